Background: an optimization exercise with open tools, aiming at small area. Do not read the settings as production practice.
RTL that was checked went through simulation tests only; none was proved equivalent to the original.
The runs stand in the order in which they began. Some may have run side by side, so a run need not build on the results above it, and the first need not be the original design.
Some runs may be left out. An edit can pass the tests and still lose a function that they never use.
Only the layout flow was run in run 1; the RTL was not checked for function there.
Power figures rest on the tool's default switching activity, not on a simulated workload.

==> flow/design.v <==
module myrrBcd7sdDecoder(Input, Output);
  input  [3:0]Input;
  output [6:0]Output;
  reg    [6:0]Output;
  always @ (Input)
  begin
    case (Input)
      4'b0000 : Output = 7'b1000000;  
      4'b0001 : Output = 7'b1111001;  
      4'b0010 : Output = 7'b0100100;  
      4'b0011 : Output = 7'b0110000;  
      4'b0100 : Output = 7'b0011001;  
      4'b0101 : Output = 7'b0010010;  
      4'b0110 : Output = 7'b0000010;  
      4'b0111 : Output = 7'b1111000;  
      4'b1000 : Output = 7'b0000000;  
      4'b1001 : Output = 7'b0010000;  
      4'b1010 : Output = 7'b0001000;  
      4'b1011 : Output = 7'b0000011;  
      4'b1100 : Output = 7'b1000110;  
      4'b1101 : Output = 7'b0100001;  
      4'b1110 : Output = 7'b0000110;  
      4'b1111 : Output = 7'b0001110;  
    endcase
  end
endmodule
module myrr50M10H(Clock, Reset, Control);
  input  Clock;
  input  Reset;
  output Control;
  reg    Control;
  reg    [31:0]Q;
  always @ (posedge Clock)
   begin
    if (Reset)
     begin
      Q <= 32'd0;
      Control <= 1'b0;
     end
    else if (Q == 32'd9)
     begin
      Q <= 32'd0;
      Control <= 1'b1;
     end
    else
     begin
      Q <= Q + 1;
      Control <= 1'b0;
     end
   end
endmodule
module LightShow(
 Clock,
 Reset,
 Disp3,
 Disp2,
 Disp1,
 Disp0,
 LedRed,
 LedGrn
 );
  input       Clock;
  input       Reset;
  output [6:0]Disp3;
  output [6:0]Disp2;
  output [6:0]Disp1;
  output [6:0]Disp0;
  output [9:0]LedRed;
  output [7:0]LedGrn;
  wire        Pulse;
  reg   [15:0]Stopwatch;
  reg    [9:0]StateLedRed;
  reg    [3:0]SlideLedRed;
  reg    [7:0]StateLedGrn;
  reg    [3:0]SlideLedGrn;
  reg   [17:0]StateLedAll;
  reg    [4:0]SlideLedAll;
  reg   [27:0]StateDisplay;
  reg    [7:0]SnakeDisplay;
  reg    [3:0]StateHex;
  wire   [6:0]DispHex;
  reg    [7:0]TextPacer;
  reg   [15:0]RTN0START;
  reg   [15:0]RTN1START;
  reg   [15:0]RTN2START;
  reg   [15:0]RTN3START;
  reg   [15:0]RTN4START;
  reg   [15:0]RTN5START;
  reg   [15:0]RTN0CYCLE;
  myrrBcd7sdDecoder HexDisplay(StateHex, DispHex);
  myrr50M10H MasterClock(Clock, Reset, Pulse);
  always @ (posedge Clock)
   if (Reset)
    begin
     Stopwatch    = 16'd0;
     StateLedRed  = 10'd0;
     SlideLedRed  = 4'd0;
     StateLedGrn  = 8'd0;
     SlideLedGrn  = 4'd0;
     StateLedAll  = 18'd0;
     SlideLedAll  = 5'd0;
     StateDisplay = 28'd0;
     SnakeDisplay = 8'd0;
     StateHex     = 4'd0;
     TextPacer    = 8'd0;
    end
   else if (Pulse)
   begin
    RTN0START = 16'b0000_0000__0000_0000;
    RTN1START = 16'b0000_0000__0001_1100;
    RTN2START = 16'b0000_0000__0100_1100;
    RTN3START = 16'b0000_0000__0111_0111;
    RTN4START = 16'b0000_0000__1011_0111;
    RTN5START = 16'b0000_0000__1111_0001;
    RTN0CYCLE = 16'b0000_0001__1110_0011;
    if (Stopwatch == RTN0START)
     begin
      StateDisplay = 28'b1000000_0000000__0000000_0000000;
      StateLedAll  = 18'b10001_00100__1000_0000;
      StateLedRed  = 10'b00000_00001;
      StateLedGrn  =               8'b0000_0000;
     end
    if (Stopwatch < RTN1START)
     begin
      StateDisplay = (StateDisplay >> 1) + (1 << 27);
      if (Stopwatch < 16'b0000_0000__0000_1010)
       begin
        StateLedAll = StateLedAll << 1;
       end
      else
       begin
        StateLedAll = (StateLedAll >> 1) + (1 << 17);
       end
      StateLedRed = StateLedAll[17:8];
      StateLedGrn = StateLedAll[7:0];
     end
    else if (Stopwatch < RTN2START)
     begin
      if (Stopwatch == RTN1START)
       begin
        StateLedRed = 10'b11110_00000;
        SlideLedRed = 4'b0000;
        StateLedGrn =   8'b0000_1111;
        SlideLedGrn = 3'b000;
        StateHex    = 4'b0000;
       end
      else
       begin
        if (SlideLedGrn < 4'b0101)
         begin
          StateLedGrn = StateLedGrn << 1;
         end
        else if (SlideLedGrn < 4'b1001)
         begin
          StateLedGrn = StateLedGrn >> 1;
         end
        else if (SlideLedGrn == 4'b1001)
         begin
          StateLedGrn = StateLedGrn << 1;
          SlideLedGrn = 4'b0001;
         end
        if (SlideLedRed < 4'b0111)
         begin
          StateLedRed = StateLedRed >> 1;
         end
        else if (SlideLedRed < 4'b1101)
         begin
          StateLedRed = StateLedRed << 1;
         end
        else if (SlideLedRed == 4'b1101)
         begin
          StateLedRed = StateLedRed >> 1;
          SlideLedRed = 4'b0001;
         end
       end
      StateDisplay[27:21] = ~DispHex;
      StateDisplay[20:14] = ~DispHex;
      StateDisplay[13:7]  = ~DispHex;
      StateDisplay[6:0]   = ~DispHex;
      SlideLedRed = SlideLedRed + 1;
      SlideLedGrn = SlideLedGrn + 1;
      StateHex    = StateHex    + 1;
     end
    else if (Stopwatch < RTN3START)
     begin
      if (Stopwatch == RTN2START)
       begin
        StateLedAll = 18'b11110_00000__0000_0000;
        SlideLedAll = 5'b0_0000;
       end
      else if (SlideLedAll < 5'b0_1111)
       begin
        StateLedAll = StateLedAll >> 1;
       end
      else if (SlideLedAll < 5'b1_1101)
       begin
        StateLedAll = StateLedAll << 1;
       end
      else if (SlideLedAll == 5'b1_1101)
       begin
        StateLedAll = StateLedAll >> 1;
        SlideLedAll = 5'b0_0001;
       end
      StateDisplay[27:21] = ~DispHex;
      StateDisplay[20:14] = ~DispHex;
      StateDisplay[13:7]  = ~DispHex;
      StateDisplay[6:0]   = ~DispHex;
      StateHex = StateHex + 1;
      StateLedRed = StateLedAll[17:8];
      StateLedGrn = StateLedAll[7:0];
      SlideLedAll = SlideLedAll + 1;
     end
    else if (Stopwatch < RTN4START)
     begin
      if (Stopwatch == RTN3START)
       begin
        StateDisplay = 28'b0000000_0000000__0000000_0000000;
        SnakeDisplay = 8'b0000_0000;
        StateLedAll  = 18'b00000_00000__0000_0011;
       end
      case (SnakeDisplay)
        8'b0000_0000 : StateDisplay = StateDisplay + (1 << 3)  - (StateDisplay[14] ? (1 << 14) : 0);
        8'b0000_0001 : StateDisplay = StateDisplay + (1 << 10) - (StateDisplay[21] ? (1 << 21) : 0);
        8'b0000_0010 : StateDisplay = StateDisplay + (1 << 17);
        8'b0000_0011 : StateDisplay = StateDisplay + (1 << 24);
        8'b0000_0100 : StateDisplay = StateDisplay + (1 << 25) - (1 << 3);
        8'b0000_0101 : StateDisplay = StateDisplay + (1 << 27) - (1 << 10);
        8'b0000_0110 : StateDisplay = StateDisplay + (1 << 20) - (1 << 17);
        8'b0000_0111 : StateDisplay = StateDisplay + (1 << 13) - (1 << 24);
        8'b0000_1000 : StateDisplay = StateDisplay + (1 << 6)  - (1 << 25);
        8'b0000_1001 : StateDisplay = StateDisplay + (1 << 1)  - (1 << 27);
        8'b0000_1010 : StateDisplay = StateDisplay + (1 << 0)  - (1 << 20);
        8'b0000_1011 : StateDisplay = StateDisplay + (1 << 7)  - (1 << 13);
        8'b0000_1100 : StateDisplay = StateDisplay + (1 << 14) - (1 << 6);
        8'b0000_1101 : StateDisplay = StateDisplay + (1 << 21) - (1 << 1);
        8'b0000_1110 : StateDisplay = StateDisplay             - (1 << 0);
        8'b0000_1111 : StateDisplay = StateDisplay             - (1 << 7);
        8'b0001_0000 : SnakeDisplay = 8'b1111_1111;
      endcase
      StateLedAll = (StateLedAll << 1) + (StateLedAll[3] ? 0 : 1);
      StateLedRed = StateLedAll[17:8];
      StateLedGrn = StateLedAll[7:0];
      SnakeDisplay = SnakeDisplay + 1;
     end
    else if (Stopwatch < RTN5START)
     begin
      if (Stopwatch == RTN4START)
       begin
        StateDisplay = 28'b0000000_0000000__0000000_0000000;
        SnakeDisplay = 8'b0000_0000;
        StateLedAll  = 18'b11000_00000__0000_0000;
       end
      case (SnakeDisplay)
        8'b00000 : StateDisplay = StateDisplay + (1 << 1);
        8'b00001 : StateDisplay = StateDisplay + (1 << 2);
        8'b00010 : StateDisplay = StateDisplay + (1 << 3);
        8'b00011 : StateDisplay = StateDisplay + (1 << 4);
        8'b00100 : StateDisplay = StateDisplay + (1 << 5)  - (1 << 1);
        8'b00101 : StateDisplay = StateDisplay + (1 << 7)  - (1 << 2);
        8'b00110 : StateDisplay = StateDisplay + (1 << 12) - (1 << 3);
        8'b00111 : StateDisplay = StateDisplay + (1 << 11) - (1 << 4);
        8'b01000 : StateDisplay = StateDisplay + (1 << 17) - (1 << 5);
        8'b01001 : StateDisplay = StateDisplay + (1 << 18) - (1 << 7);
        8'b01010 : StateDisplay = StateDisplay + (1 << 19) - (1 << 12);
        8'b01011 : StateDisplay = StateDisplay + (1 << 21) - (1 << 11);
        8'b01100 : StateDisplay = StateDisplay + (1 << 26) - (1 << 17);
        8'b01101 : StateDisplay = StateDisplay + (1 << 25) - (1 << 18);
        8'b01110 : StateDisplay = StateDisplay + (1 << 24) - (1 << 19);
        8'b01111 : StateDisplay = StateDisplay + (1 << 23) - (1 << 21);
        8'b10000 : StateDisplay = StateDisplay + (1 << 22) - (1 << 26);
        8'b10001 : StateDisplay = StateDisplay + (1 << 14) - (1 << 25);
        8'b10010 : StateDisplay = StateDisplay + (1 << 15) - (1 << 24);
        8'b10011 : StateDisplay = StateDisplay + (1 << 16) - (1 << 23);
        8'b10100 : StateDisplay = StateDisplay + (1 << 10) - (1 << 22);
        8'b10101 : StateDisplay = StateDisplay + (1 << 9)  - (1 << 14);
        8'b10110 : StateDisplay = StateDisplay + (1 << 8)  - (1 << 15);
        8'b10111 : StateDisplay = StateDisplay + (1 << 0)  - (1 << 16);
        8'b11000 : StateDisplay = StateDisplay + (1 << 1)  - (1 << 10);
        8'b11001 : StateDisplay = StateDisplay + (1 << 2)  - (1 << 9);
        8'b11010 : StateDisplay = StateDisplay             - (1 << 8);
        8'b11011 : StateDisplay = StateDisplay             - (1 << 0);
        8'b11100 : StateDisplay = StateDisplay             - (1 << 1);
        8'b11101 : StateDisplay = StateDisplay             - (1 << 2);
        8'b11110 : SnakeDisplay = 8'b1111_1111;
      endcase
      StateLedAll = (StateLedAll >> 1) + (StateLedAll[15] ? 0 : (1 << 17));
      StateLedRed = StateLedAll[17:8];
      StateLedGrn = StateLedAll[7:0];
      SnakeDisplay = SnakeDisplay + 1;
     end
    else if (Stopwatch < RTN0CYCLE)
     begin
      if (Stopwatch == RTN5START)
       begin
        StateDisplay = 28'b0000000_0000000_0000000_0000000;  
        StateLedAll = 18'b11111_11111__0000_0000;
        TextPacer = 8'b0000_0000;
       end
      if (TextPacer[2:0] == 3'b000)
       begin
        StateDisplay = StateDisplay << 7;
        case (TextPacer)
         8'b0000_1000 : StateDisplay = StateDisplay + 7'b1110110;  
         8'b0001_0000 : StateDisplay = StateDisplay + 7'b1111001;  
         8'b0001_1000 : StateDisplay = StateDisplay + 7'b0111000;  
         8'b0010_0000 : StateDisplay = StateDisplay + 7'b0111000;  
         8'b0010_1000 : StateDisplay = StateDisplay + 7'b1011100;  
         8'b0011_0000 : StateDisplay = StateDisplay + 7'b0000000;  
         8'b0011_1000 : StateDisplay = StateDisplay + 7'b1110110;  
         8'b0100_0000 : StateDisplay = StateDisplay + 7'b1110111;  
         8'b0100_1000 : StateDisplay = StateDisplay + 7'b0111110;  
         8'b0101_0000 : StateDisplay = StateDisplay + 7'b1111001;  
         8'b0101_1000 : StateDisplay = StateDisplay + 7'b0000000;  
         8'b0110_0000 : StateDisplay = StateDisplay + 7'b1110111;  
         8'b0110_1000 : StateDisplay = StateDisplay + 7'b0000000;  
         8'b0111_0000 : StateDisplay = StateDisplay + 7'b1010100;  
         8'b0111_1000 : StateDisplay = StateDisplay + 7'b0110000;  
         8'b1000_0000 : StateDisplay = StateDisplay + 7'b0111001;  
         8'b1000_1000 : StateDisplay = StateDisplay + 7'b1111001;  
         8'b1001_0000 : StateDisplay = StateDisplay + 7'b0000000;  
         8'b1001_1000 : StateDisplay = StateDisplay + 7'b1011110;  
         8'b1010_0000 : StateDisplay = StateDisplay + 7'b1110111;  
         8'b1010_1000 : StateDisplay = StateDisplay + 7'b1101110;  
        endcase
       end
      SnakeDisplay = SnakeDisplay + 1;
      StateLedAll = ~StateLedAll;
      TextPacer = TextPacer + 1;
      StateLedRed = StateLedAll[17:8];
      StateLedGrn = StateLedAll[7:0];
     end
    else
     begin
      Stopwatch = ~(16'b0000_0000__0000_0000);
     end
    Stopwatch = Stopwatch + 1;
   end
  assign Disp3 = ~StateDisplay[27:21];
  assign Disp2 = ~StateDisplay[20:14];
  assign Disp1 = ~StateDisplay[13:7];
  assign Disp0 = ~StateDisplay[6:0];
  assign LedRed = StateLedRed;
  assign LedGrn = StateLedGrn;
endmodule
==> flow/run.sh <==
#!/bin/bash
# synth_recipe.tcl (not shown) runs the flow's synth.tcl, then flattens the netlist and writes it again
# the make line also repeats each setting of config.mk as NAME=value (left out here)
make -C /OpenROAD-flow-scripts/flow DESIGN_CONFIG=/design/flow/config.mk WORK_HOME=/design/flow/orfs CLKGATE_MAP_FILE= SYNTH_SCRIPT=/design/flow/synth_recipe.tcl finish
==> flow/config.mk <==
export PLATFORM = sky130hd
export DESIGN_NAME = LightShow
export DESIGN_NICKNAME = LightShow
export VERILOG_FILES = /design/flow/design.v
export SDC_FILE = /design/flow/constraint.sdc
export NUM_CORES = 4
export LEC_CHECK = 0
export CAP_MARGIN = 20
export CORE_MARGIN = 2
export CORE_UTILIZATION = 25
export CTS_CLUSTER_DIAMETER = 20
export CTS_CLUSTER_SIZE = 5
export PLACE_DENSITY = 0.5
export SLEW_MARGIN = 20
==> flow/constraint.sdc <==
create_clock -name core_clock -period 10.0 [get_ports {Clock}]
set_input_delay 2.0000 -clock core_clock [delete_from_list [all_inputs] [get_ports {Clock}]]
set_output_delay 2.0000 -clock core_clock [all_outputs]
set_load 0.01 [all_outputs]
==> results of run 1 <==
[state kept, by name (all words and copies together), names as in the netlist, 7 cells and up]
| name | cells |
|---|---|
| StateLedRed | 10 |
| Stopwatch | 16 |
| DispHex | 7 |
| TextPacer | 8 |
| MasterClock.Q | 32 |
| StateLedGrn | 8 |
| SnakeDisplay | 8 |
| StateLedAll | 18 |
| StateDisplay | 28 |
[cell type report]
cell class / count / share of cell area, %
Antenna cell: 24 / 0.162
Clock buffer: 17 / 1.15
Clock inverter: 15 / 0.405
Inverter: 133 / 1.35
Multi-Input combinational cell: 4596 / 75.5
Sequential cell: 153 / 8.26
Tap cell: 1755 / 5.92
Timing Repair Buffer: 340 / 7.26
[routing by layer]
layer	vias up	part of all wire [%]
met4	48	10
met2	5321	37
li1	20200	-
met3	1683	15
met1	25000	37
met5	-	0.15
[cell usage in the layout (no fill, tap or decap), drive strengths merged, types with 60 or more instances in the layout]
| master | count |
|---|---|
| a211oi | 83 |
| a21oi | 522 |
| a221oi | 60 |
| a22oi | 68 |
| a31oi | 143 |
| buf | 293 |
| dfxtp | 153 |
| ha | 146 |
| inv | 127 |
| nand2 | 599 |
| nand3 | 234 |
| nand4 | 100 |
| nor2 | 582 |
| nor3 | 189 |
| nor4 | 95 |
| o211ai | 86 |
| o21ai | 509 |
| o22ai | 115 |
| xnor2 | 131 |
[worst max-delay path: cells and delay by family, from the launching register on]
kind / cells / cell delay (ns)
AO/OA/AOI/OAI: 9 / 3.51
adder cells (fa/ha/maj): 1 / 0.65
AND/OR/NAND/NOR: 6 / 2.49
flip-flops: 1 / 0.43
buffers and inverters: 2 / 0.85
[through the flow]
step	hold WS, ns	std cells
2_1_floorplan	0.441	5336
3_3_place_gp	0.457	6973
3_5_place_dp	0.470	6974
4_1_cts	0.491	7006
5_1_grt	0.514	7011
6_report	0.492	7033
[logic make-up after synthesis]
group / Yosys count / synth area share, %
flops: 153 / 9.25
simple gates: 2120 / 30.5
mux: 50 / 1.57
xor+xnor: 182 / 4.81
fa+ha+maj: 146 / 5.51
buf+inv: 587 / 7.22
compound gates: 2098 / 41.1
[cells in the mapped netlist (all sizes together), types with 115 or more instances]
| master | n | area, um2 |
|---|---|---|
| ha | 146 | 1830 |
| inv | 116 | 435 |
| clkbuf | 334 | 1250 |
| buf | 120 | 638 |
| o22ai | 115 | 719 |
| nand3 | 234 | 1170 |
| a31oi | 143 | 895 |
| nand2 | 599 | 2250 |
| nor2 | 582 | 2190 |
| dfxtp | 153 | 3060 |
| a21oi | 522 | 2630 |
| xnor2 | 131 | 1150 |
| o21ai | 509 | 2590 |
| nor3 | 189 | 956 |
[how the worst min path moves through the flow]
stage | from | end | slack [ns] | depth (start not counted)
after CTS | MasterClock.Q[0] | MasterClock.Q[0] | 0.49 | 1
after detailed placement | MasterClock.Q[0] | MasterClock.Q[0] | 0.47 | 1
after global placement | MasterClock.Q[0] | MasterClock.Q[0] | 0.46 | 1
final | MasterClock.Q[0] | MasterClock.Q[0] | 0.49 | 1
after global routing | MasterClock.Q[0] | MasterClock.Q[0] | 0.51 | 1
after floorplan | MasterClock.Q[0] | MasterClock.Q[0] | 0.44 | 1
==> results_dict.tcl, run 1 <==
set metrics [dict create \
    synth_cell_types 107 \
    io_buffers 47 \
    vias 52200 \
    die_h_um 368 \
    ff2ff_setup_slack_ns 1.89 \
    vias_per_cell 7.43 \
    regArea_um2 3060 \
    dp_slack_ns 2.46 \
    ys_seq_elements 153 \
    tns_ns 0 \
    r2r_start "Stopwatch[4]" \
    max_freq_mhz 123 \
    timing.rr.end "StateDisplay[23]" \
    cts_hold_buf 0 \
    grt_max_degree 98 \
    r2r_cells 18 \
    yosysWarnings 3 \
    antenna_found_initial 56 \
    use_met3_pct 21.5 \
    avgSynthCellArea_um2 6.21 \
    final_layout_size_suffix_gt1_share_pct 9.25 \
    grt_pass1_vias 47100 \
    fin_nets 5389 \
    use_met2_pct 59.4 \
    hold_viol_final 0 \
    layout_min_cycle_time_ns 8.11 \
    clkSlewWorstSetupHoldPaths_ns 0.12 \
    dpl.hpwl_um 231000 \
    grtUsageTotal_pct 44.5 \
    die_w_um 368 \
    die-area_um2 135000 \
    worstSetupEndpointType "flip-flop" \
    initial_core_util_pct 25.2 \
    detail_route.wl_per_cell_um 45.1 \
    multiInputGateArea_um2 28000 \
    hold_class "flip-flop to flip-flop" \
    ys.flop_type "dfxtp_1" \
    status "no timing/DRC/antenna violations" \
    netlist_area_um2 33100 \
    ant_nets 0 \
    placed_cell_area_um2 36400 \
    finalSetupViolCount 0 \
    num_rows 133 \
    crit_start "Stopwatch[4]" \
    rsz0062_at_grt "no" \
    cp_max_fo 97 \
    cts_resized 0 \
    fillers 15000 \
    io_pins 48 \
    arrival_ns 8.50 \
    crit_path_frequent_cell "o21ai_0" \
    cap_viol_max_count 0 \
    use_met1_pct 53.3 \
    final_area_um2 37100 \
    finalWorstSetupSlack_ns 1.89 \
    cts_tree "built" \
    synth_async_sr_flop_share_pct 0 \
    core_um2 131000 \
    cts-root-buf "clkbuf_16" \
    finClkSkew_ns 0.0479 \
    drtPass1Iterations 14 \
    crit_chain "nor4_1 -> nand2_1 -> a21oi_4 -> buf_12 -> nor2_1 -> clkinv_1 -> ha_1 -> and2_1 -> nand3_1 -> o21ai_0 -> nor3_1 -> a21oi_1 -> o41a_1 -> a21oi_1 -> o21ai_0 -> o2111ai_1 -> o31ai_1 -> o21ai_0" \
    crit_slowest_cell "o31ai_1" \
    clock_tree.buffer_depth 2 \
    drt_iter0_markers 10400 \
    critPathRequiredTime_ns 10.39 \
    top_usage_layer "met2" \
    worst_slew_pin_slew_ns 1.35 \
    grt_overflow 0 \
    routabilityCongestion 1.12 \
    wl_um 317000 \
    syn_nets 5484 \
    slowest_delay_ns 0.89 \
    utilization_pct 28.2 \
    synth_edf_count 0 \
    ys_seq_area_share_pct 9.25 \
    grt_pass1_wl_um 421000 \
    relSlewSlack_pct 9.03 \
    cts_sinks 153 \
    post_cts_buffers 0 \
    drc 0 \
    critPathLaunchType "flip-flop" \
    syn2layout_area_growth_pct 12.0 \
    syn_inst 5336 \
    clock_latency_ns 0.54 \
    maxSlewViolCount 0 \
    cts_buffers 17 \
    htree_levels 4 \
    crit_type "flip-flop to flip-flop" \
    worstSetupEndpoint "StateDisplay[23]" \
    fin_crit_sh_pct 81.1 \
]
Power of run 1 is not shown: the default activity estimate is doubtful for this run.
==> run 2: changes to the inputs <==
==> flow/design.v (replaced) <==
module LightShow(Clock, Reset, Disp3, Disp2, Disp1, Disp0, LedRed, LedGrn);
  input Clock;
  wire Clock;
  input Reset;
  wire Reset;
  output [6:0] Disp3;
  wire [6:0] Disp3;
  output [6:0] Disp2;
  wire [6:0] Disp2;
  output [6:0] Disp1;
  wire [6:0] Disp1;
  output [6:0] Disp0;
  wire [6:0] Disp0;
  output [9:0] LedRed;
  wire [9:0] LedRed;
  output [7:0] LedGrn;
  wire [7:0] LedGrn;
  wire _0000_;
  wire _0001_;
  wire _0002_;
  wire _0003_;
  wire _0004_;
  wire _0005_;
  wire _0006_;
  wire _0007_;
  wire _0008_;
  wire _0009_;
  wire _0010_;
  wire _0011_;
  wire _0012_;
  wire _0013_;
  wire _0014_;
  wire _0015_;
  wire _0016_;
  wire _0017_;
  wire _0018_;
  wire _0019_;
  wire _0020_;
  wire _0021_;
  wire _0022_;
  wire _0023_;
  wire _0024_;
  wire _0025_;
  wire _0026_;
  wire _0027_;
  wire _0028_;
  wire _0029_;
  wire _0030_;
  wire _0031_;
  wire _0032_;
  wire _0033_;
  wire _0034_;
  wire _0035_;
  wire _0036_;
  wire _0037_;
  wire _0038_;
  wire _0039_;
  wire _0040_;
  wire _0041_;
  wire _0042_;
  wire _0043_;
  wire _0044_;
  wire _0045_;
  wire _0046_;
  wire _0047_;
  wire _0048_;
  wire _0049_;
  wire _0050_;
  wire _0051_;
  wire _0052_;
  wire _0053_;
  wire _0054_;
  wire _0055_;
  wire _0056_;
  wire _0057_;
  wire _0058_;
  wire _0059_;
  wire _0060_;
  wire _0061_;
  wire _0062_;
  wire _0063_;
  wire _0064_;
  wire _0065_;
  wire _0066_;
  wire _0067_;
  wire _0068_;
  wire _0069_;
  wire _0070_;
  wire _0071_;
  wire _0072_;
  wire _0073_;
  wire _0074_;
  wire _0075_;
  wire _0076_;
  wire _0077_;
  wire _0078_;
  wire _0079_;
  wire _0080_;
  wire _0081_;
  wire _0082_;
  wire _0083_;
  wire _0084_;
  wire _0085_;
  wire _0086_;
  wire _0087_;
  wire _0088_;
  wire _0089_;
  wire _0090_;
  wire _0091_;
  wire _0092_;
  wire _0093_;
  wire _0094_;
  wire _0095_;
  wire _0096_;
  wire _0097_;
  wire _0098_;
  wire _0099_;
  wire _0100_;
  wire _0101_;
  wire _0102_;
  wire _0103_;
  wire _0104_;
  wire _0105_;
  wire _0106_;
  wire _0107_;
  wire _0108_;
  wire _0109_;
  wire _0110_;
  wire _0111_;
  wire _0112_;
  wire _0113_;
  wire _0114_;
  wire _0115_;
  wire _0116_;
  wire _0117_;
  wire _0118_;
  wire _0119_;
  wire _0120_;
  wire _0121_;
  wire _0122_;
  wire _0123_;
  wire _0124_;
  wire _0125_;
  wire _0126_;
  wire _0127_;
  wire _0128_;
  wire _0129_;
  wire _0130_;
  wire _0131_;
  wire _0132_;
  wire _0133_;
  wire _0134_;
  wire _0135_;
  wire _0136_;
  wire _0137_;
  wire _0138_;
  wire _0139_;
  wire _0140_;
  wire _0141_;
  wire _0142_;
  wire _0143_;
  wire _0144_;
  wire _0145_;
  wire _0146_;
  wire _0147_;
  wire _0148_;
  wire _0149_;
  wire _0150_;
  wire _0151_;
  wire _0152_;
  wire _0153_;
  wire _0154_;
  wire _0155_;
  wire _0156_;
  wire _0157_;
  wire _0158_;
  wire _0159_;
  wire _0160_;
  wire _0161_;
  wire _0162_;
  wire _0163_;
  wire _0164_;
  wire _0165_;
  wire _0166_;
  wire _0167_;
  wire _0168_;
  wire _0169_;
  wire _0170_;
  wire _0171_;
  wire _0172_;
  wire _0173_;
  wire _0174_;
  wire _0175_;
  wire _0176_;
  wire _0177_;
  wire _0178_;
  wire _0179_;
  wire _0180_;
  wire _0181_;
  wire _0182_;
  wire _0183_;
  wire _0184_;
  wire _0185_;
  wire _0186_;
  wire _0187_;
  wire _0188_;
  wire _0189_;
  wire _0190_;
  wire _0191_;
  wire _0192_;
  wire _0193_;
  wire _0194_;
  wire _0195_;
  wire _0196_;
  wire _0197_;
  wire _0198_;
  wire _0199_;
  wire _0200_;
  wire _0201_;
  wire _0202_;
  wire _0203_;
  wire _0204_;
  wire _0205_;
  wire _0206_;
  wire _0207_;
  wire _0208_;
  wire _0209_;
  wire _0210_;
  wire _0211_;
  wire _0212_;
  wire _0213_;
  wire _0214_;
  wire _0215_;
  wire _0216_;
  wire _0217_;
  wire _0218_;
  wire _0219_;
  wire _0220_;
  wire _0221_;
  wire _0222_;
  wire _0223_;
  wire _0224_;
  wire _0225_;
  wire _0226_;
  wire _0227_;
  wire _0228_;
  wire _0229_;
  wire _0230_;
  wire _0231_;
  wire _0232_;
  wire _0233_;
  wire _0234_;
  wire _0235_;
  wire _0236_;
  wire _0237_;
  wire _0238_;
  wire _0239_;
  wire _0240_;
  wire _0241_;
  wire _0242_;
  wire _0243_;
  wire _0244_;
  wire _0245_;
  wire _0246_;
  wire _0247_;
  wire _0248_;
  wire _0249_;
  wire _0250_;
  wire _0251_;
  wire _0252_;
  wire _0253_;
  wire _0254_;
  wire _0255_;
  wire _0256_;
  wire _0257_;
  wire _0258_;
  wire _0259_;
  wire _0260_;
  wire _0261_;
  wire _0262_;
  wire _0263_;
  wire _0264_;
  wire _0265_;
  wire _0266_;
  wire _0267_;
  wire _0268_;
  wire _0269_;
  wire _0270_;
  wire _0271_;
  wire _0272_;
  wire _0273_;
  wire _0274_;
  wire _0275_;
  wire _0276_;
  wire _0277_;
  wire _0278_;
  wire _0279_;
  wire _0280_;
  wire _0281_;
  wire _0282_;
  wire _0283_;
  wire _0284_;
  wire _0285_;
  wire _0286_;
  wire _0287_;
  wire _0288_;
  wire _0289_;
  wire _0290_;
  wire _0291_;
  wire _0292_;
  wire _0293_;
  wire _0294_;
  wire _0295_;
  wire _0296_;
  wire _0297_;
  wire _0298_;
  wire _0299_;
  wire _0300_;
  wire _0301_;
  wire _0302_;
  wire _0303_;
  wire _0304_;
  wire _0305_;
  wire _0306_;
  wire _0307_;
  wire _0308_;
  wire _0309_;
  wire _0310_;
  wire _0311_;
  wire _0312_;
  wire _0313_;
  wire _0314_;
  wire _0315_;
  wire _0316_;
  wire _0317_;
  wire _0318_;
  wire _0319_;
  wire _0320_;
  wire _0321_;
  wire _0322_;
  wire _0323_;
  wire _0324_;
  wire _0325_;
  wire _0326_;
  wire _0327_;
  wire _0328_;
  wire _0329_;
  wire _0330_;
  wire _0331_;
  wire _0332_;
  wire _0333_;
  wire _0334_;
  wire _0335_;
  wire _0336_;
  wire _0337_;
  wire _0338_;
  wire _0339_;
  wire _0340_;
  wire _0341_;
  wire _0342_;
  wire _0343_;
  wire _0344_;
  wire _0345_;
  wire _0346_;
  wire _0347_;
  wire _0348_;
  wire _0349_;
  wire _0350_;
  wire _0351_;
  wire _0352_;
  wire _0353_;
  wire _0354_;
  wire _0355_;
  wire _0356_;
  wire _0357_;
  wire _0358_;
  wire _0359_;
  wire _0360_;
  wire _0361_;
  wire _0362_;
  wire _0363_;
  wire _0364_;
  wire _0365_;
  wire _0366_;
  wire _0367_;
  wire _0368_;
  wire _0369_;
  wire _0370_;
  wire _0371_;
  wire _0372_;
  wire _0373_;
  wire _0374_;
  wire _0375_;
  wire _0376_;
  wire _0377_;
  wire _0378_;
  wire _0379_;
  wire _0380_;
  wire _0381_;
  wire _0382_;
  wire _0383_;
  wire _0384_;
  wire _0385_;
  wire _0386_;
  wire _0387_;
  wire _0388_;
  wire _0389_;
  wire _0390_;
  wire _0391_;
  wire _0392_;
  wire _0393_;
  wire _0394_;
  wire _0395_;
  wire _0396_;
  wire _0397_;
  wire _0398_;
  wire _0399_;
  wire _0400_;
  wire _0401_;
  wire _0402_;
  wire _0403_;
  wire _0404_;
  wire _0405_;
  wire _0406_;
  wire _0407_;
  wire _0408_;
  wire _0409_;
  wire _0410_;
  wire _0411_;
  wire _0412_;
  wire _0413_;
  wire _0414_;
  wire _0415_;
  wire _0416_;
  wire _0417_;
  wire _0418_;
  wire _0419_;
  wire _0420_;
  wire _0421_;
  wire _0422_;
  wire _0423_;
  wire _0424_;
  wire _0425_;
  wire _0426_;
  wire _0427_;
  wire _0428_;
  wire _0429_;
  wire _0430_;
  wire _0431_;
  wire _0432_;
  wire _0433_;
  wire _0434_;
  wire _0435_;
  wire _0436_;
  wire _0437_;
  wire _0438_;
  wire _0439_;
  wire _0440_;
  wire _0441_;
  wire _0442_;
  wire _0443_;
  wire _0444_;
  wire _0445_;
  wire _0446_;
  wire _0447_;
  wire _0448_;
  wire _0449_;
  wire _0450_;
  wire _0451_;
  wire _0452_;
  wire _0453_;
  wire _0454_;
  wire _0455_;
  wire _0456_;
  wire _0457_;
  wire _0458_;
  wire _0459_;
  wire _0460_;
  wire _0461_;
  wire _0462_;
  wire _0463_;
  wire _0464_;
  wire _0465_;
  wire _0466_;
  wire _0467_;
  wire _0468_;
  wire _0469_;
  wire _0470_;
  wire _0471_;
  wire _0472_;
  wire _0473_;
  wire _0474_;
  wire _0475_;
  wire _0476_;
  wire _0477_;
  wire _0478_;
  wire _0479_;
  wire _0480_;
  wire _0481_;
  wire _0482_;
  wire _0483_;
  wire _0484_;
  wire _0485_;
  wire _0486_;
  wire _0487_;
  wire _0488_;
  wire _0489_;
  wire _0490_;
  wire _0491_;
  wire _0492_;
  wire _0493_;
  wire _0494_;
  wire _0495_;
  wire _0496_;
  wire _0497_;
  wire _0498_;
  wire _0499_;
  wire _0500_;
  wire _0501_;
  wire _0502_;
  wire _0503_;
  wire _0504_;
  wire _0505_;
  wire _0506_;
  wire _0507_;
  wire _0508_;
  wire _0509_;
  wire _0510_;
  wire _0511_;
  wire _0512_;
  wire _0513_;
  wire _0514_;
  wire _0515_;
  wire _0516_;
  wire _0517_;
  wire _0518_;
  wire _0519_;
  wire _0520_;
  wire _0521_;
  wire _0522_;
  wire _0523_;
  wire _0524_;
  wire _0525_;
  wire _0526_;
  wire _0527_;
  wire _0528_;
  wire _0529_;
  wire _0530_;
  wire _0531_;
  wire _0532_;
  wire _0533_;
  wire _0534_;
  wire _0535_;
  wire _0536_;
  wire _0537_;
  wire _0538_;
  wire _0539_;
  wire _0540_;
  wire _0541_;
  wire _0542_;
  wire _0543_;
  wire _0544_;
  wire _0545_;
  wire _0546_;
  wire _0547_;
  wire _0548_;
  wire _0549_;
  wire _0550_;
  wire _0551_;
  wire _0552_;
  wire _0553_;
  wire _0554_;
  wire _0555_;
  wire _0556_;
  wire _0557_;
  wire _0558_;
  wire _0559_;
  wire _0560_;
  wire _0561_;
  wire _0562_;
  wire _0563_;
  wire _0564_;
  wire _0565_;
  wire _0566_;
  wire _0567_;
  wire _0568_;
  wire _0569_;
  wire _0570_;
  wire _0571_;
  wire _0572_;
  wire _0573_;
  wire _0574_;
  wire _0575_;
  wire _0576_;
  wire _0577_;
  wire _0578_;
  wire _0579_;
  wire _0580_;
  wire _0581_;
  wire _0582_;
  wire _0583_;
  wire _0584_;
  wire _0585_;
  wire _0586_;
  wire _0587_;
  wire _0588_;
  wire _0589_;
  wire _0590_;
  wire _0591_;
  wire _0592_;
  wire _0593_;
  wire _0594_;
  wire _0595_;
  wire _0596_;
  wire _0597_;
  wire _0598_;
  wire _0599_;
  wire _0600_;
  wire _0601_;
  wire _0602_;
  wire _0603_;
  wire _0604_;
  wire _0605_;
  wire _0606_;
  wire _0607_;
  wire _0608_;
  wire _0609_;
  wire _0610_;
  wire _0611_;
  wire _0612_;
  wire _0613_;
  wire _0614_;
  wire _0615_;
  wire _0616_;
  wire _0617_;
  wire _0618_;
  wire _0619_;
  wire _0620_;
  wire _0621_;
  wire _0622_;
  wire _0623_;
  wire _0624_;
  wire _0625_;
  wire _0626_;
  wire _0627_;
  wire _0628_;
  wire _0629_;
  wire _0630_;
  wire _0631_;
  wire _0632_;
  wire _0633_;
  wire _0634_;
  wire _0635_;
  wire _0636_;
  wire _0637_;
  wire _0638_;
  wire _0639_;
  wire _0640_;
  wire _0641_;
  wire _0642_;
  wire _0643_;
  wire _0644_;
  wire _0645_;
  wire _0646_;
  wire _0647_;
  wire _0648_;
  wire _0649_;
  wire _0650_;
  wire _0651_;
  wire _0652_;
  wire _0653_;
  wire _0654_;
  wire _0655_;
  wire _0656_;
  wire _0657_;
  wire _0658_;
  wire _0659_;
  wire _0660_;
  wire _0661_;
  wire _0662_;
  wire _0663_;
  wire _0664_;
  wire _0665_;
  wire _0666_;
  wire _0667_;
  wire _0668_;
  wire _0669_;
  wire _0670_;
  wire _0671_;
  wire _0672_;
  wire _0673_;
  wire _0674_;
  wire _0675_;
  wire _0676_;
  wire _0677_;
  wire _0678_;
  wire _0679_;
  wire _0680_;
  wire _0681_;
  wire _0682_;
  wire _0683_;
  wire _0684_;
  wire _0685_;
  wire _0686_;
  wire _0687_;
  wire _0688_;
  wire _0689_;
  wire _0690_;
  wire _0691_;
  wire _0692_;
  wire _0693_;
  wire _0694_;
  wire _0695_;
  wire _0696_;
  wire _0697_;
  wire _0698_;
  wire _0699_;
  wire _0700_;
  wire _0701_;
  wire _0702_;
  wire _0703_;
  wire _0704_;
  wire _0705_;
  wire _0706_;
  wire _0707_;
  wire _0708_;
  wire _0709_;
  wire _0710_;
  wire _0711_;
  wire _0712_;
  wire _0713_;
  wire _0714_;
  wire _0715_;
  wire _0716_;
  wire _0717_;
  wire _0718_;
  wire _0719_;
  wire _0720_;
  wire _0721_;
  wire _0722_;
  wire _0723_;
  wire _0724_;
  wire _0725_;
  wire _0726_;
  wire _0727_;
  wire _0728_;
  wire _0729_;
  wire _0730_;
  wire _0731_;
  wire _0732_;
  wire _0733_;
  wire _0734_;
  wire _0735_;
  wire _0736_;
  wire _0737_;
  wire _0738_;
  wire [3:0] _0739_;
  wire [3:0] _0740_;
  reg [4:0] A;
  wire A0;
  reg [4:0] B;
  wire [2:0] B2;
  wire [3:0] B3;
  wire [29:0] T;
  wire c;
  reg [3:0] div;
  reg first;
  wire [45:0] lit;
  reg [2:0] part;
  wire [1:0] r;
  wire [27:0] sd;
  assign _0729_ = ~part[0];
  assign _0730_ = part[1] & part[2];
  assign _0731_ = ~(_0730_ & _0729_);
  assign _0732_ = _0731_ | B[3];
  assign _0733_ = B[4] & ~(_0732_);
  assign _0734_ = ~B[1];
  assign _0735_ = B[0] & B[2];
  assign _0736_ = _0735_ & ~(_0734_);
  assign _0737_ = B[4] & B[3];
  assign _0738_ = _0737_ | _0731_;
  assign _0022_ = B[1] | ~(B[2]);
  assign _0023_ = _0022_ | B[0];
  assign _0024_ = _0733_ & ~(_0023_);
  assign _0025_ = _0024_ | _0738_;
  assign _0026_ = ~(B[4] | B[3]);
  assign _0027_ = _0735_ & ~(_0026_);
  assign _0028_ = ~B[3];
  assign _0029_ = ~B[0];
  assign _0030_ = _0022_ | _0029_;
  assign _0031_ = _0028_ & ~(_0030_);
  assign _0032_ = _0027_ & ~(_0031_);
  assign _0033_ = ~B[2];
  assign _0034_ = B[1] & B[0];
  assign _0035_ = _0033_ & ~(_0034_);
  assign _0036_ = ~(B[1] | B[0]);
  assign _0037_ = B[3] & ~(_0036_);
  assign _0038_ = _0037_ | B[4];
  assign _0039_ = _0035_ & ~(_0038_);
  assign _0040_ = _0039_ | _0032_;
  assign _0041_ = _0040_ | _0025_;
  assign _0042_ = _0041_ | _0736_;
  assign _0043_ = B[2] & ~(_0034_);
  assign _0044_ = _0043_ | B[3];
  assign _0045_ = _0044_ | _0036_;
  assign _0046_ = B[3] & ~(_0030_);
  assign _0047_ = part[2] | ~(part[1]);
  assign _0048_ = _0047_ | _0046_;
  assign _0049_ = _0045_ & ~(_0048_);
  assign _0050_ = _0042_ & ~(_0049_);
  assign _0051_ = _0050_ | _0733_;
  assign _0052_ = _0036_ | ~(_0022_);
  assign _0053_ = _0052_ | ~(_0733_);
  assign _0054_ = ~A[3];
  assign _0055_ = ~part[2];
  assign _0056_ = part[1] | ~(part[0]);
  assign _0057_ = _0056_ | _0055_;
  assign _0058_ = _0057_ | A[4];
  assign _0059_ = _0058_ | _0054_;
  assign _0060_ = A[2] & A[1];
  assign _0061_ = A[2] | A[1];
  assign _0062_ = _0061_ & ~(_0060_);
  assign _0063_ = _0062_ & ~(_0059_);
  assign _0064_ = _0055_ & ~(_0056_);
  assign _0065_ = ~(A[3] | A[4]);
  assign _0066_ = _0064_ & ~(_0065_);
  assign _0067_ = ~(A[1] & A[0]);
  assign _0068_ = ~(A[3] | A[2]);
  assign _0069_ = _0068_ | _0067_;
  assign _0070_ = _0064_ & ~(_0069_);
  assign _0071_ = _0070_ | _0066_;
  assign _0072_ = ~(_0071_ | _0063_);
  assign _0073_ = ~(_0072_ & _0053_);
  assign Disp2[5] = _0051_ & ~(_0073_);
  assign _0739_[0] = ~div[0];
  assign _0074_ = ~(div[1] | div[0]);
  assign _0075_ = div[3] | ~(div[2]);
  assign _0006_ = _0074_ & ~(_0075_);
  assign _0076_ = A[1] | A[0];
  assign _0077_ = _0076_ | A[2];
  assign _0078_ = ~(_0076_ & A[2]);
  assign _0079_ = ~(_0078_ & _0077_);
  assign _0080_ = ~_0079_;
  assign _0081_ = _0080_ & ~(_0059_);
  assign _0082_ = ~_0047_;
  assign _0083_ = ~(B[1] | B[2]);
  assign _0084_ = _0083_ | _0028_;
  assign _0085_ = _0022_ & ~(B[0]);
  assign _0086_ = _0084_ & ~(_0085_);
  assign _0087_ = _0082_ & ~(_0086_);
  assign _0088_ = _0087_ | _0066_;
  assign _0089_ = _0088_ | _0081_;
  assign Disp2[4] = _0041_ & ~(_0089_);
  assign _0090_ = ~A[4];
  assign _0091_ = _0056_ | _0090_;
  assign _0092_ = ~_0091_;
  assign _0093_ = _0061_ & ~(_0054_);
  assign _0094_ = _0054_ & ~(_0060_);
  assign _0095_ = ~(_0094_ | _0093_);
  assign _0096_ = ~(_0095_ & _0092_);
  assign _0097_ = _0047_ | part[0];
  assign _0098_ = B[2] | ~(B[1]);
  assign _0099_ = ~(_0098_ & _0022_);
  assign _0100_ = B[0] | ~(B[2]);
  assign _0101_ = ~_0100_;
  assign _0102_ = _0101_ | _0099_;
  assign _0103_ = ~(_0102_ | _0097_);
  assign _0104_ = _0065_ & ~(_0047_);
  assign _0105_ = _0104_ & ~(_0077_);
  assign _0106_ = B[0] | B[3];
  assign _0107_ = ~(_0106_ | first);
  assign _0108_ = ~(_0107_ & _0105_);
  assign _0109_ = _0103_ & ~(_0108_);
  assign _0110_ = _0043_ & _0733_;
  assign _0111_ = B[1] & ~(B[0]);
  assign _0112_ = _0731_ | B[4];
  assign _0113_ = _0112_ | B[2];
  assign _0114_ = _0111_ & ~(_0113_);
  assign _0115_ = ~(_0114_ | _0110_);
  assign _0116_ = B[3] & ~(_0100_);
  assign _0117_ = ~(_0116_ | _0047_);
  assign _0118_ = _0100_ | _0734_;
  assign _0119_ = ~(B[0] & B[3]);
  assign _0120_ = _0119_ | _0734_;
  assign _0121_ = ~(_0120_ & _0118_);
  assign _0122_ = _0121_ | _0031_;
  assign _0123_ = _0117_ & ~(_0122_);
  assign _0124_ = _0100_ & ~(B[1]);
  assign _0125_ = _0112_ | _0028_;
  assign _0126_ = _0124_ & ~(_0125_);
  assign _0127_ = _0064_ & ~(_0090_);
  assign _0128_ = _0127_ & _0061_;
  assign _0129_ = _0128_ | _0126_;
  assign _0130_ = _0129_ | _0123_;
  assign _0131_ = _0115_ & ~(_0130_);
  assign _0132_ = ~(_0131_ | _0109_);
  assign Disp1[1] = _0096_ & ~(_0132_);
  assign _0133_ = _0735_ | ~(_0733_);
  assign _0134_ = _0029_ & ~(_0125_);
  assign _0135_ = _0133_ & ~(_0134_);
  assign _0136_ = _0732_ | _0033_;
  assign _0137_ = ~_0098_;
  assign _0138_ = _0137_ & ~(_0125_);
  assign _0139_ = _0138_ | ~(_0136_);
  assign _0140_ = ~(_0139_ & _0135_);
  assign _0141_ = B[0] & ~(B[1]);
  assign _0142_ = _0141_ & ~(B[2]);
  assign _0143_ = _0023_ & ~(_0142_);
  assign _0144_ = _0028_ & ~(_0143_);
  assign _0145_ = ~(_0144_ | _0047_);
  assign _0146_ = _0098_ | B[0];
  assign _0147_ = B[3] & ~(_0146_);
  assign _0148_ = _0147_ | _0736_;
  assign _0149_ = _0145_ & ~(_0148_);
  assign _0150_ = part[1] | ~(part[2]);
  assign _0151_ = _0150_ | part[0];
  assign _0152_ = _0151_ | A[4];
  assign _0153_ = ~(_0062_ & _0054_);
  assign _0154_ = ~(_0153_ | _0152_);
  assign _0155_ = _0090_ & ~(_0077_);
  assign _0156_ = _0066_ & ~(_0155_);
  assign _0157_ = ~(_0112_ | _0023_);
  assign _0158_ = _0157_ | _0156_;
  assign _0159_ = _0158_ | _0154_;
  assign _0160_ = ~A[2];
  assign _0161_ = _0160_ & ~(_0059_);
  assign _0162_ = _0733_ & ~(_0098_);
  assign _0163_ = _0162_ | _0161_;
  assign _0164_ = _0163_ | _0159_;
  assign _0165_ = _0164_ | _0149_;
  assign Disp2[3] = _0140_ & ~(_0165_);
  assign _0166_ = _0064_ | ~(_0151_);
  assign _0167_ = ~(_0095_ & _0090_);
  assign _0168_ = _0166_ & ~(_0167_);
  assign _0169_ = _0034_ & ~(_0732_);
  assign _0170_ = ~(_0169_ | _0066_);
  assign _0171_ = _0170_ | _0733_;
  assign _0172_ = _0171_ | _0168_;
  assign _0173_ = ~(_0142_ | _0111_);
  assign _0174_ = _0173_ | _0125_;
  assign _0175_ = B[0] & ~(B[2]);
  assign _0176_ = B[1] & B[2];
  assign _0177_ = ~(_0176_ | _0124_);
  assign _0178_ = _0177_ | _0175_;
  assign _0179_ = _0733_ & ~(_0178_);
  assign _0180_ = _0174_ & ~(_0179_);
  assign _0181_ = _0028_ & ~(_0146_);
  assign _0182_ = B[2] & ~(_0120_);
  assign _0183_ = _0117_ & ~(_0182_);
  assign _0184_ = _0183_ & ~(_0181_);
  assign _0185_ = _0034_ & ~(_0113_);
  assign _0186_ = A[2] & ~(_0067_);
  assign _0187_ = A[1] & A[0];
  assign _0188_ = _0160_ & ~(_0187_);
  assign _0189_ = ~(_0188_ | _0186_);
  assign _0190_ = ~(_0189_ & _0054_);
  assign _0191_ = _0092_ & ~(_0190_);
  assign _0192_ = _0191_ | _0185_;
  assign _0193_ = ~(_0192_ | _0184_);
  assign _0194_ = ~(_0193_ & _0180_);
  assign Disp2[2] = _0172_ & ~(_0194_);
  assign _0195_ = _0153_ | _0091_;
  assign _0196_ = _0180_ | _0036_;
  assign _0197_ = _0185_ | _0127_;
  assign _0198_ = ~(A[2] | A[0]);
  assign _0199_ = _0198_ | _0054_;
  assign _0200_ = _0199_ | ~(_0061_);
  assign _0201_ = _0064_ & ~(_0200_);
  assign _0202_ = _0201_ | _0123_;
  assign _0203_ = _0202_ | _0197_;
  assign _0204_ = _0196_ & ~(_0203_);
  assign _0205_ = ~(_0204_ | _0109_);
  assign Disp2[1] = _0195_ & ~(_0205_);
  assign _0206_ = _0135_ | _0734_;
  assign _0207_ = _0099_ & ~(_0119_);
  assign _0208_ = _0207_ | _0109_;
  assign _0209_ = _0145_ & ~(_0208_);
  assign _0210_ = _0079_ | A[3];
  assign _0211_ = _0092_ & ~(_0210_);
  assign _0212_ = ~(A[3] & A[2]);
  assign _0213_ = _0212_ & ~(A[4]);
  assign _0214_ = _0166_ & ~(_0213_);
  assign _0215_ = _0214_ | _0157_;
  assign _0216_ = _0215_ | _0211_;
  assign _0217_ = _0216_ | _0209_;
  assign Disp2[0] = _0206_ & ~(_0217_);
  assign _0020_ = part[0] ^ part[1];
  assign _0218_ = ~_0026_;
  assign _0219_ = _0218_ & ~(_0118_);
  assign _0220_ = _0219_ | _0738_;
  assign _0221_ = ~B[4];
  assign _0222_ = _0034_ & ~(_0221_);
  assign _0223_ = ~(_0222_ | _0116_);
  assign _0224_ = ~_0175_;
  assign _0225_ = _0036_ | _0221_;
  assign _0226_ = _0224_ & ~(_0225_);
  assign _0227_ = _0028_ & ~(_0118_);
  assign _0228_ = _0227_ | _0207_;
  assign _0229_ = _0228_ | _0226_;
  assign _0230_ = _0223_ & ~(_0229_);
  assign _0231_ = _0230_ | _0734_;
  assign _0232_ = _0221_ & ~(_0030_);
  assign _0233_ = _0232_ | ~(_0231_);
  assign _0234_ = ~(_0148_ | _0101_);
  assign _0235_ = _0234_ & ~(_0233_);
  assign _0236_ = _0235_ | _0220_;
  assign _0237_ = A[2] & ~(_0059_);
  assign _0238_ = ~(_0237_ | _0064_);
  assign _0239_ = _0083_ & ~(B[0]);
  assign _0240_ = _0731_ | _0028_;
  assign _0241_ = _0239_ & ~(_0240_);
  assign _0242_ = _0241_ & ~(_0221_);
  assign _0243_ = _0242_ | _0049_;
  assign _0244_ = _0243_ | ~(_0238_);
  assign Disp3[5] = _0236_ & ~(_0244_);
  assign _0245_ = _0134_ & ~(B[1]);
  assign _0246_ = ~A[0];
  assign _0247_ = part[2] & ~(_0068_);
  assign _0248_ = _0068_ & ~(A[4]);
  assign _0249_ = _0248_ | _0056_;
  assign _0250_ = _0249_ | _0247_;
  assign _0251_ = _0250_ | A[1];
  assign _0252_ = _0246_ & ~(_0251_);
  assign _0253_ = A[3] | ~(A[2]);
  assign _0254_ = ~(_0253_ | _0152_);
  assign _0255_ = _0254_ | _0087_;
  assign _0256_ = _0255_ | _0252_;
  assign _0257_ = _0256_ | _0245_;
  assign _0258_ = _0076_ & ~(_0238_);
  assign _0259_ = ~(_0136_ | _0027_);
  assign _0260_ = _0053_ & ~(_0259_);
  assign _0261_ = ~(_0260_ | _0034_);
  assign _0262_ = _0261_ | _0258_;
  assign _0263_ = _0262_ | _0257_;
  assign Disp3[4] = _0236_ & ~(_0263_);
  assign _0264_ = ~(_0100_ & _0098_);
  assign _0265_ = ~(_0264_ | _0125_);
  assign _0266_ = _0111_ & ~(_0732_);
  assign _0267_ = ~_0064_;
  assign _0268_ = A[3] & ~(_0078_);
  assign _0269_ = _0268_ & ~(_0267_);
  assign _0270_ = _0269_ | _0266_;
  assign _0271_ = ~(_0270_ | _0265_);
  assign _0272_ = _0271_ | _0112_;
  assign _0273_ = ~(_0077_ & _0055_);
  assign _0274_ = _0068_ | ~(_0212_);
  assign _0275_ = _0079_ & ~(_0274_);
  assign _0276_ = _0273_ & ~(_0275_);
  assign _0277_ = _0092_ & ~(_0276_);
  assign _0278_ = _0184_ | ~(_0115_);
  assign _0279_ = _0278_ | _0277_;
  assign Disp1[2] = _0272_ & ~(_0279_);
  assign _0280_ = _0133_ | _0035_;
  assign _0281_ = _0241_ | _0157_;
  assign _0282_ = _0281_ & ~(_0028_);
  assign _0283_ = _0282_ | _0149_;
  assign _0284_ = _0280_ & ~(_0283_);
  assign _0285_ = A[1] & ~(_0238_);
  assign _0286_ = ~(_0112_ | _0030_);
  assign _0287_ = _0286_ | ~(_0251_);
  assign _0288_ = ~_0152_;
  assign _0289_ = _0288_ & ~(_0190_);
  assign _0290_ = _0732_ | B[4];
  assign _0291_ = _0176_ & ~(_0290_);
  assign _0292_ = _0291_ | _0289_;
  assign _0293_ = _0292_ | _0287_;
  assign _0294_ = _0293_ | _0285_;
  assign Disp3[3] = _0284_ & ~(_0294_);
  assign _0295_ = _0288_ & ~(_0210_);
  assign _0296_ = ~(_0253_ | _0091_);
  assign _0297_ = _0296_ | _0138_;
  assign _0298_ = _0297_ | _0295_;
  assign _0299_ = _0197_ | _0149_;
  assign _0300_ = ~(_0299_ | _0298_);
  assign Disp1[3] = _0300_ & ~(_0261_);
  assign _0301_ = _0137_ | _0053_;
  assign _0302_ = ~(_0100_ & B[1]);
  assign _0303_ = ~(_0302_ | _0125_);
  assign _0304_ = _0303_ | _0281_;
  assign _0305_ = _0301_ & ~(_0304_);
  assign _0306_ = _0187_ & ~(_0238_);
  assign _0307_ = ~(_0250_ | _0187_);
  assign _0308_ = _0307_ | _0184_;
  assign _0309_ = _0308_ | _0306_;
  assign Disp3[2] = _0305_ & ~(_0309_);
  assign _0310_ = _0127_ & ~(_0067_);
  assign _0311_ = _0127_ & ~(_0068_);
  assign _0312_ = _0311_ | _0310_;
  assign _0313_ = _0312_ | _0185_;
  assign _0314_ = _0152_ | _0054_;
  assign _0315_ = _0189_ & ~(_0314_);
  assign _0316_ = _0275_ & ~(_0058_);
  assign _0317_ = _0181_ | _0141_;
  assign _0318_ = _0026_ | _0737_;
  assign _0319_ = _0318_ | _0731_;
  assign _0320_ = _0317_ & ~(_0319_);
  assign _0321_ = _0320_ | _0316_;
  assign _0322_ = _0321_ | _0315_;
  assign _0323_ = _0322_ | _0313_;
  assign Disp1[0] = ~(_0323_ | _0209_);
  assign _0324_ = div[1] & div[0];
  assign _0740_[2] = _0324_ ^ div[2];
  assign _0325_ = ~(div[3] & div[0]);
  assign _0326_ = _0325_ | _0740_[2];
  assign _0327_ = ~(_0326_ | div[1]);
  assign _0328_ = ~(_0324_ | _0074_);
  assign _0017_ = _0328_ & ~(_0327_);
  assign _0329_ = _0305_ | _0083_;
  assign _0330_ = _0123_ | ~(_0250_);
  assign _0331_ = _0330_ | _0242_;
  assign _0332_ = _0329_ & ~(_0331_);
  assign Disp3[1] = _0332_ | _0109_;
  assign _0333_ = _0239_ & ~(_0218_);
  assign _0334_ = _0333_ | _0738_;
  assign _0335_ = _0334_ | _0233_;
  assign _0336_ = _0311_ & _0210_;
  assign _0337_ = ~(_0253_ | _0058_);
  assign _0338_ = _0337_ | _0049_;
  assign _0339_ = _0338_ | _0336_;
  assign Disp0[5] = _0335_ & ~(_0339_);
  assign _0340_ = ~(_0314_ | _0737_);
  assign _0341_ = _0267_ & ~(_0340_);
  assign _0342_ = _0341_ | _0078_;
  assign _0343_ = _0286_ | _0066_;
  assign _0344_ = _0076_ | ~(_0068_);
  assign _0345_ = ~(_0344_ | _0151_);
  assign _0346_ = A[4] ? _0737_ : _0026_;
  assign _0347_ = _0345_ & ~(_0346_);
  assign _0348_ = _0034_ & ~(_0319_);
  assign _0349_ = _0348_ | _0347_;
  assign _0350_ = _0349_ | _0343_;
  assign _0351_ = _0189_ & ~(_0059_);
  assign _0352_ = _0351_ | _0024_;
  assign _0353_ = _0352_ | _0350_;
  assign _0354_ = _0353_ | _0209_;
  assign Disp3[0] = _0342_ & ~(_0354_);
  assign _0019_ = _0730_ | _0729_;
  assign _0355_ = _0334_ | _0229_;
  assign _0356_ = ~(_0190_ | _0058_);
  assign _0357_ = _0127_ & ~(_0094_);
  assign _0358_ = _0357_ | _0087_;
  assign _0359_ = _0358_ | _0356_;
  assign Disp0[4] = _0355_ & ~(_0359_);
  assign _0360_ = _0047_ | _0729_;
  assign _0361_ = ~(_0150_ & _0731_);
  assign _0021_ = _0361_ | ~(_0360_);
  assign _0362_ = _0021_ | _0020_;
  assign _0363_ = _0097_ | A[4];
  assign _0364_ = _0182_ & ~(_0363_);
  assign _0365_ = _0364_ | _0127_;
  assign _0366_ = A[2] & ~(_0730_);
  assign _0367_ = _0366_ | _0069_;
  assign _0368_ = part[2] & ~(_0091_);
  assign _0369_ = A[0] | ~(A[1]);
  assign _0370_ = _0369_ | _0054_;
  assign _0371_ = _0368_ & ~(_0370_);
  assign _0372_ = _0367_ & ~(_0371_);
  assign _0373_ = _0365_ & ~(_0372_);
  assign _0374_ = _0360_ | A[4];
  assign _0375_ = _0374_ | _0212_;
  assign _0376_ = _0375_ | _0146_;
  assign _0377_ = _0187_ & ~(_0212_);
  assign _0378_ = _0377_ | _0068_;
  assign _0379_ = _0378_ | _0189_;
  assign _0380_ = _0368_ & ~(_0379_);
  assign _0381_ = _0376_ & ~(_0380_);
  assign _0382_ = _0381_ | _0369_;
  assign _0383_ = _0314_ | _0079_;
  assign _0384_ = _0383_ | _0160_;
  assign _0385_ = _0061_ | _0246_;
  assign _0386_ = _0730_ & ~(_0385_);
  assign _0387_ = _0386_ & ~(_0118_);
  assign _0388_ = _0384_ & ~(_0387_);
  assign _0389_ = B[4] & ~(_0388_);
  assign _0390_ = _0382_ & ~(_0389_);
  assign _0391_ = B[3] & ~(_0390_);
  assign _0392_ = _0391_ | _0373_;
  assign _0393_ = _0362_ & ~(_0392_);
  assign _0394_ = _0360_ | _0090_;
  assign _0395_ = ~(_0394_ & _0363_);
  assign _0396_ = _0160_ & ~(_0395_);
  assign _0397_ = ~(_0396_ | _0372_);
  assign _0398_ = _0345_ & ~(_0090_);
  assign _0399_ = _0398_ | _0397_;
  assign _0400_ = _0393_ & ~(_0399_);
  assign _0401_ = _0378_ | ~(_0190_);
  assign _0015_ = _0400_ & ~(_0401_);
  assign _0014_ = _0400_ & _0189_;
  assign _0402_ = ~(_0076_ & _0067_);
  assign _0013_ = _0400_ & ~(_0402_);
  assign _0403_ = _0180_ | B[1];
  assign _0404_ = _0099_ & ~(_0290_);
  assign _0405_ = _0357_ & _0190_;
  assign _0406_ = _0068_ & ~(_0152_);
  assign _0407_ = ~(_0153_ | _0058_);
  assign _0408_ = _0407_ | _0406_;
  assign _0409_ = _0408_ | _0405_;
  assign _0410_ = _0409_ | _0404_;
  assign _0411_ = _0733_ & ~(_0224_);
  assign _0412_ = _0411_ | _0114_;
  assign _0413_ = _0412_ | _0149_;
  assign _0414_ = _0413_ | _0410_;
  assign Disp0[3] = _0403_ & ~(_0414_);
  assign _0415_ = _0176_ | _0035_;
  assign _0416_ = _0733_ & ~(_0415_);
  assign _0417_ = _0736_ & ~(_0290_);
  assign _0418_ = _0142_ & ~(_0112_);
  assign _0419_ = _0418_ | _0417_;
  assign _0420_ = ~(_0419_ | _0416_);
  assign _0421_ = _0420_ & ~(_0245_);
  assign _0422_ = A[3] & A[4];
  assign _0423_ = ~(_0422_ | _0065_);
  assign _0424_ = _0423_ | _0057_;
  assign _0425_ = ~(_0424_ | _0079_);
  assign _0426_ = _0127_ & ~(_0054_);
  assign _0427_ = _0426_ | _0425_;
  assign _0428_ = _0427_ | _0184_;
  assign _0429_ = _0101_ & ~(_0125_);
  assign _0430_ = _0735_ & ~(_0290_);
  assign _0431_ = _0430_ | _0429_;
  assign _0432_ = _0431_ | _0428_;
  assign Disp0[2] = _0421_ & ~(_0432_);
  assign _0012_ = _0400_ & ~(A[0]);
  assign _0433_ = ~(_0186_ | _0731_);
  assign _0434_ = _0433_ | _0029_;
  assign _0435_ = _0052_ & ~(_0057_);
  assign _0436_ = _0435_ | B[1];
  assign _0437_ = _0434_ ? _0734_ : _0436_;
  assign _0010_ = _0393_ & ~(_0437_);
  assign _0438_ = _0433_ ^ B[0];
  assign _0009_ = _0393_ & ~(_0438_);
  assign _0439_ = _0160_ & ~(_0424_);
  assign _0440_ = _0439_ | _0123_;
  assign _0441_ = ~_0077_;
  assign _0442_ = _0426_ & ~(_0441_);
  assign _0443_ = _0442_ | ~(_0383_);
  assign _0444_ = _0443_ | _0440_;
  assign _0445_ = _0421_ & ~(_0444_);
  assign Disp0[1] = _0445_ | _0109_;
  assign _0446_ = _0135_ | B[1];
  assign _0447_ = ~_0093_;
  assign _0448_ = _0127_ & ~(_0447_);
  assign _0449_ = _0448_ | _0114_;
  assign _0450_ = _0062_ & ~(_0314_);
  assign _0451_ = _0450_ | _0380_;
  assign _0452_ = _0451_ | _0449_;
  assign _0453_ = _0452_ | _0209_;
  assign Disp0[0] = _0446_ & ~(_0453_);
  assign _0454_ = _0176_ & ~(B[4]);
  assign _0455_ = ~(_0083_ & _0026_);
  assign _0456_ = ~(_0455_ & _0223_);
  assign _0457_ = _0456_ | _0454_;
  assign _0458_ = _0457_ | _0025_;
  assign _0459_ = A[1] & ~(_0212_);
  assign _0460_ = _0090_ & ~(_0459_);
  assign _0461_ = _0064_ & ~(_0460_);
  assign _0462_ = ~(_0167_ | _0057_);
  assign _0463_ = _0462_ | _0461_;
  assign _0464_ = _0463_ | _0049_;
  assign Disp1[5] = _0458_ & ~(_0464_);
  assign _0465_ = _0022_ | ~(_0733_);
  assign _0466_ = _0735_ | _0734_;
  assign _0467_ = _0082_ & ~(_0466_);
  assign _0468_ = _0117_ & _0044_;
  assign _0469_ = _0468_ | _0467_;
  assign _0470_ = _0469_ | _0109_;
  assign _0471_ = _0465_ & ~(_0470_);
  assign _0472_ = _0141_ & ~(_0732_);
  assign _0473_ = _0472_ | _0311_;
  assign _0474_ = _0473_ | _0134_;
  assign _0475_ = _0160_ & ~(_0314_);
  assign _0476_ = _0475_ | _0430_;
  assign _0477_ = _0476_ | _0474_;
  assign _0478_ = _0477_ | _0412_;
  assign Disp0[6] = _0471_ & ~(_0478_);
  assign _0479_ = _0288_ & ~(_0379_);
  assign _0480_ = ~(_0479_ | _0197_);
  assign _0481_ = ~(_0480_ & _0271_);
  assign Disp1[6] = _0471_ & ~(_0481_);
  assign _0482_ = _0170_ & ~(_0157_);
  assign _0483_ = _0482_ & ~(_0168_);
  assign _0484_ = _0470_ | ~(_0180_);
  assign Disp2[6] = _0483_ & ~(_0484_);
  assign _0485_ = _0033_ & ~(_0106_);
  assign _0486_ = B[4] & ~(_0119_);
  assign _0487_ = _0026_ & ~(_0734_);
  assign _0488_ = _0487_ | _0486_;
  assign _0489_ = _0488_ | _0485_;
  assign _0490_ = _0099_ & ~(_0225_);
  assign _0491_ = _0116_ | _0731_;
  assign _0492_ = _0491_ | _0490_;
  assign _0493_ = _0492_ | _0489_;
  assign _0494_ = _0493_ | _0418_;
  assign _0495_ = _0275_ & ~(_0152_);
  assign _0496_ = _0495_ | _0064_;
  assign _0497_ = _0496_ | _0470_;
  assign Disp3[6] = _0494_ & ~(_0497_);
  assign _0498_ = _0393_ & ~(part[2]);
  assign _0002_ = _0006_ & ~(_0498_);
  assign _0499_ = ~_0151_;
  assign _0500_ = ~(_0035_ | _0736_);
  assign _0501_ = _0499_ & ~(_0500_);
  assign _0502_ = ~(_0026_ & _0090_);
  assign _0503_ = ~(_0377_ | _0502_);
  assign _0504_ = _0501_ & ~(_0503_);
  assign _0505_ = _0435_ | _0105_;
  assign _0506_ = _0505_ | _0156_;
  assign _0507_ = _0246_ & ~(_0731_);
  assign _0508_ = _0730_ & ~(_0507_);
  assign _0509_ = ~(_0064_ & A[1]);
  assign _0510_ = _0189_ & ~(_0509_);
  assign _0511_ = _0510_ | _0508_;
  assign _0512_ = _0511_ | _0506_;
  assign LedRed[9] = _0512_ | _0504_;
  assign _0000_ = _0006_ & ~(_0393_);
  assign _0005_ = _0327_ | Reset;
  assign _0513_ = ~(_0104_ & A[1]);
  assign _0514_ = _0104_ & ~(A[2]);
  assign _0515_ = _0213_ | part[2];
  assign _0516_ = _0020_ & ~(_0515_);
  assign _0517_ = _0516_ | _0514_;
  assign _0518_ = ~(_0151_ | _0099_);
  assign _0519_ = ~(_0459_ | _0502_);
  assign _0520_ = _0518_ & ~(_0519_);
  assign _0521_ = _0124_ & ~(_0057_);
  assign _0522_ = _0521_ | _0520_;
  assign _0523_ = ~(_0522_ | _0517_);
  assign _0524_ = _0513_ & ~(_0523_);
  assign _0525_ = A[1] | ~(_0064_);
  assign _0526_ = ~(_0525_ | _0078_);
  assign _0527_ = ~(_0068_ & _0064_);
  assign _0528_ = ~(_0527_ | _0369_);
  assign _0529_ = _0508_ | _0127_;
  assign _0530_ = _0529_ | _0528_;
  assign _0531_ = _0530_ | _0526_;
  assign _0532_ = _0395_ & ~(_0199_);
  assign _0533_ = _0532_ | _0066_;
  assign _0534_ = A[0] & ~(_0093_);
  assign _0535_ = _0533_ & ~(_0534_);
  assign _0536_ = _0535_ | _0531_;
  assign LedRed[8] = _0536_ | _0524_;
  assign _0537_ = _0186_ ? _0423_ : A[4];
  assign _0016_ = _0537_ & _0400_;
  assign _0538_ = ~(_0525_ | _0210_);
  assign _0539_ = _0538_ | _0508_;
  assign _0540_ = _0395_ & ~(_0447_);
  assign _0541_ = _0035_ & ~(_0057_);
  assign _0542_ = _0541_ | _0070_;
  assign _0543_ = _0542_ | _0540_;
  assign _0544_ = _0543_ | _0539_;
  assign _0545_ = _0502_ | _0268_;
  assign _0546_ = _0499_ & ~(_0178_);
  assign _0547_ = _0546_ & _0545_;
  assign _0548_ = ~_0104_;
  assign _0549_ = _0189_ & ~(_0548_);
  assign _0550_ = _0517_ & ~(_0549_);
  assign _0551_ = _0550_ | _0547_;
  assign LedRed[7] = _0551_ | _0544_;
  assign _0552_ = part[0] & ~(_0422_);
  assign _0553_ = _0065_ | _0047_;
  assign _0554_ = ~(_0553_ | _0552_);
  assign _0555_ = _0554_ & ~(_0441_);
  assign _0556_ = B[2] & ~(_0151_);
  assign _0557_ = _0213_ & ~(_0218_);
  assign _0558_ = _0556_ & ~(_0557_);
  assign _0559_ = _0558_ | _0555_;
  assign _0560_ = _0559_ | _0517_;
  assign _0561_ = _0402_ & ~(_0527_);
  assign _0562_ = _0561_ | _0508_;
  assign _0563_ = A[2] & ~(_0369_);
  assign _0564_ = _0563_ & _0064_;
  assign _0565_ = _0036_ | B[2];
  assign _0566_ = ~(_0565_ | _0057_);
  assign _0567_ = _0566_ | _0564_;
  assign _0568_ = _0502_ | A[3];
  assign _0569_ = _0441_ & ~(_0568_);
  assign _0570_ = _0567_ & ~(_0569_);
  assign _0571_ = _0570_ | _0562_;
  assign LedRed[6] = _0571_ | _0560_;
  assign _0572_ = _0568_ | _0061_;
  assign _0573_ = _0057_ | ~(_0177_);
  assign _0574_ = _0200_ & ~(_0502_);
  assign _0575_ = ~(_0500_ & _0499_);
  assign _0576_ = ~(_0575_ | _0574_);
  assign _0577_ = _0573_ & ~(_0576_);
  assign _0578_ = _0572_ & ~(_0577_);
  assign _0579_ = _0104_ & ~(_0079_);
  assign _0580_ = _0554_ | _0269_;
  assign _0581_ = _0580_ | _0579_;
  assign _0582_ = _0581_ | _0531_;
  assign LedRed[5] = _0582_ | _0578_;
  assign _0583_ = _0099_ & ~(_0151_);
  assign _0584_ = ~(_0502_ | _0093_);
  assign _0585_ = _0583_ & ~(_0584_);
  assign _0586_ = _0104_ & _0062_;
  assign _0587_ = _0586_ | _0461_;
  assign _0588_ = _0587_ | _0585_;
  assign _0589_ = _0395_ & ~(_0379_);
  assign _0590_ = ~(_0415_ | _0057_);
  assign _0591_ = _0188_ & ~(_0568_);
  assign _0592_ = _0590_ & ~(_0591_);
  assign _0593_ = _0592_ | _0589_;
  assign _0594_ = _0593_ | _0588_;
  assign LedRed[4] = _0594_ | _0539_;
  assign _0595_ = _0584_ & _0199_;
  assign _0596_ = _0178_ & ~(_0151_);
  assign _0597_ = _0596_ & ~(_0595_);
  assign _0598_ = _0090_ & ~(_0186_);
  assign _0599_ = _0066_ & ~(_0598_);
  assign _0600_ = _0068_ & ~(_0502_);
  assign _0601_ = _0435_ & ~(_0600_);
  assign _0602_ = _0601_ | _0549_;
  assign _0603_ = _0602_ | _0599_;
  assign _0604_ = _0395_ & _0095_;
  assign _0605_ = _0604_ | _0562_;
  assign _0606_ = _0605_ | _0603_;
  assign LedRed[3] = _0606_ | _0597_;
  assign _0607_ = _0395_ & _0275_;
  assign _0608_ = _0078_ & ~(_0568_);
  assign _0609_ = _0521_ & ~(_0608_);
  assign _0610_ = _0104_ & ~(_0160_);
  assign _0611_ = _0033_ & ~(_0151_);
  assign _0612_ = _0611_ & _0568_;
  assign _0613_ = _0612_ | _0610_;
  assign _0614_ = _0613_ | _0609_;
  assign _0615_ = _0614_ | _0607_;
  assign LedRed[2] = _0615_ | _0530_;
  assign _0616_ = _0399_ | _0055_;
  assign _0617_ = _0150_ & ~(_0736_);
  assign _0618_ = _0616_ & ~(_0617_);
  assign _0619_ = _0618_ ^ _0028_;
  assign _0008_ = _0393_ & ~(_0619_);
  assign _0620_ = _0394_ | A[3];
  assign _0621_ = A[2] & ~(_0620_);
  assign _0622_ = ~(_0568_ | _0060_);
  assign _0623_ = _0541_ & ~(_0622_);
  assign _0624_ = _0623_ | _0621_;
  assign _0625_ = ~(_0568_ | _0186_);
  assign _0626_ = _0501_ & ~(_0625_);
  assign _0627_ = _0374_ & _0548_;
  assign _0628_ = _0275_ & ~(_0627_);
  assign _0629_ = _0628_ | _0626_;
  assign _0630_ = _0629_ | _0624_;
  assign _0631_ = _0538_ & ~(_0246_);
  assign _0632_ = _0426_ | _0128_;
  assign _0633_ = _0632_ | _0508_;
  assign _0634_ = _0633_ | _0631_;
  assign LedRed[1] = _0634_ | _0630_;
  assign _0635_ = ~(_0324_ & div[2]);
  assign _0636_ = _0635_ & ~(div[3]);
  assign _0018_ = _0326_ & ~(_0636_);
  assign _0637_ = _0189_ & ~(_0620_);
  assign _0638_ = _0518_ & ~(_0622_);
  assign _0639_ = _0638_ | _0637_;
  assign _0640_ = _0566_ & ~(_0625_);
  assign _0641_ = _0090_ & ~(_0187_);
  assign _0642_ = _0641_ & _0561_;
  assign _0643_ = _0642_ | _0640_;
  assign _0644_ = _0643_ | _0639_;
  assign _0645_ = _0374_ & ~(_0549_);
  assign _0646_ = _0095_ & ~(_0645_);
  assign _0647_ = _0646_ | _0633_;
  assign LedRed[0] = _0647_ | _0644_;
  assign _0648_ = _0546_ & ~(_0608_);
  assign _0649_ = _0507_ | _0311_;
  assign _0650_ = _0649_ | _0310_;
  assign _0651_ = _0650_ | _0648_;
  assign _0652_ = _0568_ & ~(_0573_);
  assign _0653_ = ~(_0379_ | _0374_);
  assign _0654_ = _0653_ | _0652_;
  assign _0655_ = ~(_0097_ | _0023_);
  assign _0656_ = _0062_ & ~(_0620_);
  assign _0657_ = ~(_0656_ | _0655_);
  assign _0658_ = _0654_ | ~(_0657_);
  assign LedGrn[7] = _0658_ | _0651_;
  assign _0659_ = _0415_ & ~(_0097_);
  assign _0660_ = _0375_ & ~(_0659_);
  assign _0661_ = A[3] & ~(_0374_);
  assign _0662_ = _0097_ & ~(_0661_);
  assign _0663_ = _0660_ & ~(_0662_);
  assign _0664_ = _0556_ & ~(_0600_);
  assign _0665_ = _0664_ | _0649_;
  assign _0666_ = _0080_ & ~(_0620_);
  assign _0667_ = _0590_ & ~(_0595_);
  assign _0668_ = _0667_ | _0666_;
  assign _0669_ = _0668_ | _0665_;
  assign LedGrn[6] = _0669_ | _0663_;
  assign _0670_ = _0661_ & ~(_0079_);
  assign _0671_ = _0670_ | ~(_0575_);
  assign _0672_ = _0671_ & ~(_0591_);
  assign _0673_ = _0160_ & ~(_0620_);
  assign _0674_ = _0097_ ? _0673_ : _0102_;
  assign _0675_ = _0435_ & ~(_0584_);
  assign _0676_ = _0675_ | _0507_;
  assign _0677_ = _0676_ | _0336_;
  assign _0678_ = _0677_ | _0674_;
  assign LedGrn[5] = _0678_ | _0672_;
  assign _0001_ = _0006_ & ~(_0097_);
  assign _0679_ = _0574_ | ~(_0521_);
  assign _0680_ = _0583_ | _0357_;
  assign _0681_ = _0679_ & ~(_0680_);
  assign _0682_ = _0572_ & ~(_0681_);
  assign _0683_ = ~(_0673_ | _0507_);
  assign _0684_ = _0683_ | _0187_;
  assign _0685_ = ~(_0239_ | _0097_);
  assign _0686_ = _0563_ | ~(_0093_);
  assign _0687_ = ~(_0686_ | _0374_);
  assign _0688_ = ~(_0687_ | _0685_);
  assign _0689_ = ~(_0688_ & _0684_);
  assign LedGrn[4] = _0689_ | _0682_;
  assign _0690_ = _0064_ & ~(_0392_);
  assign _0004_ = _0006_ & ~(_0690_);
  assign _0691_ = ~(_0736_ | _0731_);
  assign _0692_ = _0691_ | ~(_0399_);
  assign _0693_ = _0692_ ? _0221_ : _0318_;
  assign _0007_ = _0393_ & ~(_0693_);
  assign _0694_ = _0661_ | _0596_;
  assign _0695_ = _0654_ | _0569_;
  assign _0696_ = _0694_ & ~(_0695_);
  assign _0697_ = _0097_ & ~(_0673_);
  assign _0698_ = _0657_ & ~(_0697_);
  assign _0699_ = _0541_ & ~(_0557_);
  assign _0700_ = _0699_ | _0507_;
  assign _0701_ = _0700_ | _0405_;
  assign _0702_ = _0701_ | _0698_;
  assign LedGrn[3] = _0702_ | _0696_;
  assign _0703_ = ~(_0683_ | _0666_);
  assign _0704_ = _0566_ & _0545_;
  assign _0705_ = ~(_0611_ | _0426_);
  assign _0706_ = ~(_0705_ & _0660_);
  assign _0707_ = _0706_ | _0704_;
  assign LedGrn[2] = _0707_ | _0703_;
  assign _0708_ = _0268_ & ~(_0374_);
  assign _0709_ = _0507_ | _0103_;
  assign _0710_ = ~(_0709_ | _0708_);
  assign _0711_ = ~(_0573_ | _0519_);
  assign _0712_ = _0501_ | _0442_;
  assign _0713_ = ~(_0712_ | _0711_);
  assign LedGrn[1] = ~(_0713_ & _0710_);
  assign _0714_ = _0434_ | _0098_;
  assign _0715_ = _0436_ & ~(_0434_);
  assign _0716_ = B[2] & ~(_0715_);
  assign _0717_ = _0714_ & ~(_0716_);
  assign _0011_ = _0393_ & ~(_0717_);
  assign _0718_ = _0688_ & ~(_0710_);
  assign _0719_ = _0590_ & ~(_0503_);
  assign _0720_ = _0518_ | _0448_;
  assign _0721_ = _0720_ | _0719_;
  assign LedGrn[0] = _0721_ | _0718_;
  assign _0722_ = ~(_0220_ | _0736_);
  assign _0723_ = _0125_ & ~(_0722_);
  assign _0724_ = _0723_ | _0456_;
  assign _0725_ = _0463_ & ~(_0641_);
  assign _0726_ = _0161_ & ~(_0187_);
  assign _0727_ = _0726_ | _0087_;
  assign _0728_ = _0727_ | _0725_;
  assign Disp1[4] = _0724_ & ~(_0728_);
  assign _0003_ = _0006_ & ~(_0690_);
  always @(posedge Clock)
    if (Reset) A[0] <= 1'h0;
    else if (_0006_) A[0] <= _0012_;
  always @(posedge Clock)
    if (Reset) A[1] <= 1'h0;
    else if (_0006_) A[1] <= _0013_;
  always @(posedge Clock)
    if (Reset) A[2] <= 1'h0;
    else if (_0006_) A[2] <= _0014_;
  always @(posedge Clock)
    if (Reset) A[3] <= 1'h0;
    else if (_0006_) A[3] <= _0015_;
  always @(posedge Clock)
    if (Reset) A[4] <= 1'h0;
    else if (_0006_) A[4] <= _0016_;
  always @(posedge Clock)
    if (Reset) B[0] <= 1'h0;
    else if (_0004_) B[0] <= _0009_;
  always @(posedge Clock)
    if (Reset) B[1] <= 1'h0;
    else if (_0004_) B[1] <= _0010_;
  always @(posedge Clock)
    if (Reset) B[2] <= 1'h0;
    else if (_0004_) B[2] <= _0011_;
  always @(posedge Clock)
    if (Reset) B[3] <= 1'h0;
    else if (_0003_) B[3] <= _0008_;
  always @(posedge Clock)
    if (Reset) B[4] <= 1'h0;
    else if (_0002_) B[4] <= _0007_;
  always @(posedge Clock)
    if (Reset) first <= 1'h1;
    else if (_0001_) first <= 1'h0;
  always @(posedge Clock)
    if (Reset) part[0] <= 1'h0;
    else if (_0000_) part[0] <= _0019_;
  always @(posedge Clock)
    if (Reset) part[1] <= 1'h0;
    else if (_0000_) part[1] <= _0020_;
  always @(posedge Clock)
    if (Reset) part[2] <= 1'h0;
    else if (_0000_) part[2] <= _0021_;
  always @(posedge Clock)
    if (_0005_) div[0] <= 1'h0;
    else div[0] <= _0739_[0];
  always @(posedge Clock)
    if (_0005_) div[2] <= 1'h0;
    else div[2] <= _0740_[2];
  always @(posedge Clock)
    if (Reset) div[1] <= 1'h1;
    else div[1] <= _0017_;
  always @(posedge Clock)
    if (Reset) div[3] <= 1'h1;
    else div[3] <= _0018_;
  assign _0739_[3:1] = div[3:1];
  assign T[0] = 1'hx;
  assign _0740_[0] = _0739_[0];
  assign { sd[26:23], sd[19:16], sd[12:9], sd[5:2] } = { lit[44:41], lit[37:34], lit[30:27], lit[23:20] };
  assign lit[17:0] = { LedRed, LedGrn };
  assign c = 1'h0;
  assign A0 = A[0];
  assign r = B[4:3];
  assign B3 = B[3:0];
  assign B2 = B[2:0];
endmodule
--- a/flow/config.mk
+++ b/flow/config.mk
@@ -9,6 +9,6 @@
 export CORE_MARGIN = 2
-export CORE_UTILIZATION = 25
+export CORE_UTILIZATION = 50
 export CTS_CLUSTER_DIAMETER = 20
 export CTS_CLUSTER_SIZE = 5
-export PLACE_DENSITY = 0.5
+export PLACE_DENSITY = 0.6
 export SLEW_MARGIN = 20
==> results_dict.tcl, run 2 <==
set metrics [dict create \
    io_pins 48 \
    final_common_cell "nand2_1" \
    avgSynthCellArea_um2 6.19 \
    hold_start "div[0]" \
    vias_per_cell 7.72 \
    crit_start "B[2]" \
    ant_nets 0 \
    grtUsageTotal_pct 43.3 \
    critPathLaunchType "flip-flop" \
    cts_tree "built" \
    worstSetupEndpointType "output port" \
    hold_class "flip-flop to flip-flop" \
    routabilityCongestion 1.10 \
    drc 0 \
    worstHoldEndpoint "div[0]" \
    io_buffers 47 \
    layout_common_cells "88 x nand2_1, 68 x nor2_1, 48 x o21ai_0, 47 x clkdlybuf4s50_1, 44 x a21oi_1" \
    cts_sinks 18 \
    final_area_um2 4450 \
    synth_async_sr_flop_share_pct 0 \
    r2r_start "A[2]" \
    clock_tree.buffer_depth 2 \
    finalSetupViolCount 0 \
    die-area_um2 8580 \
    syn2layout_area_growth_pct 13.3 \
    fin_crit_sh_pct 60.7 \
    crit_slowest_cell "clkdlybuf4s50_1" \
    cp_max_fo 29 \
    initial_core_util_pct 51.1 \
    clkSlewWorstSetupHoldPaths_ns 0.06 \
    status "no timing/DRC/antenna violations" \
    syn_nets 660 \
    drtPass1Iterations 9 \
    timing.rr.end "A[3]" \
    ff2ff_setup_slack_ns 6.34 \
    arrival_ns 4.07 \
    fillers 763 \
    crit_type "flip-flop to output port" \
    utilization_pct 57.9 \
    r2r_cells 7 \
    synth_top_area_share_pct 9.17 \
    ys_seq_elements 18 \
    detail_route.wl_per_cell_um 25.9 \
    crit_chain "buf_4 -> inv_1 -> ha_1 -> nor3_1 -> nand4b_1 -> and3b_1 -> a211oi_1 -> clkdlybuf4s50_1" \
    dpl.hpwl_um 14000 \
    cts_buffers 3 \
    cts_resized 0 \
    yosysWarnings 1 \
    drt_iter0_markers 1306 \
    antenna_found_initial 0 \
    finalWorstSetupSlack_ns 3.93 \
    synth_cell_types 70 \
    clock_latency_ns 0.25 \
    die_w_um 92.6 \
    worst_slew_pin_slew_ns 1.31 \
    ys_seq_area_share_pct 9.17 \
    cts_hold_buf 0 \
    cts-root-buf "clkbuf_8" \
    slowest_delay_ns 0.63 \
    relSlewSlack_pct 12.2 \
    maxSlewViolCount 0 \
    ys.flop_type "dfxtp_1" \
    syn_inst 635 \
    fin_nets 668 \
    synth_edf_count 0 \
    vias 5741 \
    holdPathStages 1 \
    grt_pass1_wl_um 29200 \
    max_freq_mhz 165 \
    layout_min_cycle_time_ns 6.07 \
    die_h_um 92.6 \
    grt_overflow 0 \
    synth_top_area_cell "dfxtp_1" \
    critPathRequiredTime_ns 8.00 \
    synth_most_common_cell "nand2_1" \
    synth_area_leaders "dfxtp_1 9.2%, nand2_1 8.4%, ha_1 7.3%" \
    diodes 0 \
    rsz0062_at_grt "no" \
    cap_viol_max_count 0 \
    htree_levels 1 \
    placed_cell_area_um2 4400 \
    final_layout_size_suffix_gt1_share_pct 4.36 \
    grt_pass1_vias 5296 \
    core_um2 7690 \
    post_cts_buffers 0 \
    grt_max_degree 36 \
    netlist_area_um2 3930 \
    num_rows 32 \
    dp_slack_ns 4.46 \
    wl_um 19200 \
    finClkSkew_ns 0.00316 \
    hold_viol_final 0 \
    ys_top_cells_by_count "88 x nand2_1, 68 x nor2_1, 48 x o21ai_0" \
    tns_ns 0 \
]
## run 2: worst max-delay path by stage
stage	end	slack, ns	cells past startpoint
3_5_place_dp	Disp3[0]	4.46	8
2_1_floorplan	Disp1[0]	5.46	8
6_report	Disp3[0]	3.93	8
3_3_place_gp	Disp3[0]	4.23	8
4_1_cts	Disp3[0]	4.16	8
5_1_grt	LedRed[5]	3.96	8
## run 2: per-stage QoR
| step | instances | hold slack, ns |
|---|---|---|
| after floorplan | 635 | 0.417 |
| after global placement | 740 | 0.433 |
| after detailed placement | 740 | 0.438 |
| after CTS | 744 | 0.449 |
| after global routing | 744 | 0.483 |
| final | 744 | 0.447 |
## run 2: cell families after synthesis
family / Yosys count / synth area share [%]
AO/OA/AOI/OAI: 211 / 35.7
XOR/XNOR: 2 / 0.446
adder cells (fa/ha/maj): 23 / 7.32
buffers and inverters: 73 / 7.39
flip-flops: 18 / 9.17
multiplexers: 4 / 1.08
AND/OR/NAND/NOR: 304 / 38.9
## run 2: critical path: cells and delay by family (launching register included)
kind / cells / cell delay, ns
simple gates: 3 / 1.44
buf+inv: 3 / 1.21
fa+ha+maj: 1 / 0.48
compound gates: 1 / 0.36
flops: 1 / 0.31
## run 2: area by class of cell
class                   count  area [um2]  share of cell area [%]
repair buffers             57         546                    12.3
flip-flops and latches     18         360                    8.10
well taps                 102         128                    2.87
inverters                  19        71.3                    1.60
clock buffers               4        55.1                    1.24
multi-input cells         544        3290                    73.9
## run 2: routing by layer
layer / global-route usage, % / up-vias / part of all wire [%] / routed length (um)
met3: 14.0 / 173 / 16 / 3130
met1: 55.8 / 2562 / 36 / 6910
met5: 0 / - / 0 / 0
met4: 24.6 / 0 / 7.9 / 1510
met2: 63.1 / 624 / 40 / 7680
li1: - / 2382 / - / -
Power of run 2 is not shown: the default activity estimate is doubtful for this run.
==> run 3: changes to the inputs <==
==> flow/flow/run.sh (new file) <==
#!/bin/bash
# Own layout flow: the standard flow (standard.sh) with two changes.
#  1. After the standard synthesis, its combinational logic is re-mapped for area by Yosys/ABC
#     (resynth.tcl with abc_area.script). The flip-flops keep their instances, names and cell types.
#  2. Ports are buffered with sky130_fd_sc_hd__buf_1 (BUFFER_PORTS_ARGS) instead of the default
#     buffer; every input and output port still gets its buffer.
# Each tool's output goes to a log file in the work folder.
set -euo pipefail
W=$(pwd)
F=$W/flow
R=$W/orfs/results/$FLOW_PLATFORM/LightShow/base
YOSYS=$FLOW_HOME/../tools/install/yosys/bin/yosys
[ -x "$YOSYS" ] || YOSYS=$(command -v yosys)
LIB=$FLOW_HOME/platforms/$FLOW_PLATFORM/lib/sky130_fd_sc_hd__tt_025C_1v80.lib
export BUFFER_PORTS_ARGS="-buffer_cell sky130_fd_sc_hd__buf_1"

bash standard.sh synth > $W/std_synth.log 2>&1
cp $R/1_2_yosys.v $W/std_1_2_yosys.v

# sequential cells of the standard netlist stay as they are
KEEP=$(grep -oE '^\s*sky130_fd_sc_hd__[a-z0-9_]+' $W/std_1_2_yosys.v | tr -d ' ' | sort -u \
       | grep -E '__(df|edf|sdf|dl|sdl)' | tr '\n' ' ' || true)
DONT_USE="sky130_fd_sc_hd__probe_p_8 sky130_fd_sc_hd__probec_p_8 sky130_fd_sc_hd__lpflow_*"
RS_LIB=$LIB RS_KEEP="$KEEP" RS_DONT_USE="$DONT_USE" RS_IN=$W/std_1_2_yosys.v RS_TOP=$FLOW_TOP \
  RS_ABC=$F/abc_area.script RS_STAT=$W/resynth_stat.txt RS_OUT=$W/resynth.v \
  $YOSYS -c $F/resynth.tcl > $W/resynth.log 2>&1
if ! grep -q "Chip area" $W/resynth_stat.txt; then echo "resynthesis failed" >&2; exit 1; fi
cp $W/resynth.v $R/1_2_yosys.v
rm -f $R/1_synth.odb

bash standard.sh finish > $W/std_finish.log 2>&1
==> flow/flow/abc_area.script (new file) <==
strash
&get -n
&deepsyn -T 60
&put
dch -f
map -a
topo
==> flow/flow/resynth.tcl (new file) <==
# Yosys script (run by run.sh): re-maps the combinational logic of the standard synthesis's
# netlist for area with ABC (abc_area.script). The flip-flop instances keep their names and
# cell types: their cells are black boxes here, so ABC never sees them.
yosys -import
set lib $::env(RS_LIB)
read_liberty -overwrite -setattr liberty_cell -lib $lib
read_liberty -overwrite -ignore_miss_func $lib
foreach ff [split $::env(RS_KEEP) " "] { if {$ff ne ""} { blackbox $ff } }
read_verilog $::env(RS_IN)
hierarchy -top $::env(RS_TOP)
flatten
opt_clean -purge
set dua {}
foreach c [split $::env(RS_DONT_USE) " "] { if {$c ne ""} { lappend dua -dont_use $c } }
abc -liberty $lib {*}$dua -script $::env(RS_ABC)
opt_clean -purge
hilomap -singleton -hicell sky130_fd_sc_hd__conb_1 HI -locell sky130_fd_sc_hd__conb_1 LO
splitnets
opt_clean -purge
tee -o $::env(RS_STAT) stat -liberty $lib
write_verilog -noattr -nohex -nodec $::env(RS_OUT)
==> flow/standard.sh (new file) <==
#!/bin/bash
# synth_recipe.tcl (not shown) runs the flow's synth.tcl, then flattens the netlist and writes it again
# the make line also repeats each setting of config.mk as NAME=value (left out here)
make -C /OpenROAD-flow-scripts/flow DESIGN_CONFIG=/design/flow/config.mk WORK_HOME=/design/flow/orfs CLKGATE_MAP_FILE= SYNTH_SCRIPT=/design/flow/synth_recipe.tcl "${@:-finish}"
removed: flow/run.sh
==> results_dict.tcl, run 3 <==
set metrics [dict create \
    vias_per_cell 7.34 \
    avgSynthCellArea_um2 5.21 \
    grt_pass1_vias 4617 \
    initial_core_util_pct 51.4 \
    worstSetupEndpointType "output port" \
    cts_resized 0 \
    hold_viol_final 0 \
    hold_class "flip-flop to flip-flop" \
    netlist_area_um2 3020 \
    crit_start "part[1]" \
    detail_route.wl_per_cell_um 23.3 \
    drt_iter0_markers 1558 \
    drc 0 \
    dpl.hpwl_um 12900 \
    num_rows 28 \
    cp_max_fo 14 \
    vias 5180 \
    multiInputGateArea_um2 2280 \
    timing.rr.end "B[2]" \
    final_area_um2 3350 \
    fillers 625 \
    syn_inst 580 \
    arrival_ns 4.47 \
    htree_levels 1 \
    io_pins 48 \
    final_common_cell "nor2_1" \
    clock_tree.buffer_depth 2 \
    syn_nets 582 \
    drtPass1Iterations 34 \
    hold_start "div[0]" \
    crit_type "flip-flop to output port" \
    layout_common_cells "160 x nor2_1, 102 x clkinv_1, 61 x nand2_1, 49 x o21ai_0, 47 x buf_1" \
    routabilityCongestion 1.22 \
    cts_buffers 3 \
    die_w_um 81.8 \
    dp_cells 702 \
    finClkSkew_ns 0.00180 \
    grt_pass1_wl_um 24700 \
    core_um2 5890 \
    clkSlewWorstSetupHoldPaths_ns 0.06 \
    status "no timing/DRC/antenna violations" \
    cap_viol_max_count 0 \
    holdPathStages 1 \
    wl_um 16400 \
    cts_tree "built" \
    tns_ns 0 \
    worstSetupEndpoint "Disp1[4]" \
    clock_latency_ns 0.26 \
    yosysWarnings 1 \
    critPathLaunchType "flip-flop" \
    maxSlewViolCount 0 \
    ff2ff_setup_slack_ns 5.51 \
    cts-root-buf "clkbuf_8" \
    syn2layout_area_growth_pct 10.8 \
    rsz0062_at_grt "no" \
    cts_hold_buf 0 \
    r2r_start "A[1]" \
    diodes 0 \
    final_layout_size_suffix_gt1_share_pct 0.792 \
    grtUsageTotal_pct 49.9 \
    worst_slew_pin_slew_ns 1.20 \
    critPathRequiredTime_ns 8.00 \
    grt_max_degree 15 \
    fin_nets 634 \
    die_h_um 81.8 \
    post_cts_buffers 0 \
    fin_crit_sh_pct 64.7 \
    regArea_um2 360 \
    r2r_cells 14 \
    placed_cell_area_um2 3290 \
    ant_nets 0 \
    die-area_um2 6690 \
    fin_cells 706 \
    antenna_found_initial 0 \
    max_freq_mhz 154 \
    layout_min_cycle_time_ns 6.47 \
    finalSetupViolCount 0 \
    grt_overflow 0 \
    cts_sinks 18 \
    io_buffers 47 \
    relSlewSlack_pct 19.2 \
]
[run 3: metrics by stage]
step           hold slack (ns)  setup slack, ns  util [%]
2_1_floorplan            0.410             5.04         -
3_3_place_gp             0.427             4.11      56.0
3_5_place_dp             0.432             4.09      56.0
4_1_cts                  0.448             3.81      56.9
5_1_grt                  0.468             3.27      56.9
6_report                 0.444             3.53      56.9
[run 3: critical path: stages (launching register included)]
cell	delay, ns
dfxtp_1	0.49
clkinv_1	0.20
nor2_1	0.25
clkinv_1	0.18
nor2_1	0.12
clkinv_1	0.20
nor2_1	0.31
clkinv_1	0.23
nor2_1	0.86
nor2_1	0.33
o21ai_0	0.17
clkinv_1	0.12
a211oi_1	0.22
clkinv_1	0.14
nor2_1	0.12
a2111oi_0	0.06
buf_1	0.20
[run 3: metal layers]
layer | wire length, um | GRT usage [%] | part of all wire [%] | vias to the layer above
met2 | 5960 | 68.9 | 36 | 637
met5 | 0 | 0 | 0 | -
met1 | 5580 | 62.8 | 34 | 2153
li1 | - | - | - | 2152
met4 | 1830 | 32.5 | 11 | 0
met3 | 3090 | 21.0 | 19 | 238
[run 3: layout make-up]
type,instances,share of cell area (%)
clock buffers,4,1.64
well taps,75,2.80
flip-flops and latches,18,10.8
repair buffers,47,5.27
multi-input cells,460,68.1
inverters,102,11.4
[run 3: worst min-delay path by stage]
stage | to
after detailed placement | div[0]
after global placement | div[0]
final | div[0]
after CTS | div[0]
after global routing | div[0]
after floorplan | div[0]
Power of run 3 is not shown: the default activity estimate is doubtful for this run.
==> run 4: changes to the inputs <==
==> flow/flow/abc_area.script (replaced) <==
strash
&get -n
&deepsyn -T 60
&put
dch -f
amap
topo
--- a/flow/config.mk
+++ b/flow/config.mk
@@ -9,6 +9,7 @@
 export CORE_MARGIN = 2
-export CORE_UTILIZATION = 50
-export CTS_CLUSTER_DIAMETER = 20
-export CTS_CLUSTER_SIZE = 5
-export PLACE_DENSITY = 0.6
+export CORE_UTILIZATION = 35
+export CTS_BUF_LIST = sky130_fd_sc_hd__clkbuf_4 sky130_fd_sc_hd__clkbuf_8
+export CTS_CLUSTER_DIAMETER = 40
+export CTS_CLUSTER_SIZE = 10
+export PLACE_DENSITY = 0.5
 export SLEW_MARGIN = 20
==> results_dict.tcl, run 4 <==
set metrics [dict create \
    cap_viol_max_count 0 \
    netlist_area_um2 3020 \
    hold_class "flip-flop to flip-flop" \
    finalSetupViolCount 0 \
    antenna_found_initial 0 \
    critPathRequiredTime_ns 8.00 \
    detail_route.wl_per_cell_um 23.9 \
    cts_resized 0 \
    status "no timing/DRC/antenna violations" \
    vias_per_cell 6.98 \
    initial_core_util_pct 36.3 \
    diodes 0 \
    die_h_um 96.8 \
    cts_buffers 3 \
    finClkSkew_ns 0.00428 \
    maxSlewViolCount 0 \
    final_common_cell "nor2_1" \
    die-area_um2 9380 \
    rsz0062_at_grt "no" \
    grt_pass1_vias 4589 \
    cts_hold_buf 0 \
    post_cts_buffers 0 \
    grt_max_degree 20 \
    syn2layout_area_growth_pct 12.3 \
    critPathLaunchType "flip-flop" \
    cts_sinks 18 \
    syn_nets 566 \
    final_layout_size_suffix_gt1_share_pct 0.812 \
    vias 5029 \
    drtPass1Iterations 16 \
    grtUsageTotal_pct 34.3 \
    io_buffers 47 \
    fin_nets 619 \
    grt_pass1_wl_um 25400 \
    clkSlewWorstSetupHoldPaths_ns 0.07 \
    io_pins 48 \
    ff2ff_setup_slack_ns 5.38 \
    layout_min_cycle_time_ns 6.86 \
    max_freq_mhz 146 \
    cts_tree "built" \
    clock_latency_ns 0.25 \
    drt_iter0_markers 1319 \
    syn_inst 564 \
    clock_tree.buffer_depth 2 \
    cp_max_fo 12 \
    grt_overflow 0 \
    relSlewSlack_pct 18.1 \
    worst_slew_pin_slew_ns 1.22 \
    hold_viol_final 0 \
    htree_levels 1 \
    avgSynthCellArea_um2 5.35 \
    crit_type "flip-flop to output port" \
    layout_common_cells "183 x nor2_1, 80 x clkinv_1, 48 x nand2_1, 47 x o21ai_0, 47 x buf_1" \
    fin_crit_sh_pct 68.6 \
    cts-root-buf "clkbuf_8" \
    drc 0 \
    dpl.hpwl_um 13400 \
    core_um2 8300 \
    ant_nets 0 \
    arrival_ns 4.86 \
    worstSetupEndpointType "output port" \
    num_rows 33 \
    routabilityCongestion 1.20 \
    die_w_um 96.8 \
    tns_ns 0 \
    yosysWarnings 1 \
    wl_um 17200 \
]
## run 4: cell types whose count changed in the layout (fill, tap and decap cells not counted), sizes merged, moves of 7 or more
cell	delta
nand2	-13
a21oi	-13
nor2	+23
clkinv	-22
a22oi	-7
nand3	-11
## run 4: final timing paths
check                                end  cells past startpoint   start
worst min register to register    div[0]                      1  div[0]
worst min-delay path              div[0]                      1  div[0]
worst max-delay path            Disp1[2]                     13    A[4]
worst max register to register   part[2]                     17    A[1]
## run 4: metrics by stage
step                      hold WS, ns  setup WS (ns)  cell area (um2)  util [%]  cells
after floorplan                 0.389           5.05             3020         -    564
after global placement          0.401           3.67             3330      40.1    717
after detailed placement        0.406           3.80             3330      40.1    717
after CTS                       0.418           3.52             3390      40.8    721
after global routing            0.446           3.11             3390      40.8    721
final                           0.412           3.14             3390      40.8    721
## run 4: worst max-delay path: stages (launching register included)
cell and delay [ns]:
dfxtp_1 0.61, clkinv_1 0.45, nor3_1 0.80, clkinv_1 0.45
nor2_1 0.42, clkinv_1 0.36, nor2_1 0.42, nor2_1 0.10
o21ai_0 0.15, a21oi_1 0.06, o21ai_0 0.14, o21ai_0 0.23
nor4bb_1 0.25, buf_1 0.16
## run 4: cell type report
class                   instances  area, um2
clock buffers                   4       55.1
well taps                     105        131
flip-flops and latches         18        360
fillers                       937       4910
multi-input cells             466       2360
inverters                      80        300
repair buffers                 48        184
## run 4: per-layer routing
layer,vias up,GRT usage (%),part of all wire [%]
li1,2122,-,-
met1,2143,43.6,34
met2,571,48.6,39
met3,193,11.1,17
met4,0,23.5,9.4
met5,-,0,0
Power of run 4 is not shown: the default activity estimate is doubtful for this run.
==> run 5: changes to the inputs <==
--- a/flow/flow/run.sh
+++ b/flow/flow/run.sh
@@ -3,3 +3,4 @@
 #  1. After the standard synthesis, its combinational logic is re-mapped for area by Yosys/ABC
-#     (resynth.tcl with abc_area.script). The flip-flops keep their instances, names and cell types.
+#     (resynth.tcl with abc_area.script), with a few random seeds of ABC's deepsyn run side by side;
+#     the smallest result is kept. The flip-flops keep their instances, names and cell types.
 #  2. Ports are buffered with sky130_fd_sc_hd__buf_1 (BUFFER_PORTS_ARGS) instead of the default
@@ -23,7 +24,20 @@
 DONT_USE="sky130_fd_sc_hd__probe_p_8 sky130_fd_sc_hd__probec_p_8 sky130_fd_sc_hd__lpflow_*"
-RS_LIB=$LIB RS_KEEP="$KEEP" RS_DONT_USE="$DONT_USE" RS_IN=$W/std_1_2_yosys.v RS_TOP=$FLOW_TOP \
-  RS_ABC=$F/abc_area.script RS_STAT=$W/resynth_stat.txt RS_OUT=$W/resynth.v \
-  $YOSYS -c $F/resynth.tcl > $W/resynth.log 2>&1
-if ! grep -q "Chip area" $W/resynth_stat.txt; then echo "resynthesis failed" >&2; exit 1; fi
-cp $W/resynth.v $R/1_2_yosys.v
+for s in 1 2 3 4; do
+  sed "s/@SEED@/$s/" $F/abc_area.script > $W/abc_area_$s.script
+  RS_LIB=$LIB RS_KEEP="$KEEP" RS_DONT_USE="$DONT_USE" RS_IN=$W/std_1_2_yosys.v RS_TOP=$FLOW_TOP \
+    RS_ABC=$W/abc_area_$s.script RS_STAT=$W/resynth_stat_$s.txt RS_OUT=$W/resynth_$s.v \
+    $YOSYS -c $F/resynth.tcl > $W/resynth_$s.log 2>&1 &
+done
+wait
+best=""; besta=""
+for s in 1 2 3 4; do
+  a=$(grep "Chip area" $W/resynth_stat_$s.txt 2>/dev/null | awk '{print $NF}' || true)
+  echo "seed $s: ${a:-failed}" >> $W/resynth_choice.log
+  if [ -n "$a" ] && { [ -z "$besta" ] || awk -v a="$a" -v b="$besta" 'BEGIN{exit !(a<b)}'; }; then
+    best=$s; besta=$a
+  fi
+done
+if [ -z "$best" ]; then echo "resynthesis failed" >&2; exit 1; fi
+echo "kept seed $best ($besta)" >> $W/resynth_choice.log
+cp $W/resynth_$best.v $R/1_2_yosys.v
 rm -f $R/1_synth.odb
==> flow/flow/abc_area.script (replaced) <==
strash
&get -n
&deepsyn -T 90 -S @SEED@
&put
dch -f
amap
topo
--- a/flow/config.mk
+++ b/flow/config.mk
@@ -10,5 +10,5 @@
 export CORE_UTILIZATION = 35
-export CTS_BUF_LIST = sky130_fd_sc_hd__clkbuf_4 sky130_fd_sc_hd__clkbuf_8
-export CTS_CLUSTER_DIAMETER = 40
-export CTS_CLUSTER_SIZE = 10
+export CTS_BUF_LIST = sky130_fd_sc_hd__clkbuf_4
+export CTS_CLUSTER_DIAMETER = 100
+export CTS_CLUSTER_SIZE = 20
 export PLACE_DENSITY = 0.5
==> results_dict.tcl, run 5 <==
set metrics [dict create \
    fin_nets 613 \
    initial_core_util_pct 36.1 \
    layout_common_cells "175 x nor2_1, 83 x clkinv_1, 47 x buf_1, 44 x o21ai_0" \
    syn_nets 557 \
    worstSetupEndpointType "output port" \
    crit_type "flip-flop to output port" \
    detail_route.wl_per_cell_um 25.1 \
    clkSlewWorstSetupHoldPaths_ns 0.11 \
    cap_viol_max_count 0 \
    finalWorstSetupSlack_ns 2.96 \
    arrival_ns 5.04 \
    final_area_um2 3350 \
    drtPass1Iterations 7 \
    hold_viol_final 0 \
    maxSlewViolCount 0 \
    fin_crit_sh_pct 70.4 \
    cts-root-buf "clkbuf_4" \
    cts_resized 0 \
    critPathRequiredTime_ns 8.00 \
    regArea_um2 360 \
    drt_iter0_markers 1059 \
    antenna_found_initial 0 \
    cts_buffers 3 \
    die-area_um2 9280 \
    crit_chain "clkinv_1 -> nor2_1 -> clkinv_1 -> nor2_1 -> clkinv_1 -> nor2_1 -> clkinv_1 -> nand3_1 -> clkinv_1 -> a2111oi_0 -> o21ai_0 -> nor3_1 -> buf_1" \
    critPathLaunchType "flip-flop" \
    htree_levels 1 \
    status "no timing/DRC/antenna violations" \
    grt_pass1_wl_um 27000 \
    relSlewSlack_pct 38.2 \
    final_common_cell "nor2_1" \
    core_um2 8260 \
    worst_slew_pin_slew_ns 0.920 \
    grt_overflow 0 \
    netlist_area_um2 2980 \
    yosysWarnings 1 \
    routabilityCongestion 1.26 \
    vias_per_cell 7.03 \
    cts_tree "built" \
    placed_cell_area_um2 3320 \
    grt_pass1_vias 4751 \
    io_pins 48 \
    post_cts_buffers 0 \
    tns_ns 0 \
    finalSetupViolCount 0 \
    die_h_um 96.3 \
    vias 5026 \
    crit_slowest_cell "dfxtp_1" \
    dpl.hpwl_um 14100 \
    clock_tree.buffer_depth 2 \
    ant_nets 0 \
    drc 0 \
    hold_class "flip-flop to flip-flop" \
    clock_latency_ns 0.29 \
    wl_um 17900 \
    cts_hold_buf 0 \
    avgSynthCellArea_um2 5.37 \
    grtUsageTotal_pct 38.9 \
    crit_path_frequent_cell "clkinv_1" \
    slowest_delay_ns 0.80 \
    max_freq_mhz 142 \
    grt_max_degree 19 \
    dp_slack_ns 3.72 \
    cp_max_fo 18 \
    diodes 0 \
    layout_min_cycle_time_ns 7.04 \
    num_rows 33 \
    syn_inst 555 \
    multiInputGateArea_um2 2310 \
    io_buffers 47 \
    final_layout_size_suffix_gt1_share_pct 1.15 \
    cts_sinks 18 \
    syn2layout_area_growth_pct 12.2 \
    finClkSkew_ns 0.00192 \
    rsz0062_at_grt "no" \
    hold_ws_ns 0.443 \
    fillers 966 \
    die_w_um 96.3 \
]
run 5: layout make-up:
class,instances,area share [%]
clock buffer,3,0.673
clock inverter,1,0.112
inverter,82,9.20
multi-input combinational,455,69.2
sequential,18,10.8
tap,105,3.93
timing repair buffer,51,6.17
run 5: layer usage:
layer	vias to the layer above	track usage, %	wire length, um
li1	2121	-	-
met1	2190	49.2	6260
met2	562	58.7	7230
met3	153	10.1	2840
met4	0	23.7	1580
met5	-	0	0
run 5: worst max-delay path: cells and delay by family (launching register included):
family,cells,cell delay [ns]
simple gates,5,1.70
buf+inv,6,1.67
flops,1,0.80
compound gates,2,0.58
run 5: final timing paths:
check / startpoint / end / slack, ns / depth (start not counted)
worst max-delay path: B[2] / Disp3[4] / 2.96 / 13
worst min-delay path: div[0] / div[0] / 0.44 / 1
worst max register to register: A[1] / A[4] / 5.39 / 16
worst min register to register: div[0] / div[0] / 0.44 / 1
run 5: stage by stage:
step | utilization [%] | std cells
2_1_floorplan | - | 555
3_3_place_gp | 40.2 | 711
3_5_place_dp | 40.2 | 711
4_1_cts | 40.5 | 715
5_1_grt | 40.5 | 715
6_report | 40.5 | 715
Power of run 5 is not shown: the default activity estimate is doubtful for this run.
==> run 6: changes to the inputs <==
==> flow/design.v (replaced) <==
module LightShow(Clock, Reset, Disp3, Disp2, Disp1, Disp0, LedRed, LedGrn);
  input Clock;
  input Reset;
  output [6:0] Disp3;
  output [6:0] Disp2;
  output [6:0] Disp1;
  output [6:0] Disp0;
  output [9:0] LedRed;
  output [7:0] LedGrn;
  reg [3:0] div;
  wire tick = (div == 4'd4);
  always @(posedge Clock)
    if (Reset) div <= 4'd10;
    else if (div == 4'd9) div <= 4'd0;
    else div <= div + 4'd1;
  reg [2:0] part;
  reg [4:0] A;
  reg [4:0] B;
  reg first;
  reg last, awrap;
  always @* begin
    last = 1'b0; awrap = 1'b0;
    case (part)
      3'd1: last = (A == 5'd27);
      3'd2: begin last = (A == 5'd11) && (B[3:0] == 4'd15); awrap = (A == 5'd11); end
      3'd3: begin last = (A == 5'd14) && (B[3:0] == 4'd10); awrap = (A == 5'd27); end
      3'd4: begin awrap = (A == 5'd16); last = (A == 5'd12) && (B[4:3] == 2'd3); end
      3'd5: begin awrap = (A == 5'd30); last = (A == 5'd26) && B[3]; end
      3'd6: begin awrap = (A[2:0] == 3'd7); last = (A[2:0] == 3'd1) && (B == 5'd30); end
      default: last = 1'b1;
    endcase
  end
  always @(posedge Clock)
    if (Reset) begin
      part <= 3'd0; A <= 5'd0; B <= 5'd0; first <= 1'b1;
    end else if (tick) begin
      if (part == 3'd2) first <= 1'b0;
      if (last) begin
        part <= (part == 3'd7) ? 3'd1 : part + 3'd1;
        A <= 5'd0; B <= 5'd0;
      end else begin
        A <= awrap ? 5'd0 : A + 5'd1;
        case (part)
          3'd2, 3'd3: B[3:0] <= B[3:0] + 4'd1;
          3'd4: begin B[2:0] <= B[2:0] + 3'd1; B[4:3] <= B[4:3] + awrap; end
          3'd5: begin B[2:0] <= (B[2:0] == 3'd5) ? 3'd0 : B[2:0] + 3'd1; B[4:3] <= B[4:3] + awrap; end
          3'd6: B <= B + awrap;
          default: ;
        endcase
      end
    end
  wire [2:0] B2 = B[2:0];
  wire [3:0] B3 = B[3:0];
  wire [1:0] r = B[4:3];
  wire A0 = A[0];
  wire c = 1'b0;
  wire [7:0] P = 8'd1 << part;
  wire [31:0] T;
  genvar gi;
  generate for (gi = 0; gi < 32; gi = gi + 1) begin : th
    assign T[gi] = (A >= gi);
  end endgenerate
  wire [45:0] lit;
  reg [6:0] H;    
  always @* case (B3)
    4'd0: H = 7'h3f;
    4'd1: H = 7'h06;
    4'd2: H = 7'h5b;
    4'd3: H = 7'h4f;
    4'd4: H = 7'h66;
    4'd5: H = 7'h6d;
    4'd6: H = 7'h7d;
    4'd7: H = 7'h07;
    4'd8: H = 7'h7f;
    4'd9: H = 7'h6f;
    4'd10: H = 7'h77;
    4'd11: H = 7'h7c;
    4'd12: H = 7'h39;
    4'd13: H = 7'h5e;
    4'd14: H = 7'h79;
    4'd15: H = 7'h71;
  endcase
  wire P23 = P[2] | P[3];
  wire r0 = (r == 2'd0);
  assign lit[0] = (P[1] & ((T[26]))) | (P[2] & ((B2 == 3'd0))) | (P[3] & ((T[14] & !T[15]))) | (P[4] & ((B2 == 3'd0) | (B2 == 3'd1) | (B2 == 3'd6) | (B2 == 3'd7)) & 1'b1) | (P[5] & ((B2 == 3'd3) | (B2 == 3'd4) | (B2 == 3'd5)) & (!r0 | T[15])) | (P[6] & ((A0 == 1'd0)));
  assign lit[1] = (P[1] & ((T[25]))) | (P[2] & ((B2 == 3'd0) | (B2 == 3'd1) | (B2 == 3'd7))) | (P[3] & ((T[13] & !T[16]))) | (P[4] & ((B2 == 3'd0) | (B2 == 3'd1) | (B2 == 3'd2) | (B2 == 3'd7)) & 1'b1) | (P[5] & ((B2 == 3'd2) | (B2 == 3'd3) | (B2 == 3'd4)) & (!r0 | T[14])) | (P[6] & ((A0 == 1'd0)));
  assign lit[2] = (P[1] & ((T[24]))) | (P[2] & ((B2 == 3'd0) | (B2 == 3'd1) | (B2 == 3'd2) | (B2 == 3'd6) | (B2 == 3'd7))) | (P[3] & ((T[12] & !T[17]))) | (P[4] & ((B2 == 3'd0) | (B2 == 3'd1) | (B2 == 3'd2) | (B2 == 3'd3)) & 1'b1) | (P[5] & ((B2 == 3'd1) | (B2 == 3'd2) | (B2 == 3'd3)) & (!r0 | T[13])) | (P[6] & ((A0 == 1'd0)));
  assign lit[3] = (P[1] & ((T[23]))) | (P[2] & ((B2 == 3'd0) | (B2 == 3'd1) | (B2 == 3'd2) | (B2 == 3'd3) | (B2 == 3'd5) | (B2 == 3'd6) | (B2 == 3'd7))) | (P[3] & ((T[11] & !T[18]))) | (P[4] & ((B2 == 3'd1) | (B2 == 3'd2) | (B2 == 3'd3) | (B2 == 3'd4)) & (!r0 | T[1])) | (P[5] & ((B2 == 3'd0) | (B2 == 3'd1) | (B2 == 3'd2)) & (!r0 | T[12])) | (P[6] & ((A0 == 1'd0)));
  assign lit[4] = (P[1] & ((T[22]))) | (P[2] & ((B2 == 3'd1) | (B2 == 3'd2) | (B2 == 3'd3) | (B2 == 3'd4) | (B2 == 3'd5) | (B2 == 3'd6) | (B2 == 3'd7))) | (P[3] & ((T[10] & !T[14]) | (T[15] & !T[19]))) | (P[4] & ((B2 == 3'd2) | (B2 == 3'd3) | (B2 == 3'd4) | (B2 == 3'd5)) & (!r0 | T[2])) | (P[5] & ((B2 == 3'd0) | (B2 == 3'd1) | (B2 == 3'd5)) & (!r0 | T[11])) | (P[6] & ((A0 == 1'd0)));
  assign lit[5] = (P[1] & ((T[21]))) | (P[2] & ((B2 == 3'd2) | (B2 == 3'd3) | (B2 == 3'd4) | (B2 == 3'd5) | (B2 == 3'd6))) | (P[3] & ((T[9] & !T[13]) | (T[16] & !T[20]))) | (P[4] & ((B2 == 3'd3) | (B2 == 3'd4) | (B2 == 3'd5) | (B2 == 3'd6)) & (!r0 | T[3])) | (P[5] & ((B2 == 3'd0) | (B2 == 3'd4) | (B2 == 3'd5)) & (!r0 | T[10])) | (P[6] & ((A0 == 1'd0)));
  assign lit[6] = (P[1] & ((T[20]))) | (P[2] & ((B2 == 3'd3) | (B2 == 3'd4) | (B2 == 3'd5))) | (P[3] & ((T[8] & !T[12]) | (T[17] & !T[21]))) | (P[4] & ((B2 == 3'd4) | (B2 == 3'd5) | (B2 == 3'd6) | (B2 == 3'd7)) & (!r0 | T[4])) | (P[5] & ((B2 == 3'd3) | (B2 == 3'd4) | (B2 == 3'd5)) & (!r0 | T[9])) | (P[6] & ((A0 == 1'd0)));
  assign lit[7] = (P[1] & ((T[19]))) | (P[2] & ((B2 == 3'd4))) | (P[3] & ((T[7] & !T[11]) | (T[18] & !T[22]))) | (P[4] & ((B2 == 3'd0) | (B2 == 3'd5) | (B2 == 3'd6) | (B2 == 3'd7)) & (!r0 | T[5])) | (P[5] & ((B2 == 3'd2) | (B2 == 3'd3) | (B2 == 3'd4)) & (!r0 | T[8])) | (P[6] & ((A0 == 1'd0)));
  assign lit[8] = (P[1] & ((!T[1]) | (T[18]))) | (P[2] & ((T[6] & !T[7]))) | (P[3] & ((T[6] & !T[10]) | (T[19] & !T[23]))) | (P[4] & ((B2 == 3'd0) | (B2 == 3'd1) | (B2 == 3'd6) | (B2 == 3'd7)) & (!r0 | T[6])) | (P[5] & ((B2 == 3'd1) | (B2 == 3'd2) | (B2 == 3'd3)) & (!r0 | T[7])) | (P[6] & ((A0 == 1'd1))) | (P[7] & 1'b1);
  assign lit[9] = (P[1] & ((T[1] & !T[2]) | (T[17]))) | (P[2] & ((T[5] & !T[8]))) | (P[3] & ((T[5] & !T[9]) | (T[20] & !T[24]))) | (P[4] & ((B2 == 3'd0) | (B2 == 3'd1) | (B2 == 3'd2) | (B2 == 3'd7)) & (!r0 | T[7])) | (P[5] & ((B2 == 3'd0) | (B2 == 3'd1) | (B2 == 3'd2)) & (!r0 | T[6])) | (P[6] & ((A0 == 1'd1))) | (P[7] & 1'b1);
  assign lit[10] = (P[1] & ((T[2] & !T[3]) | (T[16]))) | (P[2] & ((T[4] & !T[9]))) | (P[3] & ((T[4] & !T[8]) | (T[21] & !T[25]))) | (P[4] & ((B2 == 3'd0) | (B2 == 3'd1) | (B2 == 3'd2) | (B2 == 3'd3)) & (!r0 | T[8])) | (P[5] & ((B2 == 3'd0) | (B2 == 3'd1) | (B2 == 3'd5)) & (!r0 | T[5])) | (P[6] & ((A0 == 1'd1))) | (P[7] & 1'b1);
  assign lit[11] = (P[1] & ((!T[1]) | (T[3] & !T[4]) | (T[15]))) | (P[2] & ((T[3] & !T[10]))) | (P[3] & ((T[3] & !T[7]) | (T[22] & !T[26]))) | (P[4] & ((B2 == 3'd1) | (B2 == 3'd2) | (B2 == 3'd3) | (B2 == 3'd4)) & (!r0 | T[9])) | (P[5] & ((B2 == 3'd0) | (B2 == 3'd4) | (B2 == 3'd5)) & (!r0 | T[4])) | (P[6] & ((A0 == 1'd1))) | (P[7] & 1'b1);
  assign lit[12] = (P[1] & ((T[1] & !T[2]) | (T[4] & !T[5]) | (T[14]))) | (P[2] & ((T[2] & !T[6]) | (T[7] & !T[11]))) | (P[3] & ((T[2] & !T[6]) | (T[23] & !T[27]))) | (P[4] & ((B2 == 3'd2) | (B2 == 3'd3) | (B2 == 3'd4) | (B2 == 3'd5)) & (!r0 | T[10])) | (P[5] & ((B2 == 3'd3) | (B2 == 3'd4) | (B2 == 3'd5)) & (!r0 | T[3])) | (P[6] & ((A0 == 1'd1))) | (P[7] & 1'b1);
  assign lit[13] = (P[1] & ((T[2] & !T[3]) | (T[5] & !T[6]) | (T[13]))) | (P[2] & ((T[1] & !T[5]) | (T[8]))) | (P[3] & ((T[1] & !T[5]) | (T[24]))) | (P[4] & ((B2 == 3'd3) | (B2 == 3'd4) | (B2 == 3'd5) | (B2 == 3'd6)) & (!r0 | T[11])) | (P[5] & ((B2 == 3'd2) | (B2 == 3'd3) | (B2 == 3'd4)) & (!r0 | T[2])) | (P[6] & ((A0 == 1'd1))) | (P[7] & 1'b1);
  assign lit[14] = (P[1] & ((!T[1]) | (T[3] & !T[4]) | (T[6] & !T[7]) | (T[12]))) | (P[2] & ((!T[4]) | (T[9]))) | (P[3] & ((!T[4]) | (T[25]))) | (P[4] & ((B2 == 3'd4) | (B2 == 3'd5) | (B2 == 3'd6) | (B2 == 3'd7)) & (!r0 | T[12])) | (P[5] & ((B2 == 3'd1) | (B2 == 3'd2) | (B2 == 3'd3)) & (!r0 | T[1])) | (P[6] & ((A0 == 1'd1))) | (P[7] & 1'b1);
  assign lit[15] = (P[1] & ((T[1] & !T[2]) | (T[4] & !T[5]) | (T[7] & !T[8]) | (T[11]))) | (P[2] & ((!T[3]) | (T[10]))) | (P[3] & ((!T[3]) | (T[26]))) | (P[4] & ((B2 == 3'd0) | (B2 == 3'd5) | (B2 == 3'd6) | (B2 == 3'd7)) & (!r0 | T[13])) | (P[5] & ((B2 == 3'd0) | (B2 == 3'd1) | (B2 == 3'd2)) & 1'b1) | (P[6] & ((A0 == 1'd1))) | (P[7] & 1'b1);
  assign lit[16] = (P[1] & ((T[2] & !T[3]) | (T[5] & !T[6]) | (T[8] & !T[9]) | (T[10]))) | (P[2] & ((!T[2]) | (T[11]))) | (P[3] & ((!T[2]) | (T[27]))) | (P[4] & ((B2 == 3'd0) | (B2 == 3'd1) | (B2 == 3'd6) | (B2 == 3'd7)) & (!r0 | T[14])) | (P[5] & ((B2 == 3'd0) | (B2 == 3'd1) | (B2 == 3'd5)) & 1'b1) | (P[6] & ((A0 == 1'd1))) | (P[7] & 1'b1);
  assign lit[17] = (P[1] & ((T[3] & !T[4]) | (T[6] & !T[7]) | (T[9]))) | (P[2] & ((!T[1]))) | (P[3] & ((!T[1]))) | (P[4] & ((B2 == 3'd0) | (B2 == 3'd1) | (B2 == 3'd2) | (B2 == 3'd7)) & (!r0 | T[15])) | (P[5] & ((B2 == 3'd0) | (B2 == 3'd4) | (B2 == 3'd5)) & 1'b1) | (P[6] & ((A0 == 1'd1))) | (P[7] & 1'b1);
  assign lit[18] = (P[1] & ((T[26]))) | (P23 & H[0]) | (P[4] & ((T[10] & !T[14]))) | (P[5] & ((T[23] & !T[27]))) | (P[6] & ((B == 5'd2) | (B == 5'd8) | (B == 5'd10) | (B == 5'd12) | (B == 5'd16) | (B == 5'd17) | (B == 5'd20)));
  assign lit[19] = (P[1] & ((T[25]))) | (P23 & H[1]) | (P[4] & ((T[9] & !T[13]))) | (P[5] & ((!T[4]) | (T[24] & !T[28]))) | (P[6] & ((B == 5'd1) | (B == 5'd7) | (B == 5'd8) | (B == 5'd9) | (B == 5'd12) | (B == 5'd19) | (B == 5'd20) | (B == 5'd21)));
  assign lit[20] = (P[1] & ((T[24]))) | (P23 & H[2]) | (P[5] & ((T[1] & !T[5]) | (T[25] & !T[29]))) | (P[6] & ((B == 5'd1) | (B == 5'd5) | (B == 5'd7) | (B == 5'd8) | (B == 5'd9) | (B == 5'd12) | (B == 5'd14) | (B == 5'd19) | (B == 5'd20) | (B == 5'd21)));
  assign lit[21] = (P[1] & ((T[23]))) | (P23 & H[3]) | (P[4] & ((!T[4]))) | (P[5] & ((T[2] & !T[6]))) | (P[6] & ((B == 5'd2) | (B == 5'd3) | (B == 5'd4) | (B == 5'd5) | (B == 5'd9) | (B == 5'd10) | (B == 5'd16) | (B == 5'd17) | (B == 5'd19) | (B == 5'd21)));
  assign lit[22] = (P[1] & ((T[22]))) | (P23 & H[4]) | (P[5] & ((T[3] & !T[7]))) | (P[6] & ((B == 5'd1) | (B == 5'd2) | (B == 5'd3) | (B == 5'd4) | (B == 5'd5) | (B == 5'd7) | (B == 5'd8) | (B == 5'd9) | (B == 5'd10) | (B == 5'd12) | (B == 5'd14) | (B == 5'd15) | (B == 5'd16) | (B == 5'd17) | (B == 5'd19) | (B == 5'd20)));
  assign lit[23] = (P[1] & ((T[21]))) | (P23 & H[5]) | (P[5] & ((T[4] & !T[8]))) | (P[6] & ((B == 5'd1) | (B == 5'd2) | (B == 5'd3) | (B == 5'd4) | (B == 5'd7) | (B == 5'd8) | (B == 5'd9) | (B == 5'd10) | (B == 5'd12) | (B == 5'd15) | (B == 5'd16) | (B == 5'd17) | (B == 5'd20) | (B == 5'd21)));
  assign lit[24] = (P[1] & ((T[20]))) | (P23 & H[6]) | (P[4] & ((T[8] & !T[12]))) | (P[6] & ((B == 5'd1) | (B == 5'd2) | (B == 5'd5) | (B == 5'd7) | (B == 5'd8) | (B == 5'd10) | (B == 5'd12) | (B == 5'd14) | (B == 5'd17) | (B == 5'd19) | (B == 5'd20) | (B == 5'd21)));
  assign lit[25] = (P[1] & ((T[19]))) | (P23 & H[0]) | (P[4] & ((T[11] & !T[15]))) | (P[5] & ((T[5] & !T[9]))) | (P[6] & ((B == 5'd3) | (B == 5'd9) | (B == 5'd11) | (B == 5'd13) | (B == 5'd17) | (B == 5'd18) | (B == 5'd21)));
  assign lit[26] = (P[1] & ((T[18]))) | (P23 & H[1]) | (P[5] & ((T[22] & !T[26]))) | (P[6] & ((B == 5'd2) | (B == 5'd8) | (B == 5'd9) | (B == 5'd10) | (B == 5'd13) | (B == 5'd20) | (B == 5'd21) | (B == 5'd22)));
  assign lit[27] = (P[1] & ((T[17]))) | (P23 & H[2]) | (P[5] & ((T[21] & !T[25]))) | (P[6] & ((B == 5'd2) | (B == 5'd6) | (B == 5'd8) | (B == 5'd9) | (B == 5'd10) | (B == 5'd13) | (B == 5'd15) | (B == 5'd20) | (B == 5'd21) | (B == 5'd22)));
  assign lit[28] = (P[1] & ((T[16]))) | (P23 & H[3]) | (P[4] & ((T[1] & !T[5]))) | (P[5] & ((T[20] & !T[24]))) | (P[6] & ((B == 5'd3) | (B == 5'd4) | (B == 5'd5) | (B == 5'd6) | (B == 5'd10) | (B == 5'd11) | (B == 5'd17) | (B == 5'd18) | (B == 5'd20) | (B == 5'd22)));
  assign lit[29] = (P[1] & ((T[15]))) | (P23 & H[4]) | (P[5] & ((T[7] & !T[11]))) | (P[6] & ((B == 5'd2) | (B == 5'd3) | (B == 5'd4) | (B == 5'd5) | (B == 5'd6) | (B == 5'd8) | (B == 5'd9) | (B == 5'd10) | (B == 5'd11) | (B == 5'd13) | (B == 5'd15) | (B == 5'd16) | (B == 5'd17) | (B == 5'd18) | (B == 5'd20) | (B == 5'd21)));
  assign lit[30] = (P[1] & ((T[14]))) | (P23 & H[5]) | (P[5] & ((T[6] & !T[10]))) | (P[6] & ((B == 5'd2) | (B == 5'd3) | (B == 5'd4) | (B == 5'd5) | (B == 5'd8) | (B == 5'd9) | (B == 5'd10) | (B == 5'd11) | (B == 5'd13) | (B == 5'd16) | (B == 5'd17) | (B == 5'd18) | (B == 5'd21) | (B == 5'd22)));
  assign lit[31] = (P[1] & ((T[13]))) | (P23 & H[6]) | (P[4] & ((T[7] & !T[11]))) | (P[6] & ((B == 5'd2) | (B == 5'd3) | (B == 5'd6) | (B == 5'd8) | (B == 5'd9) | (B == 5'd11) | (B == 5'd13) | (B == 5'd15) | (B == 5'd18) | (B == 5'd20) | (B == 5'd21) | (B == 5'd22)));
  assign lit[32] = (P[1] & ((T[12]))) | (P23 & H[0]) | (P[4] & ((T[12]))) | (P[5] & ((T[17] & !T[21]))) | (P[6] & ((B == 5'd4) | (B == 5'd10) | (B == 5'd12) | (B == 5'd14) | (B == 5'd18) | (B == 5'd19) | (B == 5'd22)));
  assign lit[33] = (P[1] & ((T[11]))) | (P23 & H[1]) | (P[5] & ((T[18] & !T[22]))) | (P[6] & ((B == 5'd3) | (B == 5'd9) | (B == 5'd10) | (B == 5'd11) | (B == 5'd14) | (B == 5'd21) | (B == 5'd22) | (B == 5'd23)));
  assign lit[34] = (P[1] & ((T[10]))) | (P23 & H[2]) | (P[5] & ((T[19] & !T[23]))) | (P[6] & ((B == 5'd3) | (B == 5'd7) | (B == 5'd9) | (B == 5'd10) | (B == 5'd11) | (B == 5'd14) | (B == 5'd16) | (B == 5'd21) | (B == 5'd22) | (B == 5'd23)));
  assign lit[35] = (P[1] & ((T[9]))) | (P23 & H[3]) | (P[4] & ((T[2] & !T[6]))) | (P[5] & ((T[8] & !T[12]))) | (P[6] & ((B == 5'd4) | (B == 5'd5) | (B == 5'd6) | (B == 5'd7) | (B == 5'd11) | (B == 5'd12) | (B == 5'd18) | (B == 5'd19) | (B == 5'd21) | (B == 5'd23)));
  assign lit[36] = (P[1] & ((T[8]))) | (P23 & H[4]) | (P[5] & ((T[9] & !T[13]))) | (P[6] & ((B == 5'd3) | (B == 5'd4) | (B == 5'd5) | (B == 5'd6) | (B == 5'd7) | (B == 5'd9) | (B == 5'd10) | (B == 5'd11) | (B == 5'd12) | (B == 5'd14) | (B == 5'd16) | (B == 5'd17) | (B == 5'd18) | (B == 5'd19) | (B == 5'd21) | (B == 5'd22)));
  assign lit[37] = (P[1] & ((T[7]))) | (P23 & H[5]) | (P[5] & ((T[10] & !T[14]))) | (P[6] & ((B == 5'd3) | (B == 5'd4) | (B == 5'd5) | (B == 5'd6) | (B == 5'd9) | (B == 5'd10) | (B == 5'd11) | (B == 5'd12) | (B == 5'd14) | (B == 5'd17) | (B == 5'd18) | (B == 5'd19) | (B == 5'd22) | (B == 5'd23)));
  assign lit[38] = (P[1] & ((T[6]))) | (P23 & H[6]) | (P[4] & ((T[6] & !T[10]))) | (P[6] & ((B == 5'd3) | (B == 5'd4) | (B == 5'd7) | (B == 5'd9) | (B == 5'd10) | (B == 5'd12) | (B == 5'd14) | (B == 5'd16) | (B == 5'd19) | (B == 5'd21) | (B == 5'd22) | (B == 5'd23)));
  assign lit[39] = (P[1] & ((T[5]))) | (P23 & H[0]) | (P[4] & (({A,r} == 7'd1) | ({A,r} == 7'd2) | ({A,r} == 7'd3) | ({A,r} == 7'd52) | ({A,r} == 7'd53) | ({A,r} == 7'd54) | ({A,r} == 7'd56) | ({A,r} == 7'd57) | ({A,r} == 7'd58) | ({A,r} == 7'd60) | ({A,r} == 7'd61) | ({A,r} == 7'd62) | ({A,r} == 7'd64) | ({A,r} == 7'd65) | ({A,r} == 7'd66))) | (P[5] & ((T[11] & !T[15]))) | (P[6] & ((B == 5'd5) | (B == 5'd11) | (B == 5'd13) | (B == 5'd15) | (B == 5'd19) | (B == 5'd20) | (B == 5'd23)));
  assign lit[40] = (P[1] & ((T[4]))) | (P23 & H[1]) | (P[5] & ((T[16] & !T[20]))) | (P[6] & ((B == 5'd4) | (B == 5'd10) | (B == 5'd11) | (B == 5'd12) | (B == 5'd15) | (B == 5'd22) | (B == 5'd23) | (B == 5'd24)));
  assign lit[41] = (P[1] & ((T[3]))) | (P23 & H[2]) | (P[5] & ((T[15] & !T[19]))) | (P[6] & ((B == 5'd4) | (B == 5'd8) | (B == 5'd10) | (B == 5'd11) | (B == 5'd12) | (B == 5'd15) | (B == 5'd17) | (B == 5'd22) | (B == 5'd23) | (B == 5'd24)));
  assign lit[42] = (P[1] & ((T[2]))) | (P23 & H[3]) | (P[4] & ((T[3] & !T[7]))) | (P[5] & ((T[14] & !T[18]))) | (P[6] & ((B == 5'd5) | (B == 5'd6) | (B == 5'd7) | (B == 5'd8) | (B == 5'd12) | (B == 5'd13) | (B == 5'd19) | (B == 5'd20) | (B == 5'd22) | (B == 5'd24)));
  assign lit[43] = (P[1] & ((T[1]))) | (P23 & H[4]) | (P[4] & ((T[4] & !T[8]))) | (P[5] & ((T[13] & !T[17]))) | (P[6] & ((B == 5'd4) | (B == 5'd5) | (B == 5'd6) | (B == 5'd7) | (B == 5'd8) | (B == 5'd10) | (B == 5'd11) | (B == 5'd12) | (B == 5'd13) | (B == 5'd15) | (B == 5'd17) | (B == 5'd18) | (B == 5'd19) | (B == 5'd20) | (B == 5'd22) | (B == 5'd23)));
  assign lit[44] = (P[1] & 1'b1) | (P23 & H[5]) | (P[5] & ((T[12] & !T[16]))) | (P[6] & ((B == 5'd4) | (B == 5'd5) | (B == 5'd6) | (B == 5'd7) | (B == 5'd10) | (B == 5'd11) | (B == 5'd12) | (B == 5'd13) | (B == 5'd15) | (B == 5'd18) | (B == 5'd19) | (B == 5'd20) | (B == 5'd23) | (B == 5'd24)));
  assign lit[45] = (P[1] & 1'b1) | (P23 & H[6]) | (P[4] & ((T[5] & !T[9]))) | (P[6] & ((B == 5'd4) | (B == 5'd5) | (B == 5'd8) | (B == 5'd10) | (B == 5'd11) | (B == 5'd13) | (B == 5'd15) | (B == 5'd17) | (B == 5'd20) | (B == 5'd22) | (B == 5'd23) | (B == 5'd24)));
  wire fix = !first & P[2] & (B[3:0] == 4'd0) & (A == 5'd0);
  wire [27:0] sd = lit[45:18] ^ ({28{fix}} & {4{7'h3f ^ 7'h7c}});
  assign Disp3 = ~sd[27:21];
  assign Disp2 = ~sd[20:14];
  assign Disp1 = ~sd[13:7];
  assign Disp0 = ~sd[6:0];
  assign LedRed = lit[17:8];
  assign LedGrn = lit[7:0];
endmodule
==> results_dict.tcl, run 6 <==
set metrics [dict create \
    crit_path_frequent_cell "nor2_1" \
    maxSlewViolCount 0 \
    io_buffers 47 \
    cts-root-buf "clkbuf_4" \
    cts_buffers 3 \
    clock_tree.buffer_depth 2 \
    cap_viol_max_count 0 \
    crit_cells 11 \
    fin_crit_sh_pct 69.7 \
    syn_inst 547 \
    avgSynthCellArea_um2 5.42 \
    cp_max_fo 14 \
    finalWorstSetupSlack_ns 3.03 \
    worst_slew_pin_slew_ns 1.15 \
    hold_class "flip-flop to flip-flop" \
    fin_nets 603 \
    drc 0 \
    final_common_cell "nor2_1" \
    arrival_ns 4.97 \
    path_buf_inv 3 \
    crit_chain "clkinv_1 -> nor2_1 -> clkinv_1 -> nor2_1 -> nor3_1 -> o31ai_1 -> nor2_1 -> a2111oi_0 -> nand2_1 -> nand2_1 -> buf_1" \
    relSlewSlack_pct 22.9 \
    drtPass1Iterations 12 \
    tns_ns 0 \
    yosysWarnings 1 \
    critical_path.top_delay_family "simple AND/OR/NAND/NOR gates" \
    layout_common_cells "161 x nor2_1, 75 x clkinv_1, 48 x nand2_1, 48 x o21ai_0, 47 x buf_1" \
    hold_viol_final 0 \
    worstSetupEndpointType "output port" \
    initial_core_util_pct 36.1 \
    wl_um 17000 \
    dp_slack_ns 3.84 \
    critPathRequiredTime_ns 8.00 \
    die_h_um 96.0 \
    dpl.hpwl_um 13100 \
    finClkSkew_ns 0.0108 \
    status "no timing/DRC/antenna violations" \
    r2r_start "part[2]" \
    cts_tree "built" \
    htree_levels 1 \
    detail_route.wl_per_cell_um 24.1 \
    cts_sinks 18 \
    vias_per_cell 7.19 \
    ant_nets 0 \
    antenna_found_initial 0 \
    grtUsageTotal_pct 36.6 \
    dp_cells 701 \
    slowest_delay_ns 0.76 \
    crit_start "B[2]" \
    drt_iter0_markers 1147 \
    rsz0062_at_grt "no" \
    grt_overflow 0 \
    r2r_cells 15 \
    crit_type "flip-flop to output port" \
    die-area_um2 9220 \
    core_um2 8220 \
    syn2layout_area_growth_pct 11.8 \
    diodes 0 \
    die_w_um 96.0 \
    max_freq_mhz 144 \
    finalSetupViolCount 0 \
    cts_resized 0 \
    num_rows 33 \
    critPathLaunchType "flip-flop" \
    hold_start "div[0]" \
    io_pins 48 \
    clkSlewWorstSetupHoldPaths_ns 0.10 \
    crit_slowest_cell "dfxtp_1" \
    cts_hold_buf 0 \
    final_layout_size_suffix_gt1_share_pct 0.833 \
    routabilityCongestion 1.16 \
    grt_pass1_wl_um 25600 \
    netlist_area_um2 2960 \
    fin_cells 705 \
    clock_latency_ns 0.30 \
    layout_min_cycle_time_ns 6.97 \
    holdPathStages 1 \
    grt_max_degree 19 \
    syn_nets 549 \
    post_cts_buffers 0 \
    vias 5071 \
    grt_pass1_vias 4712 \
]
## run 6: cell types whose count changed in the layout (fill, tap and decap cells not counted), sizes merged, moves of 6 or more
cell    change
nand4       +6
nor4        -6
clkinv      -8
nand2      +15
a21oi      -12
nor2       -14
## run 6: metal layers
layer  routed length, um  GRT usage [%]  up-vias  part of all wire, %
li1                    -              -     2092                    -
met1                5840           45.9     2199                   34
met2                6630           51.8      570                   39
met3                2800           12.0      210                   16
met4                1750           26.4        0                   10
met5                   0              0        -                    0
## run 6: worst paths after layout
check	endpoint	slack, ns
worst max register to register	A[4]	5.77
worst max-delay path	Disp0[0]	3.03
worst min-delay path	div[0]	0.45
worst min register to register	div[0]	0.45
## run 6: metrics by stage
stage / hold slack, ns / util, % / instance area [um2]
6_report: 0.452 / 40.3 / 3310
5_1_grt: 0.477 / 40.3 / 3310
3_3_place_gp: 0.418 / 40.0 / 3290
2_1_floorplan: 0.402 / - / 2960
4_1_cts: 0.457 / 40.3 / 3310
3_5_place_dp: 0.431 / 40.0 / 3290
## run 6: final cells by class
class | instances | area, um2
fill | 917 | 4900
multi-input combinational | 455 | 2330
sequential | 18 | 360
inverter | 74 | 278
timing repair buffer | 49 | 191
tap | 105 | 131
clock buffer | 3 | 22.5
clock inverter | 1 | 3.75
## run 6: worst reg2reg max path: cells and delay by family (launching register included)
kind	cells	cell delay (ns)
buffers and inverters	4	1.18
and+or+nand+nor	9	2.21
AOI/OAI and AO/OA	2	0.16
DFF	1	0.57
Power of run 6 is not shown: the default activity estimate is doubtful for this run.
==> run 7: changes to the inputs <==
--- a/flow/design.v
+++ b/flow/design.v
@@ -18,3 +18,2 @@
   reg [4:0] B;
-  reg first;
   reg last, awrap;
@@ -34,8 +33,8 @@
     if (Reset) begin
-      part <= 3'd0; A <= 5'd0; B <= 5'd0; first <= 1'b1;
+      part <= 3'd0; A <= 5'd0; B <= 5'd0;
     end else if (tick) begin
-      if (part == 3'd2) first <= 1'b0;
       if (last) begin
         part <= (part == 3'd7) ? 3'd1 : part + 3'd1;
-        A <= 5'd0; B <= 5'd0;
+        A <= 5'd0;
+        B <= (part == 3'd7) ? 5'd1 : (part == 3'd1) ? {B[0], 4'd0} : 5'd0;
       end else begin
@@ -130,3 +129,3 @@
   assign lit[45] = (P[1] & 1'b1) | (P23 & H[6]) | (P[4] & ((T[5] & !T[9]))) | (P[6] & ((B == 5'd4) | (B == 5'd5) | (B == 5'd8) | (B == 5'd10) | (B == 5'd11) | (B == 5'd13) | (B == 5'd15) | (B == 5'd17) | (B == 5'd20) | (B == 5'd22) | (B == 5'd23) | (B == 5'd24)));
-  wire fix = !first & P[2] & (B[3:0] == 4'd0) & (A == 5'd0);
+  wire fix = P[2] & B[4] & (B[3:0] == 4'd0) & (A == 5'd0);
   wire [27:0] sd = lit[45:18] ^ ({28{fix}} & {4{7'h3f ^ 7'h7c}});
--- a/flow/flow/run.sh
+++ b/flow/flow/run.sh
@@ -3,3 +3,3 @@
 #  1. After the standard synthesis, its combinational logic is re-mapped for area by Yosys/ABC
-#     (resynth.tcl with abc_area.script), with a few random seeds of ABC's deepsyn run side by side;
+#     (resynth.tcl with abc_area.script), with eight random seeds of ABC's deepsyn (run four at a time);
 #     the smallest result is kept. The flip-flops keep their instances, names and cell types.
@@ -24,3 +24,6 @@
 DONT_USE="sky130_fd_sc_hd__probe_p_8 sky130_fd_sc_hd__probec_p_8 sky130_fd_sc_hd__lpflow_*"
-for s in 1 2 3 4; do
+SEEDS="1 2 3 4 5 6 7 8"
+PAR=${NUM_CORES:-4}
+n=0
+for s in $SEEDS; do
   sed "s/@SEED@/$s/" $F/abc_area.script > $W/abc_area_$s.script
@@ -29,2 +32,3 @@
     $YOSYS -c $F/resynth.tcl > $W/resynth_$s.log 2>&1 &
+  n=$((n+1)); if [ $((n % PAR)) -eq 0 ]; then wait; fi
 done
@@ -32,3 +36,3 @@
 best=""; besta=""
-for s in 1 2 3 4; do
+for s in $SEEDS; do
   a=$(grep "Chip area" $W/resynth_stat_$s.txt 2>/dev/null | awk '{print $NF}' || true)
==> results_dict.tcl, run 7 <==
set metrics [dict create \
    avgSynthCellArea_um2 5.42 \
    r2r_start "A[1]" \
    initial_core_util_pct 36.1 \
    cap_viol_max_count 0 \
    grtUsageTotal_pct 38.7 \
    num_rows 33 \
    fin_crit_sh_pct 74.4 \
    netlist_area_um2 2970 \
    die_w_um 96.0 \
    arrival_ns 5.44 \
    layout_common_cells "156 x nor2_1, 71 x clkinv_1, 55 x nand2_1, 47 x o21ai_0, 47 x buf_1" \
    detail_route.wl_per_cell_um 25.3 \
    htree_levels 1 \
    cts_resized 0 \
    post_cts_buffers 0 \
    worstSetupEndpoint "LedGrn[2]" \
    cts_sinks 17 \
    crit_type "flip-flop to output port" \
    finalSetupViolCount 0 \
    dp_slack_ns 3.36 \
    relSlewSlack_pct 35.8 \
    grt_overflow 0 \
    routabilityCongestion 1.16 \
    worst_slew_pin_slew_ns 0.953 \
    syn2layout_area_growth_pct 12.1 \
    clock_latency_ns 0.30 \
    clkSlewWorstSetupHoldPaths_ns 0.10 \
    cts_hold_buf 0 \
    maxSlewViolCount 0 \
    drt_iter0_markers 1132 \
    grt_pass1_vias 4722 \
    rsz0062_at_grt "no" \
    status "no timing/DRC/antenna violations" \
    timing.rr.end "B[4]" \
    io_buffers 47 \
    worstSetupEndpointType "output port" \
    wl_um 17900 \
    critPathLaunchType "flip-flop" \
    tns_ns 0 \
    yosysWarnings 1 \
    syn_nets 549 \
    antenna_found_initial 0 \
    drc 0 \
    r2r_cells 15 \
    diodes 0 \
    grt_pass1_wl_um 26600 \
    cts_tree "built" \
    final_common_cell "nor2_1" \
    finalWorstSetupSlack_ns 2.56 \
    max_freq_mhz 134 \
    fin_nets 604 \
    ant_nets 0 \
    clock_tree.buffer_depth 2 \
    vias 5122 \
    hold_class "flip-flop to flip-flop" \
    cts-root-buf "clkbuf_4" \
    die_h_um 96.0 \
    layout_min_cycle_time_ns 7.44 \
    cp_max_fo 10 \
    crit_start "part[0]" \
    dpl.hpwl_um 13800 \
    cts_buffers 3 \
    core_um2 8220 \
    drtPass1Iterations 12 \
    critPathRequiredTime_ns 8.00 \
    ff2ff_setup_slack_ns 5.21 \
    syn_inst 547 \
    hold_viol_final 0 \
    io_pins 48 \
    grt_max_degree 18 \
    vias_per_cell 7.25 \
    finClkSkew_ns 0.00677 \
    die-area_um2 9220 \
    final_layout_size_suffix_gt1_share_pct 1.16 \
]
==> run 7: final cells by class <==
cell class                      count  area (um2)
Multi-Input combinational cell    459        2360
Clock buffer                        3        22.5
Inverter                           71         267
Clock inverter                      1        5.00
Sequential cell                    17         340
Timing Repair Buffer               50         199
Fill cell                         946        4890
Tap cell                          105         131
==> run 7: worst min path at each step <==
stage	start	endpoint	cells after the start
finish	div[0]	div[0]	1
global route	div[0]	div[0]	1
CTS	div[0]	div[0]	1
detailed placement	div[0]	div[0]	1
global placement	div[0]	div[0]	1
floorplan	div[0]	div[0]	1
==> run 7: stage by stage <==
step | std cells | utilization [%] | hold WS, ns | instance area (um2)
final | 706 | 40.5 | 0.444 | 3320
after global routing | 706 | 40.5 | 0.472 | 3320
after CTS | 706 | 40.5 | 0.457 | 3320
after detailed placement | 702 | 40.1 | 0.433 | 3300
after global placement | 702 | 40.1 | 0.413 | 3300
after floorplan | 547 | - | 0.397 | 2970
==> run 7: metal layers <==
metal	GRT usage, %	up-vias	part of all wire, %
li1	-	2109	-
met1	47.6	2216	35
met2	55.0	581	38
met3	15.3	216	17
met4	25.8	0	9.6
met5	0	-	0
==> run 7: worst max-delay path: stages (launching register included) <==
cell and delay [ns]:
dfxtp_1 0.53, clkinv_1 0.33, nor2_1 0.23, clkinv_1 0.16, nor2_1 0.75, clkinv_1 0.61, nor2_1 0.78, clkinv_1 0.43
nor2_1 0.27, clkinv_1 0.16, nand2_1 0.12, nor4_1 0.08, a2111oi_0 0.37, o21ai_0 0.15, buf_1 0.16
Power of run 7 is not shown: the default activity estimate is doubtful for this run.
==> run 8: changes to the inputs <==
--- a/flow/design.v
+++ b/flow/design.v
@@ -18,2 +18,3 @@
   reg [4:0] B;
+  reg first;
   reg last, awrap;
@@ -33,8 +34,8 @@
     if (Reset) begin
-      part <= 3'd0; A <= 5'd0; B <= 5'd0;
+      part <= 3'd0; A <= 5'd0; B <= 5'd0; first <= 1'b1;
     end else if (tick) begin
+      if (part == 3'd2) first <= 1'b0;
       if (last) begin
         part <= (part == 3'd7) ? 3'd1 : part + 3'd1;
-        A <= 5'd0;
-        B <= (part == 3'd7) ? 5'd1 : (part == 3'd1) ? {B[0], 4'd0} : 5'd0;
+        A <= 5'd0; B <= 5'd0;
       end else begin
@@ -129,3 +130,3 @@
   assign lit[45] = (P[1] & 1'b1) | (P23 & H[6]) | (P[4] & ((T[5] & !T[9]))) | (P[6] & ((B == 5'd4) | (B == 5'd5) | (B == 5'd8) | (B == 5'd10) | (B == 5'd11) | (B == 5'd13) | (B == 5'd15) | (B == 5'd17) | (B == 5'd20) | (B == 5'd22) | (B == 5'd23) | (B == 5'd24)));
-  wire fix = P[2] & B[4] & (B[3:0] == 4'd0) & (A == 5'd0);
+  wire fix = !first & P[2] & (B[3:0] == 4'd0) & (A == 5'd0);
   wire [27:0] sd = lit[45:18] ^ ({28{fix}} & {4{7'h3f ^ 7'h7c}});
--- a/flow/flow/run.sh
+++ b/flow/flow/run.sh
@@ -3,3 +3,3 @@
 #  1. After the standard synthesis, its combinational logic is re-mapped for area by Yosys/ABC
-#     (resynth.tcl with abc_area.script), with eight random seeds of ABC's deepsyn (run four at a time);
+#     (resynth.tcl with abc_area.script), with a portfolio of runs (ABC deepsyn seeds, start-up passes and mappers, four at a time);
 #     the smallest result is kept. The flip-flops keep their instances, names and cell types.
@@ -24,10 +24,24 @@
 DONT_USE="sky130_fd_sc_hd__probe_p_8 sky130_fd_sc_hd__probec_p_8 sky130_fd_sc_hd__lpflow_*"
-SEEDS="1 2 3 4 5 6 7 8"
+# portfolio: deepsyn seed x start-up pass x mapper; each run is an equivalent netlist of the same
+# combinational logic, and the smallest one is kept
+RUNS=""
+for s in 1 2 3 4; do
+  for v in p d r; do RUNS="$RUNS $v$s"; done
+  RUNS="$RUNS m$s"
+done
 PAR=${NUM_CORES:-4}
 n=0
-for s in $SEEDS; do
-  sed "s/@SEED@/$s/" $F/abc_area.script > $W/abc_area_$s.script
+for run in $RUNS; do
+  v=${run:0:1}; s=${run:1}
+  case $v in
+    p|m) pre="" ;;
+    d) pre="dch -f; strash" ;;
+    r) pre="balance; rewrite; refactor; balance; rewrite -z; balance; refactor -z; rewrite -z; balance" ;;
+  esac
+  if [ $v = m ]; then map="map -a"; else map="amap"; fi
+  sed -e "s/@SEED@/$s/" -e "s/@PRE@/$pre/" -e "s/@MAP@/$map/" $F/abc_area.script | tr ';' '\n' \
+    | sed 's/^ *//' > $W/abc_area_$run.script
   RS_LIB=$LIB RS_KEEP="$KEEP" RS_DONT_USE="$DONT_USE" RS_IN=$W/std_1_2_yosys.v RS_TOP=$FLOW_TOP \
-    RS_ABC=$W/abc_area_$s.script RS_STAT=$W/resynth_stat_$s.txt RS_OUT=$W/resynth_$s.v \
-    $YOSYS -c $F/resynth.tcl > $W/resynth_$s.log 2>&1 &
+    RS_ABC=$W/abc_area_$run.script RS_STAT=$W/resynth_stat_$run.txt RS_OUT=$W/resynth_$run.v \
+    $YOSYS -c $F/resynth.tcl > $W/resynth_$run.log 2>&1 &
   n=$((n+1)); if [ $((n % PAR)) -eq 0 ]; then wait; fi
@@ -36,7 +50,7 @@
 best=""; besta=""
-for s in $SEEDS; do
-  a=$(grep "Chip area" $W/resynth_stat_$s.txt 2>/dev/null | awk '{print $NF}' || true)
-  echo "seed $s: ${a:-failed}" >> $W/resynth_choice.log
+for run in $RUNS; do
+  a=$(grep "Chip area" $W/resynth_stat_$run.txt 2>/dev/null | awk '{print $NF}' || true)
+  echo "run $run: ${a:-failed}" >> $W/resynth_choice.log
   if [ -n "$a" ] && { [ -z "$besta" ] || awk -v a="$a" -v b="$besta" 'BEGIN{exit !(a<b)}'; }; then
-    best=$s; besta=$a
+    best=$run; besta=$a
   fi
==> flow/flow/abc_area.script (replaced) <==
strash
@PRE@
&get -n
&deepsyn -T 90 -S @SEED@
&put
dch -f
@MAP@
topo
==> results_dict.tcl, run 8 <==
set metrics [dict create \
    status "no timing/DRC/antenna violations" \
    finClkSkew_ns 0.00760 \
    grtUsageTotal_pct 36.6 \
    initial_core_util_pct 36.2 \
    worstSetupEndpointType "output port" \
    die_h_um 96.1 \
    hold_class "flip-flop to flip-flop" \
    io_pins 48 \
    grt_pass1_vias 4707 \
    cts_resized 0 \
    cp_max_fo 17 \
    cts_tree "built" \
    syn_inst 552 \
    max_freq_mhz 141 \
    critPathRequiredTime_ns 8.00 \
    syn_nets 554 \
    arrival_ns 5.09 \
    netlist_area_um2 2970 \
    dp_slack_ns 3.77 \
    io_buffers 47 \
    grt_overflow 0 \
    dpl.hpwl_um 13100 \
    cts_buffers 3 \
    wl_met2_um 6760 \
    die-area_um2 9240 \
    cap_viol_max_count 0 \
    post_cts_buffers 0 \
    antenna_found_initial 0 \
    wl_met1_um 5600 \
    drtPass1Iterations 20 \
    clock_tree.buffer_depth 2 \
    critPathLaunchType "flip-flop" \
    avgSynthCellArea_um2 5.38 \
    relSlewSlack_pct 38.6 \
    yosysWarnings 1 \
    cts-root-buf "clkbuf_4" \
    htree_levels 1 \
    layout_common_cells "165 x nor2_1, 81 x clkinv_1, 60 x o21ai_0, 54 x nand2_1, 47 x buf_1" \
    finalWorstSetupSlack_ns 2.91 \
    ff2ff_setup_slack_ns 5.24 \
    grt_max_degree 18 \
    topRoutingLayerUsed "met4" \
    layout_min_cycle_time_ns 7.09 \
    worst_slew_pin_slew_ns 0.918 \
    finalSetupViolCount 0 \
    clkSlewWorstSetupHoldPaths_ns 0.11 \
    cts_hold_buf 0 \
    grt_pass1_wl_um 25500 \
    vias_per_cell 7.15 \
    clock_latency_ns 0.30 \
    route.met3.wl_um 2970 \
    rsz0062_at_grt "no" \
    syn2layout_area_growth_pct 12.0 \
    ant_nets 0 \
    detail_route.wl_per_cell_um 24.0 \
    hold_viol_final 0 \
    die_w_um 96.1 \
    num_rows 33 \
    final_common_cell "nor2_1" \
    fin_nets 609 \
    cts_sinks 18 \
    fin_crit_sh_pct 70.9 \
    crit_type "flip-flop to output port" \
    tns_ns 0 \
    core_um2 8220 \
    drt_iter0_markers 1524 \
    routabilityCongestion 1.23 \
    diodes 0 \
    final_layout_size_suffix_gt1_share_pct 0.990 \
    vias 5082 \
    maxSlewViolCount 0 \
    wl_um 17000 \
    drc 0 \
]
## run 8: final timing paths
path,start,end,cells after the start
setup / recovery,B[2],Disp3[3],11
hold / removal,div[0],div[0],1
setup reg to reg,B[1],A[2],14
hold reg to reg,div[0],div[0],1
## run 8: layout make-up
class / instances / area [um2]
inverter: 80 / 300
fill: 919 / 4890
timing repair buffer: 50 / 199
clock inverter: 1 / 3.75
multi-input combinational: 454 / 2310
clock buffer: 3 / 22.5
tap: 105 / 131
sequential: 18 / 360
## run 8: per-layer routing
| layer | vias to the layer above | GRT usage (%) |
|---|---|---|
| met5 | - | 0 |
| met4 | 0 | 22.4 |
| met3 | 224 | 17.0 |
| met2 | 587 | 53.7 |
| met1 | 2167 | 43.1 |
| li1 | 2104 | - |
## run 8: critical path, stage by stage, from the launching register on
cell and delay (ns):
dfxtp_1 0.84, clkinv_1 0.71, nor2_1 0.41, clkinv_1 0.27, nor2_1 0.76, o21ai_0 0.28
nand2_1 0.19, nor2_1 0.07, o21ai_0 0.19, nand2_1 0.12, a2111oi_0 0.73, buf_1 0.21
## run 8: per-stage QoR
step	utilization, %	instance area [um2]	hold WS (ns)	cells
6_report	40.5	3330	0.420	711
3_5_place_dp	40.2	3300	0.404	707
3_3_place_gp	40.2	3300	0.400	707
5_1_grt	40.5	3330	0.457	711
2_1_floorplan	-	2970	0.389	552
4_1_cts	40.5	3330	0.421	711
Power of run 8 is not shown: the default activity estimate is doubtful for this run.
==> run 9: changes to the inputs <==
--- a/flow/design.v
+++ b/flow/design.v
@@ -25,3 +25,3 @@
       3'd2: begin last = (A == 5'd11) && (B[3:0] == 4'd15); awrap = (A == 5'd11); end
-      3'd3: begin last = (A == 5'd14) && (B[3:0] == 4'd10); awrap = (A == 5'd27); end
+      3'd3: begin last = (A == 5'd14) && (B[3:0] == 4'd10); awrap = 1'b0; end
       3'd4: begin awrap = (A == 5'd16); last = (A == 5'd12) && (B[4:3] == 2'd3); end
@@ -41,5 +41,9 @@
       end else begin
-        A <= awrap ? 5'd0 : A + 5'd1;
+        A <= awrap ? 5'd0 : (part == 3'd3 && B[4]) ? A - 5'd1 : A + 5'd1;
         case (part)
-          3'd2, 3'd3: B[3:0] <= B[3:0] + 4'd1;
+          3'd2: B[3:0] <= B[3:0] + 4'd1;
+          3'd3: begin
+            B[3:0] <= B[3:0] + 4'd1;
+            B[4] <= B[4] ? (A != 5'd1) : (A == 5'd13);
+          end
           3'd4: begin B[2:0] <= B[2:0] + 3'd1; B[4:3] <= B[4:3] + awrap; end
@@ -84,19 +88,19 @@
   wire r0 = (r == 2'd0);
-  assign lit[0] = (P[1] & ((T[26]))) | (P[2] & ((B2 == 3'd0))) | (P[3] & ((T[14] & !T[15]))) | (P[4] & ((B2 == 3'd0) | (B2 == 3'd1) | (B2 == 3'd6) | (B2 == 3'd7)) & 1'b1) | (P[5] & ((B2 == 3'd3) | (B2 == 3'd4) | (B2 == 3'd5)) & (!r0 | T[15])) | (P[6] & ((A0 == 1'd0)));
-  assign lit[1] = (P[1] & ((T[25]))) | (P[2] & ((B2 == 3'd0) | (B2 == 3'd1) | (B2 == 3'd7))) | (P[3] & ((T[13] & !T[16]))) | (P[4] & ((B2 == 3'd0) | (B2 == 3'd1) | (B2 == 3'd2) | (B2 == 3'd7)) & 1'b1) | (P[5] & ((B2 == 3'd2) | (B2 == 3'd3) | (B2 == 3'd4)) & (!r0 | T[14])) | (P[6] & ((A0 == 1'd0)));
-  assign lit[2] = (P[1] & ((T[24]))) | (P[2] & ((B2 == 3'd0) | (B2 == 3'd1) | (B2 == 3'd2) | (B2 == 3'd6) | (B2 == 3'd7))) | (P[3] & ((T[12] & !T[17]))) | (P[4] & ((B2 == 3'd0) | (B2 == 3'd1) | (B2 == 3'd2) | (B2 == 3'd3)) & 1'b1) | (P[5] & ((B2 == 3'd1) | (B2 == 3'd2) | (B2 == 3'd3)) & (!r0 | T[13])) | (P[6] & ((A0 == 1'd0)));
-  assign lit[3] = (P[1] & ((T[23]))) | (P[2] & ((B2 == 3'd0) | (B2 == 3'd1) | (B2 == 3'd2) | (B2 == 3'd3) | (B2 == 3'd5) | (B2 == 3'd6) | (B2 == 3'd7))) | (P[3] & ((T[11] & !T[18]))) | (P[4] & ((B2 == 3'd1) | (B2 == 3'd2) | (B2 == 3'd3) | (B2 == 3'd4)) & (!r0 | T[1])) | (P[5] & ((B2 == 3'd0) | (B2 == 3'd1) | (B2 == 3'd2)) & (!r0 | T[12])) | (P[6] & ((A0 == 1'd0)));
-  assign lit[4] = (P[1] & ((T[22]))) | (P[2] & ((B2 == 3'd1) | (B2 == 3'd2) | (B2 == 3'd3) | (B2 == 3'd4) | (B2 == 3'd5) | (B2 == 3'd6) | (B2 == 3'd7))) | (P[3] & ((T[10] & !T[14]) | (T[15] & !T[19]))) | (P[4] & ((B2 == 3'd2) | (B2 == 3'd3) | (B2 == 3'd4) | (B2 == 3'd5)) & (!r0 | T[2])) | (P[5] & ((B2 == 3'd0) | (B2 == 3'd1) | (B2 == 3'd5)) & (!r0 | T[11])) | (P[6] & ((A0 == 1'd0)));
-  assign lit[5] = (P[1] & ((T[21]))) | (P[2] & ((B2 == 3'd2) | (B2 == 3'd3) | (B2 == 3'd4) | (B2 == 3'd5) | (B2 == 3'd6))) | (P[3] & ((T[9] & !T[13]) | (T[16] & !T[20]))) | (P[4] & ((B2 == 3'd3) | (B2 == 3'd4) | (B2 == 3'd5) | (B2 == 3'd6)) & (!r0 | T[3])) | (P[5] & ((B2 == 3'd0) | (B2 == 3'd4) | (B2 == 3'd5)) & (!r0 | T[10])) | (P[6] & ((A0 == 1'd0)));
-  assign lit[6] = (P[1] & ((T[20]))) | (P[2] & ((B2 == 3'd3) | (B2 == 3'd4) | (B2 == 3'd5))) | (P[3] & ((T[8] & !T[12]) | (T[17] & !T[21]))) | (P[4] & ((B2 == 3'd4) | (B2 == 3'd5) | (B2 == 3'd6) | (B2 == 3'd7)) & (!r0 | T[4])) | (P[5] & ((B2 == 3'd3) | (B2 == 3'd4) | (B2 == 3'd5)) & (!r0 | T[9])) | (P[6] & ((A0 == 1'd0)));
-  assign lit[7] = (P[1] & ((T[19]))) | (P[2] & ((B2 == 3'd4))) | (P[3] & ((T[7] & !T[11]) | (T[18] & !T[22]))) | (P[4] & ((B2 == 3'd0) | (B2 == 3'd5) | (B2 == 3'd6) | (B2 == 3'd7)) & (!r0 | T[5])) | (P[5] & ((B2 == 3'd2) | (B2 == 3'd3) | (B2 == 3'd4)) & (!r0 | T[8])) | (P[6] & ((A0 == 1'd0)));
-  assign lit[8] = (P[1] & ((!T[1]) | (T[18]))) | (P[2] & ((T[6] & !T[7]))) | (P[3] & ((T[6] & !T[10]) | (T[19] & !T[23]))) | (P[4] & ((B2 == 3'd0) | (B2 == 3'd1) | (B2 == 3'd6) | (B2 == 3'd7)) & (!r0 | T[6])) | (P[5] & ((B2 == 3'd1) | (B2 == 3'd2) | (B2 == 3'd3)) & (!r0 | T[7])) | (P[6] & ((A0 == 1'd1))) | (P[7] & 1'b1);
-  assign lit[9] = (P[1] & ((T[1] & !T[2]) | (T[17]))) | (P[2] & ((T[5] & !T[8]))) | (P[3] & ((T[5] & !T[9]) | (T[20] & !T[24]))) | (P[4] & ((B2 == 3'd0) | (B2 == 3'd1) | (B2 == 3'd2) | (B2 == 3'd7)) & (!r0 | T[7])) | (P[5] & ((B2 == 3'd0) | (B2 == 3'd1) | (B2 == 3'd2)) & (!r0 | T[6])) | (P[6] & ((A0 == 1'd1))) | (P[7] & 1'b1);
-  assign lit[10] = (P[1] & ((T[2] & !T[3]) | (T[16]))) | (P[2] & ((T[4] & !T[9]))) | (P[3] & ((T[4] & !T[8]) | (T[21] & !T[25]))) | (P[4] & ((B2 == 3'd0) | (B2 == 3'd1) | (B2 == 3'd2) | (B2 == 3'd3)) & (!r0 | T[8])) | (P[5] & ((B2 == 3'd0) | (B2 == 3'd1) | (B2 == 3'd5)) & (!r0 | T[5])) | (P[6] & ((A0 == 1'd1))) | (P[7] & 1'b1);
-  assign lit[11] = (P[1] & ((!T[1]) | (T[3] & !T[4]) | (T[15]))) | (P[2] & ((T[3] & !T[10]))) | (P[3] & ((T[3] & !T[7]) | (T[22] & !T[26]))) | (P[4] & ((B2 == 3'd1) | (B2 == 3'd2) | (B2 == 3'd3) | (B2 == 3'd4)) & (!r0 | T[9])) | (P[5] & ((B2 == 3'd0) | (B2 == 3'd4) | (B2 == 3'd5)) & (!r0 | T[4])) | (P[6] & ((A0 == 1'd1))) | (P[7] & 1'b1);
-  assign lit[12] = (P[1] & ((T[1] & !T[2]) | (T[4] & !T[5]) | (T[14]))) | (P[2] & ((T[2] & !T[6]) | (T[7] & !T[11]))) | (P[3] & ((T[2] & !T[6]) | (T[23] & !T[27]))) | (P[4] & ((B2 == 3'd2) | (B2 == 3'd3) | (B2 == 3'd4) | (B2 == 3'd5)) & (!r0 | T[10])) | (P[5] & ((B2 == 3'd3) | (B2 == 3'd4) | (B2 == 3'd5)) & (!r0 | T[3])) | (P[6] & ((A0 == 1'd1))) | (P[7] & 1'b1);
-  assign lit[13] = (P[1] & ((T[2] & !T[3]) | (T[5] & !T[6]) | (T[13]))) | (P[2] & ((T[1] & !T[5]) | (T[8]))) | (P[3] & ((T[1] & !T[5]) | (T[24]))) | (P[4] & ((B2 == 3'd3) | (B2 == 3'd4) | (B2 == 3'd5) | (B2 == 3'd6)) & (!r0 | T[11])) | (P[5] & ((B2 == 3'd2) | (B2 == 3'd3) | (B2 == 3'd4)) & (!r0 | T[2])) | (P[6] & ((A0 == 1'd1))) | (P[7] & 1'b1);
-  assign lit[14] = (P[1] & ((!T[1]) | (T[3] & !T[4]) | (T[6] & !T[7]) | (T[12]))) | (P[2] & ((!T[4]) | (T[9]))) | (P[3] & ((!T[4]) | (T[25]))) | (P[4] & ((B2 == 3'd4) | (B2 == 3'd5) | (B2 == 3'd6) | (B2 == 3'd7)) & (!r0 | T[12])) | (P[5] & ((B2 == 3'd1) | (B2 == 3'd2) | (B2 == 3'd3)) & (!r0 | T[1])) | (P[6] & ((A0 == 1'd1))) | (P[7] & 1'b1);
-  assign lit[15] = (P[1] & ((T[1] & !T[2]) | (T[4] & !T[5]) | (T[7] & !T[8]) | (T[11]))) | (P[2] & ((!T[3]) | (T[10]))) | (P[3] & ((!T[3]) | (T[26]))) | (P[4] & ((B2 == 3'd0) | (B2 == 3'd5) | (B2 == 3'd6) | (B2 == 3'd7)) & (!r0 | T[13])) | (P[5] & ((B2 == 3'd0) | (B2 == 3'd1) | (B2 == 3'd2)) & 1'b1) | (P[6] & ((A0 == 1'd1))) | (P[7] & 1'b1);
-  assign lit[16] = (P[1] & ((T[2] & !T[3]) | (T[5] & !T[6]) | (T[8] & !T[9]) | (T[10]))) | (P[2] & ((!T[2]) | (T[11]))) | (P[3] & ((!T[2]) | (T[27]))) | (P[4] & ((B2 == 3'd0) | (B2 == 3'd1) | (B2 == 3'd6) | (B2 == 3'd7)) & (!r0 | T[14])) | (P[5] & ((B2 == 3'd0) | (B2 == 3'd1) | (B2 == 3'd5)) & 1'b1) | (P[6] & ((A0 == 1'd1))) | (P[7] & 1'b1);
+  assign lit[0] = (P[1] & ((T[26]))) | (P[2] & ((B2 == 3'd0))) | (P[3] & ((T[14]))) | (P[4] & ((B2 == 3'd0) | (B2 == 3'd1) | (B2 == 3'd6) | (B2 == 3'd7)) & 1'b1) | (P[5] & ((B2 == 3'd3) | (B2 == 3'd4) | (B2 == 3'd5)) & (!r0 | T[15])) | (P[6] & ((A0 == 1'd0)));
+  assign lit[1] = (P[1] & ((T[25]))) | (P[2] & ((B2 == 3'd0) | (B2 == 3'd1) | (B2 == 3'd7))) | (P[3] & ((T[13]))) | (P[4] & ((B2 == 3'd0) | (B2 == 3'd1) | (B2 == 3'd2) | (B2 == 3'd7)) & 1'b1) | (P[5] & ((B2 == 3'd2) | (B2 == 3'd3) | (B2 == 3'd4)) & (!r0 | T[14])) | (P[6] & ((A0 == 1'd0)));
+  assign lit[2] = (P[1] & ((T[24]))) | (P[2] & ((B2 == 3'd0) | (B2 == 3'd1) | (B2 == 3'd2) | (B2 == 3'd6) | (B2 == 3'd7))) | (P[3] & ((T[12]))) | (P[4] & ((B2 == 3'd0) | (B2 == 3'd1) | (B2 == 3'd2) | (B2 == 3'd3)) & 1'b1) | (P[5] & ((B2 == 3'd1) | (B2 == 3'd2) | (B2 == 3'd3)) & (!r0 | T[13])) | (P[6] & ((A0 == 1'd0)));
+  assign lit[3] = (P[1] & ((T[23]))) | (P[2] & ((B2 == 3'd0) | (B2 == 3'd1) | (B2 == 3'd2) | (B2 == 3'd3) | (B2 == 3'd5) | (B2 == 3'd6) | (B2 == 3'd7))) | (P[3] & ((T[11]))) | (P[4] & ((B2 == 3'd1) | (B2 == 3'd2) | (B2 == 3'd3) | (B2 == 3'd4)) & (!r0 | T[1])) | (P[5] & ((B2 == 3'd0) | (B2 == 3'd1) | (B2 == 3'd2)) & (!r0 | T[12])) | (P[6] & ((A0 == 1'd0)));
+  assign lit[4] = (P[1] & ((T[22]))) | (P[2] & ((B2 == 3'd1) | (B2 == 3'd2) | (B2 == 3'd3) | (B2 == 3'd4) | (B2 == 3'd5) | (B2 == 3'd6) | (B2 == 3'd7))) | (P[3] & ((T[10] & !T[14]))) | (P[4] & ((B2 == 3'd2) | (B2 == 3'd3) | (B2 == 3'd4) | (B2 == 3'd5)) & (!r0 | T[2])) | (P[5] & ((B2 == 3'd0) | (B2 == 3'd1) | (B2 == 3'd5)) & (!r0 | T[11])) | (P[6] & ((A0 == 1'd0)));
+  assign lit[5] = (P[1] & ((T[21]))) | (P[2] & ((B2 == 3'd2) | (B2 == 3'd3) | (B2 == 3'd4) | (B2 == 3'd5) | (B2 == 3'd6))) | (P[3] & ((T[9] & !T[13]))) | (P[4] & ((B2 == 3'd3) | (B2 == 3'd4) | (B2 == 3'd5) | (B2 == 3'd6)) & (!r0 | T[3])) | (P[5] & ((B2 == 3'd0) | (B2 == 3'd4) | (B2 == 3'd5)) & (!r0 | T[10])) | (P[6] & ((A0 == 1'd0)));
+  assign lit[6] = (P[1] & ((T[20]))) | (P[2] & ((B2 == 3'd3) | (B2 == 3'd4) | (B2 == 3'd5))) | (P[3] & ((T[8] & !T[12]))) | (P[4] & ((B2 == 3'd4) | (B2 == 3'd5) | (B2 == 3'd6) | (B2 == 3'd7)) & (!r0 | T[4])) | (P[5] & ((B2 == 3'd3) | (B2 == 3'd4) | (B2 == 3'd5)) & (!r0 | T[9])) | (P[6] & ((A0 == 1'd0)));
+  assign lit[7] = (P[1] & ((T[19]))) | (P[2] & ((B2 == 3'd4))) | (P[3] & ((T[7] & !T[11]))) | (P[4] & ((B2 == 3'd0) | (B2 == 3'd5) | (B2 == 3'd6) | (B2 == 3'd7)) & (!r0 | T[5])) | (P[5] & ((B2 == 3'd2) | (B2 == 3'd3) | (B2 == 3'd4)) & (!r0 | T[8])) | (P[6] & ((A0 == 1'd0)));
+  assign lit[8] = (P[1] & ((!T[1]) | (T[18]))) | (P[2] & ((T[6] & !T[7]))) | (P[3] & ((T[6] & !T[10]))) | (P[4] & ((B2 == 3'd0) | (B2 == 3'd1) | (B2 == 3'd6) | (B2 == 3'd7)) & (!r0 | T[6])) | (P[5] & ((B2 == 3'd1) | (B2 == 3'd2) | (B2 == 3'd3)) & (!r0 | T[7])) | (P[6] & ((A0 == 1'd1))) | (P[7] & 1'b1);
+  assign lit[9] = (P[1] & ((T[1] & !T[2]) | (T[17]))) | (P[2] & ((T[5] & !T[8]))) | (P[3] & ((T[5] & !T[9]))) | (P[4] & ((B2 == 3'd0) | (B2 == 3'd1) | (B2 == 3'd2) | (B2 == 3'd7)) & (!r0 | T[7])) | (P[5] & ((B2 == 3'd0) | (B2 == 3'd1) | (B2 == 3'd2)) & (!r0 | T[6])) | (P[6] & ((A0 == 1'd1))) | (P[7] & 1'b1);
+  assign lit[10] = (P[1] & ((T[2] & !T[3]) | (T[16]))) | (P[2] & ((T[4] & !T[9]))) | (P[3] & ((T[4] & !T[8]))) | (P[4] & ((B2 == 3'd0) | (B2 == 3'd1) | (B2 == 3'd2) | (B2 == 3'd3)) & (!r0 | T[8])) | (P[5] & ((B2 == 3'd0) | (B2 == 3'd1) | (B2 == 3'd5)) & (!r0 | T[5])) | (P[6] & ((A0 == 1'd1))) | (P[7] & 1'b1);
+  assign lit[11] = (P[1] & ((!T[1]) | (T[3] & !T[4]) | (T[15]))) | (P[2] & ((T[3] & !T[10]))) | (P[3] & ((T[3] & !T[7]))) | (P[4] & ((B2 == 3'd1) | (B2 == 3'd2) | (B2 == 3'd3) | (B2 == 3'd4)) & (!r0 | T[9])) | (P[5] & ((B2 == 3'd0) | (B2 == 3'd4) | (B2 == 3'd5)) & (!r0 | T[4])) | (P[6] & ((A0 == 1'd1))) | (P[7] & 1'b1);
+  assign lit[12] = (P[1] & ((T[1] & !T[2]) | (T[4] & !T[5]) | (T[14]))) | (P[2] & ((T[2] & !T[6]) | (T[7] & !T[11]))) | (P[3] & ((T[2] & !T[6]))) | (P[4] & ((B2 == 3'd2) | (B2 == 3'd3) | (B2 == 3'd4) | (B2 == 3'd5)) & (!r0 | T[10])) | (P[5] & ((B2 == 3'd3) | (B2 == 3'd4) | (B2 == 3'd5)) & (!r0 | T[3])) | (P[6] & ((A0 == 1'd1))) | (P[7] & 1'b1);
+  assign lit[13] = (P[1] & ((T[2] & !T[3]) | (T[5] & !T[6]) | (T[13]))) | (P[2] & ((T[1] & !T[5]) | (T[8]))) | (P[3] & ((T[1] & !T[5]))) | (P[4] & ((B2 == 3'd3) | (B2 == 3'd4) | (B2 == 3'd5) | (B2 == 3'd6)) & (!r0 | T[11])) | (P[5] & ((B2 == 3'd2) | (B2 == 3'd3) | (B2 == 3'd4)) & (!r0 | T[2])) | (P[6] & ((A0 == 1'd1))) | (P[7] & 1'b1);
+  assign lit[14] = (P[1] & ((!T[1]) | (T[3] & !T[4]) | (T[6] & !T[7]) | (T[12]))) | (P[2] & ((!T[4]) | (T[9]))) | (P[3] & ((!T[4]))) | (P[4] & ((B2 == 3'd4) | (B2 == 3'd5) | (B2 == 3'd6) | (B2 == 3'd7)) & (!r0 | T[12])) | (P[5] & ((B2 == 3'd1) | (B2 == 3'd2) | (B2 == 3'd3)) & (!r0 | T[1])) | (P[6] & ((A0 == 1'd1))) | (P[7] & 1'b1);
+  assign lit[15] = (P[1] & ((T[1] & !T[2]) | (T[4] & !T[5]) | (T[7] & !T[8]) | (T[11]))) | (P[2] & ((!T[3]) | (T[10]))) | (P[3] & ((!T[3]))) | (P[4] & ((B2 == 3'd0) | (B2 == 3'd5) | (B2 == 3'd6) | (B2 == 3'd7)) & (!r0 | T[13])) | (P[5] & ((B2 == 3'd0) | (B2 == 3'd1) | (B2 == 3'd2)) & 1'b1) | (P[6] & ((A0 == 1'd1))) | (P[7] & 1'b1);
+  assign lit[16] = (P[1] & ((T[2] & !T[3]) | (T[5] & !T[6]) | (T[8] & !T[9]) | (T[10]))) | (P[2] & ((!T[2]) | (T[11]))) | (P[3] & ((!T[2]))) | (P[4] & ((B2 == 3'd0) | (B2 == 3'd1) | (B2 == 3'd6) | (B2 == 3'd7)) & (!r0 | T[14])) | (P[5] & ((B2 == 3'd0) | (B2 == 3'd1) | (B2 == 3'd5)) & 1'b1) | (P[6] & ((A0 == 1'd1))) | (P[7] & 1'b1);
   assign lit[17] = (P[1] & ((T[3] & !T[4]) | (T[6] & !T[7]) | (T[9]))) | (P[2] & ((!T[1]))) | (P[3] & ((!T[1]))) | (P[4] & ((B2 == 3'd0) | (B2 == 3'd1) | (B2 == 3'd2) | (B2 == 3'd7)) & (!r0 | T[15])) | (P[5] & ((B2 == 3'd0) | (B2 == 3'd4) | (B2 == 3'd5)) & 1'b1) | (P[6] & ((A0 == 1'd1))) | (P[7] & 1'b1);
==> results_dict.tcl, run 9 <==
set metrics [dict create \
    grt_pass1_wl_um 25500 \
    layout_min_cycle_time_ns 7.50 \
    routabilityCongestion 1.24 \
    critPathLaunchType "flip-flop" \
    syn_nets 543 \
    cts_sinks 18 \
    cts_hold_buf 0 \
    relSlewSlack_pct 37.1 \
    finalSetupViolCount 0 \
    drc 0 \
    syn2layout_area_growth_pct 12.7 \
    ant_nets 0 \
    crit_type "flip-flop to output port" \
    cap_viol_max_count 0 \
    tns_ns 0 \
    placed_cell_area_um2 3280 \
    drtPass1Iterations 20 \
    die_w_um 95.6 \
    fin_nets 600 \
    worst_slew_pin_slew_ns 0.920 \
    netlist_area_um2 2940 \
    final_area_um2 3310 \
    maxSlewViolCount 0 \
    clock_latency_ns 0.29 \
    grt_max_degree 20 \
    cp_max_fo 15 \
    core_um2 8180 \
    hold_class "flip-flop to flip-flop" \
    die_h_um 95.6 \
    status "no timing/DRC/antenna violations" \
    vias_per_cell 7.15 \
    grtUsageTotal_pct 37.3 \
    clock_tree.buffer_depth 2 \
    fillers 937 \
    syn_inst 541 \
    grt_overflow 0 \
    vias 5017 \
    num_rows 33 \
    grt_pass1_vias 4587 \
    worstSetupEndpointType "output port" \
    layout_common_cells "175 x nor2_1, 73 x clkinv_1, 47 x buf_1, 44 x o21ai_0, 41 x nor3_1" \
    io_pins 48 \
    htree_levels 1 \
    avgSynthCellArea_um2 5.43 \
    cts_buffers 3 \
    detail_route.wl_per_cell_um 24.7 \
    max_freq_mhz 133 \
    final_common_cell "nor2_1" \
    finClkSkew_ns 0.00710 \
    wl_um 17300 \
    initial_core_util_pct 35.9 \
    fin_crit_sh_pct 75.0 \
    yosysWarnings 1 \
    post_cts_buffers 0 \
    arrival_ns 5.50 \
    critPathRequiredTime_ns 8.00 \
    final_layout_size_suffix_gt1_share_pct 1.34 \
    cts_resized 0 \
    clkSlewWorstSetupHoldPaths_ns 0.10 \
    drt_iter0_markers 1161 \
    diodes 0 \
    cts-root-buf "clkbuf_4" \
    cts_tree "built" \
    die-area_um2 9140 \
    hold_ws_ns 0.444 \
    rsz0062_at_grt "no" \
    io_buffers 47 \
    dpl.hpwl_um 13400 \
    hold_viol_final 0 \
    utilization_pct 40.5 \
    antenna_found_initial 0 \
]
==> run 9: metrics by stage <==
step           worst slack, ns  instances
2_1_floorplan             5.13        541
3_3_place_gp              2.95        698
3_5_place_dp              3.25        698
4_1_cts                   2.90        702
5_1_grt                   2.43        702
6_report                  2.50        702
==> run 9: metal layers <==
layer / up-vias / track usage (%) / wire [um]
li1: 2087 / - / -
met1: 2199 / 47.4 / 5990
met2: 560 / 53.3 / 6650
met3: 171 / 13.4 / 3090
met4: 0 / 22.5 / 1610
met5: - / 0 / 0
==> run 9: cell type report <==
class	instances	area, um2	area share, %
clock buffer	3	22.5	0.681
clock inverter	1	3.75	0.113
inverter	72	270	8.17
multi-input combinational	451	2310	69.7
sequential	18	360	10.9
tap	105	131	3.97
timing repair buffer	52	214	6.47
==> run 9: path summary, 6_finish.rpt <==
| kind | to | cells after the start | from | slack, ns |
|---|---|---|---|---|
| setup / recovery | Disp0[3] | 12 | B[2] | 2.50 |
| hold / removal | div[0] | 1 | div[0] | 0.44 |
| setup reg to reg | A[2] | 16 | A[1] | 4.93 |
| hold reg to reg | div[0] | 1 | div[0] | 0.44 |
==> run 9: critical path, cell delays in order (launching register included) <==
cell      delay [ns]
dfxtp_1         0.80
clkinv_1        0.76
nor2_1          0.50
clkinv_1        0.36
nor2_1          0.63
clkinv_1        0.23
o21ai_0         0.39
nor2_1          0.18
o21ai_0         0.35
o221ai_1        0.27
o21a_1          0.28
nor4_1          0.27
buf_1           0.20
Power of run 9 is not shown: the default activity estimate is doubtful for this run.
==> run 10: changes to the inputs <==
--- a/flow/flow/run.sh
+++ b/flow/flow/run.sh
@@ -26,7 +26,3 @@
 # combinational logic, and the smallest one is kept
-RUNS=""
-for s in 1 2 3 4; do
-  for v in p d r; do RUNS="$RUNS $v$s"; done
-  RUNS="$RUNS m$s"
-done
+RUNS="p1 p2 p3 p4 p5 p6 p7 p8 d1 d2 d3 d4 r1 r2 r3 r4"
 PAR=${NUM_CORES:-4}
--- a/flow/config.mk
+++ b/flow/config.mk
@@ -13,2 +13,3 @@
 export CTS_CLUSTER_SIZE = 20
+export GPL_TIMING_DRIVEN = 0
 export PLACE_DENSITY = 0.5
==> results_dict.tcl, run 10 <==
set metrics [dict create \
    grt_max_degree 20 \
    vias 4914 \
    crit_type "flip-flop to output port" \
    syn_nets 543 \
    worstHoldEndpoint "div[0]" \
    holdPathStages 1 \
    die_h_um 95.6 \
    status "no timing/DRC/antenna violations" \
    rsz0062_at_grt "no" \
    maxSlewViolCount 0 \
    grt_overflow 0 \
    routabilityCongestion 1.09 \
    grtUsageTotal_pct 36.2 \
    tns_ns 0 \
    die_w_um 95.6 \
    critPathLaunchType "flip-flop" \
    drt_iter0_markers 1064 \
    worstSetupEndpointType "output port" \
    cts_hold_buf 0 \
    grt_pass1_wl_um 24900 \
    cts_buffers 3 \
    cts_sinks 18 \
    hold_viol_final 0 \
    arrival_ns 5.47 \
    grt_pass1_vias 4404 \
    diodes 0 \
    syn_inst 541 \
    cap_viol_max_count 0 \
    cp_max_fo 15 \
    final_common_cell "nor2_1" \
    core_um2 8180 \
    layout_common_cells "175 x nor2_1, 73 x clkinv_1, 47 x buf_1, 43 x o21ai_0, 41 x nor3_1" \
    final_area_um2 3270 \
    placed_cell_area_um2 3240 \
    detail_route.wl_per_cell_um 23.8 \
    yosysWarnings 1 \
    fin_crit_sh_pct 74.7 \
    finalSetupViolCount 0 \
    io_pins 48 \
    hold_start "div[0]" \
    r2r_start "A[1]" \
    drtPass1Iterations 7 \
    dp_slack_ns 3.35 \
    syn2layout_area_growth_pct 11.4 \
    critPathRequiredTime_ns 8.00 \
    initial_core_util_pct 35.9 \
    cts_tree "built" \
    dpl.hpwl_um 13000 \
    netlist_area_um2 2940 \
    io_buffers 47 \
    antenna_found_initial 0 \
    hold_ws_ns 0.454 \
    fillers 974 \
    clkSlewWorstSetupHoldPaths_ns 0.10 \
    ff2ff_setup_slack_ns 4.66 \
    final_layout_size_suffix_gt1_share_pct 0.507 \
    clock_latency_ns 0.29 \
    hold_class "flip-flop to flip-flop" \
    cts-root-buf "clkbuf_4" \
    fin_nets 595 \
    die-area_um2 9140 \
    cts_resized 0 \
    r2r_cells 15 \
    drc 0 \
    htree_levels 1 \
    max_freq_mhz 134 \
    avgSynthCellArea_um2 5.43 \
    wl_um 16600 \
    finalWorstSetupSlack_ns 2.53 \
    layout_min_cycle_time_ns 7.47 \
    ant_nets 0 \
    post_cts_buffers 0 \
    worst_slew_pin_slew_ns 1.09 \
    relSlewSlack_pct 26.8 \
    vias_per_cell 7.05 \
    timing.rr.end "A[2]" \
    clock_tree.buffer_depth 2 \
    num_rows 33 \
    finClkSkew_ns 0.00703 \
]
## run 10: per-stage QoR
step,cells,utilization [%]
3_3_place_gp,693,39.7
2_1_floorplan,541,-
3_5_place_dp,693,39.7
6_report,697,40.0
5_1_grt,697,40.0
4_1_cts,697,40.0
## run 10: per-layer routing
metal / GRT usage, % / wire [um]
met3: 10.4 / 2580
met2: 52.4 / 6600
met4: 21.2 / 1440
met1: 47.2 / 5990
met5: 0 / 0
## run 10: worst max path at each step
stage,from,endpoint,slack (ns),cells past startpoint
2_1_floorplan,B[2],Disp2[5],5.13,13
3_3_place_gp,B[2],Disp0[3],3.07,12
3_5_place_dp,B[2],Disp0[3],3.35,12
4_1_cts,B[2],Disp0[3],3.02,12
5_1_grt,B[2],Disp0[0],2.48,12
6_report,B[2],Disp0[3],2.53,12
## run 10: area by class of cell
class	count	area, um2	area share (%)
flip-flops and latches	18	360	11.0
multi-input cells	451	2310	70.5
clock buffers	3	22.5	0.689
well taps	105	131	4.02
clock inverters	1	3.75	0.115
repair buffers	47	176	5.39
inverters	72	270	8.26
## run 10: critical path: stages, from the launching register on
cell,delay [ns]
dfxtp_1,0.81
clkinv_1,0.76
nor2_1,0.50
clkinv_1,0.36
nor2_1,0.47
clkinv_1,0.20
o21ai_0,0.32
nor2_1,0.18
o21ai_0,0.47
o221ai_1,0.34
o21a_1,0.27
nor4_1,0.29
buf_1,0.19
Power of run 10 is not shown: the default activity estimate is doubtful for this run.
==> run 11: changes to the inputs <==
--- a/flow/design.v
+++ b/flow/design.v
@@ -18,3 +18,2 @@
   reg [4:0] B;
-  reg first;
   reg last, awrap;
@@ -34,8 +33,8 @@
     if (Reset) begin
-      part <= 3'd0; A <= 5'd0; B <= 5'd0; first <= 1'b1;
+      part <= 3'd0; A <= 5'd0; B <= 5'd0;
     end else if (tick) begin
-      if (part == 3'd2) first <= 1'b0;
       if (last) begin
         part <= (part == 3'd7) ? 3'd1 : part + 3'd1;
-        A <= 5'd0; B <= 5'd0;
+        A <= 5'd0;
+        B <= (part == 3'd7) ? 5'd1 : (part == 3'd1) ? {B[0], 4'd0} : 5'd0;
       end else begin
@@ -134,3 +133,3 @@
   assign lit[45] = (P[1] & 1'b1) | (P23 & H[6]) | (P[4] & ((T[5] & !T[9]))) | (P[6] & ((B == 5'd4) | (B == 5'd5) | (B == 5'd8) | (B == 5'd10) | (B == 5'd11) | (B == 5'd13) | (B == 5'd15) | (B == 5'd17) | (B == 5'd20) | (B == 5'd22) | (B == 5'd23) | (B == 5'd24)));
-  wire fix = !first & P[2] & (B[3:0] == 4'd0) & (A == 5'd0);
+  wire fix = P[2] & B[4] & (B[3:0] == 4'd0) & (A == 5'd0);
   wire [27:0] sd = lit[45:18] ^ ({28{fix}} & {4{7'h3f ^ 7'h7c}});
==> results_dict.tcl, run 11 <==
set metrics [dict create \
    arrival_ns 4.58 \
    clock_tree.buffer_depth 2 \
    vias 4977 \
    grt_overflow 0 \
    ant_nets 0 \
    cts_buffers 3 \
    io_pins 48 \
    rsz0062_at_grt "no" \
    yosysWarnings 1 \
    r2r_start "part[0]" \
    dpl.hpwl_um 13900 \
    placed_cell_area_um2 3270 \
    clock_latency_ns 0.30 \
    fin_crit_sh_pct 65.8 \
    drc 0 \
    hold_viol_final 0 \
    cts_hold_buf 0 \
    use_met3_pct 11.0 \
    diodes 0 \
    crit_chain "clkinv_1 -> nor2_1 -> clkinv_1 -> nor2_1 -> clkinv_1 -> nor2_1 -> nor3_1 -> nand2_1 -> o21ai_0 -> a2111oi_0 -> buf_1" \
    slowest_delay_ns 0.64 \
    cp_max_fo 12 \
    cap_viol_max_count 0 \
    timing.rr.end "A[4]" \
    worstSetupEndpoint "Disp0[0]" \
    r2r_cells 16 \
    io_buffers 47 \
    syn2layout_area_growth_pct 11.4 \
    cts_tree "built" \
    wl_um 17600 \
    core_um2 8220 \
    crit_type "flip-flop to output port" \
    final_common_cell "nor2_1" \
    syn_inst 554 \
    initial_core_util_pct 36.0 \
    post_cts_buffers 0 \
    grt_pass1_wl_um 26300 \
    tns_ns 0 \
    drt_iter0_markers 958 \
    layout_common_cells "177 x nor2_1, 76 x clkinv_1, 47 x buf_1, 41 x o21ai_0, 41 x nand2_1" \
    die_h_um 96.0 \
    htree_levels 1 \
    cts-root-buf "clkbuf_4" \
    cts_resized 0 \
    top_usage_layer "met2" \
    antenna_found_initial 0 \
    maxSlewViolCount 0 \
    critPathRequiredTime_ns 8.00 \
    clkSlewWorstSetupHoldPaths_ns 0.10 \
    drtPass1Iterations 7 \
    grt_pass1_vias 4544 \
    syn_nets 556 \
    worst_slew_pin_slew_ns 1.04 \
    avgSynthCellArea_um2 5.34 \
    crit_slowest_cell "dfxtp_1" \
    final_layout_size_suffix_gt1_share_pct 0.661 \
    relSlewSlack_pct 29.9 \
    die_w_um 96.0 \
    peakVddDrop_v 0.0000783 \
    netlist_area_um2 2960 \
    detail_route.wl_per_cell_um 24.8 \
    status "no timing/DRC/antenna violations" \
    grt_max_degree 18 \
    num_rows 33 \
    finClkSkew_ns 0.0125 \
    final_area_um2 3300 \
    layout_min_cycle_time_ns 6.58 \
    die-area_um2 9210 \
    max_freq_mhz 152 \
    vias_per_cell 7.01 \
    leakage_uw 0.000982 \
    grtUsageTotal_pct 38.5 \
    fin_nets 608 \
    cts_sinks 17 \
    ff2ff_setup_slack_ns 5.09 \
    routabilityCongestion 1.12 \
    hold_class "flip-flop to flip-flop" \
    use_met1_pct 48.7 \
    finalSetupViolCount 0 \
    power_density_nw_per_um2 45.1 \
    use_met2_pct 56.1 \
    worstSetupEndpointType "output port" \
    critPathLaunchType "flip-flop" \
    crit_start "B[1]" \
]
[run 11: cell count changes in the layout (fill, tap and decap cells not counted), sizes merged, moves of 5 or more]
cell / before / now
a2111oi: 3 / 9
a221oi: 9 / 3
or3: 3 / 10
nand2: 36 / 41
o211ai: 12 / 3
o22ai: 7 / 15
[run 11: metal layers]
metal	routed length, um	up-vias
met2	6990	527
li1	-	2115
met4	1560	0
met1	6310	2186
met5	0	-
met3	2730	149
[run 11: layout make-up]
type	instances	area (um2)
tap	105	131
fill	948	4920
inverter	76	285
clock inverter	1	7.51
multi-input combinational	461	2330
sequential	17	340
timing repair buffer	47	176
clock buffer	3	22.5
[run 11: worst max-delay path, delay by kind of cell, from the launching register on]
kind | cells | cell delay [ns]
flip-flops | 1 | 0.64
buffers and inverters | 4 | 1.33
AO/OA/AOI/OAI | 2 | 0.76
AND/OR/NAND/NOR | 5 | 1.54
[run 11: how the worst min path moves through the flow]
stage | slack, ns | depth (start not counted) | end | from
6_report | 0.46 | 1 | div[0] | div[0]
5_1_grt | 0.52 | 1 | div[0] | div[0]
4_1_cts | 0.47 | 1 | div[0] | div[0]
3_5_place_dp | 0.44 | 1 | div[0] | div[0]
3_3_place_gp | 0.43 | 1 | div[0] | div[0]
2_1_floorplan | 0.42 | 1 | div[0] | div[0]
[run 11: per-stage QoR]
stage          total power (uW)  setup WS [ns]  hold WS (ns)  utilization (%)  instances
3_5_place_dp                110           4.05         0.443             39.8        706
3_3_place_gp                111           3.86         0.435             39.8        706
4_1_cts                     148           3.68         0.469             40.1        710
6_report                    149           3.42         0.463             40.1        710
2_1_floorplan              96.4           5.42         0.418                -        554
5_1_grt                     157           3.24         0.516             40.1        710
[run 11: power breakdown]
group / total (uW) / switching (uW) / internal (uW)
combinational: 34.4 / 27.8 / 6.60
sequential: 77.0 / 6.46 / 70.5
clock: 37.5 / 22.2 / 15.3
total: 149 / 56.4 / 92.4
==> run 12: changes to the inputs <==
--- a/flow/design.v
+++ b/flow/design.v
@@ -18,2 +18,3 @@
   reg [4:0] B;
+  reg first;
   reg last, awrap;
@@ -27,3 +28,3 @@
       3'd5: begin awrap = (A == 5'd30); last = (A == 5'd26) && B[3]; end
-      3'd6: begin awrap = (A[2:0] == 3'd7); last = (A[2:0] == 3'd1) && (B == 5'd30); end
+      3'd6: begin awrap = (A[2:0] == 3'd7); last = (A == 5'd9) && (B == 5'd30); end
       default: last = 1'b1;
@@ -33,10 +34,10 @@
     if (Reset) begin
-      part <= 3'd0; A <= 5'd0; B <= 5'd0;
+      part <= 3'd0; A <= 5'd0; B <= 5'd0; first <= 1'b1;
     end else if (tick) begin
+      if (part == 3'd2) first <= 1'b0;
       if (last) begin
-        part <= (part == 3'd7) ? 3'd1 : part + 3'd1;
-        A <= 5'd0;
-        B <= (part == 3'd7) ? 5'd1 : (part == 3'd1) ? {B[0], 4'd0} : 5'd0;
+        part <= (part == 3'd6) ? 3'd1 : part + 3'd1;
+        A <= 5'd0; B <= 5'd0;
       end else begin
-        A <= awrap ? 5'd0 : (part == 3'd3 && B[4]) ? A - 5'd1 : A + 5'd1;
+        A <= awrap ? 5'd0 : (part == 3'd3 && B[4]) ? A - 5'd1 : (part == 3'd6 && B == 5'd30 && A == 5'd1) ? 5'd9 : A + 5'd1;
         case (part)
@@ -87,20 +88,20 @@
   wire r0 = (r == 2'd0);
-  assign lit[0] = (P[1] & ((T[26]))) | (P[2] & ((B2 == 3'd0))) | (P[3] & ((T[14]))) | (P[4] & ((B2 == 3'd0) | (B2 == 3'd1) | (B2 == 3'd6) | (B2 == 3'd7)) & 1'b1) | (P[5] & ((B2 == 3'd3) | (B2 == 3'd4) | (B2 == 3'd5)) & (!r0 | T[15])) | (P[6] & ((A0 == 1'd0)));
-  assign lit[1] = (P[1] & ((T[25]))) | (P[2] & ((B2 == 3'd0) | (B2 == 3'd1) | (B2 == 3'd7))) | (P[3] & ((T[13]))) | (P[4] & ((B2 == 3'd0) | (B2 == 3'd1) | (B2 == 3'd2) | (B2 == 3'd7)) & 1'b1) | (P[5] & ((B2 == 3'd2) | (B2 == 3'd3) | (B2 == 3'd4)) & (!r0 | T[14])) | (P[6] & ((A0 == 1'd0)));
-  assign lit[2] = (P[1] & ((T[24]))) | (P[2] & ((B2 == 3'd0) | (B2 == 3'd1) | (B2 == 3'd2) | (B2 == 3'd6) | (B2 == 3'd7))) | (P[3] & ((T[12]))) | (P[4] & ((B2 == 3'd0) | (B2 == 3'd1) | (B2 == 3'd2) | (B2 == 3'd3)) & 1'b1) | (P[5] & ((B2 == 3'd1) | (B2 == 3'd2) | (B2 == 3'd3)) & (!r0 | T[13])) | (P[6] & ((A0 == 1'd0)));
-  assign lit[3] = (P[1] & ((T[23]))) | (P[2] & ((B2 == 3'd0) | (B2 == 3'd1) | (B2 == 3'd2) | (B2 == 3'd3) | (B2 == 3'd5) | (B2 == 3'd6) | (B2 == 3'd7))) | (P[3] & ((T[11]))) | (P[4] & ((B2 == 3'd1) | (B2 == 3'd2) | (B2 == 3'd3) | (B2 == 3'd4)) & (!r0 | T[1])) | (P[5] & ((B2 == 3'd0) | (B2 == 3'd1) | (B2 == 3'd2)) & (!r0 | T[12])) | (P[6] & ((A0 == 1'd0)));
-  assign lit[4] = (P[1] & ((T[22]))) | (P[2] & ((B2 == 3'd1) | (B2 == 3'd2) | (B2 == 3'd3) | (B2 == 3'd4) | (B2 == 3'd5) | (B2 == 3'd6) | (B2 == 3'd7))) | (P[3] & ((T[10] & !T[14]))) | (P[4] & ((B2 == 3'd2) | (B2 == 3'd3) | (B2 == 3'd4) | (B2 == 3'd5)) & (!r0 | T[2])) | (P[5] & ((B2 == 3'd0) | (B2 == 3'd1) | (B2 == 3'd5)) & (!r0 | T[11])) | (P[6] & ((A0 == 1'd0)));
-  assign lit[5] = (P[1] & ((T[21]))) | (P[2] & ((B2 == 3'd2) | (B2 == 3'd3) | (B2 == 3'd4) | (B2 == 3'd5) | (B2 == 3'd6))) | (P[3] & ((T[9] & !T[13]))) | (P[4] & ((B2 == 3'd3) | (B2 == 3'd4) | (B2 == 3'd5) | (B2 == 3'd6)) & (!r0 | T[3])) | (P[5] & ((B2 == 3'd0) | (B2 == 3'd4) | (B2 == 3'd5)) & (!r0 | T[10])) | (P[6] & ((A0 == 1'd0)));
-  assign lit[6] = (P[1] & ((T[20]))) | (P[2] & ((B2 == 3'd3) | (B2 == 3'd4) | (B2 == 3'd5))) | (P[3] & ((T[8] & !T[12]))) | (P[4] & ((B2 == 3'd4) | (B2 == 3'd5) | (B2 == 3'd6) | (B2 == 3'd7)) & (!r0 | T[4])) | (P[5] & ((B2 == 3'd3) | (B2 == 3'd4) | (B2 == 3'd5)) & (!r0 | T[9])) | (P[6] & ((A0 == 1'd0)));
-  assign lit[7] = (P[1] & ((T[19]))) | (P[2] & ((B2 == 3'd4))) | (P[3] & ((T[7] & !T[11]))) | (P[4] & ((B2 == 3'd0) | (B2 == 3'd5) | (B2 == 3'd6) | (B2 == 3'd7)) & (!r0 | T[5])) | (P[5] & ((B2 == 3'd2) | (B2 == 3'd3) | (B2 == 3'd4)) & (!r0 | T[8])) | (P[6] & ((A0 == 1'd0)));
-  assign lit[8] = (P[1] & ((!T[1]) | (T[18]))) | (P[2] & ((T[6] & !T[7]))) | (P[3] & ((T[6] & !T[10]))) | (P[4] & ((B2 == 3'd0) | (B2 == 3'd1) | (B2 == 3'd6) | (B2 == 3'd7)) & (!r0 | T[6])) | (P[5] & ((B2 == 3'd1) | (B2 == 3'd2) | (B2 == 3'd3)) & (!r0 | T[7])) | (P[6] & ((A0 == 1'd1))) | (P[7] & 1'b1);
-  assign lit[9] = (P[1] & ((T[1] & !T[2]) | (T[17]))) | (P[2] & ((T[5] & !T[8]))) | (P[3] & ((T[5] & !T[9]))) | (P[4] & ((B2 == 3'd0) | (B2 == 3'd1) | (B2 == 3'd2) | (B2 == 3'd7)) & (!r0 | T[7])) | (P[5] & ((B2 == 3'd0) | (B2 == 3'd1) | (B2 == 3'd2)) & (!r0 | T[6])) | (P[6] & ((A0 == 1'd1))) | (P[7] & 1'b1);
-  assign lit[10] = (P[1] & ((T[2] & !T[3]) | (T[16]))) | (P[2] & ((T[4] & !T[9]))) | (P[3] & ((T[4] & !T[8]))) | (P[4] & ((B2 == 3'd0) | (B2 == 3'd1) | (B2 == 3'd2) | (B2 == 3'd3)) & (!r0 | T[8])) | (P[5] & ((B2 == 3'd0) | (B2 == 3'd1) | (B2 == 3'd5)) & (!r0 | T[5])) | (P[6] & ((A0 == 1'd1))) | (P[7] & 1'b1);
-  assign lit[11] = (P[1] & ((!T[1]) | (T[3] & !T[4]) | (T[15]))) | (P[2] & ((T[3] & !T[10]))) | (P[3] & ((T[3] & !T[7]))) | (P[4] & ((B2 == 3'd1) | (B2 == 3'd2) | (B2 == 3'd3) | (B2 == 3'd4)) & (!r0 | T[9])) | (P[5] & ((B2 == 3'd0) | (B2 == 3'd4) | (B2 == 3'd5)) & (!r0 | T[4])) | (P[6] & ((A0 == 1'd1))) | (P[7] & 1'b1);
-  assign lit[12] = (P[1] & ((T[1] & !T[2]) | (T[4] & !T[5]) | (T[14]))) | (P[2] & ((T[2] & !T[6]) | (T[7] & !T[11]))) | (P[3] & ((T[2] & !T[6]))) | (P[4] & ((B2 == 3'd2) | (B2 == 3'd3) | (B2 == 3'd4) | (B2 == 3'd5)) & (!r0 | T[10])) | (P[5] & ((B2 == 3'd3) | (B2 == 3'd4) | (B2 == 3'd5)) & (!r0 | T[3])) | (P[6] & ((A0 == 1'd1))) | (P[7] & 1'b1);
-  assign lit[13] = (P[1] & ((T[2] & !T[3]) | (T[5] & !T[6]) | (T[13]))) | (P[2] & ((T[1] & !T[5]) | (T[8]))) | (P[3] & ((T[1] & !T[5]))) | (P[4] & ((B2 == 3'd3) | (B2 == 3'd4) | (B2 == 3'd5) | (B2 == 3'd6)) & (!r0 | T[11])) | (P[5] & ((B2 == 3'd2) | (B2 == 3'd3) | (B2 == 3'd4)) & (!r0 | T[2])) | (P[6] & ((A0 == 1'd1))) | (P[7] & 1'b1);
-  assign lit[14] = (P[1] & ((!T[1]) | (T[3] & !T[4]) | (T[6] & !T[7]) | (T[12]))) | (P[2] & ((!T[4]) | (T[9]))) | (P[3] & ((!T[4]))) | (P[4] & ((B2 == 3'd4) | (B2 == 3'd5) | (B2 == 3'd6) | (B2 == 3'd7)) & (!r0 | T[12])) | (P[5] & ((B2 == 3'd1) | (B2 == 3'd2) | (B2 == 3'd3)) & (!r0 | T[1])) | (P[6] & ((A0 == 1'd1))) | (P[7] & 1'b1);
-  assign lit[15] = (P[1] & ((T[1] & !T[2]) | (T[4] & !T[5]) | (T[7] & !T[8]) | (T[11]))) | (P[2] & ((!T[3]) | (T[10]))) | (P[3] & ((!T[3]))) | (P[4] & ((B2 == 3'd0) | (B2 == 3'd5) | (B2 == 3'd6) | (B2 == 3'd7)) & (!r0 | T[13])) | (P[5] & ((B2 == 3'd0) | (B2 == 3'd1) | (B2 == 3'd2)) & 1'b1) | (P[6] & ((A0 == 1'd1))) | (P[7] & 1'b1);
-  assign lit[16] = (P[1] & ((T[2] & !T[3]) | (T[5] & !T[6]) | (T[8] & !T[9]) | (T[10]))) | (P[2] & ((!T[2]) | (T[11]))) | (P[3] & ((!T[2]))) | (P[4] & ((B2 == 3'd0) | (B2 == 3'd1) | (B2 == 3'd6) | (B2 == 3'd7)) & (!r0 | T[14])) | (P[5] & ((B2 == 3'd0) | (B2 == 3'd1) | (B2 == 3'd5)) & 1'b1) | (P[6] & ((A0 == 1'd1))) | (P[7] & 1'b1);
-  assign lit[17] = (P[1] & ((T[3] & !T[4]) | (T[6] & !T[7]) | (T[9]))) | (P[2] & ((!T[1]))) | (P[3] & ((!T[1]))) | (P[4] & ((B2 == 3'd0) | (B2 == 3'd1) | (B2 == 3'd2) | (B2 == 3'd7)) & (!r0 | T[15])) | (P[5] & ((B2 == 3'd0) | (B2 == 3'd4) | (B2 == 3'd5)) & 1'b1) | (P[6] & ((A0 == 1'd1))) | (P[7] & 1'b1);
+  assign lit[0] = (P[1] & ((T[26]))) | (P[2] & ((B2 == 3'd0))) | (P[3] & ((T[14]))) | (P[4] & ((!B2[1] & !B2[2]) | (B2[1] & B2[2])) & 1'b1) | (P[5] & ((B2[0] & B2[1]) | (B2[2])) & (!r0 | T[15])) | (P[6] & ((A0 == 1'd0)));
+  assign lit[1] = (P[1] & ((T[25]))) | (P[2] & ((B2 == 3'd0) | (B2 == 3'd1) | (B2 == 3'd7))) | (P[3] & ((T[13]))) | (P[4] & ((!B2[0] & !B2[2]) | (B2[0] & B2[1] & B2[2]) | (!B2[1] & !B2[2])) & 1'b1) | (P[5] & ((!B2[0] & B2[2]) | (B2[1])) & (!r0 | T[14])) | (P[6] & ((A0 == 1'd0)));
+  assign lit[2] = (P[1] & ((T[24]))) | (P[2] & ((B2 == 3'd0) | (B2 == 3'd1) | (B2 == 3'd2) | (B2 == 3'd6) | (B2 == 3'd7))) | (P[3] & ((T[12]))) | (P[4] & ((!B2[2])) & 1'b1) | (P[5] & ((B2[0] & !B2[2]) | (B2[1])) & (!r0 | T[13])) | (P[6] & ((A0 == 1'd0)));
+  assign lit[3] = (P[1] & ((T[23]))) | (P[2] & ((B2 == 3'd0) | (B2 == 3'd1) | (B2 == 3'd2) | (B2 == 3'd3) | (B2 == 3'd5) | (B2 == 3'd6) | (B2 == 3'd7))) | (P[3] & ((T[11]))) | (P[4] & ((!B2[0] & !B2[1] & B2[2]) | (B2[0] & !B2[2]) | (B2[1] & !B2[2])) & (!r0 | T[1])) | (P[5] & ((!B2[0] & B2[1]) | (!B2[1] & !B2[2])) & (!r0 | T[12])) | (P[6] & ((A0 == 1'd0)));
+  assign lit[4] = (P[1] & ((T[22]))) | (P[2] & ((B2 == 3'd1) | (B2 == 3'd2) | (B2 == 3'd3) | (B2 == 3'd4) | (B2 == 3'd5) | (B2 == 3'd6) | (B2 == 3'd7))) | (P[3] & ((T[10] & !T[14]))) | (P[4] & ((!B2[1] & B2[2]) | (B2[1] & !B2[2])) & (!r0 | T[2])) | (P[5] & ((B2[0] & !B2[1]) | (!B2[1] & !B2[2])) & (!r0 | T[11])) | (P[6] & ((A0 == 1'd0)));
+  assign lit[5] = (P[1] & ((T[21]))) | (P[2] & ((B2 == 3'd2) | (B2 == 3'd3) | (B2 == 3'd4) | (B2 == 3'd5) | (B2 == 3'd6))) | (P[3] & ((T[9] & !T[13]))) | (P[4] & ((!B2[0] & B2[2]) | (B2[0] & B2[1] & !B2[2]) | (!B2[1] & B2[2])) & (!r0 | T[3])) | (P[5] & ((!B2[0] & !B2[1]) | (B2[2])) & (!r0 | T[10])) | (P[6] & ((A0 == 1'd0)));
+  assign lit[6] = (P[1] & ((T[20]))) | (P[2] & ((B2 == 3'd3) | (B2 == 3'd4) | (B2 == 3'd5))) | (P[3] & ((T[8] & !T[12]))) | (P[4] & ((B2[2])) & (!r0 | T[4])) | (P[5] & ((B2[0] & B2[1]) | (B2[2])) & (!r0 | T[9])) | (P[6] & ((A0 == 1'd0)));
+  assign lit[7] = (P[1] & ((T[19]))) | (P[2] & ((B2 == 3'd4))) | (P[3] & ((T[7] & !T[11]))) | (P[4] & ((!B2[0] & !B2[1] & !B2[2]) | (B2[0] & B2[2]) | (B2[1] & B2[2])) & (!r0 | T[5])) | (P[5] & ((!B2[0] & B2[2]) | (B2[1])) & (!r0 | T[8])) | (P[6] & ((A0 == 1'd0)));
+  assign lit[8] = (P[1] & ((!T[1]) | (T[18]))) | (P[2] & ((T[6] & !T[7]))) | (P[3] & ((T[6] & !T[10]))) | (P[4] & ((!B2[1] & !B2[2]) | (B2[1] & B2[2])) & (!r0 | T[6])) | (P[5] & ((B2[0] & !B2[2]) | (B2[1])) & (!r0 | T[7])) | (P[6] & ((A0 == 1'd1)));
+  assign lit[9] = (P[1] & ((T[1] & !T[2]) | (T[17]))) | (P[2] & ((T[5] & !T[8]))) | (P[3] & ((T[5] & !T[9]))) | (P[4] & ((!B2[0] & !B2[2]) | (B2[0] & B2[1] & B2[2]) | (!B2[1] & !B2[2])) & (!r0 | T[7])) | (P[5] & ((!B2[0] & B2[1]) | (!B2[1] & !B2[2])) & (!r0 | T[6])) | (P[6] & ((A0 == 1'd1)));
+  assign lit[10] = (P[1] & ((T[2] & !T[3]) | (T[16]))) | (P[2] & ((T[4] & !T[9]))) | (P[3] & ((T[4] & !T[8]))) | (P[4] & ((!B2[2])) & (!r0 | T[8])) | (P[5] & ((B2[0] & !B2[1]) | (!B2[1] & !B2[2])) & (!r0 | T[5])) | (P[6] & ((A0 == 1'd1)));
+  assign lit[11] = (P[1] & ((!T[1]) | (T[3] & !T[4]) | (T[15]))) | (P[2] & ((T[3] & !T[10]))) | (P[3] & ((T[3] & !T[7]))) | (P[4] & ((!B2[0] & !B2[1] & B2[2]) | (B2[0] & !B2[2]) | (B2[1] & !B2[2])) & (!r0 | T[9])) | (P[5] & ((!B2[0] & !B2[1]) | (B2[2])) & (!r0 | T[4])) | (P[6] & ((A0 == 1'd1)));
+  assign lit[12] = (P[1] & ((T[1] & !T[2]) | (T[4] & !T[5]) | (T[14]))) | (P[2] & ((T[2] & !T[6]) | (T[7] & !T[11]))) | (P[3] & ((T[2] & !T[6]))) | (P[4] & ((!B2[1] & B2[2]) | (B2[1] & !B2[2])) & (!r0 | T[10])) | (P[5] & ((B2[0] & B2[1]) | (B2[2])) & (!r0 | T[3])) | (P[6] & ((A0 == 1'd1)));
+  assign lit[13] = (P[1] & ((T[2] & !T[3]) | (T[5] & !T[6]) | (T[13]))) | (P[2] & ((T[1] & !T[5]) | (T[8]))) | (P[3] & ((T[1] & !T[5]))) | (P[4] & ((!B2[0] & B2[2]) | (B2[0] & B2[1] & !B2[2]) | (!B2[1] & B2[2])) & (!r0 | T[11])) | (P[5] & ((!B2[0] & B2[2]) | (B2[1])) & (!r0 | T[2])) | (P[6] & ((A0 == 1'd1)));
+  assign lit[14] = (P[1] & ((!T[1]) | (T[3] & !T[4]) | (T[6] & !T[7]) | (T[12]))) | (P[2] & ((!T[4]) | (T[9]))) | (P[3] & ((!T[4]))) | (P[4] & ((B2[2])) & (!r0 | T[12])) | (P[5] & ((B2[0] & !B2[2]) | (B2[1])) & (!r0 | T[1])) | (P[6] & ((A0 == 1'd1)));
+  assign lit[15] = (P[1] & ((T[1] & !T[2]) | (T[4] & !T[5]) | (T[7] & !T[8]) | (T[11]))) | (P[2] & ((!T[3]) | (T[10]))) | (P[3] & ((!T[3]))) | (P[4] & ((!B2[0] & !B2[1] & !B2[2]) | (B2[0] & B2[2]) | (B2[1] & B2[2])) & (!r0 | T[13])) | (P[5] & ((!B2[0] & B2[1]) | (!B2[1] & !B2[2])) & 1'b1) | (P[6] & ((A0 == 1'd1)));
+  assign lit[16] = (P[1] & ((T[2] & !T[3]) | (T[5] & !T[6]) | (T[8] & !T[9]) | (T[10]))) | (P[2] & ((!T[2]) | (T[11]))) | (P[3] & ((!T[2]))) | (P[4] & ((!B2[1] & !B2[2]) | (B2[1] & B2[2])) & (!r0 | T[14])) | (P[5] & ((B2[0] & !B2[1]) | (!B2[1] & !B2[2])) & 1'b1) | (P[6] & ((A0 == 1'd1)));
+  assign lit[17] = (P[1] & ((T[3] & !T[4]) | (T[6] & !T[7]) | (T[9]))) | (P[2] & ((!T[1]))) | (P[3] & ((!T[1]))) | (P[4] & ((!B2[0] & !B2[2]) | (B2[0] & B2[1] & B2[2]) | (!B2[1] & !B2[2])) & (!r0 | T[15])) | (P[5] & ((!B2[0] & !B2[1]) | (B2[2])) & 1'b1) | (P[6] & ((A0 == 1'd1)));
   assign lit[18] = (P[1] & ((T[26]))) | (P23 & H[0]) | (P[4] & ((T[10] & !T[14]))) | (P[5] & ((T[23] & !T[27]))) | (P[6] & ((B == 5'd2) | (B == 5'd8) | (B == 5'd10) | (B == 5'd12) | (B == 5'd16) | (B == 5'd17) | (B == 5'd20)));
@@ -133,3 +134,3 @@
   assign lit[45] = (P[1] & 1'b1) | (P23 & H[6]) | (P[4] & ((T[5] & !T[9]))) | (P[6] & ((B == 5'd4) | (B == 5'd5) | (B == 5'd8) | (B == 5'd10) | (B == 5'd11) | (B == 5'd13) | (B == 5'd15) | (B == 5'd17) | (B == 5'd20) | (B == 5'd22) | (B == 5'd23) | (B == 5'd24)));
-  wire fix = P[2] & B[4] & (B[3:0] == 4'd0) & (A == 5'd0);
+  wire fix = !first & P[2] & (B[3:0] == 4'd0) & (A == 5'd0);
   wire [27:0] sd = lit[45:18] ^ ({28{fix}} & {4{7'h3f ^ 7'h7c}});
==> results_dict.tcl, run 12 <==
set metrics [dict create \
    status "no timing/DRC/antenna violations" \
    critPathLaunchType "flip-flop" \
    total_power_uw 140 \
    dp_cells 694 \
    num_rows 33 \
    clkSlewWorstSetupHoldPaths_ns 0.10 \
    grt_max_degree 19 \
    layout_min_cycle_time_ns 7.19 \
    fin_cells 698 \
    antenna_found_initial 0 \
    yosysWarnings 1 \
    power_density_nw_per_um2 42.2 \
    worst_slew_pin_slew_ns 0.938 \
    arrival_ns 5.19 \
    crit_type "flip-flop to output port" \
    core_um2 8220 \
    final_common_cell "nor2_1" \
    io_buffers 47 \
    die_w_um 96.1 \
    cap_viol_max_count 0 \
    die-area_um2 9230 \
    vias 4963 \
    io_pins 48 \
    initial_core_util_pct 36.1 \
    post_cts_buffers 0 \
    clock_latency_ns 0.30 \
    drtPass1Iterations 5 \
    maxSlewViolCount 0 \
    syn2layout_area_growth_pct 11.7 \
    diodes 0 \
    fin_crit_sh_pct 71.9 \
    tns_ns 0 \
    clock_tree.buffer_depth 2 \
    cts_sinks 18 \
    drc 0 \
    leakage_uw 0.000996 \
    grt_overflow 0 \
    critPathRequiredTime_ns 8.00 \
    syn_inst 541 \
    avgSynthCellArea_um2 5.48 \
    dpl.hpwl_um 14400 \
    die_h_um 96.1 \
    relSlewSlack_pct 36.8 \
    peakVddDrop_v 0.000100 \
    syn_nets 543 \
    rsz0062_at_grt "no" \
    vias_per_cell 7.11 \
    max_freq_mhz 139 \
    cts_hold_buf 0 \
    cp_max_fo 8 \
    htree_levels 1 \
    ant_nets 0 \
    routabilityCongestion 1.10 \
    hold_class "flip-flop to flip-flop" \
    cts_buffers 3 \
    hold_viol_final 0 \
    cts_resized 0 \
    cts-root-buf "clkbuf_4" \
    utilization_pct 40.3 \
    drt_iter0_markers 690 \
    fillers 981 \
    finalSetupViolCount 0 \
    worstSetupEndpointType "output port" \
    final_layout_size_suffix_gt1_share_pct 0.843 \
    grt_pass1_vias 4445 \
    grtUsageTotal_pct 39.0 \
    detail_route.wl_per_cell_um 26.1 \
    wl_um 18200 \
    finClkSkew_ns 0.00311 \
    grt_pass1_wl_um 26300 \
    layout_common_cells "163 x nor2_1, 80 x clkinv_1, 48 x o21ai_0, 47 x buf_1" \
    netlist_area_um2 2970 \
    fin_nets 596 \
    cts_tree "built" \
]
-- run 12: layout make-up --
type	count	area, um2	share of cell area (%)
Tap cell	105	131	3.97
Clock inverter	1	3.75	0.113
Timing Repair Buffer	48	184	5.55
Multi-Input combinational cell	444	2310	69.9
Inverter	79	297	8.95
Sequential cell	18	360	10.9
Clock buffer	3	22.5	0.680
-- run 12: path summary, 6_finish.rpt --
kind | from | to | slack, ns | depth (start not counted)
worst max-delay path | part[1] | Disp0[6] | 2.81 | 13
worst min-delay path | div[0] | div[0] | 0.42 | 1
worst max register to register | part[0] | part[0] | 5.20 | 15
worst min register to register | div[0] | div[0] | 0.42 | 1
-- run 12: report_power, final --
| part | switching, uW | leakage, uW | internal, uW | total, uW |
|---|---|---|---|---|
| Clock | 23.2 | 0.0000154 | 14.6 | 37.8 |
| Combinational | 18.5 | 0.000835 | 7.14 | 25.7 |
| Sequential | 2.75 | 0.000146 | 73.8 | 76.5 |
-- run 12: per-layer routing --
| layer | track usage (%) | part of all wire (%) |
|---|---|---|
| met5 | 0 | 0 |
| met4 | 20.8 | 6.7 |
| met3 | 12.8 | 15 |
| met2 | 56.3 | 40 |
| met1 | 51.0 | 38 |
-- run 12: worst max-delay path: stages, from the launching register on --
cell and delay [ns]:
dfxtp_1 0.47, clkinv_1 0.18, nor2_1 0.60, clkinv_1 0.50, nor2_1 0.62, clkinv_1 0.44
nor2_1 0.22, o22ai_1 0.26, nor4_1 0.36, clkinv_1 0.40, o21ai_0 0.38, o21bai_1 0.23
nor4b_1 0.09, buf_1 0.14
-- run 12: through the flow --
stage               setup slack [ns]  area, um2  hold slack (ns)
CTS                             3.28       3310            0.423
global placement                3.49       3270            0.400
finish                          2.81       3310            0.425
global route                    2.75       3310            0.457
floorplan                       5.10       2970            0.389
detailed placement              3.61       3290            0.407

static timing again, ports no longer ideal:
In the flow no input, the clock included, has a driving cell. The finished layouts below were timed again as built, in two steps.
Step 1, drivers: a clkbuf_16 drives Clock and a buf_2 each remaining input, both assumed.
Step 2 also shifts input and output timing later by t, the mid clock arrival at the registers, as if the neighbouring blocks saw the same clock.
Three values: ideal ports, drivers, drivers and shift; two values: the first two.
| run | t (ns) | setup WS [ns] | worst hold slack (ns) | pins driven straight from the clock port |
|---|---|---|---|---|
| run 1 | 0.586 | 1.892 / 1.892 / 1.892 | 0.492 / 0.492 / 0.492 | 1 |
| run 2 | 0.276 | 3.928 / 3.905 / 4.181 | 0.447 / 0.447 / 0.447 | 1 |
| run 3 | 0.278 | 3.527 / 3.504 / 3.782 | 0.444 / 0.444 / 0.444 | 1 |
| run 4 | 0.271 | 3.136 / 3.115 / 3.386 | 0.412 / 0.412 / 0.412 | 1 |
| run 5 | 0.312 | 2.958 / 2.939 / 3.251 | 0.443 / 0.443 / 0.443 | 1 |
| run 6 | 0.312 | 3.034 / 3.012 / 3.324 | 0.452 / 0.452 / 0.452 | 1 |
| run 7 | 0.318 | 2.555 / 2.535 / 2.853 | 0.444 / 0.444 / 0.444 | 1 |
| run 8 | 0.320 | 2.907 / 2.884 / 3.204 | 0.420 / 0.420 / 0.420 | 1 |
| run 9 | 0.309 | 2.499 / 2.478 / 2.788 | 0.444 / 0.444 / 0.444 | 1 |
| run 10 | 0.307 | 2.533 / 2.514 / 2.822 | 0.454 / 0.454 / 0.454 | 1 |
| run 11 | 0.316 | 3.417 / 3.397 / 3.713 | 0.463 / 0.463 / 0.463 | 1 |
| run 12 | 0.320 | 2.812 / 2.791 / 3.111 | 0.425 / 0.425 / 0.425 | 1 |
After both steps every run listed still meets setup and hold.
